Background: an optimization exercise with open tools, aiming at small area and a short achievable clock period. Do not read the settings as production practice. At most, simulation tests tie the RTL to the original design; equivalence was not proved. Order is by start time. A run may have started before the one above it ended, and the first run may already hold edits. The series may have gaps, and a smaller design here may also do less where the tests do not look. The RTL of runs 3 and 4 was laid out without a check of its function.

File: design/flow/design.v
`timescale 1ns / 1ps
module core(
    input clk,rst_ni,
    input [31:0] instr,
    input [31:0] data_in,
    output [31:0] out_FU_me,
    output mw_o,
    output [31:0] pc_o,write_data_M
    );
    wire V,Z,C,N;
    wire mw,we,mb,md,mf;
    wire [4:0] rs1,rs2,rd;
    wire [2:0] func3;
    wire func7;
    wire [31:0] imm;
    wire [31:0] pc_plus4;
    wire pc_write;
    wire [31:0] pc_branch;
    wire pc_rs1_sel;
    wire pcSrcE;
    wire flushD,flushE,stallD,stallF; 
        wire [31:0] pc_plus4_id;
        wire [31:0] pc_id;
        reg [31:0] instr_id;
    always @(posedge clk) begin 
        if((~rst_ni)|flushD) begin
            instr_id <= 0;
        end
        else begin
        if(~stallD)
            instr_id <= instr;
        end
    end
    CU control_unit(
    .clk(clk),
    .rst_ni(rst_ni),
    .instr(instr_id),
    .V(V),.Z(Z),.C(C),.N(N),
    .pc_o(pc_o),
    .mw(mw),.we(we),.mb(mb),.md(md),.mf(mf),
    .func3(func3),
    .func7(func7),
   .imm(imm),
   .pc_plus4(pc_plus4),
   .pc_write(pc_write),
   .pc_branch(pc_branch),
   .PC_rs1_sel(pc_rs1_sel),
   .pcSrcE(pcSrcE),
   .stallD(stallD),.stallF(stallF),
   .flushD(flushD),.flushE(flushE)
    );
    Datapath datapath(
    .clk(clk),.rst_ni(rst_ni),
    .instr(instr_id),
    .mw(mw),.we(we),  
    .mb(mb),  
    .func3(func3),
    .select_2(func7), 
    .md(md), 
    .data_in(data_in), .imm_extend(imm),  
    .mf(mf),  
    .out_FU(),
    .out_FU_me_o(out_FU_me),
    .pc_write(pc_write),
    .V(V),.C(C),.Z(Z),.N(N),   
    .pc_plus4(pc_plus4),
    .pc_branch(pc_branch),
    .PC(pc_o),
    .PC_rs1_sel(pc_rs1_sel),
    .pcSrcE(pcSrcE),
    .flushD(flushD),.flushE(flushE),
    .write_data_M_o(write_data_M),
    .mw_me_o(mw_o),
    .stallD(stallD),.stallF(stallF)
    );
endmodule
`timescale 1ns / 1ps
module Datapath(
    input clk,rst_ni,
    input [31:0] instr,
    input mw,we,  
    input mb,  
    input [2:0] func3,
    input select_2, 
    input md, 
    input [31:0] data_in, imm_extend,  
    input mf,  
    input pc_write,
    input [31:0] pc_plus4,
    input [31:0] PC, 
    input [31:0] pc_branch,
    input PC_rs1_sel,
    input pcSrcE,
    output mw_me_o,
    output [31:0] out_FU,write_data_M_o,
    output [31:0] out_FU_me_o,
    output V,C,Z,N,   
    output flushD,flushE,stallD,stallF
    );
    wire [31:0] rf_data_A, rf_data_B;
    wire [31:0] rf_data_in;
    reg [31:0] rf_data_A_ex,rf_data_B_ex,imm_ex; 
    reg [4:0] RF_wr_addr_ex;
    reg mw_ex,we_ex,mb_ex,md_ex,mf_ex,pc_write_ex,PC_rs1_sel_ex;
    reg [31:0] pc_plus4_ex,PC_ex,pc_branch_ex;
    reg [2:0] func3_ex;
    reg select_2_ex;
assign write_data_M_o=write_data_M;
assign mw_me_o = mw_me;
    hazard_unit hu(
    .pcsrcE(pcSrcE),.regwriteW(we_wb),.regwriteM(we_me),
    .resultsrcE0(md_ex),
    .Rs1D(instr[19:15]),.Rs2D(instr[24:20]),.RdE(RF_wr_addr_ex),.Rs2E(RS2E),.Rs1E(RS1E),.RdM(RF_wr_addr_me),.pcplusW(),.RdW(RF_wr_addr_wb),
    .stallF(stallF),.stallD(stallD),.flushD(flushD),.flushE(flushE),
    .forwardAE(forwardAE),.forwardBE(forwardBE)
    );
wire [31:0] alu_i0_temp,alu_i1_temp;
mux_4 forwardA(.i0(rf_data_A_ex),.i1(rf_data_in),.i2(out_FU_me),.i3(),.sel(forwardAE),.o(alu_i0_temp));
mux_4 forwardB(.i0(rf_data_B_ex),.i1(rf_data_in),.i2(out_FU_me),.i3(),.sel(forwardBE),.o(alu_i1_temp));
reg [4:0] RS1E,RS2E,RS1D,RS2D,RDE,RDM,RDW;
wire [1:0] forwardAE,forwardBE;
    always @(posedge clk) begin
        if((~rst_ni)|flushE) begin
            mw_ex <= 0;
            we_ex <= 0;
            mb_ex <= 0;
            md_ex <= 0;
            mf_ex <= 0;
            pc_write_ex <= 0;
            pc_plus4_ex <= 0;
            PC_ex <= 0;
            pc_branch_ex <= 0;
            PC_rs1_sel_ex <= 0; 
            func3_ex <= 0;
            select_2_ex <= 0;
            rf_data_A_ex <= 0;
            rf_data_B_ex <= 0;
            imm_ex<=0;
            RF_wr_addr_ex<=0;
            RS1E <= 0;
            RS2E <= 0;
        end
        else begin
            mw_ex <= mw;
            we_ex <= we;
            mb_ex <= mb;
            md_ex <= md;
            mf_ex <= mf;
            pc_write_ex <= pc_write;
            pc_plus4_ex <= pc_plus4;
            PC_ex <= PC;
            pc_branch_ex <= pc_branch;
            PC_rs1_sel_ex <= PC_rs1_sel;
            func3_ex <= func3;
            select_2_ex <= select_2;
            rf_data_A_ex <= rf_data_A;
            rf_data_B_ex <= rf_data_B;
            imm_ex <= imm_extend;
            RF_wr_addr_ex<= instr[11:7];
            RS1E <= instr[19:15];
            RS2E <= instr[24:20];
        end
    end
    reg mw_me;
    reg we_me;
    reg pc_write_me;
    reg md_me;
    reg [31:0] out_FU_me;
    reg [31:0] pc_plus4_me;
    reg [4:0] RF_wr_addr_me;
    reg [31:0] imm_me;
    reg [31:0] write_data_M;
    always @(posedge clk) begin  
        if(~rst_ni) begin
            we_me <= 0;
            pc_write_me <= 0;
            md_me <= 0;
            mw_me <= 0;
        end
        else begin
            we_me <= we_ex;
            pc_write_me <= pc_write_ex;
            md_me <= md_ex;
            mw_me <= mw_ex;
        end
    end
    always @(posedge clk) begin  
        if(~rst_ni) begin
            out_FU_me <= 0;
            pc_plus4_me <= 0;
            RF_wr_addr_me <= 0;
            imm_me<=0;
            write_data_M<=0;
        end
        else begin
            out_FU_me <= out_FU;
            pc_plus4_me <= pc_plus4_ex;
            RF_wr_addr_me <= RF_wr_addr_ex;
            imm_me <= imm_ex;
            write_data_M<= alu_i1_temp;
        end
    end
    assign out_FU_me_o = out_FU_me;
    reg [31:0] out_FU_wb;
    reg [31:0] mem_read_data_wb;
    reg [31:0] pc_plus4_wb;
    reg we_wb;
    reg pc_write_wb;
    reg [4:0] RF_wr_addr_wb;
    reg md_wb;
    reg [31:0] data_in_wb;
    reg [31:0] imm_wb;
    always @(posedge clk) begin
        if(~rst_ni) begin
            we_wb <= 0;
            md_wb <= 0;
            pc_write_wb <= 0;
            out_FU_wb <= 0;
            mem_read_data_wb <= 0;
            RF_wr_addr_wb <= 0;
            pc_plus4_wb <= 0;
            data_in_wb <= 0;
            imm_wb <= 0;
        end
        else begin
            we_wb <= we_me;
            md_wb <= md_me;
            pc_write_wb <= pc_write_me;
            out_FU_wb <= out_FU_me;
            RF_wr_addr_wb <= RF_wr_addr_me;
            pc_plus4_wb <= pc_plus4_me;
            data_in_wb <= data_in;
            imm_wb <= imm_ex;
        end
    end
    RF#(.DEPTH(32),.WIDTH(32)) RF(
    .clk(clk),
    .rst_ni(rst_ni),
    .rd_addr0(instr[19:15]),
    .wr_addr0(RF_wr_addr_wb),
    .rd_addr1(instr[24:20]),
    .wr_din0(rf_data_in),
    .rd_out0(rf_data_A),
    .rd_out1(rf_data_B),
    .we(we_wb)
    );
    wire [31:0] B_fu;
    wire [31:0] A_fu;
    mux_2 mux_PC_rd1(.i0(alu_i0_temp),.i1(PC_ex),.sel(PC_rs1_sel_ex),.o(A_fu));
    mux_2 mux_MB(.i0(alu_i1_temp),.i1(imm_ex),.sel(mb_ex),.o(B_fu));
    FU FU(
    .A(A_fu),
    .B(B_fu),
    .select(func3_ex),
    .select_2(select_2_ex),
    .select_ALU_Shifter(mf_ex),
    .out_FU(out_FU),
    .V(V),.C(C),.N(N),.Z(Z)
    );
    mux_4 mux_MD(.i0(out_FU_wb),.i1(data_in_wb),.i2(pc_plus4_wb),.i3( imm_wb),.sel({pc_write_wb,md_wb}),.o(rf_data_in));
endmodule
`timescale 1ns / 1ps
module CU( input clk,
    input rst_ni,
    input [31:0] instr,
    input V,Z,C,N,
    input flushD,flushE,stallD,stallF,
    output [31:0] pc_o,
    output pc_write,
    output mw,we,mb,md,mf,
    output [2:0] func3,
    output func7,
    output [31:0] imm,
    output [31:0] pc_plus4,
    output [31:0] pc_branch,
    output PC_rs1_sel,
    output pcSrcE
    );
    wire [31:0] pc;
    wire [2:0] select;
    wire jb,bc;
    wire rf_select;
    wire select2;
    reg [31:0] imm_ex;
    reg jb_ex,bc_ex;
    reg [2:0] branch_sel_ex;
    always @(posedge clk) begin
        if((~rst_ni)|flushE) begin
            imm_ex <= 0;
            jb_ex <= 0;
            bc_ex <= 0;
            branch_sel_ex <= 0;    
        end
        else begin
            imm_ex <= imm;
            jb_ex <= jb;
            bc_ex <= bc;
            branch_sel_ex <= instr[14:12];
        end
    end
    assign func3 = select;
    assign func7 = select2;
    assign pc_o = pc;
    PC program_count(.clk(clk),
    .rst_ni(rst_ni),
    .pc(pc),
    .imm(imm_ex),
    .select(branch_sel_ex),
    .V(V),
    .Z(Z),
    .C(C),
    .N(N),
    .jb(jb_ex),.bc(bc_ex),.rf_select(rf_select),
    .pcSrcE(pcSrcE),
    .pc_o(pc),
    .pc_plus4(pc_plus4),
    .pc_branch(pc_branch),
    .flushD(flushD),.flushE(flushE),.stallD(stallD),.stallF(stallF));
    ID instr_decode(.rst_ni(rst_ni),
    .instr(instr),
    .mw(mw),.we(we),.mb(mb),.md(md),.mf(mf),.bc(bc),.jb(jb),.rf_select(rf_select),
    .select(select),
    .select2(select2),
    .imm(imm),
    .pc_write(pc_write),
    .PC_rs1_sel(PC_rs1_sel));
endmodule
`timescale 1ns / 1ps
module PC(
    input clk, rst_ni,
    input [31:0] pc, imm, register_value_ex,
    input [2:0] select,
    input V,Z,C,N,jb,bc,rf_select,
    output reg [31:0] pc_o,
    output [31:0] pc_plus4,
    output [31:0] pc_branch,
    output pcSrcE,
    input flushD,flushE,stallD,stallF
    );
    wire [31:0] pc_4,pc_b;
    wire pcsel;
    wire [31:0] to_branchadder;
    reg [31:0] pc_id;
    reg [31:0] pc_ex;
    reg rf_select_ex;
    assign pcSrcE = pcsel;
    assign pc_plus4 = pc_4;
    assign pc_branch = pc_b;
    Brach_Controller branch_c(.select(select),.V(V),.Z(Z),.C(C),.N(N),.jb(jb),.bc(bc),.pcsel(pcsel));
    always @(posedge clk) begin  
        if((~rst_ni)|flushD) begin
            pc_id <=0;
        end
        else begin
        if(~stallD)
            pc_id <= pc;
        end
    end
    always @(posedge clk) begin  
        if((~rst_ni)|flushE) begin
            pc_ex <=0;
            rf_select_ex <= 0;
        end
        else begin
            pc_ex <= pc_id;
            rf_select_ex <= rf_select;
        end
    end
    mux_2 branch_input_select(.i0(pc_ex),.i1(register_value_ex),.sel(1'b0),.o(to_branchadder));
    CLA_32 add4(.A(pc),.B(1),.cin(1'b0),.cout(),.sum(pc_4),.V());
    CLA_32 branchadder(.A(to_branchadder),.B({imm>>2}),.cin(1'b0),.cout(),.sum(pc_b),.V());
    always @(posedge clk) begin
        if(~rst_ni) begin
            pc_o <= 0;
        end
        else begin
        if(~stallF)
            pc_o <= pcsel ? pc_b : pc_4;
        end
    end
endmodule
`timescale 1ns / 1ps
module ID(
    input [31:0] instr,
    input rst_ni,
    output reg rf_select,
    output reg [31:0] imm,
    output reg mw,we,mb,md,mf,bc,jb,pc_write,
    output reg [2:0] select,
    output reg select2,
    output reg PC_rs1_sel
    );
    wire [6:0] opcode;
    wire [2:0] func3;
    wire func7;
    assign opcode = instr[6:0];
    assign func3 = instr[14:12];
    assign func7 = instr[30];
    always @(*) begin
        bc <= 0; jb <= 0; select <= 0; select2 <= 0;
        mw <= 0; md <= 0; mf <= 0; mb <= 0; we <= 0;
        imm <= 0; pc_write <= 0; PC_rs1_sel <= 0; rf_select <= 0;
        if(~rst_ni) begin
            bc <= 0;
            jb <= 0;
            select <= func3;
            select2 <= func7;
            mw <= 0;
            md <= 0;
            mf <= (~func3[1])&(func3[0]);
            mb <= 0;
            we <= 1;
            pc_write<=0;
            PC_rs1_sel<=0;
            rf_select <= 0;
        end
        else begin
        case(opcode) 
        7'b0110111: begin   
            bc <= 0;
            jb <= 0;
            select <= 0;
            select2 <= 0;
            mw <= 0;
            md <= 1;
            mf <= 0;
            mb <= 1;
            we <= 1;
            imm <= instr[31:12]<<12;
            pc_write<=1;
            PC_rs1_sel<=1;
            rf_select <= 0;
        end
        7'b0010111: begin   
            bc <= 0;
            jb <= 0;
            select <= 0;
            select2 <=0;
            mw <= 0;
            we <= 1;
            mb <= 1;
            imm <= instr[31:12]<<12;
            pc_write <= 0;
            md <= 0;
            PC_rs1_sel<=1;
            rf_select <= 0;
        end
        7'b1101111: begin   
            bc <= 0;
            jb <= 1;
            select <= 0;
            select2 <= 0;
            mw <=0;
            we <=1;
            mb <=0;
            imm <= {{13{instr[31]}},instr[31],instr[19:12],instr[20],instr[30:21],1'b0};
            pc_write <= 1;
            md <= 0;
            rf_select <= 0;
        end
        7'b1100111: begin   
            bc <= 0;
            jb <= 1;
            select <= 0;
            select2 <= 0;
            mw <=0;
            we <=1;
            mb <=0;
            imm <= instr[31:20];
            pc_write <= 1;
            md <= 0;
            rf_select <= 1;
        end
        7'b1100011: begin   
            bc <= 1;
            jb <= 0;
            select <=0;
            select2 <=1;
            mw <= 0;
            we <= 0;
            mb <= 0;
            imm <= {instr[31],instr[7],instr[30:25],instr[11:8],1'b0};
            pc_write<=0;
            PC_rs1_sel<=0;
            rf_select <= 0;
        end
        7'b0000011: begin   
            bc <= 0;
            jb <= 0;
            mw <= 0;
            mb <= 1;
            mf <= 0;
            we <= 1;
            md <= 1;
            select <= 0;
            select2 <= 0;
            pc_write <= 0;
            PC_rs1_sel<=0;
            imm <= instr[31:20];
        end
        7'b0100011: begin   
            bc <= 0;
            jb <= 0;
            mw <= 1;
            we <= 0;
            mb <= 1;
            mf <= 0;
            select <= 0;
            select2 <= 0;
            md <= 0;
            pc_write <= 0;
            PC_rs1_sel<=0;
            imm <= {instr[31:25],instr[11:7]};
        end
        7'b0010011: begin   
            bc <= 0;
            jb <= 0;
            select <= func3;
            select2 <= func7;
            mw <= 0;
            md <= 0;
            mf <= (~func3[1])&(func3[0]);
            mb <= 1;
            we <= 1;
            imm <= instr[31:20];
            pc_write<=0;
            PC_rs1_sel<=0;
        end
        7'b0110011: begin   
            bc <= 0;
            jb <= 0;
            select <= func3;
            select2 <= func7;
            mw <= 0;
            md <= 0;
            mf <= (~func3[1])&(func3[0]);
            mb <= 0;
            we <= 1;
            pc_write<=0;
            PC_rs1_sel<=0;
        end
        endcase
        end
    end
endmodule
`timescale 1ns / 1ps
module Brach_Controller(
    input [2:0] select,
    input V,Z,N,C,
    input jb,bc,  
    output pcsel
    );
    reg pcsel_temp;
    assign pcsel = (jb | (bc&pcsel_temp));
    always @(*)begin
        case(select) 
            default : begin
                pcsel_temp <= 1'b0;
            end
            3'b000 : begin
                pcsel_temp <= Z;          
            end
            3'b001 : begin
                pcsel_temp <= (~Z);  
            end
            3'b100 : begin
                pcsel_temp <= N^V;  
            end
            3'b101 : begin
                pcsel_temp <= ~(N^V);  
            end
            3'b110 : begin
                pcsel_temp <= ~C;  
            end
            3'b111 : begin
                pcsel_temp <= C;
            end
        endcase
    end
endmodule
`timescale 1ns / 1ps
module hazard_unit(
    input pcsrcE,regwriteW,regwriteM,
    input resultsrcE0,
    input [4:0] Rs1D,Rs2D,RdE,Rs2E,Rs1E,RdM,pcplusW,RdW,
    output wire stallF,stallD,flushD,flushE,
    output reg [1:0] forwardAE,forwardBE
    );
    always @(*) begin 
        if((Rs1E == RdM) & (regwriteM) & (Rs1E != 0)) begin
            forwardAE <= 2'b10;
        end
        else if((Rs1E == RdW) & (regwriteW) & (Rs1E != 0))begin
            forwardAE <= 2'b01;
        end
        else begin
            forwardAE<=0;
        end
        if ((Rs2E == RdM) & (regwriteM) & (Rs2E != 0)) begin
            forwardBE <= 2'b10;  
        end
        else if ((Rs2E == RdW) & (regwriteW) & (Rs2E != 0)) begin
            forwardBE <= 2'b01;  
        end
        else begin
            forwardBE <=0;
        end
    end
    wire lwst;
    assign lwst =  ((RdE == Rs1D) | (RdE == Rs2D)) & (resultsrcE0 == 1);
    assign stallF = lwst;
	assign stallD = lwst;
	assign flushE = 0; 
	assign flushD = 0; 
endmodule
`timescale 1ns / 1ps
module RF#(parameter DEPTH=32,WIDTH=32,initFile="")(
    input clk,rst_ni,
    input [$clog2(WIDTH)-1:0] rd_addr0,wr_addr0,rd_addr1,
    input [WIDTH-1:0]wr_din0,
    output [WIDTH-1:0] rd_out0,rd_out1,
    input we
    );
    reg [WIDTH-1:0] mem [DEPTH-1:0];
assign rd_out0 = mem[rd_addr0];
assign rd_out1 = mem[rd_addr1];
    integer i;
    always @(posedge clk or negedge rst_ni) begin
        if(~rst_ni) begin
            for (i=0;i<=DEPTH;i=i+1) begin
                mem[i]<=0;
            end
        end
        else begin
            if((we==1) & (|wr_addr0)!=0) begin
                mem[wr_addr0] <= wr_din0; 
            end
        end
    end
endmodule
`timescale 1ns / 1ps
module FU(
    input [31:0] A,B,
    input [2:0] select,
    input select_2,
    input select_ALU_Shifter,
    output  [31:0] out_FU,
    output V,C,N,Z
    );
    wire [31:0] result_ALU,result_Shifter;
    ALU ALU(
    .A(A),
    .B(B),
    .select(select),
    .func_7(select_2),
    .result_ALU(result_ALU),
    .V(V),.C(C),.Z(Z),.S(N)
    );
    Shifter Shifter(
    .A(A),
    .B(B),
    .select(select),
    .select_2(select_2),
    .shifter_Res(result_Shifter)
    );
    assign out_FU = select_ALU_Shifter ? result_Shifter:result_ALU;
endmodule
`timescale 1ns / 1ps
module ALU(
    input [31:0] A,
    input [31:0] B,
    input [2:0] select,
    input func_7,
    output reg [31:0] result_ALU,
    output V,C,Z,S
    );
    wire [31:0] add_sub_res;
    wire co;
    add_sub as(.A(A),.B(B),.add_sub_sel(func_7),.add_res(add_sub_res),.V(V),.Z(Z),.C(co),.S(S));
    assign C = co;
    always @ * begin
        case (select) 
            default: begin
                result_ALU <= 0;
            end
            'b000: begin
                result_ALU <= add_sub_res;
            end
            'b100: begin
                result_ALU <= A ^ B;
            end
            'b110: begin
                result_ALU <= A | B;
            end
            'b111: begin
                result_ALU <= A & B;
            end
            'b010: begin
                if(A[31]!=B[31]) result_ALU <= A[31]; 
                else result_ALU <= {S};
            end
            'b011: begin
                if(A[31]!=B[31]) result_ALU <= ~A[31];
                else result_ALU <= {~co};
            end
        endcase 
    end
endmodule
`timescale 1ns / 1ps
module add_sub(
    input [31:0] A,B,
    input add_sub_sel, 
    output [31:0] add_res,
    output V,C,Z,S
    );
    wire [31:0] cla_res;
    CLA_32   cla_32(.A(A),.B(B),
              .cin(add_sub_sel),
              .cout(cout),
              .sum(cla_res),
              .V(V));
    assign add_res = cla_res;
    assign Z = ~(|cla_res);
    assign S = cla_res[31];
    assign C = cout;
    endmodule
module CLA_32(input [31:0] A,B,
              input cin,
              output cout,
              output [31:0] sum,
              output V);
    wire [31:0] B_one_comp;
    assign B_one_comp = B^{32{cin}};
    assign cout = carry_vector[6];
    wire [7:0] carry_vector;
    CLA_4 add0(.x(A[3:0]  ),.y(B_one_comp[3:0]  ),.c0(cin),.sum(sum[3:0]),.V(),.cout(carry_vector[0]));
    CLA_4 add1(.x(A[7:4]  ),.y(B_one_comp[7:4]  ),.c0(carry_vector[0]),.sum(sum[7:4]),.V(),.cout(carry_vector[1]));
    CLA_4 add2(.x(A[11:8] ),.y(B_one_comp[11:8] ),.c0(carry_vector[1]),.sum(sum[11:8]),.V(),.cout(carry_vector[2]));
    CLA_4 add3(.x(A[15:12]),.y(B_one_comp[15:12]),.c0(carry_vector[2]),.sum(sum[15:12]),.V(),.cout(carry_vector[3]));
    CLA_4 add4(.x(A[19:16]),.y(B_one_comp[19:16]),.c0(carry_vector[3]),.sum(sum[19:16]),.V(),.cout(carry_vector[4]));
    CLA_4 add5(.x(A[23:20]),.y(B_one_comp[23:20]),.c0(carry_vector[4]),.sum(sum[23:20]),.V(),.cout(carry_vector[5]));
    CLA_4 add6(.x(A[27:24]),.y(B_one_comp[27:24]),.c0(carry_vector[5]),.sum(sum[27:24]),.V(),.cout(carry_vector[6]));
    CLA_4 add7(.x(A[31:28]),.y(B_one_comp[31:28]),.c0(carry_vector[6]),.sum(sum[31:28]),.V(V),.cout(carry_vector[7]));
endmodule
module CLA_4(input [3:0] x,y,
        input c0,
        output cout,
        output [3:0] sum,
        output V);
        wire [4:0] c_values;
        assign V = c_values[4] ^ c_values[3];  
        assign c_values[0] = c0;
        assign cout = c_values[4];
        genvar i;
        generate
            for (i=0;i<4;i=i+1)begin
                assign c_values[i+1] = (x[i]&y[i])|((x[i]^y[i])&c_values[i]);
                assign sum[i]=x[i]^y[i]^c_values[i];
            end
        endgenerate
endmodule
module HA(input x,y,
          output cout,s);
    assign s = x^y;
    assign c = x&y;
endmodule
module FA(input x,y,ci,
          output cout,s);
    wire c1;
    wire c2;
    wire s1;
    HA ha1(.x(x),.y(y),.cout(c1),.s(s1));
    HA ha2(.x(s1),.y(ci),.cout(c2),.s(s));
    assign cout = c1|c2;
endmodule
`timescale 1ns / 1ps
module Shifter(
    input [31:0] A,
    input [31:0] B,
    input [2:0] select,
    input select_2,
    output reg [31:0] shifter_Res
    ); 
    always @ * begin
        case(select[2])
            'b0: begin
               shifter_Res <= A << B; 
            end
            'b1: begin
                if(select_2) begin
                    shifter_Res <= $signed(A)>>>B;
                end
                else begin
                    shifter_Res <= A>>B;
                end
            end
        endcase
    end    
endmodule
`timescale 1ns / 1ps
module mux_2(
    input [31:0] i0,i1,
    input sel,
    output [31:0] o
    );
    assign o = sel ? i1:i0;
endmodule
`timescale 1ns / 1ps
module mux_4(
    input [31:0] i0,i1,i2,i3,
    input [1:0] sel,
    output [31:0] o
    );
    assign o = sel[1] ? (sel[0] ? i3:i2):(sel[0] ? i1:i0);
endmodule
File: design/flow/run.sh
#!/bin/bash
# synth_recipe.tcl (not shown) runs the flow's synth.tcl, then flattens the netlist and writes it again
# the make line also repeats each setting of config.mk as NAME=value (left out here)
make -C /OpenROAD-flow-scripts/flow DESIGN_CONFIG=/design/flow/config.mk WORK_HOME=/design/flow/orfs CLKGATE_MAP_FILE= SYNTH_SCRIPT=/design/flow/synth_recipe.tcl finish
File: design/flow/config.mk
export PLATFORM = sky130hd
export DESIGN_NAME = core
export DESIGN_NICKNAME = core
export VERILOG_FILES = /design/flow/design.v
export SDC_FILE = /design/flow/constraint.sdc
export NUM_CORES = 4
export LEC_CHECK = 0
export CAP_MARGIN = 20
export CORE_MARGIN = 2
export CORE_UTILIZATION = 30
export PLACE_DENSITY = 0.5
export SLEW_MARGIN = 20
File: design/flow/constraint.sdc
create_clock -name core_clock -period 22.0 [get_ports {clk}]
set_input_delay 4.4000 -clock core_clock [delete_from_list [all_inputs] [get_ports {clk}]]
set_output_delay 4.4000 -clock core_clock [all_outputs]
set_load 0.01 [all_outputs]
==> summary.txt, run 1 <==
* Worst-skew pair later-pin latency: 0.86 ns
* Clock slew seen by the registers of the worst setup and hold paths: 0.06 ns
* First-pass detailed-route iteration total: 8
- After layout, the minimum clock period comes to 19.93 ns.
- Using the TritonRoute via totals, the vias-per-cell ratio works out to 6.309.
- The first global-routing pass estimated 602,800 um of wire.
- Full die area: 257,900 um^2
- Final standard cell area without fillers: 88,090 um^2
* Synthesized cell area: 76,140 um^2
- At the placement stage, the worst setup path has a slack of 2.161 ns.
- Max FO, Critical Path: 34
- Remaining DRCs: 0
- From left edge to right edge, the die measures 507.8 um.
- After detailed placement, the total cell area comes to 81,940 um^2.
* Crit-path slowest cell: a31oi_4
* Outcome: finished clean
* Die Height: 507.8 um
* Setup Viol. Count Final: 0
* Timing-limited maximum frequency: 50.18 MHz
- Area growth from synthesis to layout: 15.70%
- Sequential fraction of the synthesis area: 48.38%
- After detailed routing, the total wire length is 447,000 um.
* Total area of multi-input combinational cells: 36,800 um^2
* Maximum clock skew at final layout: 0.07083 ns
- Yosys printed 76 warnings.
- At the pin with the least slew margin, the transition time is 1.297 ns.
* Capturing element of the worst setup path: control_unit.program_count.pc_o[13]
- After the last flow step, the layout net total stands at 8,415.
* Primary flip-flop cell chosen by synthesis mapping: dfrtp_1
- Register bit total from synthesis: 1,584
- The number of endpoints with negative hold slack in the final report was 0.
* Largest cells by area after synthesis: dfrtp_1 34%, dfxtp_1 15%, o21ai_0 8.1%, nand2_1 6.4%, a22oi_1 3.9%
* Setup crit start kind: flip-flop
- Of the post-synthesis cell area, the dominant cell type holds 33.65%.
* Area taken by flip-flops and latches: 36,850 um^2
- For this run, asynchronously set or reset flops after synthesis account for 64.65%.
- Number of instances in the synthesized netlist: 8,364
* RSZ-0062 raised after global routing: false
- Nature of the critical path endpoint: flip-flop
* All-Layer GR Usage: 33.60%
* GR Overflow Total: 0
- The root buffer cell chosen for the clock tree is clkbuf_16.
* Wire per inst: 38.12 um
* Worst flop-to-flop path endpoint: control_unit.program_count.pc_o[13]
* Gp weighted congestion: 1.008
- dfrtp_1 takes more of the synthesized area than any other cell.
* Vias: 73,990
* Source of the worst register-to-register timing path: datapath.RS1E[1]
- Classification of the worst-slack hold path: reg -> reg
* Mean post-synth cell area: 9.104 um^2
- Final max-slew violation count: 0
* PnR worst setup slack: 2.073 ns
- During I/O placement, the number of pins put on the boundary was 163.
- The synthesized design contains 0 enable-type register cells.
- In the synthesized netlist, the cells that appear most often are 1,300 x nand2_1, 1,226 x o21ai_0, 1,024 x dfrtp_1, 683 x clkbuf_1, 560 x dfxtp_1.
- TritonCTS built the clock tree.
* Req. time, crit path: 22.68 ns
- R2R cell count: 51
- Counting stages on the worst path, the most repeated cell is fa_1.
- The number of antenna violations at the first check in global routing came to 51.
- Slowest stage delay, CP: 0.78 ns
- Counting tap cells, the placed design contains a total of 11,360 instances.
- Once the floorplan was initialized, standard cells occupied 30.23% of the core.
- Across the run, the number of max-cap violations was 0.
- Headroom to the max-slew limit came out at 12.95%.
- The clock net in this run drives a total of 1,584 sinks.
* Number of distinct library cell variants in the gate-level netlist after synthesis: 94
* Final setup TNS: 0 ns
- Proportion of layout cells with a drive suffix above 1: 9.839%
- The setup path with the least slack is of type reg -> reg.
* Buffers added on ports: 162
- # resized after CTS: 0
* Critical path arrival: 20.60 ns
- Once detailed placement completed, the half-perimeter wirelength came to 288,900 um.
* Number of placement rows: 184
* Via count of the first global-routing pass: 69,460
* Count of H-tree levels built during CTS: 4
- The filler cells instantiated in the layout total 25,710.
* Iteration-0 DRC count of the detailed router: 11,180
- Once layout is complete, the cells apart from fillers number 11,730.
- DRT antenna net count: 0
* Crit share post-route: 90.58%
- The most critical setup path has its startpoint at datapath.RS1E[1].
- Among all cell types in the netlist, the one instantiated most often is nand2_1.
* FF-to-FF setup slack: 2.07 ns
- Counting every net in the synthesized netlist gives 8,587.
- After clock tree synthesis, the flow added hold-fix buffers numbering 0.
- In this run the deepest clock path goes through 3 buffers.
- Area of the core: 251,900 um^2
- Num CTS Buffers: 176
- In this run the post-CTS setup repair buffer count came out at 0.
- Entering global routing, the biggest net connects 219 pins.
critical path: cells and delay by family, from the launching register on:
| kind | cells | cell delay, ns |
|---|---|---|
| AO/OA/AOI/OAI | 9 | 2.49 |
| flip-flops | 1 | 0.33 |
| buffers and inverters | 6 | 1.59 |
| multiplexers | 1 | 0.22 |
| adder cells (fa/ha/maj) | 31 | 13.54 |
| AND/OR/NAND/NOR | 4 | 1.61 |
through the flow:
stage,utilization [%],hold WS (ns)
detailed placement,32.54,0.3785
global route,34.94,0.3979
floorplan,-,0.4119
CTS,34.93,0.3917
finish,34.98,0.3906
global placement,32.53,0.3752
layer usage:
layer	part of all wire, %	GRT usage (%)	up-vias
li1	-	-	30120
met1	38	42.53	36600
met2	42	49.03	5474
met3	12	10.66	1760
met4	8.0	22.05	34
met5	0.059	0.09259	-
kinds of logic after synthesis:
| group | after synthesis | synth area share [%] |
|---|---|---|
| AOI/OAI and AO/OA | 2926 | 25.24 |
| DFF | 1584 | 48.38 |
| buffers and inverters | 881 | 4.516 |
| muxes | 169 | 2.439 |
| and+or+nand+nor | 2583 | 15.51 |
| xor gates and xnor gates | 64 | 0.7362 |
| adders and majority gates | 157 | 3.181 |
cells in the final DEF (no fill, tap or decap), types with 26 or more instances in the layout:
| cell | count |
|---|---|
| a211oi_1 | 44 |
| a21oi_1 | 285 |
| a221oi_1 | 305 |
| a22o_1 | 295 |
| a22oi_1 | 391 |
| a31oi_1 | 29 |
| and2_1 | 312 |
| buf_4 | 278 |
| clkbuf_1 | 37 |
| clkbuf_16 | 180 |
| clkbuf_8 | 40 |
| clkdlybuf4s50_1 | 161 |
| clkinv_2 | 41 |
| dfrtp_1 | 1024 |
| dfxtp_1 | 554 |
| diode_2 | 35 |
| fa_1 | 61 |
| ha_1 | 96 |
| inv_1 | 79 |
| mux2_2 | 42 |
| mux2i_1 | 118 |
| nand2_1 | 1281 |
| nand2b_1 | 38 |
| nand3_1 | 195 |
| nand4_1 | 147 |
| nor2_1 | 225 |
| nor2_4 | 64 |
| nor3_1 | 136 |
| nor4_1 | 32 |
| o211ai_1 | 50 |
| o21ai_0 | 1226 |
| o22ai_1 | 26 |
| o41ai_1 | 32 |
| or3_1 | 44 |
| xnor2_1 | 57 |
flip-flops by register name, summed over array words and instances (netlist names), 32 cells and up:
signal / flops
datapath.out_FU_me: 32
control_unit.program_count.pc_o: 32
datapath.rf_data_A_ex: 32
datapath.pc_plus4_ex: 32
datapath.pc_plus4_me: 32
control_unit.imm_ex: 32
control_unit.program_count.pc_ex: 32
datapath.RF.mem: 1024
datapath.PC_ex: 32
datapath.out_FU_wb: 32
datapath.rf_data_B_ex: 32
datapath.pc_plus4_wb: 32
control_unit.program_count.pc_id: 32
datapath.imm_wb: 32
datapath.data_in_wb: 32
instr_id: 32
datapath.write_data_M: 32
how the worst min path moves through the flow:
stage / start / endpoint / slack (ns) / cells after the start
detailed placement: datapath.RF.mem[0][19] / datapath.RF.mem[0][19] / 0.38 / 0
global placement: datapath.RF.mem[0][2] / datapath.RF.mem[0][2] / 0.38 / 0
global route: datapath.RF.mem[0][13] / datapath.RF.mem[0][13] / 0.40 / 0
CTS: datapath.RF.mem[0][19] / datapath.RF.mem[0][19] / 0.39 / 0
floorplan: datapath.md_me / datapath.md_wb / 0.41 / 1
finish: datapath.RF.mem[0][13] / datapath.RF.mem[0][13] / 0.39 / 0
layout make-up:
| cell class | count | area share (%) |
|---|---|---|
| Antenna cell | 35 | 0.09942 |
| Clock buffer | 257 | 5.896 |
| Clock inverter | 73 | 0.9516 |
| Inverter | 86 | 0.3693 |
| Multi-Input combinational cell | 5899 | 41.78 |
| Sequential cell | 1584 | 41.83 |
| Tap cell | 3348 | 4.755 |
| Timing Repair Buffer | 445 | 4.326 |
Power of run 1 is not shown: the default activity estimate is doubtful for this run.
==> inputs of run 2 (changes only) <==
==> design/flow/design.v (replaced) <==
`timescale 1ns / 1ps
module core(
    input clk, rst_ni,
    input [31:0] instr,
    input [31:0] data_in,
    output [31:0] out_FU_me,
    output mw_o,
    output [31:0] pc_o, write_data_M
    );
    integer i;
    reg [31:0] pc_q, instr_id, pc_id;
    wire stall;
    wire pcsel;
    reg [31:0] target_ex;
    wire [31:0] pc_inc = pc_q + 32'd1;
    always @(posedge clk) begin
        if (~rst_ni) begin
            pc_q <= 0;
            instr_id <= 0;
        end else if (~stall) begin
            pc_q <= pcsel ? target_ex : pc_inc;
            instr_id <= instr;
        end
    end
    always @(posedge clk) if (~stall) pc_id <= pc_q;
    assign pc_o = pc_q;
    wire [6:0] opc = instr_id[6:0];
    wire [2:0] f3  = instr_id[14:12];
    wire [4:0] rs1 = instr_id[19:15];
    wire [4:0] rs2 = instr_id[24:20];
    wire [4:0] rd  = instr_id[11:7];
    wire o_lui   = opc == 7'b0110111;
    wire o_auipc = opc == 7'b0010111;
    wire o_jal   = opc == 7'b1101111;
    wire o_jalr  = opc == 7'b1100111;
    wire o_br    = opc == 7'b1100011;
    wire o_ld    = opc == 7'b0000011;
    wire o_st    = opc == 7'b0100011;
    wire o_opi   = opc == 7'b0010011;
    wire o_op    = opc == 7'b0110011;
    wire o_alu   = o_opi | o_op;
    wire d_mb  = o_lui | o_auipc | o_ld | o_st | o_opi;
    wire d_md  = o_lui | o_ld;
    wire d_we  = o_lui | o_auipc | o_jal | o_jalr | o_ld | o_opi | o_op;
    wire d_pcw = o_lui | o_jal | o_jalr;
    wire d_pcs = o_lui | o_auipc;
    wire d_s2  = (o_alu & instr_id[30]) | o_br;
    wire [2:0] d_f3 = o_alu ? f3 : 3'b000;
    reg [31:0] imm;
    always @(*) begin
        imm = 0;
        if (o_lui | o_auipc) imm = {instr_id[31:12], 12'b0};
        if (o_jal)  imm = {{12{instr_id[31]}}, instr_id[19:12], instr_id[20], instr_id[30:21], 1'b0};
        if (o_jalr | o_ld | o_opi) imm = {20'b0, instr_id[31:20]};
        if (o_br)   imm = {19'b0, instr_id[31], instr_id[7], instr_id[30:25], instr_id[11:8], 1'b0};
        if (o_st)   imm = {20'b0, instr_id[31:25], instr_id[11:7]};
    end
    reg [31:0] A_op, B_fwd, imm_ex, link_ex;
    reg [2:0] f3_ex, bf3_ex;
    reg s2_ex, mb_ex, bc_ex, jb_ex, we_ex, md_ex, pcw_ex, mw_ex;
    reg [4:0] rd_ex;
    reg [31:0] fu_me, wd_me, link_me, wb;
    reg mw_me, we_me, md_me, pcw_me, we_wb;
    reg [4:0] rd_me, rd_wb;
    assign out_FU_me = fu_me;
    assign write_data_M = wd_me;
    assign mw_o = mw_me;
    reg [31:0] rf [1:31];
    reg [31:1] valid;
    wire [31:0] oh1 = 32'd1 << rs1;
    wire [31:0] oh2 = 32'd1 << rs2;
    wire [31:0] ohw = 32'd1 << rd_wb;
    wire [31:1] sel1 = valid & oh1[31:1];
    wire [31:1] sel2 = valid & oh2[31:1];
    wire [31:1] wsel = {31{we_wb}} & ohw[31:1];
    wire [31:1] wseln = ~wsel;
    wire [31:0] rdA, rdB;
    wire [31:0] rf_nxt [1:31];
    genvar gr, gb;
    generate for (gb = 0; gb < 32; gb = gb + 1) begin : g_bit
        wire [31:1] q;
        for (gr = 1; gr < 32; gr = gr + 1) begin : g_reg
            assign q[gr] = rf[gr][gb];
            rf_ao22 u_hold(.a1(wsel[gr]), .a2(wb[gb]), .b1(wseln[gr]), .b2(rf[gr][gb]), .y(rf_nxt[gr][gb]));
        end
        rf_rdbit u_ra(.s(sel1), .q(q), .y(rdA[gb]));
        rf_rdbit u_rb(.s(sel2), .q(q), .y(rdB[gb]));
    end endgenerate
    always @(posedge clk)
        for (i = 1; i < 32; i = i + 1) rf[i] <= rf_nxt[i];
    always @(posedge clk or negedge rst_ni) begin
        if (~rst_ni) valid <= 0;
        else valid <= valid | wsel;
    end
    wire [31:0] B = mb_ex ? imm_ex : B_fwd;
    wire [31:0] Bx = B ^ {32{s2_ex}};
    wire [32:0] sum33 = {1'b0, A_op} + {1'b0, Bx} + {32'b0, s2_ex};
    wire [31:0] sum = sum33[31:0];
    wire c28 = sum[28] ^ A_op[28] ^ Bx[28];
    wire c31 = sum[31] ^ A_op[31] ^ Bx[31];
    wire fV = sum33[32] ^ c31;
    wire fZ = ~|sum;
    wire fN = sum[31];
    wire slt  = (A_op[31] != B[31]) ? A_op[31] : fN;
    wire [31:0] sltu = (A_op[31] != B[31]) ? {31'h7fffffff, ~A_op[31]} : {31'b0, ~c28};
    wire sh_left = ~f3_ex[2];
    wire fill = f3_ex[2] & s2_ex & A_op[31];
    reg [31:0] a_rev, r_rev;
    wire [31:0] sh_in = sh_left ? a_rev : A_op;
    wire [32:0] sh_t = $signed({fill, sh_in}) >>> B[4:0];
    wire [31:0] sh_r = (|B[31:5]) ? {32{fill}} : sh_t[31:0];
    always @(*) for (i = 0; i < 32; i = i + 1) begin
        a_rev[i] = A_op[31-i];
        r_rev[i] = sh_r[31-i];
    end
    wire [31:0] shres = sh_left ? r_rev : sh_r;
    reg [31:0] fu;
    always @(*) begin
        case (f3_ex)
            3'b000: fu = sum;
            3'b010: fu = {31'b0, slt};
            3'b011: fu = sltu;
            3'b100: fu = A_op ^ B;
            3'b110: fu = A_op | B;
            3'b111: fu = A_op & B;
            default: fu = shres;
        endcase
    end
    reg cond;
    always @(*) begin
        case (bf3_ex)
            3'b000: cond = fZ;
            3'b001: cond = ~fZ;
            3'b100: cond = fN ^ fV;
            3'b101: cond = ~(fN ^ fV);
            3'b110: cond = ~c28;
            3'b111: cond = c28;
            default: cond = 1'b0;
        endcase
    end
    assign pcsel = jb_ex | (bc_ex & cond);
    assign stall = md_ex & ((rd_ex == rs1) | (rd_ex == rs2));
    wire [31:0] wbval = pcw_me ? (md_me ? imm_ex : link_me) : (md_me ? data_in : fu_me);
    wire fA_m = we_ex & (rd_ex == rs1) & (|rs1);
    wire fA_w = we_me & (rd_me == rs1) & (|rs1);
    wire fB_m = we_ex & (rd_ex == rs2) & (|rs2);
    wire fB_w = we_me & (rd_me == rs2) & (|rs2);
    wire [31:0] a_next = d_pcs ? pc_q : fA_m ? fu : fA_w ? wbval : rdA;
    wire [31:0] b_next = fB_m ? fu : fB_w ? wbval : rdB;
    always @(posedge clk) begin
        if (~rst_ni) begin
            A_op <= 0; B_fwd <= 0;
            f3_ex <= 0; s2_ex <= 0; mb_ex <= 0;
            bc_ex <= 0; jb_ex <= 0; we_ex <= 0; md_ex <= 0; pcw_ex <= 0; mw_ex <= 0;
        end else begin
            A_op <= a_next; B_fwd <= b_next;
            f3_ex <= d_f3; s2_ex <= d_s2; mb_ex <= d_mb;
            bc_ex <= o_br; jb_ex <= o_jal | o_jalr; we_ex <= d_we; md_ex <= d_md;
            pcw_ex <= d_pcw; mw_ex <= o_st;
        end
    end
    always @(posedge clk) begin
        imm_ex <= imm;
        link_ex <= pc_inc;
        target_ex <= pc_id + (imm >> 2);
        bf3_ex <= f3;
        rd_ex <= rd;
    end
    always @(posedge clk) begin
        if (~rst_ni) begin
            fu_me <= 0; wd_me <= 0; mw_me <= 0; we_me <= 0; we_wb <= 0;
        end else begin
            fu_me <= fu; wd_me <= B_fwd; mw_me <= mw_ex; we_me <= we_ex; we_wb <= we_me;
        end
    end
    always @(posedge clk) begin
        md_me <= md_ex; pcw_me <= pcw_ex; rd_me <= rd_ex; link_me <= link_ex;
        wb <= wbval; rd_wb <= rd_me;
    end
endmodule
module rf_aoi222(input a1, a2, b1, b2, c1, c2, output y);
    assign y = ~((a1 & a2) | (b1 & b2) | (c1 & c2));
endmodule
module rf_nand2(input a, b, output y);
    assign y = ~(a & b);
endmodule
module rf_ao22(input a1, a2, b1, b2, output y);
    assign y = (a1 & a2) | (b1 & b2);
endmodule
module rf_rdbit(input [31:1] s, input [31:1] q, output y);
    wire [10:0] g;
    genvar k;
    generate for (k = 0; k < 10; k = k + 1) begin : g3
        rf_aoi222 u(.a1(s[3*k+1]), .a2(q[3*k+1]), .b1(s[3*k+2]), .b2(q[3*k+2]),
                    .c1(s[3*k+3]), .c2(q[3*k+3]), .y(g[k]));
    end endgenerate
    rf_nand2 u10(.a(s[31]), .b(q[31]), .y(g[10]));
    assign y = ~&g;
endmodule
--- a/design/flow/config.mk
+++ b/design/flow/config.mk
@@ -10,3 +10,4 @@
 export CORE_UTILIZATION = 30
 export PLACE_DENSITY = 0.5
 export SLEW_MARGIN = 20
+export SYNTH_HIERARCHICAL = 1
==> run 2 against run 1 <==
- synthesized cell count down 31%
- area after synthesis down 19%
- die area fell by 19%
- worst hold slack lost 0.087 ns
==> summary.txt, run 2 <==
* DRT antenna net count: 0 (unchanged)
- Net count reported at finish: 6,292 (was 8,415)
- The register area share after synthesis was 47.51% (was 48.38%).
- Classification of the worst-slack hold path: reg -> reg (unchanged)
* Worst-skew pair later-pin latency: 0.86 ns (about the same)
- The average cell area after synthesis came to 10.74 um^2 (was 9.104 um^2).
- The DRC violations left is 0 (unchanged).
- The iteration-0 DRC count of the detailed router is 10,560 (was 11,180).
* Top register by number of flip-flops: rf (was datapath.RF.mem)
- Capturing element of the worst setup path: pc_q[25] (was control_unit.program_count.pc_o[13])
- The portion of synthesized cell area occupied by the leading cell type is 44.69% (was 33.65%).
* Setup crit start kind: flip-flop (unchanged)
- Area growth from synthesis to layout: 18.49% (was 15.70%)
- The number of cells upsized or downsized after cts is 0 (unchanged).
* Final max-slew violation count: 0 (unchanged)
- Top-Level Pins: 163 (unchanged)
- Bufs on Longest Clock Path: 3 (unchanged)
* Largest cells by area after synthesis: dfxtp_1 45%, a22o_1 14%, a222oi_1 10%, mux2i_1 2.6%, ha_1 2.6% (was dfrtp_1 34%, dfxtp_1 15%, o21ai_0 8.1%, nand2_1 6.4%, a22oi_1 3.9%)
- Worst Max-Slew Pin Slew: 1.149 ns (was 1.297 ns)
* Most area-hungry cell type in the Yosys netlist: dfxtp_1 (was dfrtp_1)
* Post-CTS Repair Setup Buffers: 0 (unchanged)
* Number of synthesized flops with an enable pin: 32 (was 0)
- Nature of the critical path endpoint: flip-flop (unchanged)
- The clock tree from TritonCTS is yes (unchanged).
- The total of endpoints with negative setup slack in the final report came to 0 (unchanged).
- The largest driver fanout on the critical path is 36 (was 34).
- The detailed-route via count is 58,630 (was 73,990).
* Total area of multi-input combinational cells: 31,500 um^2 (was 36,800 um^2)
* Proportion of layout cells with a drive suffix above 1: 10.07% (was 9.839%)
* Pre-CTS setup slack: 14.55 ns (was 2.161 ns)
- Flip-flop count of the largest register after layout: 992 (was 1,024)
- Die W: 457.6 um (was 507.8 um)
* RSZ-0062 raised after global routing: false (unchanged)
- The net count after synthesis came to 5,944 (was 8,587).
* Req. time, crit path: 22.73 ns (was 22.68 ns)
- The largest net degree at the start of global routing came to 77 (was 219).
* Post-detailed-route via-to-cell ratio: 6.571 (was 6.309)
- PnR worst setup slack: 14.38 ns (was 2.073 ns)
* Async SR Flop Fraction: 2.151% (was 64.65%)
* Worst flop-to-flop path endpoint: pc_q[25] (was control_unit.program_count.pc_o[13])
- R2R cell count: 21 (was 51)
- Non-Filler Instances: 8,923 (was 11,730)
* Clock slew seen by the registers of the worst setup and hold paths: 0.06 ns (about the same)
- Full die area: 209,400 um^2 (was 257,900 um^2)
- Primary flip-flop cell chosen by synthesis mapping: dfxtp_1 (was dfrtp_1)
- Buffers added on ports: 162 (unchanged)
- Detailed placer's ending HPWL: 194,800 um (was 288,900 um)
* Number of placement rows: 166 (was 184)
- The post-route setup TNS is 0 ns (unchanged).
- The worst-case clock skew came to 0.05785 ns (was 0.07083 ns).
- The root buffer selected by CTS is clkbuf_16 (unchanged).
* Final routed wirelength across all metal layers: 307,500 um (was 447,000 um)
- The clock buffer count from CTS is 155 (was 176).
- Synthesized cell area: 61,720 um^2 (was 76,140 um^2)
- GR Overflow Total: 0 (unchanged)
- Count of H-tree levels built during CTS: 4 (unchanged)
* Highest-count cells in the layout ignoring fill and taps: 1,373 x dfxtp_1, 1,005 x a22o_1, 641 x a222oi_1, 365 x nand2_1, 217 x nor2_1 (was 1,281 x nand2_1, 1,226 x o21ai_0, 1,024 x dfrtp_1, 554 x dfxtp_1, 391 x a22oi_1)
* Die Height: 457.6 um (was 507.8 um)
- The maximum clock frequency is 131.2 MHz (was 50.18 MHz).
- The first element of the critical path is mb_ex (was datapath.RS1E[1]).
- Gp weighted congestion: 0.9773 (was 1.008)
* Post-layout minimum cycle time: 7.623 ns (was 19.93 ns)
* All-Layer GR Usage: 28.00% (was 33.60%)
* Initial Utilization: 30.17% (was 30.23%)
- CTS Sinks: 1,441 (was 1,584)
- The number of antenna violations at the first check in global routing was 26 (was 51).
- The critical path start-end classification is reg -> reg (unchanged).
* Register bit total from synthesis: 1,441 (was 1,584)
- The number of buffers added to fix hold violations after cts came to 0 (unchanged).
* Source of the worst register-to-register timing path: mb_ex (was datapath.RS1E[1])
* FF-to-FF setup slack: 14.38 ns (was 2.07 ns)
- The first-pass GRT wire length is 424,500 um (was 602,800 um).
* Most numerous cell in the Yosys netlist: dfxtp_1 (was nand2_1)
- Most common cell after layout, fill and taps aside: dfxtp_1 (was nand2_1)
- Reported max-cap violation count: 0 (unchanged)
* Area of the core: 204,600 um^2 (was 251,900 um^2)
- Commonest cells post-synth: 1,378 x dfxtp_1, 1,005 x a22o_1, 641 x a222oi_1, 389 x nand2_1, 220 x nor2_1 (was 1,300 x nand2_1, 1,226 x o21ai_0, 1,024 x dfrtp_1, 683 x clkbuf_1, 560 x dfxtp_1).
- The combined flip-flop and latch cell area is 29,330 um^2 (was 36,850 um^2).
* Placed Cells incl. Taps: 8,627 (was 11,360)
- Wire per inst: 34.46 um (was 38.12 um)
- The via count of the first global-routing pass was 54,480 (was 69,460).
- Number of instances in the synthesized netlist: 5,748 (was 8,364)
- Number of distinct library cell variants in the gate-level netlist after synthesis: 82 (was 94)
- The period utilization was 34.65% (was 90.58%).
* Outcome: finished clean (unchanged)
- The endpoint arrival time on the critical path came to 8.35 ns (was 20.60 ns).
- The count of synthesis-stage warnings from yosys was 9 (was 76).
- The remaining max-slew budget at the tightest pin was 23.23% (was 12.95%).
- First-pass detailed-route iteration total: 11 (was 8)
- Start point of the worst hold path: link_ex[2] (was datapath.RF.mem[0][13])
* Final Hold Vio Count: 0 (unchanged)
- The filler cell count in the final layout came to 20,150 (was 25,710).
run 2: logic make-up after synthesis:
family / synth area share (%)
adders and majority gates: 2.660
xor gates and xnor gates: 1.944
and+or+nand+nor: 10.23
buffers and inverters: 1.792
muxes: 5.309
DFF: 47.51
AOI/OAI and AO/OA: 30.56
run 2: area by class of cell:
type	count	area share [%]
Antenna cell	9	0.03080
Timing Repair Buffer	357	4.216
Clock inverter	42	0.8400
Sequential cell	1441	40.11
Clock buffer	245	6.501
Multi-Input combinational cell	4019	43.08
Tap cell	2688	4.599
Inverter	122	0.6296
run 2: worst max-delay path, cell delays in order, from the launching register on:
cell and delay, ns:
dfxtp_2 0.31, buf_4 0.51, mux2i_4 0.77, inv_2 0.49
mux2_2 0.42, fa_1 0.40, a21o_1 0.19, a22o_1 0.24
o2111ai_1 0.38, a21oi_1 0.18, o41ai_1 0.42, xnor2_1 0.16
nor4_1 0.29, and4b_1 0.26, nand4_1 0.17, o31a_1 0.32
o31a_1 0.43, a221oi_4 0.26, buf_4 0.53, o21ai_1 0.28
buf_4 0.29, o22ai_1 0.15
run 2: how the worst min path moves through the flow:
stage,cells after the start,to,slack (ns)
4_1_cts,0,link_me[2],0.32
2_1_floorplan,0,link_me[0],0.31
6_report,0,link_me[2],0.30
5_1_grt,0,link_me[1],0.33
3_3_place_gp,0,link_me[1],0.31
3_5_place_dp,0,link_me[1],0.31
run 2: metrics by stage:
stage	utilization [%]	hold slack, ns	instance area [um^2]
2_1_floorplan	-	0.3096	61720
3_3_place_gp	33.11	0.3116	67740
3_5_place_dp	33.11	0.3121	67740
4_1_cts	35.73	0.3182	73110
5_1_grt	35.74	0.3289	73110
6_report	35.75	0.3033	73130
run 2: routing by layer:
layer  part of all wire, %  global-route usage (%)  up-vias
met4                   6.6                   16.12        8
met1                    40                   37.46    29120
met5                 0.019                       0        -
met2                    41                   40.70     4137
met3                    12                   7.058      773
li1                      -                       -    24590
run 2: Yosys stat by module (local to each module, per instance):
module | times used | flip-flops and latches
rf_nand2 | 64 | 0
rf_ao22 | 992 | 0
core | 1 | 1441
rf_aoi222 | 640 | 0
rf_rdbit | 64 | 0
Power of run 2 is not shown: the default activity estimate is doubtful for this run.
==> inputs of run 3 (changes only) <==
==> design/flow/design.v (replaced) <==
`timescale 1ns / 1ps
module core(
    input clk, rst_ni,
    input [31:0] instr,
    input [31:0] data_in,
    output [31:0] out_FU_me,
    output mw_o,
    output [31:0] pc_o, write_data_M
    );
    integer i;
    reg [31:0] pc_q, instr_id, pc_id;
    wire stall;
    wire pcsel;
    reg [31:0] target_ex;
    wire [31:0] pc_inc = pc_q + 32'd1;
    wire [31:0] pc_hold = stall ? pc_q : pc_inc;
    always @(posedge clk) begin
        pc_q <= {32{rst_ni}} & (pcsel ? target_ex : pc_hold);
        if (~rst_ni) instr_id <= 0;
        else if (~stall) instr_id <= instr;
    end
    always @(posedge clk) if (~stall) pc_id <= pc_q;
    assign pc_o = pc_q;
    wire [6:0] opc = instr_id[6:0];
    wire [2:0] f3  = instr_id[14:12];
    wire [4:0] rs1 = instr_id[19:15];
    wire [4:0] rs2 = instr_id[24:20];
    wire [4:0] rd  = instr_id[11:7];
    wire o_lui   = opc == 7'b0110111;
    wire o_auipc = opc == 7'b0010111;
    wire o_jal   = opc == 7'b1101111;
    wire o_jalr  = opc == 7'b1100111;
    wire o_br    = opc == 7'b1100011;
    wire o_ld    = opc == 7'b0000011;
    wire o_st    = opc == 7'b0100011;
    wire o_opi   = opc == 7'b0010011;
    wire o_op    = opc == 7'b0110011;
    wire o_alu   = o_opi | o_op;
    wire d_mb  = o_lui | o_auipc | o_ld | o_st | o_opi;
    wire d_md  = o_lui | o_ld;
    wire d_we  = o_lui | o_auipc | o_jal | o_jalr | o_ld | o_opi | o_op;
    wire d_pcw = o_lui | o_jal | o_jalr;
    wire d_pcs = o_lui | o_auipc;
    wire d_s2  = (o_alu & instr_id[30]) | o_br;
    wire [2:0] d_f3 = o_alu ? f3 : 3'b000;
    reg [31:0] imm;
    always @(*) begin
        imm = 0;
        if (o_lui | o_auipc) imm = {instr_id[31:12], 12'b0};
        if (o_jal)  imm = {{12{instr_id[31]}}, instr_id[19:12], instr_id[20], instr_id[30:21], 1'b0};
        if (o_jalr | o_ld | o_opi) imm = {20'b0, instr_id[31:20]};
        if (o_br)   imm = {19'b0, instr_id[31], instr_id[7], instr_id[30:25], instr_id[11:8], 1'b0};
        if (o_st)   imm = {20'b0, instr_id[31:25], instr_id[11:7]};
    end
    reg [31:0] A_op, B_fwd, imm_ex, link_ex;
    reg [2:0] f3_ex, bf3_ex;
    reg s2_ex, mb_ex, bc_ex, jb_ex, we_ex, md_ex, pcw_ex, mw_ex;
    reg [4:0] rd_ex;
    reg [31:0] fu_me, wd_me, link_me, wb;
    reg mw_me, we_me, md_me, pcw_me, we_wb;
    reg [4:0] rd_me, rd_wb;
    assign out_FU_me = fu_me;
    assign write_data_M = wd_me;
    assign mw_o = mw_me;
    assign stall = md_ex & ((rd_ex == rs1) | (rd_ex == rs2));
    wire [31:0] wbval = pcw_me ? (md_me ? imm_ex : link_me) : (md_me ? data_in : fu_me);
    wire fA_m = we_ex & (rd_ex == rs1) & (|rs1);
    wire fA_w = we_me & (rd_me == rs1) & (|rs1);
    wire fB_m = we_ex & (rd_ex == rs2) & (|rs2);
    wire fB_w = we_me & (rd_me == rs2) & (|rs2);
    wire [31:0] fu;
    ex_alu u_alu(.A_op(A_op), .B_fwd(B_fwd), .imm_ex(imm_ex), .mb_ex(mb_ex), .s2_ex(s2_ex),
                 .f3_ex(f3_ex), .fu(fu));
    ex_br u_br(.A_op(A_op), .B_fwd(B_fwd), .bf3_ex(bf3_ex), .bc_ex(bc_ex), .jb_ex(jb_ex),
               .pcsel(pcsel));
    reg [31:0] rf [1:31];
    reg [31:1] valid;
    wire [31:0] oh1 = 32'd1 << rs1;
    wire [31:0] oh2 = 32'd1 << rs2;
    wire [31:0] ohw = 32'd1 << rd_wb;
    wire [31:1] sel1 = valid & oh1[31:1] & {31{~(fA_m | fA_w | d_pcs)}};
    wire [31:1] sel2 = valid & oh2[31:1] & {31{~(fB_m | fB_w)}};
    wire sA_pc = d_pcs;
    wire sA_fu = ~d_pcs & fA_m;
    wire sA_wb = ~d_pcs & ~fA_m & fA_w;
    wire sB_fu = fB_m;
    wire sB_wb = ~fB_m & fB_w;
    wire [31:1] wsel = {31{we_wb}} & ohw[31:1];
    wire [31:1] wseln = ~wsel;
    wire [31:0] a_next, b_next;
    wire [31:0] rf_nxt [1:31];
    genvar gr, gb;
    generate for (gb = 0; gb < 32; gb = gb + 1) begin : g_bit
        wire [31:1] q;
        for (gr = 1; gr < 32; gr = gr + 1) begin : g_reg
            assign q[gr] = rf[gr][gb];
            rf_ao22 u_hold(.a1(wsel[gr]), .a2(wb[gb]), .b1(wseln[gr]), .b2(rf[gr][gb]), .y(rf_nxt[gr][gb]));
        end
        rf_rd34 u_ra(.s({sA_pc, sA_fu, sA_wb, sel1}), .q({pc_q[gb], fu[gb], wbval[gb], q}),
                     .rst_ni(rst_ni), .y(a_next[gb]));
        rf_rd33 u_rb(.s({sB_fu, sB_wb, sel2}), .q({fu[gb], wbval[gb], q}),
                     .rst_ni(rst_ni), .y(b_next[gb]));
    end endgenerate
    always @(posedge clk)
        for (i = 1; i < 32; i = i + 1) rf[i] <= rf_nxt[i];
    always @(posedge clk or negedge rst_ni) begin
        if (~rst_ni) valid <= 0;
        else valid <= valid | wsel;
    end
    always @(posedge clk) begin
        if (~rst_ni) begin
            f3_ex <= 0; s2_ex <= 0; mb_ex <= 0;
            bc_ex <= 0; jb_ex <= 0; we_ex <= 0; md_ex <= 0; pcw_ex <= 0; mw_ex <= 0;
        end else begin
            f3_ex <= d_f3; s2_ex <= d_s2; mb_ex <= d_mb;
            bc_ex <= o_br; jb_ex <= o_jal | o_jalr; we_ex <= d_we; md_ex <= d_md;
            pcw_ex <= d_pcw; mw_ex <= o_st;
        end
    end
    always @(posedge clk) begin
        A_op <= a_next;      
        B_fwd <= b_next;
        imm_ex <= imm;
        link_ex <= pc_inc;
        target_ex <= pc_id + (imm >> 2);
        bf3_ex <= f3;
        rd_ex <= rd;
    end
    always @(posedge clk) begin
        if (~rst_ni) begin
            fu_me <= 0; wd_me <= 0; mw_me <= 0; we_me <= 0; we_wb <= 0;
        end else begin
            fu_me <= fu; wd_me <= B_fwd; mw_me <= mw_ex; we_me <= we_ex; we_wb <= we_me;
        end
    end
    always @(posedge clk) begin
        md_me <= md_ex; pcw_me <= pcw_ex; rd_me <= rd_ex; link_me <= link_ex;
        wb <= wbval; rd_wb <= rd_me;
    end
endmodule
module rf_aoi222(input a1, a2, b1, b2, c1, c2, output y);
    assign y = ~((a1 & a2) | (b1 & b2) | (c1 & c2));
endmodule
module rf_nand2(input a, b, output y);
    assign y = ~(a & b);
endmodule
module rf_ao22(input a1, a2, b1, b2, output y);
    assign y = (a1 & a2) | (b1 & b2);
endmodule
module rf_rd34(input [33:0] s, input [33:0] q, input rst_ni, output y);
    wire [11:0] g;
    genvar k;
    generate for (k = 0; k < 11; k = k + 1) begin : g3
        rf_aoi222 u(.a1(s[3*k]), .a2(q[3*k]), .b1(s[3*k+1]), .b2(q[3*k+1]),
                    .c1(s[3*k+2]), .c2(q[3*k+2]), .y(g[k]));
    end endgenerate
    rf_nand2 u11(.a(s[33]), .b(q[33]), .y(g[11]));
    assign y = rst_ni & ~&g;
endmodule
module rf_rd33(input [32:0] s, input [32:0] q, input rst_ni, output y);
    wire [10:0] g;
    genvar k;
    generate for (k = 0; k < 11; k = k + 1) begin : g3
        rf_aoi222 u(.a1(s[3*k]), .a2(q[3*k]), .b1(s[3*k+1]), .b2(q[3*k+1]),
                    .c1(s[3*k+2]), .c2(q[3*k+2]), .y(g[k]));
    end endgenerate
    assign y = rst_ni & ~&g;
endmodule
module ex_alu(input [31:0] A_op, B_fwd, imm_ex, input mb_ex, s2_ex, input [2:0] f3_ex,
              output [31:0] fu);
    integer i;
    wire [31:0] B = mb_ex ? imm_ex : B_fwd;
    wire [31:0] Bx = B ^ {32{s2_ex}};
    wire [33:0] sum34 = {1'b0, A_op, 1'b1} + {1'b0, Bx, s2_ex};
    wire [31:0] sum = sum34[32:1];
    wire c28 = sum[28] ^ A_op[28] ^ Bx[28];
    wire sgn_d = A_op[31] ^ B[31];
    wire slt  = sgn_d ? A_op[31] : sum[31];
    wire sltu0 = sgn_d ? ~A_op[31] : ~c28;
    wire [31:0] S = A_op ^ B;
    wire [31:0] C = A_op & B;
    wire fill = f3_ex[2] & s2_ex & A_op[31];
    reg [31:0] a_rev, r_rev;
    always @(*) for (i = 0; i < 32; i = i + 1) a_rev[i] = A_op[31-i];
    wire [31:0] sh_in = f3_ex[2] ? A_op : a_rev;
    wire [32:0] sh_t = $signed({fill, sh_in}) >>> B[4:0];
    wire [31:0] sh_r = (|B[31:5]) ? {32{fill}} : sh_t[31:0];
    always @(*) for (i = 0; i < 32; i = i + 1) r_rev[i] = sh_r[31-i];
    wire s_add = f3_ex == 3'b000;
    wire s_sll = f3_ex == 3'b001;
    wire s_slt = f3_ex == 3'b010;
    wire s_sltu = f3_ex == 3'b011;
    wire s_xor = f3_ex == 3'b100;
    wire s_srl = f3_ex == 3'b101;
    wire s_or  = f3_ex == 3'b110;
    wire s_and = f3_ex == 3'b111;
    wire [31:0] lo = {31'b0, (s_slt & slt) | (s_sltu & sltu0)};
    wire [31:0] hi = {{31{s_sltu & sgn_d}}, 1'b0};
    assign fu = ({32{s_add}} & sum) | ({32{s_xor | s_or}} & S) | ({32{s_and | s_or}} & C)
              | ({32{s_sll}} & r_rev) | ({32{s_srl}} & sh_r) | lo | hi;
endmodule
module ex_br(input [31:0] A_op, B_fwd, input [2:0] bf3_ex, input bc_ex, jb_ex, output pcsel);
    wire br_eq = A_op == B_fwd;
    wire br_lt28 = A_op[27:0] < B_fwd[27:0];
    wire br_hi_eq = A_op[30:28] == B_fwd[30:28];
    wire br_hi_lt = A_op[30:28] < B_fwd[30:28];
    wire br_ltu31 = br_hi_lt | (br_hi_eq & br_lt28);
    wire br_lts = (A_op[31] ^ B_fwd[31]) ? A_op[31] : br_ltu31;
    reg cond;
    always @(*) begin
        case (bf3_ex)
            3'b000: cond = br_eq;
            3'b001: cond = ~br_eq;
            3'b100: cond = br_lts;
            3'b101: cond = ~br_lts;
            3'b110: cond = br_lt28;
            3'b111: cond = ~br_lt28;
            default: cond = 1'b0;
        endcase
    end
    assign pcsel = jb_ex | (bc_ex & cond);
endmodule
==> run 3 against run 2 <==
- critical endpoint is now write_data_M[1]
- first-iteration DRC count rose by 5.3%
- worst hold slack better by 0.021 ns
- sequential share of layout area up 0.54 points
- register-to-register slack better by 1.6 ns
- largest cell class unchanged
- setup slack improved by 1.1 ns
- critical path type is now reg -> out
- die area decreased by 1.6%
==> summary.txt, run 3 <==
- The iteration-0 DRC count of the detailed router is 11,120 (was 10,560).
- Vias: 57,560 (was 58,630)
* Worst setup path class: reg -> out (was reg -> reg)
- The maximum clock frequency came to 154.0 MHz (was 131.2 MHz).
- The total number of placement rows is 165 (was 166).
* TritonCTS clock tree: yes (unchanged)
* Uppermost metal layer occupied by signal nets: met5 (unchanged)
- The net count reported at finish came to 5,942 (was 6,292).
- The number of setup buffers added after CTS came to 0 (unchanged).
- The routed length on met1 was 120,700 um (was 123,900 um).
* Post-layout minimum cycle time: 6.493 ns (was 7.623 ns)
- Antenna violations before repair: 23 (was 26)
- The filler cell count in the final layout came to 19,760 (was 20,150).
- Critical path arrival: 2.09 ns (was 8.35 ns)
- Reported max-cap violation count: 0 (unchanged)
- Maximum clock skew at final layout: 0.04565 ns (was 0.05785 ns)
* Full die area: 206,100 um^2 (was 209,400 um^2)
* Pin count of the biggest net entering global routing: 116 (was 77)
* Remaining DRCs: 0 (unchanged)
* Register bit total from synthesis: 1,441 (unchanged)
- Count of warnings emitted by yosys: 11 (was 9)
* Detailed route wirelength on metal3: 36,220 um (was 35,690 um)
* Largest cells by area after synthesis: dfxtp_1 45%, a22o_1 14%, a222oi_1 12%, ha_1 2.7%, mux4_2 2.3% (was dfxtp_1 45%, a22o_1 14%, a222oi_1 10%, mux2i_1 2.6%, ha_1 2.6%)
- Initial Utilization: 30.12% (was 30.17%)
- The die boundary width came to 454.0 um (was 457.6 um).
- Area of the core: 201,700 um^2 (was 204,600 um^2)
- Worst-skew pair later-pin latency: 0.83 ns (was 0.86 ns)
- Highest-count cells in the layout ignoring fill and taps: 1,371 x dfxtp_1, 996 x a22o_1, 704 x a222oi_1, 240 x nand2_1, 185 x buf_4 (was 1,373 x dfxtp_1, 1,005 x a22o_1, 641 x a222oi_1, 365 x nand2_1, 217 x nor2_1).
- Number of synthesized flops with an enable pin: 32 (unchanged)
* # resized after CTS: 0 (unchanged)
- Gp weighted congestion: 0.9882 (was 0.9773)
- RSZ-0062 raised after global routing: false (unchanged).
* Most numerous cell in the Yosys netlist: dfxtp_1 (unchanged)
- Total of hold buffers inserted after clock tree synthesis: 0 (unchanged)
- Slowest stage delay, CP: 0.65 ns (was 0.77 ns)
* Max FO, Critical Path: 1 (was 36)
* Bufs and invs on worst path: 1 (was 4)
- The count of final max-slew check failures is 0 (unchanged).
- The I/O pin count was 163 (unchanged).
- The startpoint class of the critical path is a flip-flop (unchanged).
- The net count after synthesis came to 5,549 (was 5,944).
- Async SR Flop Fraction: 2.151% (unchanged)
* Buffers added on ports: 162 (unchanged)
- Commonest cells post-synth: 1,378 x dfxtp_1, 996 x a22o_1, 704 x a222oi_1, 240 x nand2_1, 174 x nand4_1 (was 1,378 x dfxtp_1, 1,005 x a22o_1, 641 x a222oi_1, 389 x nand2_1, 220 x nor2_1)
- The met2 layer wire length in the routed design was 135,700 um (was 127,600 um).
- The area added between synthesis and finish is 18.80% (was 18.49%).
- All-Layer GR Usage: 29.48% (was 28.00%)
* Synthesized cell area: 60,740 um^2 (was 61,720 um^2)
* Crit share post-route: 29.51% (was 34.65%)
- The number of buffers on the longest clock path came to 3 (unchanged).
- The overall routed net length was 317,600 um (was 307,500 um).
- The worst endpoint required time came to 17.60 ns (was 22.73 ns).
- The half-perimeter wire length of the detailed placement result came to 205,300 um (was 194,800 um).
* Outcome: finished clean (unchanged)
- First-pass detailed-route iteration total: 14 (was 11)
* Die Height: 454.0 um (was 457.6 um)
- The number of nets with antenna violations after detailed routing is 0 (unchanged).
- The critical path endpoint category is an output pin (was flip-flop).
- Crit-path slowest cell: clkdlybuf4s50_1 (was mux2i_4)
* Primary flip-flop cell chosen by synthesis mapping: dfxtp_1 (unchanged)
- The register containing the most flip-flops in the final layout is rf (unchanged).
- Wire length of the first global-routing pass: 436,200 um (was 424,500 um)
- Number of distinct library cell variants in the gate-level netlist after synthesis: 102 (was 82)
* Gate family responsible for the most delay along the worst path: buffers and inverters (was compound AO/OA/AOI/OAI gates)
- Proportion of layout cells with a drive suffix above 1: 10.51% (was 10.07%)
- Post-detailed-route via-to-cell ratio: 6.727 (was 6.571)
- Max transition margin: 16.31% (was 23.23%)
* Worst path cell trace: clkdlybuf4s50_1 (was buf_4 > mux2i_4 > inv_2 > mux2_2 > fa_1 > a21o_1 > a22o_1 > o2111ai_1 > a21oi_1 > o41ai_1 > xnor2_1 > nor4_1 > and4b_1 > nand4_1 > o31a_1 > o31a_1 > a221oi_4 > buf_4 > o21ai_1 > buf_4 > o22ai_1)
- Flip-flop count of the largest register after layout: 992 (unchanged)
- Wire per inst: 37.12 um (was 34.46 um)
* Most area-hungry cell type in the Yosys netlist: dfxtp_1 (unchanged)
- The post-route setup TNS came to 0 ns (unchanged).
- Worst Max-Slew Pin Slew: 1.255 ns (was 1.149 ns)
- Clock root buffer: clkbuf_16 (unchanged)
- Via count of the first global-routing pass: 53,850 (was 54,480)
- Setup Viol. Count Final: 0 (unchanged)
- The post-synthesis instance total came to 5,349 (was 5,748).
- Classification of the worst-slack hold path: reg -> reg (unchanged)
* Num CTS Buffers: 155 (unchanged)
- Clock slew seen by the registers of the worst setup and hold paths: 0.06 ns (about the same)
* Most common cell after layout, fill and taps aside: dfxtp_1 (unchanged)
- The number of endpoints with negative hold slack in the final report was 0 (unchanged).
* CTS Sinks: 1,441 (unchanged)
- Sequential fraction of the synthesis area: 48.27% (was 47.51%)
* GR Overflow Total: 0 (unchanged)
- Mean post-synth cell area: 11.36 um^2 (was 10.74 um^2)
* Area share of the largest cell type after synthesis: 45.41% (was 44.69%)
* Count of H-tree levels built during CTS: 4 (unchanged)
==> run 3: cell types whose count changed after synthesis, sizes merged, moves of 66 or more <==
cell / previous run / this run
a21oi: 215 / 115
mux2i: 163 / 85
nand2: 389 / 240
nor2: 220 / 100
xor2: 32 / 98
==> run 3: Yosys stat by module, one instance, submodules excluded <==
module / times used / flip-flops and latches / cells
ex_alu: 1 / 0 / 801
rf_nand2: 32 / 0 / 1
rf_aoi222: 704 / 0 / 1
rf_ao22: 992 / 0 / 1
rf_rd34: 32 / 0 / 4
core: 1 / 1441 / 2441
rf_rd33: 32 / 0 / 4
ex_br: 1 / 0 / 123
==> run 3: worst reg2reg max path: cells and delay by family, from the launching register on <==
family / cells / cell delay (ns)
flip-flops: 1 / 0.31
AO/OA/AOI/OAI: 8 / 2.84
multiplexers: 1 / 0.39
adder cells (fa/ha/maj): 1 / 0.33
AND/OR/NAND/NOR: 2 / 0.32
XOR/XNOR: 3 / 0.61
buffers and inverters: 3 / 1.08
==> run 3: path summary, 6_finish.rpt <==
| check | start | end | slack [ns] | cells past startpoint |
|---|---|---|---|---|
| max | wd_me[1] | write_data_M[1] | 15.51 | 1 |
| min | link_ex[29] | link_me[29] | 0.32 | 0 |
| max reg2reg | mb_ex | A_op[0] | 16.01 | 18 |
| min reg2reg | link_ex[29] | link_me[29] | 0.32 | 0 |
| max in group asynchronous | rst_ni | valid[12] | 16.76 | 2 |
| min in group asynchronous | rst_ni | valid[6] | 3.58 | 1 |
==> run 3: final cells by class <==
type | count | area (um^2) | area share [%]
Antenna cell | 11 | 27.53 | 0.03814
Clock buffer | 232 | 4666 | 6.466
Sequential cell | 1441 | 29330 | 40.65
Timing Repair Buffer | 350 | 3039 | 4.212
Inverter | 102 | 386.6 | 0.5358
Multi-Input combinational cell | 3692 | 30670 | 42.50
Clock inverter | 56 | 700.7 | 0.9710
Tap cell | 2672 | 3343 | 4.633
==> run 3: cell families (layout without fill, tap and decap cells) <==
kind of cell	after synthesis	count (layout)	synth area share, %
AND/OR/NAND/NOR	994	994	8.853
XOR/XNOR	178	178	2.566
buffers and inverters	216	740	1.444
flip-flops	1441	1441	48.27
other	0	11	0
AO/OA/AOI/OAI	2211	2211	31.85
adder cells (fa/ha/maj)	134	134	2.772
multiplexers	175	175	4.239
==> run 3: per-layer routing <==
layer	up-vias	global-route usage (%)
met5	-	0
met2	4275	44.23
li1	23710	-
met4	14	19.55
met3	838	6.517
met1	28720	37.87
==> run 3: through the flow <==
step / setup slack [ns] / instances / utilization (%) / cell area [um^2] / hold WS [ns]
after detailed placement: 15.49 / 8257 / 33.10 / 66770 / 0.3121
final: 15.51 / 8556 / 35.78 / 72160 / 0.3242
after global routing: 15.43 / 8545 / 35.76 / 72140 / 0.3304
after global placement: 15.41 / 8254 / 33.09 / 66740 / 0.3101
after floorplan: 16.47 / 5349 / - / 60740 / 0.3096
after CTS: 15.46 / 8545 / 35.76 / 72130 / 0.3239
Power of run 3 is not shown: the default activity estimate is doubtful for this run.
==> inputs of run 4 (changes only) <==
--- a/design/flow/config.mk
+++ b/design/flow/config.mk
@@ -7,7 +7,8 @@
 export LEC_CHECK = 0
 export CAP_MARGIN = 20
 export CORE_MARGIN = 2
-export CORE_UTILIZATION = 30
-export PLACE_DENSITY = 0.5
+export CORE_UTILIZATION = 55
+export CTS_BUF_LIST = sky130_fd_sc_hd__clkbuf_8
+export PLACE_DENSITY = 0.65
 export SLEW_MARGIN = 20
 export SYNTH_HIERARCHICAL = 1
==> run 4 against run 3 <==
- clock-buffer cell count is 60 higher
- critical path depth stayed put
- synthesized cell count stayed put
- worst hold slack worse by 0.0092 ns
- routed wire length is 7.5% lower
- critical path type unchanged
==> summary.txt, run 4 <==
* Vias: 58,920 (was 57,560)
- The largest driver fanout on the critical path is 9 (was 1).
- Die W: 336.3 um (was 454.0 um)
* Clock slew seen by the registers of the worst setup and hold paths: 0.07 ns (was 0.06 ns)
- Final routed wirelength across all metal layers: 293,800 um (was 317,600 um)
- The worst-case clock skew was 0.06094 ns (was 0.04565 ns).
- RSZ-0062 raised after global routing: false (unchanged).
* Detailed placer's ending HPWL: 197,500 um (was 205,300 um)
- Filler cell count: 8,802 (was 19,760)
* Mean post-synth cell area: 11.36 um^2 (unchanged)
- The number of endpoints with negative hold slack in the final report is 0 (unchanged).
- Critical path arrival: 2.21 ns (was 2.09 ns)
- Full die area: 113,100 um^2 (was 206,100 um^2)
* Timing-limited maximum frequency: 151.3 MHz (was 154.0 MHz)
* All-Layer GR Usage: 49.79% (was 29.48%)
* Area share of the largest cell type after synthesis: 45.41% (unchanged)
- The final weighted congestion in routability-driven placement came to 1.057 (was 0.9882).
* Highest-count cells in the layout ignoring fill and taps: 1,357 x dfxtp_1, 996 x a22o_1, 704 x a222oi_1, 292 x clkbuf_8, 240 x nand2_1 (was 1,371 x dfxtp_1, 996 x a22o_1, 704 x a222oi_1, 240 x nand2_1, 185 x buf_4)
* Num CTS Buffers: 226 (was 155)
* Most area-hungry cell type in the Yosys netlist: dfxtp_1 (unchanged)
- The clock insertion delay at the later pin of the skew report is 0.92 ns (was 0.83 ns).
* Async SR Flop Fraction: 2.151% (unchanged)
- The number of setup buffers added after CTS came to 0 (unchanged).
- The cell at the slowest stage of the critical path was dfxtp_1 (was clkdlybuf4s50_1).
* CTS Sinks: 1,441 (unchanged)
- The clock tree from TritonCTS is yes (unchanged).
- Remaining DRCs: 0 (unchanged)
* Count of warnings emitted by yosys: 11 (unchanged)
* Area of the core: 109,200 um^2 (was 201,700 um^2)
- Max transition margin: 6.453% (was 16.31%)
- Flip-flop count of the largest register after layout: 992 (unchanged)
- The most instantiated library cell after synthesis was dfxtp_1 (unchanged).
- The number of cells upsized or downsized after cts came to 0 (unchanged).
* Classification of the worst-slack hold path: reg -> reg (unchanged)
* Top-Level Pins: 163 (unchanged)
- The commonest non-fill, non-tap cell in the layout is dfxtp_1 (unchanged).
- The highest cell delay on the worst timing path came to 0.65 ns (about the same).
- Number of instances in the synthesized netlist: 5,349 (unchanged)
- The post-synthesis cell area is 60,740 um^2 (unchanged).
- The largest net degree at the start of global routing was 101 (was 116).
- The critical path endpoint category is an output pin (unchanged).
- DRT antenna net count: 0 (unchanged)
* Primary flip-flop cell chosen by synthesis mapping: dfxtp_1 (unchanged)
- The count of buffering cells on the critical path with inverters included is 1 (unchanged).
* Die Height: 336.3 um (was 454.0 um)
- The sum of overflow across all layers after global routing is 0 (unchanged).
- The count of input and output buffers came to 162 (unchanged).
* Net count after synthesis: 5,549 (unchanged)
- Outcome: finished clean (unchanged)
- The post-route setup TNS is 0 ns (unchanged).
- Clock root buffer: clkbuf_8 (was clkbuf_16)
- The register area share after synthesis came to 48.27% (unchanged).
- Area growth from synthesis to layout: 15.20% (was 18.80%)
- Net count reported at finish: 5,999 (was 5,942)
* Largest cells by area after synthesis: dfxtp_1 45%, a22o_1 14%, a222oi_1 12%, ha_1 2.7%, mux4_2 2.3% (unchanged)
* Req. time, crit path: 17.60 ns (about the same)
- Count of H-tree levels built during CTS: 4 (unchanged)
- The share of final-layout standard cells stronger than drive strength 1 is 11.43% (was 10.51%).
- Commonest cells post-synth: 1,378 x dfxtp_1, 996 x a22o_1, 704 x a222oi_1, 240 x nand2_1, 174 x nand4_1 (unchanged).
- Initial Utilization: 55.65% (was 30.12%)
* Via count of the first global-routing pass: 52,680 (was 53,850)
- Register bit total from synthesis: 1,441 (unchanged)
- The transition time at the pin with the least slew margin was 1.389 ns (was 1.255 ns).
- The number of enable-type register cells in the synthesized netlist came to 32 (unchanged).
- The via density per instance is 7.880 (was 6.727).
* Top register by number of flip-flops: rf (unchanged)
- Reported max-cap violation count: 0 (unchanged)
- The period utilization came to 30.04% (was 29.51%).
- First-pass detailed-route iteration total: 15 (was 14)
- The top cell family by delay on the critical path was flip-flops (was buffers and inverters).
- Number of placement rows: 121 (was 165)
- The number of buffers added to fix hold violations after cts was 0 (unchanged).
- Iteration-0 DRC count of the detailed router: 13,310 (was 11,120)
* Wire per inst: 39.29 um (was 37.12 um)
- The critical path start-end classification is reg -> out (unchanged).
* Final max-slew violation count: 0 (unchanged)
* Antenna violations before repair: 46 (was 23)
* Setup Viol. Count Final: 0 (unchanged)
- Bufs on Longest Clock Path: 3 (unchanged)
- Setup crit start kind: flip-flop (unchanged)
- Post-layout minimum cycle time: 6.610 ns (was 6.493 ns)
- Worst path cell trace: clkdlybuf4s50_1 (unchanged).
- The first-pass GRT wire length is 403,300 um (was 436,200 um).
- Number of distinct library cell variants in the gate-level netlist after synthesis: 102 (unchanged)
[run 4: area by class of cell]
type,instances,area (um^2),share of cell area (%)
Clock buffer,292,4019,5.743
Timing Repair Buffer,336,2954,4.221
Inverter,102,385.4,0.5507
Tap cell,1476,1847,2.639
Sequential cell,1441,29350,41.94
Multi-Input combinational cell,3692,30660,43.81
Clock inverter,123,726.9,1.039
Antenna cell,16,40.04,0.05721
[run 4: kinds of logic (layout without fill, tap and decap cells)]
logic type,count (synthesis),count (layout),synth area share (%)
flip-flops,1441,1441,48.27
adder cells (fa/ha/maj),134,134,2.772
buffers and inverters,216,853,1.444
multiplexers,175,175,4.239
other,0,16,0
AO/OA/AOI/OAI,2211,2211,31.85
XOR/XNOR,178,178,2.566
AND/OR/NAND/NOR,994,994,8.853
[run 4: modules after synthesis, one instance, submodules excluded]
module	cell area [um^2]	cells	flip-flops and latches
core	36110	2441	1441
ex_alu	6195	801	0
ex_br	865.8	123	0
rf_rd34	27.53	4	0
rf_rd33	26.28	4	0
rf_aoi222	10.01	1	0
rf_ao22	8.758	1	0
rf_nand2	3.754	1	0
[run 4: through the flow]
stage | hold slack [ns] | std cells | setup WS [ns] | util, % | cell area, um^2
after global routing | 0.3155 | 7465 | 15.36 | 64.08 | 69950
after global placement | 0.3112 | 7036 | 15.82 | 59.62 | 65080
after floorplan | 0.3096 | 5349 | 16.47 | - | 60740
final | 0.3150 | 7478 | 15.39 | 64.11 | 69980
after detailed placement | 0.3121 | 7038 | 15.78 | 59.66 | 65120
after CTS | 0.3092 | 7453 | 15.35 | 64.01 | 69870
[run 4: per-layer routing]
layer | global-route usage [%] | wire length, um
met3 | 27.23 | 54460
met2 | 65.24 | 112400
met4 | 34.08 | 24370
met5 | 0.8085 | 462
met1 | 61.58 | 102100
[run 4: final timing paths]
check                             from           to  slack [ns]  cells after the start
min in group asynchronous       rst_ni     valid[7]        3.55                      1
min                        link_ex[20]  link_me[20]        0.32                      0
max                           pc_q[22]     pc_o[22]       15.39                      1
max reg2reg                      mb_ex     B_fwd[0]       16.07                     17
max in group asynchronous       rst_ni    valid[11]       17.20                      2
min reg2reg                link_ex[20]  link_me[20]        0.32                      0
[run 4: worst register-to-register path, stage by stage, from the launching register on]
cell	delay, ns
dfxtp_2	0.31
buf_4	0.49
mux2i_4	0.38
buf_4	0.41
xnor2_1	0.13
ha_1	0.32
and3_1	0.18
a211oi_1	0.45
o41ai_1	0.25
a2111o_1	0.41
a21oi_1	0.48
o221ai_1	0.30
xor2_1	0.32
xnor2_1	0.14
a221o_1	0.51
a222oi_1	0.38
nand3_1	0.12
o31a_1	0.26
Power of run 4 is not shown: the default activity estimate is doubtful for this run.
==> inputs of run 5 (changes only) <==
--- a/design/flow/design.v
+++ b/design/flow/design.v
@@ -16,12 +16,13 @@
     wire [31:0] pc_hold = stall ? pc_q : pc_inc;
     always @(posedge clk) begin
         pc_q <= {32{rst_ni}} & (pcsel ? target_ex : pc_hold);
-        if (~rst_ni) instr_id <= 0;
-        else if (~stall) instr_id <= instr;
+        if (~stall) instr_id <= instr;
     end
     always @(posedge clk) if (~stall) pc_id <= pc_q;
     assign pc_o = pc_q;
-    wire [6:0] opc = instr_id[6:0];
+    reg rst_d;
+    always @(posedge clk) rst_d <= ~rst_ni;
+    wire [6:0] opc = instr_id[6:0] & {7{~rst_d}};
     wire [2:0] f3  = instr_id[14:12];
     wire [4:0] rs1 = instr_id[19:15];
     wire [4:0] rs2 = instr_id[24:20];
@@ -52,10 +53,11 @@
         if (o_br)   imm = {19'b0, instr_id[31], instr_id[7], instr_id[30:25], instr_id[11:8], 1'b0};
         if (o_st)   imm = {20'b0, instr_id[31:25], instr_id[11:7]};
     end
-    reg [31:0] A_op, B_fwd, imm_ex, link_ex;
+    reg [31:0] A_op, B_fwd, link_ex;
     reg [2:0] f3_ex, bf3_ex;
     reg s2_ex, mb_ex, bc_ex, jb_ex, we_ex, md_ex, pcw_ex, mw_ex;
     reg [4:0] rd_ex;
+    reg [31:0] B_op;     
     reg [31:0] fu_me, wd_me, link_me, wb;
     reg mw_me, we_me, md_me, pcw_me, we_wb;
     reg [4:0] rd_me, rd_wb;
@@ -63,13 +65,13 @@
     assign write_data_M = wd_me;
     assign mw_o = mw_me;
     assign stall = md_ex & ((rd_ex == rs1) | (rd_ex == rs2));
-    wire [31:0] wbval = pcw_me ? (md_me ? imm_ex : link_me) : (md_me ? data_in : fu_me);
+    wire [31:0] wbval = pcw_me ? link_me : (md_me ? data_in : fu_me);
     wire fA_m = we_ex & (rd_ex == rs1) & (|rs1);
     wire fA_w = we_me & (rd_me == rs1) & (|rs1);
     wire fB_m = we_ex & (rd_ex == rs2) & (|rs2);
     wire fB_w = we_me & (rd_me == rs2) & (|rs2);
     wire [31:0] fu;
-    ex_alu u_alu(.A_op(A_op), .B_fwd(B_fwd), .imm_ex(imm_ex), .mb_ex(mb_ex), .s2_ex(s2_ex),
+    ex_alu u_alu(.A_op(A_op), .B(B_op), .s2_ex(s2_ex),
                  .f3_ex(f3_ex), .fu(fu));
     ex_br u_br(.A_op(A_op), .B_fwd(B_fwd), .bf3_ex(bf3_ex), .bc_ex(bc_ex), .jb_ex(jb_ex),
                .pcsel(pcsel));
@@ -78,13 +80,16 @@
     wire [31:0] oh1 = 32'd1 << rs1;
     wire [31:0] oh2 = 32'd1 << rs2;
     wire [31:0] ohw = 32'd1 << rd_wb;
-    wire [31:1] sel1 = valid & oh1[31:1] & {31{~(fA_m | fA_w | d_pcs)}};
-    wire [31:1] sel2 = valid & oh2[31:1] & {31{~(fB_m | fB_w)}};
+    wire [31:1] sel1 = valid & oh1[31:1];
+    wire [31:1] sel2 = valid & oh2[31:1];
     wire sA_pc = d_pcs;
     wire sA_fu = ~d_pcs & fA_m;
     wire sA_wb = ~d_pcs & ~fA_m & fA_w;
+    wire sA_rf = ~(d_pcs | fA_m | fA_w);
     wire sB_fu = fB_m;
     wire sB_wb = ~fB_m & fB_w;
+    wire sB_rf = ~(fB_m | fB_w);
+    wire [31:0] rdA, rdB;
     wire [31:1] wsel = {31{we_wb}} & ohw[31:1];
     wire [31:1] wseln = ~wsel;
     wire [31:0] a_next, b_next;
@@ -96,11 +101,12 @@
             assign q[gr] = rf[gr][gb];
             rf_ao22 u_hold(.a1(wsel[gr]), .a2(wb[gb]), .b1(wseln[gr]), .b2(rf[gr][gb]), .y(rf_nxt[gr][gb]));
         end
-        rf_rd34 u_ra(.s({sA_pc, sA_fu, sA_wb, sel1}), .q({pc_q[gb], fu[gb], wbval[gb], q}),
-                     .rst_ni(rst_ni), .y(a_next[gb]));
-        rf_rd33 u_rb(.s({sB_fu, sB_wb, sel2}), .q({fu[gb], wbval[gb], q}),
-                     .rst_ni(rst_ni), .y(b_next[gb]));
+        rf_rd31 u_ra(.s(sel1), .q(q), .y(rdA[gb]));
+        rf_rd31 u_rb(.s(sel2), .q(q), .y(rdB[gb]));
     end endgenerate
+    assign a_next = ({32{sA_pc}} & pc_q) | ({32{sA_fu}} & fu) | ({32{sA_wb}} & wbval)
+                  | ({32{sA_rf}} & rdA);
+    assign b_next = ({32{sB_fu}} & fu) | ({32{sB_wb}} & wbval) | ({32{sB_rf}} & rdB);
     always @(posedge clk)
         for (i = 1; i < 32; i = i + 1) rf[i] <= rf_nxt[i];
     always @(posedge clk or negedge rst_ni) begin
@@ -118,9 +124,9 @@
         end
     end
     always @(posedge clk) begin
-        A_op <= a_next;      
+        A_op <= a_next;
         B_fwd <= b_next;
-        imm_ex <= imm;
+        B_op <= d_mb ? imm : b_next;
         link_ex <= pc_inc;
         target_ex <= pc_id + (imm >> 2);
         bf3_ex <= f3;
@@ -130,11 +136,13 @@
         if (~rst_ni) begin
             fu_me <= 0; wd_me <= 0; mw_me <= 0; we_me <= 0; we_wb <= 0;
         end else begin
-            fu_me <= fu; wd_me <= B_fwd; mw_me <= mw_ex; we_me <= we_ex; we_wb <= we_me;
+            fu_me <= rst_d ? 32'd0 : fu;
+            wd_me <= rst_d ? 32'd0 : B_fwd;
+            mw_me <= mw_ex; we_me <= we_ex; we_wb <= we_me;
         end
     end
     always @(posedge clk) begin
-        md_me <= md_ex; pcw_me <= pcw_ex; rd_me <= rd_ex; link_me <= link_ex;
+        md_me <= md_ex; pcw_me <= pcw_ex; rd_me <= rd_ex; link_me <= (pcw_ex & md_ex) ? imm : link_ex;
         wb <= wbval; rd_wb <= rd_me;
     end
 endmodule
@@ -147,29 +155,19 @@
 module rf_ao22(input a1, a2, b1, b2, output y);
     assign y = (a1 & a2) | (b1 & b2);
 endmodule
-module rf_rd34(input [33:0] s, input [33:0] q, input rst_ni, output y);
-    wire [11:0] g;
-    genvar k;
-    generate for (k = 0; k < 11; k = k + 1) begin : g3
-        rf_aoi222 u(.a1(s[3*k]), .a2(q[3*k]), .b1(s[3*k+1]), .b2(q[3*k+1]),
-                    .c1(s[3*k+2]), .c2(q[3*k+2]), .y(g[k]));
-    end endgenerate
-    rf_nand2 u11(.a(s[33]), .b(q[33]), .y(g[11]));
-    assign y = rst_ni & ~&g;
-endmodule
-module rf_rd33(input [32:0] s, input [32:0] q, input rst_ni, output y);
+module rf_rd31(input [31:1] s, input [31:1] q, output y);
     wire [10:0] g;
     genvar k;
-    generate for (k = 0; k < 11; k = k + 1) begin : g3
-        rf_aoi222 u(.a1(s[3*k]), .a2(q[3*k]), .b1(s[3*k+1]), .b2(q[3*k+1]),
-                    .c1(s[3*k+2]), .c2(q[3*k+2]), .y(g[k]));
+    generate for (k = 0; k < 10; k = k + 1) begin : g3
+        rf_aoi222 u(.a1(s[3*k+1]), .a2(q[3*k+1]), .b1(s[3*k+2]), .b2(q[3*k+2]),
+                    .c1(s[3*k+3]), .c2(q[3*k+3]), .y(g[k]));
     end endgenerate
-    assign y = rst_ni & ~&g;
-endmodule
-module ex_alu(input [31:0] A_op, B_fwd, imm_ex, input mb_ex, s2_ex, input [2:0] f3_ex,
+    rf_nand2 u10(.a(s[31]), .b(q[31]), .y(g[10]));
+    assign y = ~&g;
+endmodule
+module ex_alu(input [31:0] A_op, B, input s2_ex, input [2:0] f3_ex,
               output [31:0] fu);
     integer i;
-    wire [31:0] B = mb_ex ? imm_ex : B_fwd;
     wire [31:0] Bx = B ^ {32{s2_ex}};
     wire [33:0] sum34 = {1'b0, A_op, 1'b1} + {1'b0, Bx, s2_ex};
     wire [31:0] sum = sum34[32:1];
--- a/design/flow/config.mk
+++ b/design/flow/config.mk
@@ -7,8 +7,9 @@
 export LEC_CHECK = 0
 export CAP_MARGIN = 20
 export CORE_MARGIN = 2
-export CORE_UTILIZATION = 55
-export CTS_BUF_LIST = sky130_fd_sc_hd__clkbuf_8
-export PLACE_DENSITY = 0.65
+export CORE_UTILIZATION = 35
+export CTS_CLUSTER_DIAMETER = 80
+export CTS_CLUSTER_SIZE = 20
+export PLACE_DENSITY = 0.55
 export SLEW_MARGIN = 20
 export SYNTH_HIERARCHICAL = 1
==> run 5 against run 4 <==
- routed wire length increased by 2.7%
- cell area decreased by 0.45%
- register-to-register slack improved by 0.66 ns
- sequential share of layout area increased by 0.63 points
- critical path depth unchanged
- cell count increased by 10%
- synthesized cell count increased by 4.6%
- area after synthesis increased by 1.5%
- non-clock buffer count unchanged
- via count decreased by 1.4%
- critical endpoint is now pc_o[18]
- maximum frequency increased by 0.48%
- worst hold slack improved by 0.034 ns
==> summary.txt, run 5 <==
* Wire per inst: 36.56 um (was 39.29 um)
- Remaining DRCs: 0 (unchanged)
- The number of setup buffers added after CTS is 0 (unchanged).
- Wire length of the first global-routing pass: 419,100 um (was 403,300 um)
- Clock root buffer: clkbuf_16 (was clkbuf_8)
- Most common cell after layout, fill and taps aside: dfxtp_1 (unchanged)
* Crit share post-route: 29.90% (was 30.04%)
- The combined flip-flop and latch cell area was 29,650 um^2 (was 29,350 um^2).
- Async SR Flop Fraction: 2.151% (unchanged)
- Vias: 58,120 (was 58,920)
- # resized after CTS: 0 (unchanged)
- The via count of the first global-routing pass came to 54,410 (was 52,680).
- Largest cells by area after synthesis: dfxtp_1 44%, a22o_1 15%, a222oi_1 11%, edfxtp_1 3.1%, ha_1 2.7% (was dfxtp_1 45%, a22o_1 14%, a222oi_1 12%, ha_1 2.7%, mux4_2 2.3%).
* Pin count of the biggest net entering global routing: 71 (was 101)
- The count of buffering cells on the critical path with inverters included is 1 (unchanged).
* Final worst hold slack: 0.3493 ns (was 0.3150 ns)
* CTS Sinks: 1,441 (unchanged)
- Proportion of layout cells with a drive suffix above 1: 7.879% (was 11.43%)
- The die boundary width is 423.8 um (was 336.3 um).
- Worst path cell trace: clkdlybuf4s50_1 (unchanged)
* Top register by number of flip-flops: rf (unchanged)
* FF-to-FF setup slack: 16.73 ns (was 16.07 ns)
* Source of the worst register-to-register timing path: B_fwd[15] (was mb_ex)
- The clock tree from TritonCTS is yes (unchanged).
* Number of distinct library cell variants in the gate-level netlist after synthesis: 107 (was 102)
- Classification of the worst-slack hold path: reg -> reg (unchanged)
- The count of input and output buffers came to 162 (unchanged).
- The number of buffers on the longest clock path is 3 (unchanged).
* Count of warnings emitted by yosys: 11 (unchanged)
* Most numerous cell in the Yosys netlist: dfxtp_1 (unchanged)
* Num CTS Buffers: 88 (was 226)
* RSZ-0062 raised after global routing: false (unchanged)
- Capturing element of the worst setup path: pc_o[18] (was pc_o[22])
- The final critical-path required period was 6.578 ns (was 6.610 ns).
* R2R cell count: 13 (was 17)
- The startpoint class of the critical path is a flip-flop (unchanged).
* Total area of multi-input combinational cells: 30,960 um^2 (was 30,660 um^2)
- Gp weighted congestion: 1.025 (was 1.057)
* Sequential fraction of the synthesis area: 48.07% (was 48.27%)
- The critical path start-end classification was reg -> out (unchanged).
- Source of the critical timing path: pc_q[18] (was pc_q[22])
* Maximum clock skew at final layout: 0.04573 ns (was 0.06094 ns)
- The die extent in y is 423.8 um (was 336.3 um).
- Area growth from synthesis to layout: 12.97% (was 15.20%)
- Clock slew seen by the registers of the worst setup and hold paths: 0.08 ns (was 0.07 ns)
* Final Hold Vio Count: 0 (unchanged)
* Slowest stage delay, CP: 0.76 ns (was 0.65 ns)
- The cell taking the most area after synthesis was dfxtp_1 (unchanged).
* Highest-count cells in the layout ignoring fill and taps: 1,340 x dfxtp_1, 1,034 x a22o_1, 663 x a222oi_1, 264 x nand2_1 (was 1,357 x dfxtp_1, 996 x a22o_1, 704 x a222oi_1, 292 x clkbuf_8, 240 x nand2_1)
- Net count after synthesis: 5,796 (was 5,549)
- Area of the core: 175,500 um^2 (was 109,200 um^2)
- Full die area: 179,600 um^2 (was 113,100 um^2)
- The overall routed net length was 301,800 um (was 293,800 um).
- First-pass detailed-route iteration total: 14 (was 15)
- The endpoint arrival time on the critical path is 2.18 ns (was 2.21 ns).
- The number of buffers added to fix hold violations after cts was 0 (unchanged).
- Commonest cells post-synth: 1,346 x dfxtp_1, 1,034 x a22o_1, 663 x a222oi_1, 276 x nand2_1, 173 x a21oi_1 (was 1,378 x dfxtp_1, 996 x a22o_1, 704 x a222oi_1, 240 x nand2_1, 174 x nand4_1).
* Final standard cell area without fillers: 69,660 um^2 (was 69,980 um^2)
- The cell depth of the worst setup path was 1 (unchanged).
- The worst endpoint required time came to 17.60 ns (about the same).
* Max FO, Critical Path: 7 (was 9)
- Post-detailed-route via-to-cell ratio: 7.041 (was 7.880)
* Nature of the critical path endpoint: output pin (unchanged)
- The number of enable-type register cells in the synthesized netlist is 64 (was 32).
- The average cell area after synthesis was 11.02 um^2 (was 11.36 um^2).
* Number of placement rows: 154 (was 121)
- Max transition margin: 17.03% (was 6.453%)
* Count of H-tree levels built during CTS: 3 (was 4)
- Net count reported at finish: 6,058 (was 5,999)
- Top-Level Pins: 163 (unchanged)
* DRT antenna net count: 0 (unchanged)
* Final setup TNS: 0 ns (unchanged)
* Filler cell count: 16,930 (was 8,802)
* Worst-skew pair later-pin latency: 0.77 ns (was 0.92 ns)
- Antenna violations before repair: 27 (was 46)
- The post-synthesis instance total is 5,595 (was 5,349).
- Setup Viol. Count Final: 0 (unchanged)
* Outcome: finished clean (unchanged)
- The number of flip-flops under the largest register name came to 992 (unchanged).
- Reported max-cap violation count: 0 (unchanged)
- Worst flop-to-flop path endpoint: pc_q[11] (was B_fwd[0])
* Iteration-0 DRC count of the detailed router: 12,040 (was 13,310)
- The portion of synthesized cell area occupied by the leading cell type was 43.70% (was 45.41%).
- The post-synthesis sequential element count is 1,441 (unchanged).
- The global-route usage over all layers came to 31.94% (was 49.79%).
* GR Overflow Total: 0 (unchanged)
* Standard cell area after detailed placement: 66,880 um^2 (was 65,120 um^2)
- The top cell family by delay on the critical path was flip-flops (unchanged).
- Timing-limited maximum frequency: 152.0 MHz (was 151.3 MHz)
- Detailed placer's ending HPWL: 193,600 um (was 197,500 um)
- Initial Utilization: 35.13% (was 55.65%)
- The primary flip-flop cell chosen by synthesis mapping is dfxtp_1 (unchanged).
* Synthesized cell area: 61,670 um^2 (was 60,740 um^2)
* Crit-path slowest cell: dfxtp_1 (unchanged)
- Final max-slew violation count: 0 (unchanged)
- Worst Max-Slew Pin Slew: 1.245 ns (was 1.389 ns)
run 5: per-stage QoR:
stage          worst slack, ns  cells  util, %
2_1_floorplan            16.68   5595        -
6_report                 15.42   8255    39.69
4_1_cts                  15.40   8241    39.65
3_3_place_gp             14.70   8106    38.10
3_5_place_dp             14.61   8106    38.10
5_1_grt                  15.22   8243    39.67
run 5: worst min path at each step:
stage	startpoint	slack [ns]	endpoint	cells past startpoint
after floorplan	pcw_ex	0.33	pcw_me	0
after detailed placement	pcw_ex	0.33	pcw_me	0
after global routing	pcw_ex	0.35	pcw_me	0
after CTS	pcw_ex	0.35	pcw_me	0
final	pcw_ex	0.35	pcw_me	0
after global placement	pcw_ex	0.34	pcw_me	0
run 5: area by class of cell:
cell class | count | area share (%)
multi-input cells | 3875 | 44.44
flip-flops and latches | 1441 | 42.57
repair buffers | 336 | 4.214
well taps | 2340 | 4.203
clock buffers | 110 | 3.445
inverters | 115 | 0.6196
clock inverters | 25 | 0.4616
diodes | 13 | 0.04670
run 5: modules after synthesis (local to each module, per instance):
module | flip-flops and latches | area [um^2] | cells | copies in the design
core | 1441 | 37970 | 2746 | 1
ex_alu | 0 | 5971 | 774 | 1
ex_br | 0 | 865.8 | 123 | 1
rf_ao22 | 0 | 8.758 | 1 | 992
rf_aoi222 | 0 | 10.01 | 1 | 640
rf_nand2 | 0 | 3.754 | 1 | 64
rf_rd31 | 0 | 23.77 | 4 | 64
run 5: per-layer routing:
| metal | track usage [%] | vias to the layer above | share of wire [%] |
|---|---|---|---|
| li1 | - | 24140 | - |
| met3 | 9.143 | 895 | 12 |
| met2 | 47.71 | 4208 | 43 |
| met4 | 21.36 | 18 | 7.5 |
| met1 | 39.92 | 28860 | 37 |
| met5 | 0 | - | 0.040 |
run 5: cell families (layout without fill, tap and decap cells):
group	Yosys count	in the layout	synth area share [%]
multiplexers	146	146	3.171
XOR/XNOR	163	163	2.315
adder cells (fa/ha/maj)	135	135	2.751
AO/OA/AOI/OAI	2348	2348	32.37
other	0	13	0
buffers and inverters	279	586	1.932
flip-flops	1441	1441	48.07
AND/OR/NAND/NOR	1083	1083	9.394
Power of run 5 is not shown: the default activity estimate is doubtful for this run.
==> inputs of run 6 (changes only) <==
==> design/flow/flow/run.sh (new file) <==
#!/bin/bash
# The standard layout, with two changes:
#  - the ports are buffered with plain buffers instead of delay cells;
#  - clock tree synthesis clusters up to 20 flip-flops per leaf buffer and
#    inserts no dummy loads.
export BUFFER_PORTS_ARGS="-buffer_cell sky130_fd_sc_hd__buf_2"
export CTS_ARGS="-sink_clustering_enable -repair_clock_nets -dont_use_dummy_load -sink_clustering_size 20 -sink_clustering_max_diameter 80"
bash standard.sh > standard.log 2>&1
==> design/flow/standard.sh (new file) <==
#!/bin/bash
# synth_recipe.tcl (not shown) runs the flow's synth.tcl, then flattens the netlist and writes it again
# the make line also repeats each setting of config.mk as NAME=value (left out here)
make -C /OpenROAD-flow-scripts/flow DESIGN_CONFIG=/design/flow/config.mk WORK_HOME=/design/flow/orfs CLKGATE_MAP_FILE= SYNTH_SCRIPT=/design/flow/synth_recipe.tcl "${@:-finish}"
--- a/design/flow/config.mk
+++ b/design/flow/config.mk
@@ -8,8 +8,6 @@
 export CAP_MARGIN = 20
 export CORE_MARGIN = 2
 export CORE_UTILIZATION = 35
-export CTS_CLUSTER_DIAMETER = 80
-export CTS_CLUSTER_SIZE = 20
 export PLACE_DENSITY = 0.55
 export SLEW_MARGIN = 20
 export SYNTH_HIERARCHICAL = 1
removed: design/flow/run.sh
==> run 6 against run 5 <==
- register-to-register slack improved by 0.37 ns
- cell area decreased by 1.9%
- non-clock buffer count is 9 lower
- still clean on timing, DRC and antenna
- cell count down 0.71%
- die area unchanged
- critical endpoint is now f3_ex[2]
- setup slack improved by 0.13 ns
- synthesized cell count is the same
- utilization fell by 0.74 points
- maximum frequency increased by 2.1%
- worst hold slack about the same
==> summary.txt, run 6 <==
* Number of distinct library cell variants in the gate-level netlist after synthesis: 107 (unchanged)
- Largest family of logic cells by synthesized area: compound AO/OA/AOI/OAI gates (unchanged)
- Most numerous cell in the Yosys netlist: dfxtp_1 (unchanged)
- The number of nets with antenna violations after detailed routing was 0 (unchanged).
- The overall routed net length is 294,100 um (was 301,800 um).
* Number of placement rows: 154 (unchanged)
- Async SR Flop Fraction: 2.151% (unchanged)
- The net count reported at finish is 6,053 (was 6,058).
- The root buffer selected by CTS is clkbuf_16 (unchanged).
- Maximum clock skew at final layout: 0.1217 ns (was 0.04573 ns)
- Remaining DRCs: 0 (unchanged)
- Gp weighted congestion: 1.049 (was 1.025)
* Die W: 423.8 um (unchanged)
* Top register by number of flip-flops: rf (unchanged)
* Arithmetic-cell share of the synthesized area counting full adders, half adders and majority gates: 2.751% (unchanged)
- The clock tree from TritonCTS is yes (unchanged).
- Wire length of the first global-routing pass: 407,600 um (was 419,100 um)
- Die Height: 423.8 um (unchanged)
* Full die area: 179,600 um^2 (unchanged)
- The final critical-path required period was 6.444 ns (was 6.578 ns).
* GR Overflow Total: 0 (unchanged)
- The share of final-layout standard cells stronger than drive strength 1 is 10.09% (was 7.879%).
- The post-synthesis instance total was 5,595 (unchanged).
- Max FO, Critical Path: 55 (was 7)
- The launch instance of the worst min-delay path is pcw_ex (unchanged).
* RSZ-0062 raised after global routing: false (unchanged)
- The via count of the first global-routing pass came to 53,390 (was 54,410).
- The endpoint arrival time on the critical path is 7.13 ns (was 2.18 ns).
- The half-perimeter wire length of the detailed placement result is 187,400 um (was 193,600 um).
- The critical path start-end classification is in -> reg (was reg -> out).
- The commonest non-fill, non-tap cell in the layout was dfxtp_1 (unchanged).
- Buffers added on ports: 162 (unchanged)
* Total of hold buffers inserted after clock tree synthesis: 0 (unchanged)
- The area share of and/or/nand/nor cells after synthesis came to 9.394% (unchanged).
* Area of the core: 175,500 um^2 (unchanged)
- The number of iterations in the first detailed-routing pass came to 14 (unchanged).
- The filler cell count in the final layout was 16,960 (was 16,930).
- The startpoint class of the critical path is an input port (was flip-flop).
- Vias: 57,580 (was 58,120)
* Worst-skew pair later-pin latency: 0.76 ns (was 0.77 ns)
- The first element of the critical path is rst_ni (was pc_q[18]).
- Num CTS Buffers: 92 (was 88)
- Antenna violations before repair: 10 (was 27)
- The wire length per cell after detailed routing is 35.89 um (was 36.56 um).
- Commonest cells post-synth: 1,346 x dfxtp_1, 1,034 x a22o_1, 663 x a222oi_1, 276 x nand2_1, 173 x a21oi_1 (unchanged).
- # resized after CTS: 0 (unchanged)
- Top-Level Pins: 163 (unchanged)
* Req. time, crit path: 22.68 ns (was 17.60 ns)
- The count of final max-slew check failures came to 0 (unchanged).
- Synth Area in XOR/XNOR: 2.315% (unchanged)
- Iteration-0 DRC count of the detailed router: 11,410 (was 12,040)
- Post-synthesis compound-gate area fraction: 32.37% (unchanged)
- Source of the worst register-to-register timing path: s2_ex (was B_fwd[15])
* Count of H-tree levels built during CTS: 3 (unchanged)
* Flip-flop count of the largest register after layout: 992 (unchanged)
- Post-CTS Repair Setup Buffers: 0 (unchanged)
* Outcome: finished clean (unchanged)
- Bufs on Longest Clock Path: 3 (unchanged)
- Count of warnings emitted by yosys: 11 (unchanged)
* Primary flip-flop cell chosen by synthesis mapping: dfxtp_1 (unchanged)
* Initial Utilization: 35.13% (unchanged)
* Setup Viol. Count Final: 0 (unchanged)
* Highest-count cells in the layout ignoring fill and taps: 1,340 x dfxtp_1, 1,034 x a22o_1, 663 x a222oi_1, 261 x nand2_1, 173 x a21oi_1 (was 1,340 x dfxtp_1, 1,034 x a22o_1, 663 x a222oi_1, 264 x nand2_1)
- The period utilization came to 29.29% (was 29.90%).
- The cell taking the most area after synthesis is dfxtp_1 (unchanged).
- Post-detailed-route via-to-cell ratio: 7.026 (was 7.041)
* Multiplexer area fraction after synthesis: 3.171% (unchanged)
- All-Layer GR Usage: 31.02% (was 31.94%)
* Synthesized cell area: 61,670 um^2 (unchanged)
- The portion of synthesized cell area occupied by the leading cell type is 43.70% (unchanged).
- Timing-limited maximum frequency: 155.2 MHz (was 152.0 MHz)
- Net count after synthesis: 5,796 (unchanged)
* Classification of the worst-slack hold path: reg -> reg (unchanged)
* Worst Max-Slew Pin Slew: 1.282 ns (was 1.245 ns)
- Largest cells by area after synthesis: dfxtp_1 44%, a22o_1 15%, a222oi_1 11%, edfxtp_1 3.1%, ha_1 2.7% (unchanged)
* Final setup TNS: 0 ns (unchanged)
- The number of enable-type register cells in the synthesized netlist came to 64 (unchanged).
* Pin count of the biggest net entering global routing: 67 (was 71)
- Area growth from synthesis to layout: 10.85% (was 12.97%)
* Mean post-synth cell area: 11.02 um^2 (unchanged)
- The number of maximum-capacitance constraint violations came to 0 (unchanged).
- Clock slew seen by the registers of the worst setup and hold paths: 0.08 ns (about the same)
- The remaining max-slew budget at the tightest pin was 13.64% (was 17.03%).
- Register bit total from synthesis: 1,441 (unchanged)
* Sequential fraction of the synthesis area: 48.07% (unchanged)
- Final Hold Vio Count: 0 (unchanged)
- CTS Sinks: 1,441 (unchanged)
- Nature of the critical path endpoint: flip-flop (was output pin)
-- run 6: Yosys stat by module (local to each module, per instance) --
| module | times used | cells inside |
|---|---|---|
| rf_nand2 | 64 | 1 |
| ex_br | 1 | 123 |
| ex_alu | 1 | 774 |
| core | 1 | 2746 |
| rf_rd31 | 64 | 4 |
| rf_aoi222 | 640 | 1 |
| rf_ao22 | 992 | 1 |
-- run 6: final timing paths --
path / cells after the start / to / slack [ns]
hold reg to reg: 0 / pcw_me / 0.35
hold / removal: 0 / pcw_me / 0.35
setup / recovery: 7 / f3_ex[2] / 15.56
min in group asynchronous: 2 / valid[4] / 3.84
setup reg to reg: 12 / A_op[20] / 17.10
max in group asynchronous: 2 / valid[30] / 17.55
-- run 6: logic make-up after synthesis --
group / Yosys count
AO/OA/AOI/OAI: 2348
flip-flops: 1441
AND/OR/NAND/NOR: 1083
buffers and inverters: 279
XOR/XNOR: 163
multiplexers: 146
adder cells (fa/ha/maj): 135
-- run 6: routing by layer --
layer | track usage (%) | part of all wire [%] | vias to the layer above
met1 | 39.58 | 37 | 28310
met2 | 46.41 | 42 | 4348
met3 | 8.079 | 13 | 860
li1 | - | - | 24050
met5 | 0 | 0.077 | -
met4 | 19.76 | 7.6 | 8
-- run 6: cell type report --
class                      instances  area (um^2)  share of cell area, %
multi-input combinational       3875        30960                  45.30
sequential                      1441        29650                  43.38
tap                             2340         2928                  4.283
clock buffer                      92         2302                  3.368
timing repair buffer             327         2062                  3.016
inverter                         115        431.7                 0.6315
antenna                            6        15.01                0.02196
-- run 6: per-stage QoR --
stage          hold WS, ns  instance area [um^2]  cells  worst slack, ns  utilization [%]
6_report            0.3490                 68360   8196            15.56            38.94
5_1_grt             0.3565                 68340   8190            15.35            38.93
4_1_cts             0.3505                 68310   8189            15.52            38.92
3_5_place_dp        0.3348                 66010   8097            14.75            37.60
3_3_place_gp        0.3356                 66010   8097            14.81            37.60
2_1_floorplan       0.3311                 61670   5595            16.68                -
-- run 6: critical path: stages --
cell    delay [ns]
buf_2         0.08
buf_4         0.59
inv_1         0.64
nor2_4        0.45
buf_4         0.49
and3_1        0.30
and2_1        0.13
Power of run 6 is not shown: the default activity estimate is doubtful for this run.
==> inputs of run 7 (changes only) <==
--- a/design/flow/design.v
+++ b/design/flow/design.v
@@ -14,8 +14,10 @@
     reg [31:0] target_ex;
     wire [31:0] pc_inc = pc_q + 32'd1;
     wire [31:0] pc_hold = stall ? pc_q : pc_inc;
-    always @(posedge clk) begin
-        pc_q <= {32{rst_ni}} & (pcsel ? target_ex : pc_hold);
+    wire [31:0] pc_d;
+    clr32 u_clr_pc(.d(pcsel ? target_ex : pc_hold), .en(rst_ni), .q(pc_d));
+    always @(posedge clk) begin
+        pc_q <= pc_d;
         if (~stall) instr_id <= instr;
     end
     always @(posedge clk) if (~stall) pc_id <= pc_q;
@@ -44,6 +46,9 @@
     wire d_pcs = o_lui | o_auipc;
     wire d_s2  = (o_alu & instr_id[30]) | o_br;
     wire [2:0] d_f3 = o_alu ? f3 : 3'b000;
+    wire [31:0] imm_t = instr_id[3] ? {{12{instr_id[31]}}, instr_id[19:12], instr_id[20], instr_id[30:21], 1'b0}
+                      : instr_id[2] ? {20'b0, instr_id[31:20]}
+                      : {19'b0, instr_id[31], instr_id[7], instr_id[30:25], instr_id[11:8], 1'b0};
     reg [31:0] imm;
     always @(*) begin
         imm = 0;
@@ -113,33 +118,28 @@
         if (~rst_ni) valid <= 0;
         else valid <= valid | wsel;
     end
-    always @(posedge clk) begin
-        if (~rst_ni) begin
-            f3_ex <= 0; s2_ex <= 0; mb_ex <= 0;
-            bc_ex <= 0; jb_ex <= 0; we_ex <= 0; md_ex <= 0; pcw_ex <= 0; mw_ex <= 0;
-        end else begin
-            f3_ex <= d_f3; s2_ex <= d_s2; mb_ex <= d_mb;
-            bc_ex <= o_br; jb_ex <= o_jal | o_jalr; we_ex <= d_we; md_ex <= d_md;
-            pcw_ex <= d_pcw; mw_ex <= o_st;
-        end
-    end
+    wire [10:0] ctl_d;
+    clr11 u_clr_ctl(.d({d_f3, d_s2, d_mb, o_br, o_jal | o_jalr, d_we, d_md, d_pcw, o_st}),
+                    .en(rst_ni), .q(ctl_d));
+    always @(posedge clk)
+        {f3_ex, s2_ex, mb_ex, bc_ex, jb_ex, we_ex, md_ex, pcw_ex, mw_ex} <= ctl_d;
     always @(posedge clk) begin
         A_op <= a_next;
         B_fwd <= b_next;
         B_op <= d_mb ? imm : b_next;
         link_ex <= pc_inc;
-        target_ex <= pc_id + (imm >> 2);
+        target_ex <= pc_id + (imm_t >> 2);
         bf3_ex <= f3;
         rd_ex <= rd;
     end
-    always @(posedge clk) begin
-        if (~rst_ni) begin
-            fu_me <= 0; wd_me <= 0; mw_me <= 0; we_me <= 0; we_wb <= 0;
-        end else begin
-            fu_me <= rst_d ? 32'd0 : fu;
-            wd_me <= rst_d ? 32'd0 : B_fwd;
-            mw_me <= mw_ex; we_me <= we_ex; we_wb <= we_me;
-        end
+    wire [31:0] fu_d, wd_d;
+    wire [2:0] mctl_d;
+    clr32 u_clr_fu(.d(fu & {32{~rst_d}}), .en(rst_ni), .q(fu_d));
+    clr32 u_clr_wd(.d(B_fwd & {32{~rst_d}}), .en(rst_ni), .q(wd_d));
+    clr3 u_clr_mctl(.d({mw_ex, we_ex, we_me}), .en(rst_ni), .q(mctl_d));
+    always @(posedge clk) begin
+        fu_me <= fu_d; wd_me <= wd_d;
+        {mw_me, we_me, we_wb} <= mctl_d;
     end
     always @(posedge clk) begin
         md_me <= md_ex; pcw_me <= pcw_ex; rd_me <= rd_ex; link_me <= (pcw_ex & md_ex) ? imm : link_ex;
@@ -218,3 +218,12 @@
     end
     assign pcsel = jb_ex | (bc_ex & cond);
 endmodule
+module clr32(input [31:0] d, input en, output [31:0] q);
+    assign q = d & {32{en}};
+endmodule
+module clr11(input [10:0] d, input en, output [10:0] q);
+    assign q = d & {11{en}};
+endmodule
+module clr3(input [2:0] d, input en, output [2:0] q);
+    assign q = d & {3{en}};
+endmodule
==> run 7 against run 6 <==
- worst hold slack better by 0.015 ns
- first-iteration DRC count up 2.8%
- non-clock buffer count up 16
- cell area up 1.5%
- synthesized cell count up 2.8%
- utilization up 0.059 points
- highest routed layer unchanged
==> summary.txt, run 7 <==
- The average cell area after synthesis was 10.85 um^2 (was 11.02 um^2).
* Clock slew seen by the registers of the worst setup and hold paths: 0.08 ns (about the same)
- The global-route usage over all layers was 32.80% (was 31.02%).
- RSZ-0062 raised after global routing: false (unchanged).
- Highest-count cells in the layout ignoring fill and taps: 1,331 x dfxtp_1, 1,013 x a22o_1, 659 x a222oi_1, 346 x nand2_1, 180 x buf_4 (was 1,340 x dfxtp_1, 1,034 x a22o_1, 663 x a222oi_1, 261 x nand2_1, 173 x a21oi_1).
- Bufs on Longest Clock Path: 3 (unchanged)
- The worst setup slack after placement came to 15.81 ns (was 14.75 ns).
* Critical path arrival: 1.65 ns (was 7.13 ns)
- The setup slack of the most critical reg-to-reg path was 16.89 ns (was 17.10 ns).
* First-pass detailed-route iteration total: 14 (unchanged)
- Timing-limited maximum frequency: 165.3 MHz (was 155.2 MHz)
- The clock buffer count from CTS is 96 (was 92).
- Net count after synthesis: 5,954 (was 5,796)
* Detailed placer's ending HPWL: 198,500 um (was 187,400 um)
- The total number of placement rows is 155 (was 154).
- The I/O pin count came to 163 (unchanged).
* Post-detailed-route via-to-cell ratio: 7.007 (was 7.026)
- Bufs and invs on worst path: 1 (was 4)
- The net count reported at finish is 6,221 (was 6,053).
- TritonCTS clock tree: yes (unchanged)
- The die area is 181,800 um^2 (was 179,600 um^2).
* Met3 Use GR: 9.694% (was 8.079%)
- Count of H-tree levels built during CTS: 3 (unchanged)
* Area growth from synthesis to layout: 11.08% (was 10.85%)
* Worst-skew pair later-pin latency: 0.78 ns (was 0.76 ns)
* Slowest stage delay, CP: 0.66 ns (was 0.64 ns)
* Gate family responsible for the most delay along the worst path: flip-flops (was buffers and inverters)
- The worst-case clock skew was 0.08646 ns (was 0.1217 ns).
- The remaining max-slew budget at the tightest pin came to 17.30% (was 13.64%).
- The startpoint class of the critical path is a flip-flop (was input port).
- The critical path start-end classification is reg -> out (was in -> reg).
- The largest driver fanout on the critical path came to 9 (was 55).
- The detailed-route via count was 58,900 (was 57,580).
- The cell at the slowest stage of the critical path is dfxtp_1 (was inv_1).
- Global-route met1 utilization: 40.85% (was 39.58%)
* Buffers added on ports: 162 (unchanged)
* Post-CTS Repair Setup Buffers: 0 (unchanged)
* Total of hold buffers inserted after clock tree synthesis: 0 (unchanged)
- The number of flip-flops under the largest register name came to 992 (unchanged).
* Via count of the first global-routing pass: 54,730 (was 53,390)
* Count of warnings emitted by yosys: 11 (unchanged)
- The slack of the critical path came to 15.95 ns (was 15.56 ns).
- The worst endpoint required time came to 17.60 ns (was 22.68 ns).
* Pin count of the biggest net entering global routing: 87 (was 67)
- Global routing usage on met2: 48.48% (was 46.41%)
- The post-synthesis cell area was 62,440 um^2 (was 61,670 um^2).
- Number of instances in the synthesized netlist: 5,754 (was 5,595)
* Crit share post-route: 27.49% (was 29.29%)
* CTS Sinks: 1,441 (unchanged)
- The number of antenna violations at the first check in global routing came to 40 (was 10).
- The total core area was 177,800 um^2 (was 175,500 um^2).
- Filler cell count: 17,350 (was 16,960)
* GR Overflow Total: 0 (unchanged)
* Most common cell after layout, fill and taps aside: dfxtp_1 (unchanged)
- Gp weighted congestion: 0.9747 (was 1.049)
- The worst min-delay path category was reg -> reg (unchanged).
- The overall routed net length was 312,000 um (was 294,100 um).
* Worst Max-Slew Pin Slew: 1.240 ns (was 1.282 ns)
- Wire per inst: 37.12 um (was 35.89 um)
- Remaining DRCs: 0 (unchanged)
- Final setup TNS: 0 ns (unchanged)
* DRT antenna net count: 0 (unchanged)
* Top Usage Layer GRT: met2 (unchanged)
- # resized after CTS: 0 (unchanged)
- Reported max-cap violation count: 0 (unchanged)
- The die boundary width came to 426.4 um (was 423.8 um).
* Final max-slew violation count: 0 (unchanged)
- Top register by number of flip-flops: rf (unchanged)
- Wire length of the first global-routing pass: 429,800 um (was 407,600 um)
* Clock root buffer: clkbuf_16 (unchanged)
- Outcome: finished clean (unchanged)
- Initial Utilization: 35.11% (was 35.13%)
- The critical path endpoint category is an output pin (was flip-flop).
* Worst path cell trace: buf_2 (was buf_2 > buf_4 > inv_1 > nor2_4 > buf_4 > and3_1 > and2_1)
- Proportion of layout cells with a drive suffix above 1: 11.15% (was 10.09%)
- Setup Viol. Count Final: 0 (unchanged)
- The final critical-path required period is 6.048 ns (was 6.444 ns).
* Final Hold Vio Count: 0 (unchanged)
- Die Height: 426.4 um (was 423.8 um)
- The iteration-0 DRC count of the detailed router came to 11,730 (was 11,410).
## run 7: path summary, 6_finish.rpt
path,cells past startpoint,to,start
setup / recovery,1,pc_o[8],pc_q[8]
hold / removal,0,pcw_me,pcw_ex
setup reg to reg,12,B_op[0],s2_ex
hold reg to reg,0,pcw_me,pcw_ex
max in group asynchronous,2,valid[25],rst_ni
min in group asynchronous,2,valid[3],rst_ni
## run 7: cell type report
| type | count | area (um^2) | area share, % |
|---|---|---|---|
| multi-input cells | 4021 | 31610 | 45.58 |
| flip-flops and latches | 1441 | 29660 | 42.77 |
| well taps | 2355 | 2947 | 4.248 |
| clock buffers | 96 | 2402 | 3.464 |
| repair buffers | 343 | 2212 | 3.189 |
| inverters | 118 | 444.2 | 0.6404 |
| diodes | 31 | 77.57 | 0.1118 |
## run 7: metal layers
layer,up-vias,wire length [um]
li1,24440,-
met3,982,39350
met2,4371,131200
met1,29080,114800
met5,-,160
met4,24,26490
## run 7: metrics by stage
step	instance area (um^2)	hold WS, ns	instances	utilization, %
5_1_grt	69330	0.3654	8395	38.99
3_3_place_gp	66820	0.3512	8276	37.58
3_5_place_dp	66850	0.3518	8277	37.59
6_report	69360	0.3638	8405	39.00
2_1_floorplan	62440	0.3311	5754	-
4_1_cts	69250	0.3618	8373	38.94
Power of run 7 is not shown: the default activity estimate is doubtful for this run.
==> inputs of run 8 (changes only) <==
--- a/design/flow/design.v
+++ b/design/flow/design.v
@@ -9,19 +9,23 @@
     );
     integer i;
     reg [31:0] pc_q, instr_id, pc_id;
+    reg [31:0] pc_out;   
     wire stall;
     wire pcsel;
     reg [31:0] target_ex;
     wire [31:0] pc_inc = pc_q + 32'd1;
     wire [31:0] pc_hold = stall ? pc_q : pc_inc;
-    wire [31:0] pc_d;
-    clr32 u_clr_pc(.d(pcsel ? target_ex : pc_hold), .en(rst_ni), .q(pc_d));
+    wire [31:0] pc_nxt = pcsel ? target_ex : pc_hold;
+    wire [31:0] pc_d, pc_out_d;
+    clr32 u_clr_pc(.d(pc_nxt), .en(rst_ni), .q(pc_d));
+    clr32 u_clr_pco(.d(pc_nxt), .en(rst_ni), .q(pc_out_d));
     always @(posedge clk) begin
         pc_q <= pc_d;
+        pc_out <= pc_out_d;
         if (~stall) instr_id <= instr;
     end
     always @(posedge clk) if (~stall) pc_id <= pc_q;
-    assign pc_o = pc_q;
+    assign pc_o = pc_out;
     reg rst_d;
     always @(posedge clk) rst_d <= ~rst_ni;
     wire [6:0] opc = instr_id[6:0] & {7{~rst_d}};
==> design/flow/flow/run.sh (replaced) <==
#!/bin/bash
# The standard layout, with two changes:
#  - the ports are buffered with plain buffers instead of delay cells;
#  - clock tree synthesis clusters up to 28 flip-flops per leaf buffer and
#    inserts no dummy loads.
export BUFFER_PORTS_ARGS="-buffer_cell sky130_fd_sc_hd__buf_2"
export CTS_ARGS="-sink_clustering_enable -repair_clock_nets -dont_use_dummy_load -sink_clustering_size 28 -sink_clustering_max_diameter 100"
bash standard.sh > standard.log 2>&1
==> run 8 against run 7 <==
- setup slack better by 0.38 ns
- register-to-register slack improved by 0.14 ns
- non-clock buffer count grew 16
- critical path type unchanged
==> summary.txt, run 8 <==
- Outcome: finished clean (unchanged)
* Net count reported at finish: 6,272 (was 6,221)
* Net count after synthesis: 6,019 (was 5,954)
- FF-to-FF setup slack: 17.03 ns (was 16.89 ns)
- Bufs on Longest Clock Path: 3 (unchanged)
- The number of maximum-capacitance constraint violations came to 0 (unchanged).
* Cell count along the critical path: 1 (unchanged)
- The met2 layer wire length in the routed design came to 135,400 um (was 131,200 um).
* Maximum clock skew at final layout: 0.07353 ns (was 0.08646 ns)
- Full die area: 184,500 um^2 (was 181,800 um^2)
- The largest driver fanout on the critical path came to 1 (was 9).
* Final setup TNS: 0 ns (unchanged)
- The combined area of the multi-input logic cells is 31,910 um^2 (was 31,610 um^2).
* Num CTS Buffers: 68 (was 96)
- The overall routed net length was 314,500 um (was 312,000 um).
- Buffers added on ports: 162 (unchanged)
- Die W: 429.6 um (was 426.4 um)
- The clock input transition at the sequential cells of the worst setup and hold paths came to 0.11 ns (was 0.08 ns).
* Critical path arrival: 1.26 ns (was 1.65 ns)
- Bufs and invs on worst path: 1 (unchanged)
* Crit-path slowest cell: dfxtp_1 (unchanged)
- Final standard cell area without fillers: 69,700 um^2 (was 69,360 um^2)
- Worst-skew pair later-pin latency: 0.75 ns (was 0.78 ns)
- Antenna violations before repair: 38 (was 40)
* Req. time, crit path: 17.60 ns (about the same)
- Count of H-tree levels built during CTS: 3 (unchanged)
- The number of setup buffers added after CTS came to 0 (unchanged).
* Post-detailed-route via-to-cell ratio: 7.017 (was 7.007)
* Wire length the detailed router placed on met1: 116,100 um (was 114,800 um)
- The detailed-route via count was 59,400 (was 58,900).
- Top-Level Pins: 163 (unchanged)
* Area of the core: 180,400 um^2 (was 177,800 um^2)
- The first-pass GRT wire length came to 433,600 um (was 429,800 um).
* Count of warnings emitted by yosys: 11 (unchanged)
* Total of hold buffers inserted after clock tree synthesis: 0 (unchanged)
* Worst path cell trace: buf_2 (unchanged)
* Final worst hold slack: 0.3670 ns (was 0.3638 ns)
- Highest-count cells in the layout ignoring fill and taps: 1,371 x dfxtp_1, 1,012 x a22o_1, 659 x a222oi_1, 343 x nand2_1, 197 x buf_4 (was 1,331 x dfxtp_1, 1,013 x a22o_1, 659 x a222oi_1, 346 x nand2_1, 180 x buf_4).
* # resized after CTS: 0 (unchanged)
* RSZ-0062 raised after global routing: false (unchanged)
- The origin of the critical flop-to-flop path is s2_ex (unchanged).
- The number of endpoints with negative hold slack in the final report came to 0 (unchanged).
- Synthesized cell area: 63,380 um^2 (was 62,440 um^2)
- The remaining max-slew budget at the tightest pin is 19.98% (was 17.30%).
* Worst Max-Slew Pin Slew: 1.192 ns (was 1.240 ns)
- Standard cell area after detailed placement: 67,910 um^2 (was 66,850 um^2)
- The uppermost signal routing layer after detailed routing is met5 (unchanged).
- The final weighted congestion in routability-driven placement came to 1.043 (was 0.9747).
- The largest net degree at the start of global routing is 106 (was 87).
- The area added between synthesis and finish came to 9.959% (was 11.08%).
* Die Height: 429.6 um (was 426.4 um)
* Detailed placer's ending HPWL: 199,400 um (was 198,500 um)
- The count of final max-slew check failures was 0 (unchanged).
* Flip-flop count of the largest register after layout: 992 (unchanged)
* Slowest stage delay, CP: 0.38 ns (was 0.66 ns)
* Most common cell after layout, fill and taps aside: dfxtp_1 (unchanged)
- The count of cells along the worst register-to-register path was 12 (unchanged).
- The number of iterations in the first detailed-routing pass was 14 (unchanged).
* Number of placement rows: 156 (was 155)
* Area taken by flip-flops and latches: 30,290 um^2 (was 29,660 um^2)
- Remaining DRCs: 0 (unchanged)
* Initial Utilization: 35.14% (was 35.11%)
- The share of final-layout standard cells stronger than drive strength 1 came to 11.61% (was 11.15%).
* Top register by number of flip-flops: rf (unchanged)
- Post-layout minimum cycle time: 5.665 ns (was 6.048 ns)
- The total number of clock tree sinks came to 1,473 (was 1,441).
- Clock root buffer: clkbuf_16 (unchanged)
- The startpoint class of the critical path is a flip-flop (unchanged).
- The total of endpoints with negative setup slack in the final report came to 0 (unchanged).
* Via count of the first global-routing pass: 55,540 (was 54,730)
- The timing endpoint of the critical path was pc_o[17] (was pc_o[8]).
- Crit share post-route: 25.75% (was 27.49%)
* Mean post-synth cell area: 10.89 um^2 (was 10.85 um^2)
* Gate family responsible for the most delay along the worst path: flip-flops (unchanged)
- The worst min-delay path category is reg -> reg (unchanged).
- The critical path start-end classification was reg -> out (unchanged).
- The maximum clock frequency came to 176.5 MHz (was 165.3 MHz).
- Nature of the critical path endpoint: output pin (unchanged)
- The capture instance of the worst register-to-register path is B_op[20] (was B_op[0]).
* Wire per inst: 37.15 um (was 37.12 um)
* All-Layer GR Usage: 32.41% (was 32.80%)
- The number of nets with antenna violations after detailed routing was 0 (unchanged).
* Filler cell count: 17,660 (was 17,350)
* GR Overflow Total: 0 (unchanged)
- Source of the critical timing path: pc_out[17] (was pc_q[8])
* TritonCTS clock tree: yes (unchanged)
* Iteration-0 DRC count of the detailed router: 11,910 (was 11,730)
* Number of instances in the synthesized netlist: 5,819 (was 5,754)
- The detailed route wirelength on metal3 came to 39,660 um (was 39,350 um).
-- run 8: metrics by stage --
stage | utilization, % | setup WS, ns | instances
after floorplan | - | 16.64 | 5819
after global placement | 37.66 | 15.68 | 8372
after detailed placement | 37.66 | 15.68 | 8372
after CTS | 38.60 | 16.31 | 8440
after global routing | 38.63 | 16.30 | 8455
final | 38.64 | 16.34 | 8465
-- run 8: layer usage --
layer / global-route usage (%) / vias to the layer above
li1: - / 24580
met1: 39.94 / 29230
met2: 48.87 / 4589
met3: 9.844 / 980
met4: 21.04 / 22
met5: 0.7286 / -
-- run 8: final cells by class --
cell class                 instances  area share (%)
timing repair buffer             359           3.294
multi-input combinational       4047           45.79
sequential                      1473           43.46
tap                             2370           4.255
inverter                         123          0.6642
clock buffer                      68           2.442
antenna                           25         0.08976
-- run 8: worst min path at each step --
stage	start	end	slack, ns	depth (start not counted)
global route	pcw_ex	pcw_me	0.38	0
global placement	pcw_ex	pcw_me	0.35	0
floorplan	pcw_ex	pcw_me	0.33	0
detailed placement	pcw_ex	pcw_me	0.35	0
CTS	pcw_ex	pcw_me	0.37	0
finish	pcw_ex	pcw_me	0.37	0
Power of run 8 is not shown: the default activity estimate is doubtful for this run.
==> inputs of run 9 (changes only) <==
==> design/flow/flow/run.sh (replaced) <==
#!/bin/bash
# The standard layout, with two changes:
#  - the ports are buffered with plain buffers instead of delay cells;
#  - clock tree synthesis clusters up to 20 flip-flops per leaf buffer and
#    inserts no dummy loads.
export BUFFER_PORTS_ARGS="-buffer_cell sky130_fd_sc_hd__buf_2"
export CTS_ARGS="-sink_clustering_enable -repair_clock_nets -dont_use_dummy_load -sink_clustering_size 20 -sink_clustering_max_diameter 80"
bash standard.sh > standard.log 2>&1
==> run 9 against run 8 <==
- die area stayed put
- flip-flop and latch count did not move
- first-iteration DRC count barely moved
- global-route usage increased by 0.11 points
- routed wire length up 0.15%
- area after synthesis stayed put
- cell area is 1.1% higher
- synthesized cell count did not move
- clock skew rose by 0.047 ns
==> summary.txt, run 9 <==
- The clock buffer count from CTS came to 98 (was 68).
- The count of synthesis-stage warnings from yosys was 11 (unchanged).
- Outcome: finished clean (unchanged).
- The setup slack of the most critical reg-to-reg path is 17.11 ns (was 17.03 ns).
* GR Overflow Total: 0 (unchanged)
- Setup crit start kind: flip-flop (unchanged)
- The cell depth of the worst setup path is 1 (unchanged).
- Max transition margin: 17.26% (was 19.98%)
- The endpoint arrival time on the critical path came to 1.31 ns (was 1.26 ns).
- The detailed-route via count was 59,450 (was 59,400).
* Worst Max-Slew Pin Slew: 1.232 ns (was 1.192 ns)
- Wire length of the first global-routing pass: 435,300 um (was 433,600 um)
- The number of maximum-capacitance constraint violations is 0 (unchanged).
* Setup Viol. Count Final: 0 (unchanged)
* Final worst hold slack: 0.3614 ns (was 0.3670 ns)
- Nature of the critical path endpoint: output pin (unchanged)
- The net count after synthesis was 6,019 (unchanged).
* Worst flop-to-flop path endpoint: B_op[20] (unchanged)
- The cell at the slowest stage of the critical path is dfxtp_1 (unchanged).
- Area growth from synthesis to layout: 11.19% (was 9.959%)
- Die Height: 429.6 um (unchanged)
* TritonCTS clock tree: yes (unchanged)
* Non-Filler Instances: 8,497 (was 8,465)
* Mean post-synth cell area: 10.89 um^2 (unchanged)
- Placed Cells incl. Taps: 8,372 (unchanged)
- The clock insertion delay at the later pin of the skew report came to 0.80 ns (was 0.75 ns).
* Initial Utilization: 35.14% (unchanged)
- Timing-limited maximum frequency: 175.2 MHz (was 176.5 MHz)
- Highest-count cells in the layout ignoring fill and taps: 1,371 x dfxtp_1, 1,012 x a22o_1, 659 x a222oi_1, 343 x nand2_1, 197 x buf_4 (unchanged).
* Worst setup path class: reg -> out (unchanged)
- Crit share post-route: 25.94% (was 25.75%)
* Worst path cell trace: buf_2 (unchanged)
* RSZ-0062 raised after global routing: false (unchanged)
- Capturing element of the worst setup path: out_FU_me[11] (was pc_o[17])
- Full die area: 184,500 um^2 (unchanged)
* Total of hold buffers inserted after clock tree synthesis: 0 (unchanged)
- Pin count of the biggest net entering global routing: 106 (unchanged)
- The total number of placement rows is 156 (unchanged).
* Source of the critical timing path: fu_me[11] (was pc_out[17])
- The top cell family by delay on the critical path is flip-flops (unchanged).
- The half-perimeter wire length of the detailed placement result was 199,400 um (unchanged).
* Final routed wirelength across all metal layers: 314,900 um (was 314,500 um)
- The count of final max-slew check failures is 0 (unchanged).
* Synthesized cell area: 63,380 um^2 (unchanged)
- The total number of clock tree sinks is 1,473 (unchanged).
- The end-of-flow core utilization is 39.08% (was 38.64%).
- The commonest non-fill, non-tap cell in the layout is dfxtp_1 (unchanged).
- The number of buffers on the longest clock path came to 3 (unchanged).
* All-Layer GR Usage: 32.52% (was 32.41%)
- Classification of the worst-slack hold path: reg -> reg (unchanged)
- Top-Level Pins: 163 (unchanged)
- The number of nets with antenna violations after detailed routing is 0 (unchanged).
* Count of H-tree levels built during CTS: 3 (unchanged)
- The combined flip-flop and latch cell area came to 30,290 um^2 (unchanged).
* Number of instances in the synthesized netlist: 5,819 (unchanged)
- The iteration-0 DRC count of the detailed router is 11,910 (about the same).
- The combined area of the multi-input logic cells is 31,910 um^2 (unchanged).
* Req. time, crit path: 17.60 ns (about the same)
- The count of buffering cells on the critical path with inverters included came to 1 (unchanged).
- Maximum clock skew at final layout: 0.1201 ns (was 0.07353 ns)
- The origin of the critical flop-to-flop path is s2_ex (unchanged).
- The filler cell count in the final layout came to 17,600 (was 17,660).
- The number of flip-flops under the largest register name came to 992 (unchanged).
- Proportion of layout cells with a drive suffix above 1: 12.06% (was 11.61%)
- Final setup TNS: 0 ns (unchanged)
* Gp weighted congestion: 1.043 (unchanged)
* Clock slew seen by the registers of the worst setup and hold paths: 0.08 ns (was 0.11 ns)
- The number of iterations in the first detailed-routing pass is 13 (was 14).
* Area of the core: 180,400 um^2 (unchanged)
* R2R cell count: 12 (unchanged)
* Via count of the first global-routing pass: 55,950 (was 55,540)
- Remaining DRCs: 0 (unchanged)
- Max FO, Critical Path: 2 (was 1)
* Hold path depth: 0 (unchanged)
- The number of antenna violations at the first check in global routing is 37 (was 38).
* Slowest stage delay, CP: 0.37 ns (was 0.38 ns)
* Wire per inst: 37.07 um (was 37.15 um)
- The register containing the most flip-flops in the final layout is rf (unchanged).
- The die boundary width is 429.6 um (unchanged).
- # resized after CTS: 0 (unchanged)
* Buffers added on ports: 162 (unchanged)
- The net count reported at finish was 6,303 (was 6,272).
- Post-detailed-route via-to-cell ratio: 6.997 (was 7.017)
- The root buffer selected by CTS is clkbuf_16 (unchanged).
* Final Hold Vio Count: 0 (unchanged)
* Post-layout minimum cycle time: 5.708 ns (was 5.665 ns)
* Post-CTS Repair Setup Buffers: 0 (unchanged)
[run 9: routing by layer]
layer  vias up  routed length, um  GRT usage (%)
met5         -                141              0
met4        22              23950          21.33
met3      1069              39760          10.54
met2      4563             135500          49.01
met1     29130             115600          39.66
li1      24670                  -              -
[run 9: per-stage QoR]
stage / setup slack, ns / instance area (um^2)
4_1_cts: 16.27 / 70370
2_1_floorplan: 16.64 / 63380
3_3_place_gp: 15.68 / 67910
6_report: 16.29 / 70480
5_1_grt: 16.27 / 70460
3_5_place_dp: 15.68 / 67910
[run 9: layout make-up]
type	instances	area share [%]
inverter	123	0.6569
tap	2370	4.208
clock buffer	98	3.480
multi-input combinational	4047	45.28
sequential	1473	42.98
antenna	26	0.09232
timing repair buffer	360	3.297
[run 9: worst min-delay path by stage]
stage          startpoint      to  slack, ns
3_5_place_dp       pcw_ex  pcw_me       0.35
4_1_cts            pcw_ex  pcw_me       0.36
2_1_floorplan      pcw_ex  pcw_me       0.33
6_report           pcw_ex  pcw_me       0.36
5_1_grt            pcw_ex  pcw_me       0.38
3_3_place_gp       pcw_ex  pcw_me       0.35
Power of run 9 is not shown: the default activity estimate is doubtful for this run.
==> inputs of run 10 (changes only) <==
==> design/flow/flow/run.sh (replaced) <==
#!/bin/bash
# The standard layout, with two changes:
#  - the ports are buffered with plain buffers instead of delay cells;
#  - clock tree synthesis clusters up to 28 flip-flops per leaf buffer and
#    inserts no dummy loads.
export BUFFER_PORTS_ARGS="-buffer_cell sky130_fd_sc_hd__buf_2"
export CTS_ARGS="-sink_clustering_enable -repair_clock_nets -dont_use_dummy_load -sink_clustering_size 28 -sink_clustering_max_diameter 100"
bash standard.sh > standard.log 2>&1
--- a/design/flow/config.mk
+++ b/design/flow/config.mk
@@ -7,7 +7,7 @@
 export LEC_CHECK = 0
 export CAP_MARGIN = 20
 export CORE_MARGIN = 2
-export CORE_UTILIZATION = 35
-export PLACE_DENSITY = 0.55
+export CORE_UTILIZATION = 40
+export PLACE_DENSITY = 0.6
 export SLEW_MARGIN = 20
 export SYNTH_HIERARCHICAL = 1
==> run 10 against run 9 <==
- still clean
- setup slack worse by 0.074 ns
- die area down 12%
- area after synthesis unchanged
- synthesized cell count unchanged
- cell count down 4.5%
- global-route usage up 0.98 points
- cell area down 2.4%
- utilization up 4.5 points
- clock-buffer cell count down 39
- highest routed layer unchanged
==> summary.txt, run 10 <==
* Area of the core: 157,800 um^2 (was 180,400 um^2)
- Top-Level Pins: 163 (unchanged)
- Crit-path slowest cell: dfxtp_1 (unchanged)
- Net count reported at finish: 6,233 (was 6,303)
- Count of H-tree levels built during CTS: 2 (was 3)
- The number of flip-flops under the largest register name came to 992 (unchanged).
* Buffers added on ports: 162 (unchanged)
* Iteration-0 DRC count of the detailed router: 11,470 (was 11,910)
* Number of instances in the synthesized netlist: 5,819 (unchanged)
- Wire per inst: 35.33 um (was 37.07 um)
- Via count of the first global-routing pass: 53,660 (was 55,950)
- Die Height: 402.1 um (was 429.6 um)
- The remaining max-slew budget at the tightest pin came to 19.91% (was 17.26%).
- The net count after synthesis was 6,019 (unchanged).
* Die W: 402.1 um (was 429.6 um)
- Vias: 58,500 (was 59,450)
* Remaining DRCs: 0 (unchanged)
- Wire length of the first global-routing pass: 399,300 um (was 435,300 um)
- Full die area: 161,700 um^2 (was 184,500 um^2)
* Count of warnings emitted by yosys: 11 (unchanged)
* Top register by number of flip-flops: rf (unchanged)
- DRT antenna net count: 0 (unchanged)
- Req. time, crit path: 17.60 ns (about the same)
- The total of endpoints with negative setup slack in the final report is 0 (unchanged).
* Worst setup path class: reg -> out (unchanged)
* Highest-count cells in the layout ignoring fill and taps: 1,347 x dfxtp_1, 1,012 x a22o_1, 659 x a222oi_1, 347 x nand2_1 (was 1,371 x dfxtp_1, 1,012 x a22o_1, 659 x a222oi_1, 343 x nand2_1, 197 x buf_4)
* Post-detailed-route via-to-cell ratio: 7.212 (was 6.997)
* Initial Utilization: 40.16% (was 35.14%)
- The cell depth of the worst setup path came to 1 (unchanged).
- The final weighted congestion in routability-driven placement came to 1.005 (was 1.043).
* Clock root buffer: clkbuf_16 (unchanged)
- The count of buffering cells on the critical path with inverters included was 1 (unchanged).
- Area growth from synthesis to layout: 8.577% (was 11.19%)
- The post-route setup TNS came to 0 ns (unchanged).
- Clock slew seen by the registers of the worst setup and hold paths: 0.11 ns (was 0.08 ns)
- The count of final max-slew check failures came to 0 (unchanged).
- The transition time at the pin with the least slew margin came to 1.199 ns (was 1.232 ns).
* Reported max-cap violation count: 0 (unchanged)
* Pin count of the biggest net entering global routing: 102 (was 106)
- Post-CTS Repair Setup Buffers: 0 (unchanged)
* Post-layout minimum cycle time: 5.782 ns (was 5.708 ns)
- The number of buffers added to fix hold violations after cts was 0 (unchanged).
- TritonCTS clock tree: yes (unchanged)
* Nature of the critical path endpoint: output pin (unchanged)
* All-Layer GR Usage: 33.49% (was 32.52%)
- The top cell family by delay on the critical path was flip-flops (unchanged).
* Synthesized cell area: 63,380 um^2 (unchanged)
- Outcome: finished clean (unchanged).
* Most common cell after layout, fill and taps aside: dfxtp_1 (unchanged)
- First-pass detailed-route iteration total: 13 (unchanged)
* Antenna violations before repair: 14 (was 37)
- The share of final-layout standard cells stronger than drive strength 1 is 11.06% (was 12.06%).
- The count of cells along the worst register-to-register path came to 13 (was 12).
* Area taken by flip-flops and latches: 30,320 um^2 (was 30,290 um^2)
- Total area of multi-input combinational cells: 31,880 um^2 (was 31,910 um^2)
- Classification of the worst-slack hold path: reg -> reg (unchanged)
- The sum of overflow across all layers after global routing was 0 (unchanged).
- Bufs on Longest Clock Path: 3 (unchanged)
- The overall routed net length was 286,600 um (was 314,900 um).
- Worst path cell trace: buf_2 (unchanged)
- RSZ-0062 raised after global routing: false (unchanged)
- # resized after CTS: 0 (unchanged)
* Critical path arrival: 1.38 ns (was 1.31 ns)
* Setup crit start kind: flip-flop (unchanged)
- The half-perimeter wire length of the detailed placement result came to 181,300 um (was 199,400 um).
- Worst-skew pair later-pin latency: 0.78 ns (was 0.80 ns)
* Number of placement rows: 146 (was 156)
- The filler cell count in the final layout came to 14,990 (was 17,600).
* Crit share post-route: 26.28% (was 25.94%)
- Hold path depth: 0 (unchanged)
- The highest cell delay on the worst timing path was 0.50 ns (was 0.37 ns).
* Final Hold Vio Count: 0 (unchanged)
- The worst-case clock skew was 0.1472 ns (was 0.1201 ns).
- The clock buffer count from CTS is 59 (was 98).
* Mean post-synth cell area: 10.89 um^2 (unchanged)
- Timing-limited maximum frequency: 173.0 MHz (was 175.2 MHz)
- The largest driver fanout on the critical path was 2 (unchanged).
- CTS Sinks: 1,473 (unchanged)
-- run 10: cell types whose count changed in the layout (fill, tap and decap cells not counted), moves of 4 or more --
cell       previous run  this run
and3_2               16         2
clkbuf_16            98        59
buf_4               197       168
dfxtp_2               7        31
nand2_2               5         0
dfxtp_1            1371      1347
nand2_1             343       347
diode_2              26         8
and3_1               69        83
-- run 10: cell type report --
type | count | area share, %
Multi-Input combinational cell | 4047 | 46.32
Sequential cell | 1473 | 44.06
Tap cell | 2072 | 3.767
Timing Repair Buffer | 329 | 3.003
Clock buffer | 59 | 2.145
Inverter | 123 | 0.6727
Antenna cell | 8 | 0.02909
-- run 10: routing by layer --
metal	part of all wire, %	track usage (%)
met4	7.4	21.16
met1	37	43.07
met2	42	49.17
met5	0.033	0
met3	14	9.669
-- run 10: worst paths after layout --
path / start / endpoint / slack [ns]
max in group asynchronous: rst_ni / valid[8] / 16.80
min in group asynchronous: rst_ni / valid[28] / 4.59
hold / removal: pcw_ex / pcw_me / 0.39
hold reg to reg: pcw_ex / pcw_me / 0.39
setup / recovery: fu_me[11] / out_FU_me[11] / 16.22
setup reg to reg: s2_ex / B_op[0] / 17.29
-- run 10: per-stage QoR --
stage	std cells	hold slack, ns	utilization (%)	area, um^2	worst slack (ns)
finish	8111	0.3882	43.60	68820	16.22
global route	8103	0.3665	43.59	68800	16.24
CTS	8103	0.3655	43.59	68790	16.22
detailed placement	8044	0.3478	42.65	67320	15.72
global placement	8044	0.3472	42.65	67310	15.76
floorplan	5819	0.3311	-	63380	16.64
Power of run 10 is not shown: the default activity estimate is doubtful for this run.
==> inputs of run 11 (changes only) <==
--- a/design/flow/config.mk
+++ b/design/flow/config.mk
@@ -7,7 +7,7 @@
 export LEC_CHECK = 0
 export CAP_MARGIN = 20
 export CORE_MARGIN = 2
-export CORE_UTILIZATION = 40
-export PLACE_DENSITY = 0.6
+export CORE_UTILIZATION = 35
+export PLACE_DENSITY = 0.65
 export SLEW_MARGIN = 20
 export SYNTH_HIERARCHICAL = 1
==> run 11 against run 10 <==
- largest cell class unchanged
- still clean on timing, DRC and antenna
- die area up 14%
- non-clock buffer count up 7
- via count up 2.5%
- area after synthesis unchanged
- global-route usage down 2.1 points
- highest routed layer unchanged
- setup slack better by 0.071 ns
- cell count up 3.9%
- utilization down 5.1 points
==> summary.txt, run 11 <==
- Outcome: finished clean (unchanged)
* Proportion of layout cells with a drive suffix above 1: 11.23% (was 11.06%)
- Timing-limited maximum frequency: 175.1 MHz (was 173.0 MHz)
- Post-detailed-route via-to-cell ratio: 7.112 (was 7.212)
* Buffers added on ports: 162 (unchanged)
- The initial core utilization was 35.14% (was 40.16%).
* Total of hold buffers inserted after clock tree synthesis: 0 (unchanged)
- Area growth from synthesis to layout: 9.580% (was 8.577%)
- The largest net degree at the start of global routing was 109 (was 102).
* Classification of the worst-slack hold path: reg -> reg (unchanged)
- The number of iterations in the first detailed-routing pass was 13 (unchanged).
- Final routed wirelength across all metal layers: 304,500 um (was 286,600 um)
* RSZ-0062 raised after global routing: false (unchanged)
* Worst path cell trace: buf_2 (unchanged)
* Clock slew seen by the registers of the worst setup and hold paths: 0.11 ns (about the same)
- Number of placement rows: 156 (was 146)
- Highest-count cells in the layout ignoring fill and taps: 1,360 x dfxtp_1, 1,012 x a22o_1, 659 x a222oi_1, 347 x nand2_1, 174 x buf_4 (was 1,347 x dfxtp_1, 1,012 x a22o_1, 659 x a222oi_1, 347 x nand2_1)
- Count of H-tree levels built during CTS: 3 (was 2)
- The die area is 184,500 um^2 (was 161,700 um^2).
- The sum of overflow across all layers after global routing was 0 (unchanged).
- The number of nets with antenna violations after detailed routing was 0 (unchanged).
- The iteration-0 DRC count of the detailed router came to 13,440 (was 11,470).
- Antenna violations before repair: 45 (was 14)
* All-Layer GR Usage: 31.35% (was 33.49%)
* Setup crit start kind: flip-flop (unchanged)
- The post-synthesis instance total came to 5,819 (unchanged).
- The number of setup buffers added after CTS was 0 (unchanged).
- The count of buffering cells on the critical path with inverters included was 1 (unchanged).
* Die W: 429.6 um (was 402.1 um)
* Reported max-cap violation count: 0 (unchanged)
- Clock root buffer: clkbuf_16 (unchanged)
- The total of endpoints with negative setup slack in the final report is 0 (unchanged).
- Critical path arrival: 1.31 ns (was 1.38 ns)
- Die Height: 429.6 um (was 402.1 um)
- The largest driver fanout on the critical path was 1 (was 2).
- Net count reported at finish: 6,249 (was 6,233)
- Count of warnings emitted by yosys: 11 (unchanged)
* Req. time, crit path: 17.60 ns (about the same)
* Most common cell after layout, fill and taps aside: dfxtp_1 (unchanged)
* CTS Sinks: 1,473 (unchanged)
- TritonCTS clock tree: yes (unchanged)
- Final setup TNS: 0 ns (unchanged)
- The final weighted congestion in routability-driven placement came to 1.046 (was 1.005).
- The net count after synthesis is 6,019 (unchanged).
- Area of the core: 180,400 um^2 (was 157,800 um^2)
- Crit share post-route: 25.96% (was 26.28%)
- Wire per inst: 36.12 um (was 35.33 um)
- Worst-skew pair later-pin latency: 0.75 ns (was 0.78 ns)
* # resized after CTS: 0 (unchanged)
* Wire length of the first global-routing pass: 424,600 um (was 399,300 um)
* Maximum clock skew at final layout: 0.1155 ns (was 0.1472 ns)
- The final critical-path required period is 5.710 ns (was 5.782 ns).
- Synthesized cell area: 63,380 um^2 (unchanged)
- Slowest stage delay, CP: 0.40 ns (was 0.50 ns)
- Nature of the critical path endpoint: output pin (unchanged)
- The setup slack of the most critical reg-to-reg path is 17.00 ns (was 17.29 ns).
- Mean post-synth cell area: 10.89 um^2 (unchanged)
* Num CTS Buffers: 68 (was 59)
- The number of flip-flops under the largest register name came to 992 (unchanged).
- The critical path start-end classification was reg -> out (unchanged).
* Vias: 59,950 (was 58,500)
- Top-Level Pins: 163 (unchanged)
- The count of final max-slew check failures was 0 (unchanged).
* Detailed placer's ending HPWL: 197,500 um (was 181,300 um)
- Gate family responsible for the most delay along the worst path: flip-flops (unchanged)
* Max transition margin: 19.85% (was 19.91%)
* Final Hold Vio Count: 0 (unchanged)
- The DRC violations left was 0 (unchanged).
- The via count of the first global-routing pass came to 56,410 (was 53,660).
- Bufs on Longest Clock Path: 3 (unchanged)
* Top register by number of flip-flops: rf (unchanged)
- The cell at the slowest stage of the critical path is dfxtp_1 (unchanged).
* Worst Max-Slew Pin Slew: 1.190 ns (was 1.199 ns)
[run 11: routing by layer]
layer  wire, um  part of all wire, %  global-route usage, %
met1     107300                   35                  37.43
met4      25370                  8.3                  20.96
met3      43450                   14                  11.50
met2     128000                   42                  46.99
met5        312                 0.10                 0.2082
[run 11: through the flow]
stage          cells  utilization, %  cell area (um^2)  hold WS, ns  worst slack (ns)
2_1_floorplan   5819               -             63380       0.3311             16.64
3_3_place_gp    8349           37.55             67720       0.3512             15.74
3_5_place_dp    8349           37.55             67720       0.3526             15.69
4_1_cts         8417           38.49             69420       0.3573             16.29
5_1_grt         8421           38.50             69430       0.3674             16.27
6_report        8430           38.51             69460       0.3605             16.29
[run 11: final cells by class]
type,count,area (um^2)
antenna,13,32.53
clock buffer,68,1702
fill,17550,110900
inverter,123,462.9
multi-input combinational,4047,31860
sequential,1473,30310
tap,2370,2965
timing repair buffer,336,2123
[run 11: worst paths after layout]
path,startpoint,endpoint,depth (start not counted)
setup / recovery,pc_out[16],pc_o[16],1
hold / removal,rd_ex[4],rd_me[4],0
setup reg to reg,B_op[1],B_op[20],12
hold reg to reg,rd_ex[4],rd_me[4],0
max in group asynchronous,rst_ni,valid[18],2
min in group asynchronous,rst_ni,valid[16],2
Power of run 11 is not shown: the default activity estimate is doubtful for this run.
==> inputs of run 12 (changes only) <==
--- a/design/flow/design.v
+++ b/design/flow/design.v
@@ -22,9 +22,16 @@
     always @(posedge clk) begin
         pc_q <= pc_d;
         pc_out <= pc_out_d;
-        if (~stall) instr_id <= instr;
-    end
-    always @(posedge clk) if (~stall) pc_id <= pc_q;
+        instr_id <= id_d;
+    end
+    always @(posedge clk) pc_id <= pcid_d;
+    wire nstall = ~stall;
+    wire [31:0] id_d, pcid_d;
+    genvar gh;
+    generate for (gh = 0; gh < 32; gh = gh + 1) begin : g_hold
+        rf_ao22 u_i(.a1(nstall), .a2(instr[gh]), .b1(stall), .b2(instr_id[gh]), .y(id_d[gh]));
+        rf_ao22 u_p(.a1(nstall), .a2(pc_q[gh]), .b1(stall), .b2(pc_id[gh]), .y(pcid_d[gh]));
+    end endgenerate
     assign pc_o = pc_out;
     reg rst_d;
     always @(posedge clk) rst_d <= ~rst_ni;
@@ -74,7 +81,14 @@
     assign write_data_M = wd_me;
     assign mw_o = mw_me;
     assign stall = md_ex & ((rd_ex == rs1) | (rd_ex == rs2));
-    wire [31:0] wbval = pcw_me ? link_me : (md_me ? data_in : fu_me);
+    wire wsl = pcw_me, wsd = ~pcw_me & md_me, wsf = ~pcw_me & ~md_me;
+    wire [31:0] wbval_n, wbval;
+    genvar gw;
+    generate for (gw = 0; gw < 32; gw = gw + 1) begin : g_wbv
+        rf_aoi222 u(.a1(wsl), .a2(link_me[gw]), .b1(wsd), .b2(data_in[gw]), .c1(wsf), .c2(fu_me[gw]),
+                    .y(wbval_n[gw]));
+    end endgenerate
+    assign wbval = ~wbval_n;
     wire fA_m = we_ex & (rd_ex == rs1) & (|rs1);
     wire fA_w = we_me & (rd_me == rs1) & (|rs1);
     wire fB_m = we_ex & (rd_ex == rs2) & (|rs2);
--- a/design/flow/config.mk
+++ b/design/flow/config.mk
@@ -8,6 +8,6 @@
 export CAP_MARGIN = 20
 export CORE_MARGIN = 2
 export CORE_UTILIZATION = 35
-export PLACE_DENSITY = 0.65
+export PLACE_DENSITY = 0.55
 export SLEW_MARGIN = 20
 export SYNTH_HIERARCHICAL = 1
==> run 12 against run 11 <==
- non-clock buffer count rose by 16
- first-iteration DRC count fell by 14%
- via count fell by 0.25%
- critical path depth did not move
- register-to-register slack improved by 0.06 ns
- setup slack got worse by 0.17 ns
- largest cell class unchanged
- highest routed layer unchanged
==> summary.txt, run 12 <==
* Total of hold buffers inserted after clock tree synthesis: 0 (unchanged)
- The post-synthesis instance total was 5,847 (was 5,819).
- The number of antenna violations at the first check in global routing came to 25 (was 45).
- Iteration-0 DRC count of the detailed router: 11,560 (was 13,440)
- The via count of the first global-routing pass came to 56,550 (was 56,410).
- Final routed wirelength across all metal layers: 308,100 um (was 304,500 um)
- The total core area came to 178,800 um^2 (was 180,400 um^2).
- The number of buffers on the longest clock path was 3 (unchanged).
- Worst Max-Slew Pin Slew: 1.288 ns (was 1.190 ns)
- Mean post-synth cell area: 10.79 um^2 (was 10.89 um^2)
* Number of placement rows: 155 (was 156)
- The net count reported at finish came to 6,290 (was 6,249).
- Post-detailed-route via-to-cell ratio: 7.074 (was 7.112)
* Final Hold Vio Count: 0 (unchanged)
- Setup Viol. Count Final: 0 (unchanged)
* Worst setup path class: reg -> out (unchanged)
- Outcome: finished clean (unchanged)
- The count of input and output buffers came to 162 (unchanged).
- The commonest non-fill, non-tap cell in the layout is dfxtp_1 (unchanged).
* Final max-slew violation count: 0 (unchanged)
- The global-route usage over all layers came to 31.77% (was 31.35%).
* CTS Sinks: 1,473 (unchanged)
- RSZ-0062 raised after global routing: false (unchanged).
- The remaining max-slew budget at the tightest pin came to 13.20% (was 19.85%).
* Count of warnings emitted by yosys: 11 (unchanged)
* Slowest stage delay, CP: 0.53 ns (was 0.40 ns)
* First-pass detailed-route iteration total: 11 (was 13)
* Num CTS Buffers: 61 (was 68)
- # resized after CTS: 0 (unchanged)
- The die area came to 183,600 um^2 (was 184,500 um^2).
* Die W: 428.5 um (was 429.6 um)
- The final weighted congestion in routability-driven placement was 0.9874 (was 1.046).
- Highest-count cells in the layout ignoring fill and taps: 1,434 x dfxtp_1, 1,077 x a22o_1, 673 x a222oi_1, 311 x nand2_1, 191 x buf_4 (was 1,360 x dfxtp_1, 1,012 x a22o_1, 659 x a222oi_1, 347 x nand2_1, 174 x buf_4)
* Area growth from synthesis to layout: 9.598% (was 9.580%)
- Critical path arrival: 1.48 ns (was 1.31 ns)
- Detailed placer's ending HPWL: 197,300 um (was 197,500 um)
- Vias: 59,800 (was 59,950)
* Reported max-cap violation count: 0 (unchanged)
- Die Height: 428.5 um (was 429.6 um)
- Remaining DRCs: 0 (unchanged)
* Wire per inst: 36.44 um (was 36.12 um)
* Post-CTS Repair Setup Buffers: 0 (unchanged)
- Wire length of the first global-routing pass: 429,800 um (was 424,600 um)
* Crit share post-route: 26.74% (was 25.96%)
- Top register by number of flip-flops: rf (unchanged)
- Worst path cell trace: buf_2 (unchanged).
- Worst-skew pair later-pin latency: 0.77 ns (was 0.75 ns)
- The cell at the slowest stage of the critical path is dfxtp_1 (unchanged).
* Net count after synthesis: 6,047 (was 6,019)
- The clock input transition at the sequential cells of the worst setup and hold paths is 0.12 ns (was 0.11 ns).
- The startpoint class of the critical path was a flip-flop (unchanged).
- The number of flip-flops under the largest register name came to 992 (unchanged).
- The share of final-layout standard cells stronger than drive strength 1 came to 11.65% (was 11.23%).
* Synthesized cell area: 63,070 um^2 (was 63,380 um^2)
- The top cell family by delay on the critical path was flip-flops (unchanged).
- Post-layout minimum cycle time: 5.883 ns (was 5.710 ns)
- The critical path endpoint category is an output pin (unchanged).
- The worst endpoint required time was 17.60 ns (about the same).
- Pin count of the biggest net entering global routing: 91 (was 109)
- The number of nets with antenna violations after detailed routing was 0 (unchanged).
* Final setup TNS: 0 ns (unchanged)
- Bufs and invs on worst path: 1 (unchanged)
- The initial core utilization was 35.27% (was 35.14%).
- The maximum clock frequency was 170.0 MHz (was 175.1 MHz).
- The sum of overflow across all layers after global routing was 0 (unchanged).
- Max FO, Critical Path: 2 (was 1)
- TritonCTS clock tree: yes (unchanged)
* Clock root buffer: clkbuf_16 (unchanged)
- Maximum clock skew at final layout: 0.1100 ns (was 0.1155 ns)
- Count of H-tree levels built during CTS: 2 (was 3)
- The I/O pin count came to 163 (unchanged).
- Classification of the worst-slack hold path: reg -> reg (unchanged)
[run 12: cell count changes in the layout (fill, tap and decap cells not counted), moves of 21 or more]
cell      previous run  this run
a221o_1             27        64
edfxtp_1            64         0
a22o_1            1012      1077
o211ai_1            38        16
mux2i_1             88        28
nor2_1             119       165
nor3_1              16        37
o21ai_0            152       110
dfxtp_1           1360      1434
nand2_1            347       311
[run 12: final timing paths]
check / startpoint / end / slack, ns / depth (start not counted)
setup / recovery: fu_me[12] / out_FU_me[12] / 16.12 / 1
hold / removal: pcw_ex / pcw_me / 0.36 / 0
setup reg to reg: B_op[4] / B_op[0] / 17.06 / 12
hold reg to reg: pcw_ex / pcw_me / 0.36 / 0
max in group asynchronous: rst_ni / valid[26] / 16.55 / 2
min in group asynchronous: rst_ni / valid[29] / 4.75 / 2
[run 12: routing by layer]
metal | GRT usage, % | vias up | routed length (um)
met4 | 19.20 | 14 | 22300
met5 | 0.3383 | - | 161
li1 | - | 24770 | -
met3 | 8.398 | 984 | 36330
met1 | 39.85 | 29660 | 115800
met2 | 48.76 | 4376 | 133500
[run 12: area by class of cell]
type	instances	area [um^2]
well taps	2355	2947
repair buffers	352	2240
diodes	11	27.53
multi-input cells	4077	32260
clock buffers	61	1526
fillers	17600	109700
inverters	125	469.2
flip-flops and latches	1473	29650
[run 12: through the flow]
step	area, um^2	util, %	hold slack, ns	instances	setup slack [ns]
finish	69120	38.66	0.3634	8454	16.12
global route	69100	38.64	0.3694	8444	16.13
CTS	69100	38.64	0.3630	8443	16.11
detailed placement	67570	37.79	0.3478	8382	15.62
global placement	67570	37.79	0.3601	8382	15.63
floorplan	63070	-	0.3311	5847	16.51
[run 12: worst register-to-register path, cell delays in order (launching register included)]
cell and delay [ns]:
dfxtp_1 0.98, xor2_1 0.18, ha_1 0.40, and3_1 0.22, a221oi_1 0.33, o21ai_2 0.17
a221o_1 0.38, o22a_1 0.36, a31oi_2 0.29, o211ai_1 0.13, o211ai_1 0.95, a221o_1 0.37
o21a_1 0.11
Power of run 12 is not shown: the default activity estimate is doubtful for this run.
==> inputs of run 13 (changes only) <==
==> design/flow/flow/run.sh (replaced) <==
#!/bin/bash
# The standard layout, with two changes:
#  - the ports are buffered with plain buffers instead of delay cells;
#  - clock tree synthesis clusters up to 24 flip-flops per leaf buffer and
#    inserts no dummy loads.
export BUFFER_PORTS_ARGS="-buffer_cell sky130_fd_sc_hd__buf_2"
export CTS_ARGS="-sink_clustering_enable -repair_clock_nets -dont_use_dummy_load -sink_clustering_size 24 -sink_clustering_max_diameter 90"
bash standard.sh > standard.log 2>&1
==> run 13 against run 12 <==
- still clean on timing, DRC and antenna
- global-route usage rose by 0.15 points
- clock skew fell by 0.018 ns
- area after synthesis did not move
- die area did not move
- flip-flop and latch count did not move
- critical path depth did not move
- first-iteration DRC count fell by 2.1%
- synthesized cell count did not move
- cell count rose by 0.20%
- maximum frequency rose by 0.66%
==> summary.txt, run 13 <==
- Outcome: finished clean (unchanged)
* Classification of the worst-slack hold path: reg -> reg (unchanged)
- The number of flip-flops under the largest register name came to 992 (unchanged).
- Post-detailed-route via-to-cell ratio: 7.072 (was 7.074)
* Final Hold Vio Count: 0 (unchanged)
- Area growth from synthesis to layout: 10.31% (was 9.598%)
- Nature of the critical path endpoint: output pin (unchanged)
- Setup crit start kind: flip-flop (unchanged)
- The root buffer selected by CTS is clkbuf_16 (unchanged).
- Net count after synthesis: 6,047 (unchanged)
- The count of cells along the worst register-to-register path is 12 (unchanged).
- The number of cells upsized or downsized after cts is 0 (unchanged).
- Initial Utilization: 35.27% (unchanged)
- Count of warnings emitted by yosys: 11 (unchanged)
* Req. time, crit path: 17.60 ns (about the same)
- Wire per inst: 36.47 um (was 36.44 um)
- The count of buffering cells on the critical path with inverters included was 1 (unchanged).
* Clock slew seen by the registers of the worst setup and hold paths: 0.10 ns (was 0.12 ns)
- The post-synthesis instance total is 5,847 (unchanged).
- Reported max-cap violation count: 0 (unchanged)
- Cell count along the critical path: 1 (unchanged)
- Worst path cell trace: buf_2 (unchanged)
- Remaining DRCs: 0 (unchanged)
- Most common cell after layout, fill and taps aside: dfxtp_1 (unchanged)
- RSZ-0062 raised after global routing: false (unchanged).
- Wire length of the first global-routing pass: 430,900 um (was 429,800 um)
- Antenna violations before repair: 29 (was 25)
- The remaining max-slew budget at the tightest pin is 18.75% (was 13.20%).
- The post-route setup TNS is 0 ns (unchanged).
- Die Height: 428.5 um (unchanged)
- Maximum clock skew at final layout: 0.09216 ns (was 0.1100 ns)
- First-pass detailed-route iteration total: 14 (was 11)
- Max FO, Critical Path: 2 (unchanged)
- Worst setup path class: reg -> out (unchanged)
- Vias: 59,910 (was 59,800)
- Detailed placer's ending HPWL: 197,300 um (unchanged)
- Pin count of the biggest net entering global routing: 91 (unchanged)
* Full die area: 183,600 um^2 (unchanged)
- The via count of the first global-routing pass was 56,720 (was 56,550).
* Crit-path slowest cell: dfxtp_1 (unchanged)
- GR Overflow Total: 0 (unchanged)
- Area of the core: 178,800 um^2 (unchanged)
- The clock tree from TritonCTS was yes (unchanged).
- Timing-limited maximum frequency: 171.1 MHz (was 170.0 MHz)
* Net count reported at finish: 6,308 (was 6,290)
- Number of placement rows: 155 (unchanged)
- Highest-count cells in the layout ignoring fill and taps: 1,434 x dfxtp_1, 1,077 x a22o_1, 673 x a222oi_1, 311 x nand2_1, 191 x buf_4 (unchanged).
* Setup Viol. Count Final: 0 (unchanged)
- The total number of clock tree sinks was 1,473 (unchanged).
* Hold path depth: 0 (unchanged)
- The count of input and output buffers is 162 (unchanged).
- The die boundary width came to 428.5 um (unchanged).
- Count of H-tree levels built during CTS: 3 (was 2)
- The global-route usage over all layers is 31.92% (was 31.77%).
* Worst-skew pair later-pin latency: 0.76 ns (was 0.77 ns)
- Final routed wirelength across all metal layers: 309,000 um (was 308,100 um)
- Post-CTS Repair Setup Buffers: 0 (unchanged)
- Crit share post-route: 26.56% (was 26.74%)
- The iteration-0 DRC count of the detailed router was 11,320 (was 11,560).
* Num CTS Buffers: 79 (was 61)
- Total of hold buffers inserted after clock tree synthesis: 0 (unchanged)
* Critical path arrival: 1.44 ns (was 1.48 ns)
* Gate family responsible for the most delay along the worst path: flip-flops (unchanged)
- Synthesized cell area: 63,070 um^2 (unchanged)
* DRT antenna net count: 0 (unchanged)
- The count of final max-slew check failures is 0 (unchanged).
- The I/O pin count came to 163 (unchanged).
- The register containing the most flip-flops in the final layout is rf (unchanged).
- Slowest stage delay, CP: 0.53 ns (about the same)
* Post-layout minimum cycle time: 5.844 ns (was 5.883 ns)
* Bufs on Longest Clock Path: 3 (unchanged)
* Mean post-synth cell area: 10.79 um^2 (unchanged)
- The final weighted congestion in routability-driven placement is 0.9874 (unchanged).
- Proportion of layout cells with a drive suffix above 1: 11.91% (was 11.65%)
- Worst Max-Slew Pin Slew: 1.206 ns (was 1.288 ns)
run 13: cell type report:
cell class | instances | area (um^2)
fill | 17550 | 109200
multi-input combinational | 4077 | 32260
sequential | 1473 | 29650
tap | 2355 | 2947
timing repair buffer | 352 | 2240
clock buffer | 79 | 1977
inverter | 125 | 469.2
antenna | 10 | 25.02
run 13: path summary, 6_finish.rpt:
check / startpoint / slack (ns) / end
worst max register to register: B_op[4] / 17.10 / B_op[0]
max in group asynchronous: rst_ni / 16.54 / valid[20]
worst max-delay path: fu_me[12] / 16.16 / out_FU_me[12]
worst min-delay path: rd_ex[0] / 0.35 / rd_me[0]
min in group asynchronous: rst_ni / 4.77 / valid[22]
worst min register to register: rd_ex[0] / 0.35 / rd_me[0]
run 13: routing by layer:
metal | vias to the layer above | track usage, % | routed length (um)
met3 | 1064 | 8.479 | 35580
met2 | 4377 | 48.74 | 132900
met4 | 18 | 20.01 | 22980
met5 | - | 0 | 129
met1 | 29650 | 39.96 | 117400
li1 | 24800 | - | -
run 13: per-stage QoR:
stage	utilization (%)	cell area, um^2	hold slack, ns	std cells	setup slack (ns)
after floorplan	-	63070	0.3311	5847	16.51
after CTS	38.89	69550	0.3490	8461	16.18
after global placement	37.79	67570	0.3601	8382	15.63
after detailed placement	37.79	67570	0.3478	8382	15.62
final	38.91	69570	0.3506	8471	16.16
after global routing	38.90	69550	0.3583	8462	16.16
Power of run 13 is not shown: the default activity estimate is doubtful for this run.

[what the ideal ports hide]
No port has a modelled driver above. Below, the same layouts with a new extraction and two added sets of constraints. Step 1, drivers: a clkbuf_16 drives clk and a buf_2 each remaining input, both assumed. Step 2 moves the port delays by t, midway between the first and last clock arrival at a register: inputs arrive t later, outputs are due t later. That takes back most of the time a late clock gives input paths. a / b / c = ideal / step 1 / step 2; a / b = the first two.
run	t, ns	setup slack, ns	hold WS [ns]	worst setup path after step 2	cell pins on the clock port's net
run 1	0.922	2.073 / 2.073 / 2.073	0.391 / 0.391 / 0.391	register to register	1
run 2	0.921	14.377 / 14.377 / 14.377	0.303 / 0.303 / 0.303	register to register	1
run 3	0.907	15.508 / 15.409 / 15.357	0.324 / 0.324 / 0.324	input to register	1
run 4	0.976	15.390 / 15.315 / 15.517	0.315 / 0.315 / 0.315	input to register	1
run 5	0.823	15.422 / 15.341 / 14.729	0.349 / 0.349 / 0.349	input to register	1
run 6	0.791	15.556 / 15.617 / 14.826	0.349 / 0.349 / 0.349	input to register	1
run 7	0.824	15.952 / 15.862 / 15.850	0.364 / 0.364 / 0.364	input to register	1
run 8	0.788	16.335 / 16.251 / 16.000	0.367 / 0.367 / 0.367	input to register	1
run 9	0.829	16.292 / 16.206 / 16.003	0.361 / 0.361 / 0.361	input to register	1
run 10	0.792	16.218 / 16.137 / 15.665	0.388 / 0.388 / 0.388	input to register	1
run 11	0.774	16.290 / 16.211 / 16.027	0.361 / 0.361 / 0.361	input to register	1
run 12	0.797	16.117 / 16.030 / 15.627	0.363 / 0.363 / 0.363	input to register	1
run 13	0.804	16.156 / 16.069 / 15.533	0.351 / 0.351 / 0.351	input to register	1
After both steps every run listed still meets setup and hold. The setup slack of run 6, which loses most, moves by +0.061 ns with the drivers and by -0.730 ns with both steps.
